What follows belongs to an exercise in optimizing a design on an open flow for small area; a production flow would make more cautious choices. At most, simulation tests tie the RTL to the original design; equivalence was not proved. Runs are listed by start time; runs that overlapped did not see each other's results, and the first one shown may already differ from the original design. The series may have gaps, and a smaller design here may also do less where the tests do not look. No functional check of the RTL was part of runs 3 to 8 and 11. No activity file was given, so power comes from the tool's default toggle rates.

`design/flow/run.sh`:
```
#!/bin/bash
# synth_recipe.tcl (not shown) runs the flow's synth.tcl, then flattens the netlist and writes it again
# the make line also repeats each setting of config.mk as NAME=value (left out here)
make -C /OpenROAD-flow-scripts/flow DESIGN_CONFIG=/design/flow/config.mk WORK_HOME=/design/flow/orfs CLKGATE_MAP_FILE= SYNTH_SCRIPT=/design/flow/synth_recipe.tcl finish
```
`design/flow/design.v`:
```
module Rx(
  input        clock,
  input        reset,
  input        io_rxd,  
  input        io_channel_ready,  
  output       io_channel_valid,  
  output [7:0] io_channel_bits  
);
  reg  rxReg_REG;  
  reg  rxReg;  
  reg  falling_REG;  
  wire  falling = ~rxReg & falling_REG;  
  reg [7:0] shiftReg;  
  reg [19:0] cntReg;  
  reg [3:0] bitsReg;  
  reg  valReg;  
  wire [19:0] _cntReg_T_1 = cntReg - 20'h1;  
  wire [7:0] _shiftReg_T_1 = {rxReg,shiftReg[7:1]};  
  wire [3:0] _bitsReg_T_1 = bitsReg - 4'h1;  
  wire  _GEN_0 = bitsReg == 4'h1 | valReg;  
  assign io_channel_valid = valReg;  
  assign io_channel_bits = shiftReg;  
  always @(posedge clock) begin
    if (reset) begin  
      rxReg_REG <= 1'h0;  
    end else begin
      rxReg_REG <= io_rxd;  
    end
    if (reset) begin  
      rxReg <= 1'h0;  
    end else begin
      rxReg <= rxReg_REG;  
    end
    falling_REG <= rxReg;  
    if (reset) begin  
      shiftReg <= 8'h0;  
    end else if (!(cntReg != 20'h0)) begin  
      if (bitsReg != 4'h0) begin  
        shiftReg <= _shiftReg_T_1;  
      end
    end
    if (reset) begin  
      cntReg <= 20'h363;  
    end else if (cntReg != 20'h0) begin  
      cntReg <= _cntReg_T_1;  
    end else if (bitsReg != 4'h0) begin  
      cntReg <= 20'h363;  
    end else if (falling) begin  
      cntReg <= 20'h514;  
    end
    if (reset) begin  
      bitsReg <= 4'h0;  
    end else if (!(cntReg != 20'h0)) begin  
      if (bitsReg != 4'h0) begin  
        bitsReg <= _bitsReg_T_1;  
      end else if (falling) begin  
        bitsReg <= 4'h8;  
      end
    end
    if (reset) begin  
      valReg <= 1'h0;  
    end else if (valReg & io_channel_ready) begin  
      valReg <= 1'h0;  
    end else if (!(cntReg != 20'h0)) begin  
      if (bitsReg != 4'h0) begin  
        valReg <= _GEN_0;
      end
    end
  end
endmodule
module Tx(
  input        clock,
  input        reset,
  output       io_txd,  
  output       io_channel_ready,  
  input        io_channel_valid,  
  input  [7:0] io_channel_bits  
);
  reg [10:0] shiftReg;  
  reg [19:0] cntReg;  
  reg [3:0] bitsReg;  
  wire  _io_channel_ready_T = cntReg == 20'h0;  
  wire [9:0] shift = shiftReg[10:1];  
  wire [10:0] _shiftReg_T_1 = {1'h1,shift};  
  wire [3:0] _bitsReg_T_1 = bitsReg - 4'h1;  
  wire [10:0] _shiftReg_T_3 = {2'h3,io_channel_bits,1'h0};  
  wire [19:0] _cntReg_T_1 = cntReg - 20'h1;  
  assign io_txd = shiftReg[0];  
  assign io_channel_ready = cntReg == 20'h0 & bitsReg == 4'h0;  
  always @(posedge clock) begin
    if (reset) begin  
      shiftReg <= 11'h7ff;  
    end else if (_io_channel_ready_T) begin  
      if (bitsReg != 4'h0) begin  
        shiftReg <= _shiftReg_T_1;  
      end else if (io_channel_valid) begin  
        shiftReg <= _shiftReg_T_3;  
      end else begin
        shiftReg <= 11'h7ff;  
      end
    end
    if (reset) begin  
      cntReg <= 20'h0;  
    end else if (_io_channel_ready_T) begin  
      cntReg <= 20'h363;  
    end else begin
      cntReg <= _cntReg_T_1;  
    end
    if (reset) begin  
      bitsReg <= 4'h0;  
    end else if (_io_channel_ready_T) begin  
      if (bitsReg != 4'h0) begin  
        bitsReg <= _bitsReg_T_1;  
      end else if (io_channel_valid) begin  
        bitsReg <= 4'hb;  
      end
    end
  end
endmodule
module Buffer(
  input        clock,
  input        reset,
  output       io_in_ready,  
  input        io_in_valid,  
  input  [7:0] io_in_bits,  
  input        io_out_ready,  
  output       io_out_valid,  
  output [7:0] io_out_bits  
);
  reg  stateReg;  
  reg [7:0] dataReg;  
  wire  _io_in_ready_T = ~stateReg;  
  wire  _GEN_1 = io_in_valid | stateReg;  
  assign io_in_ready = ~stateReg;  
  assign io_out_valid = stateReg;  
  assign io_out_bits = dataReg;  
  always @(posedge clock) begin
    if (reset) begin  
      stateReg <= 1'h0;  
    end else if (_io_in_ready_T) begin  
      stateReg <= _GEN_1;
    end else if (io_out_ready) begin  
      stateReg <= 1'h0;  
    end
    if (reset) begin  
      dataReg <= 8'h0;  
    end else if (_io_in_ready_T) begin  
      if (io_in_valid) begin  
        dataReg <= io_in_bits;  
      end
    end
  end
endmodule
module BufferedTx(
  input        clock,
  input        reset,
  output       io_txd,  
  output       io_channel_ready,  
  input        io_channel_valid,  
  input  [7:0] io_channel_bits  
);
  wire  tx_clock;  
  wire  tx_reset;  
  wire  tx_io_txd;  
  wire  tx_io_channel_ready;  
  wire  tx_io_channel_valid;  
  wire [7:0] tx_io_channel_bits;  
  wire  buf__clock;  
  wire  buf__reset;  
  wire  buf__io_in_ready;  
  wire  buf__io_in_valid;  
  wire [7:0] buf__io_in_bits;  
  wire  buf__io_out_ready;  
  wire  buf__io_out_valid;  
  wire [7:0] buf__io_out_bits;  
  Tx tx (  
    .clock(tx_clock),
    .reset(tx_reset),
    .io_txd(tx_io_txd),
    .io_channel_ready(tx_io_channel_ready),
    .io_channel_valid(tx_io_channel_valid),
    .io_channel_bits(tx_io_channel_bits)
  );
  Buffer buf_ (  
    .clock(buf__clock),
    .reset(buf__reset),
    .io_in_ready(buf__io_in_ready),
    .io_in_valid(buf__io_in_valid),
    .io_in_bits(buf__io_in_bits),
    .io_out_ready(buf__io_out_ready),
    .io_out_valid(buf__io_out_valid),
    .io_out_bits(buf__io_out_bits)
  );
  assign io_txd = tx_io_txd;  
  assign io_channel_ready = buf__io_in_ready;  
  assign tx_clock = clock;
  assign tx_reset = reset;
  assign tx_io_channel_valid = buf__io_out_valid;  
  assign tx_io_channel_bits = buf__io_out_bits;  
  assign buf__clock = clock;
  assign buf__reset = reset;
  assign buf__io_in_valid = io_channel_valid;  
  assign buf__io_in_bits = io_channel_bits;  
  assign buf__io_out_ready = tx_io_channel_ready;  
endmodule
module Queue(
  input   clock,
  input   reset,
  output  io_enq_ready,  
  input   io_enq_valid  
);
  reg [4:0] enq_ptr_value;  
  reg  maybe_full;  
  wire  ptr_match = enq_ptr_value == 5'h0;  
  wire  full = ptr_match & maybe_full;  
  wire  do_enq = io_enq_ready & io_enq_valid;  
  wire [4:0] _value_T_1 = enq_ptr_value + 5'h1;  
  assign io_enq_ready = ~full;  
  always @(posedge clock) begin
    if (reset) begin  
      enq_ptr_value <= 5'h0;  
    end else if (do_enq) begin  
      enq_ptr_value <= _value_T_1;  
    end
    if (reset) begin  
      maybe_full <= 1'h0;  
    end else if (do_enq) begin  
      maybe_full <= do_enq;  
    end
  end
endmodule
module Uart(
  input        clock,
  input        reset,
  input        io_rx,  
  input        io_sendResponse,  
  input  [3:0] io_responseType,  
  input        io_captureEnable,  
  input        io_clearBuffer,  
  output       io_tx  
);
  wire  rxm_clock;  
  wire  rxm_reset;  
  wire  rxm_io_rxd;  
  wire  rxm_io_channel_ready;  
  wire  rxm_io_channel_valid;  
  wire [7:0] rxm_io_channel_bits;  
  wire  txm_clock;  
  wire  txm_reset;  
  wire  txm_io_txd;  
  wire  txm_io_channel_ready;  
  wire  txm_io_channel_valid;  
  wire [7:0] txm_io_channel_bits;  
  wire  inQ_clock;  
  wire  inQ_reset;  
  wire  inQ_io_enq_ready;  
  wire  inQ_io_enq_valid;  
  reg [7:0] rxStored_0;  
  reg [7:0] rxStored_1;  
  reg [7:0] rxStored_2;  
  reg [7:0] rxStored_3;  
  reg [7:0] rxStored_4;  
  reg [7:0] rxStored_5;  
  reg [7:0] rxStored_6;  
  reg [7:0] rxStored_7;  
  reg [7:0] rxStored_8;  
  reg [7:0] rxStored_9;  
  reg [7:0] rxStored_10;  
  reg [7:0] rxStored_11;  
  reg [7:0] rxStored_12;  
  reg [7:0] rxStored_13;  
  reg [7:0] rxStored_14;  
  reg [7:0] rxStored_15;  
  reg [7:0] rxStored_16;  
  reg [7:0] rxStored_17;  
  reg [7:0] rxStored_18;  
  reg [7:0] rxStored_19;  
  reg [7:0] rxStored_20;  
  reg [7:0] rxStored_21;  
  reg [7:0] rxStored_22;  
  reg [7:0] rxStored_23;  
  reg [7:0] rxStored_24;  
  reg [7:0] rxStored_25;  
  reg [7:0] rxStored_26;  
  reg [7:0] rxStored_27;  
  reg [7:0] rxStored_28;  
  reg [7:0] rxStored_29;  
  reg [7:0] rxStored_30;  
  reg [7:0] rxStored_31;  
  reg [5:0] rxCount;  
  wire  rxFire = rxm_io_channel_valid & rxm_io_channel_ready;  
  wire [7:0] _rxStored_T_3 = rxm_io_channel_bits;  
  wire [5:0] _rxCount_T_1 = rxCount + 6'h1;  
  wire [3:0] _msgSel_T_1 = io_responseType <= 4'h2 ? io_responseType : 4'h3;  
  reg [5:0] idx;  
  reg  sending;  
  reg  sendPrev;  
  wire  sendRise = io_sendResponse & ~sendPrev;  
  wire  _GEN_66 = sendRise & ~sending | sending;  
  wire [5:0] _GEN_67 = sendRise & ~sending ? 6'h0 : idx;  
  wire [1:0] msgSel = _msgSel_T_1[1:0];  
  wire [7:0] _GEN_69 = 2'h0 == msgSel & 6'h1 == idx ? 8'h72 : 8'h50;  
  wire [7:0] _GEN_70 = 2'h0 == msgSel & 6'h2 == idx ? 8'h6f : _GEN_69;  
  wire [7:0] _GEN_71 = 2'h0 == msgSel & 6'h3 == idx ? 8'h67 : _GEN_70;  
  wire [7:0] _GEN_72 = 2'h0 == msgSel & 6'h4 == idx ? 8'h72 : _GEN_71;  
  wire [7:0] _GEN_73 = 2'h0 == msgSel & 6'h5 == idx ? 8'h61 : _GEN_72;  
  wire [7:0] _GEN_74 = 2'h0 == msgSel & 6'h6 == idx ? 8'h6d : _GEN_73;  
  wire [7:0] _GEN_75 = 2'h0 == msgSel & 6'h7 == idx ? 8'h20 : _GEN_74;  
  wire [7:0] _GEN_76 = 2'h0 == msgSel & 6'h8 == idx ? 8'h52 : _GEN_75;  
  wire [7:0] _GEN_77 = 2'h0 == msgSel & 6'h9 == idx ? 8'h65 : _GEN_76;  
  wire [7:0] _GEN_78 = 2'h0 == msgSel & 6'ha == idx ? 8'h63 : _GEN_77;  
  wire [7:0] _GEN_79 = 2'h0 == msgSel & 6'hb == idx ? 8'h65 : _GEN_78;  
  wire [7:0] _GEN_80 = 2'h0 == msgSel & 6'hc == idx ? 8'h69 : _GEN_79;  
  wire [7:0] _GEN_81 = 2'h0 == msgSel & 6'hd == idx ? 8'h76 : _GEN_80;  
  wire [7:0] _GEN_82 = 2'h0 == msgSel & 6'he == idx ? 8'h65 : _GEN_81;  
  wire [7:0] _GEN_83 = 2'h0 == msgSel & 6'hf == idx ? 8'h64 : _GEN_82;  
  wire [7:0] _GEN_84 = 2'h0 == msgSel & 6'h10 == idx ? 8'h21 : _GEN_83;  
  wire [7:0] _GEN_85 = 2'h0 == msgSel & 6'h11 == idx ? 8'hd : _GEN_84;  
  wire [7:0] _GEN_86 = 2'h0 == msgSel & 6'h12 == idx ? 8'ha : _GEN_85;  
  wire [7:0] _GEN_87 = 2'h0 == msgSel & 6'h13 == idx ? 8'h20 : _GEN_86;  
  wire [7:0] _GEN_88 = 2'h0 == msgSel & 6'h14 == idx ? 8'h20 : _GEN_87;  
  wire [7:0] _GEN_89 = 2'h0 == msgSel & 6'h15 == idx ? 8'h20 : _GEN_88;  
  wire [7:0] _GEN_90 = 2'h0 == msgSel & 6'h16 == idx ? 8'h20 : _GEN_89;  
  wire [7:0] _GEN_91 = 2'h0 == msgSel & 6'h17 == idx ? 8'h20 : _GEN_90;  
  wire [7:0] _GEN_92 = 2'h0 == msgSel & 6'h18 == idx ? 8'h20 : _GEN_91;  
  wire [7:0] _GEN_93 = 2'h0 == msgSel & 6'h19 == idx ? 8'h20 : _GEN_92;  
  wire [7:0] _GEN_94 = 2'h0 == msgSel & 6'h1a == idx ? 8'h20 : _GEN_93;  
  wire [7:0] _GEN_95 = 2'h0 == msgSel & 6'h1b == idx ? 8'h20 : _GEN_94;  
  wire [7:0] _GEN_96 = 2'h0 == msgSel & 6'h1c == idx ? 8'h20 : _GEN_95;  
  wire [7:0] _GEN_97 = 2'h0 == msgSel & 6'h1d == idx ? 8'h20 : _GEN_96;  
  wire [7:0] _GEN_98 = 2'h0 == msgSel & 6'h1e == idx ? 8'h20 : _GEN_97;  
  wire [7:0] _GEN_99 = 2'h0 == msgSel & 6'h1f == idx ? 8'h20 : _GEN_98;  
  wire [7:0] _GEN_100 = 2'h0 == msgSel & 6'h20 == idx ? 8'h20 : _GEN_99;  
  wire [7:0] _GEN_101 = 2'h0 == msgSel & 6'h21 == idx ? 8'h20 : _GEN_100;  
  wire [7:0] _GEN_102 = 2'h0 == msgSel & 6'h22 == idx ? 8'h20 : _GEN_101;  
  wire [7:0] _GEN_103 = 2'h0 == msgSel & 6'h23 == idx ? 8'h20 : _GEN_102;  
  wire [7:0] _GEN_104 = 2'h0 == msgSel & 6'h24 == idx ? 8'h20 : _GEN_103;  
  wire [7:0] _GEN_105 = 2'h0 == msgSel & 6'h25 == idx ? 8'h20 : _GEN_104;  
  wire [7:0] _GEN_106 = 2'h0 == msgSel & 6'h26 == idx ? 8'h20 : _GEN_105;  
  wire [7:0] _GEN_107 = 2'h0 == msgSel & 6'h27 == idx ? 8'h20 : _GEN_106;  
  wire [7:0] _GEN_108 = 2'h0 == msgSel & 6'h28 == idx ? 8'h20 : _GEN_107;  
  wire [7:0] _GEN_109 = 2'h0 == msgSel & 6'h29 == idx ? 8'h20 : _GEN_108;  
  wire [7:0] _GEN_110 = 2'h0 == msgSel & 6'h2a == idx ? 8'h20 : _GEN_109;  
  wire [7:0] _GEN_111 = 2'h0 == msgSel & 6'h2b == idx ? 8'h20 : _GEN_110;  
  wire [7:0] _GEN_112 = 2'h0 == msgSel & 6'h2c == idx ? 8'h20 : _GEN_111;  
  wire [7:0] _GEN_113 = 2'h0 == msgSel & 6'h2d == idx ? 8'h20 : _GEN_112;  
  wire [7:0] _GEN_114 = 2'h0 == msgSel & 6'h2e == idx ? 8'h20 : _GEN_113;  
  wire [7:0] _GEN_115 = 2'h0 == msgSel & 6'h2f == idx ? 8'h20 : _GEN_114;  
  wire [7:0] _GEN_116 = 2'h0 == msgSel & 6'h30 == idx ? 8'h20 : _GEN_115;  
  wire [7:0] _GEN_117 = 2'h0 == msgSel & 6'h31 == idx ? 8'h20 : _GEN_116;  
  wire [7:0] _GEN_118 = 2'h0 == msgSel & 6'h32 == idx ? 8'h20 : _GEN_117;  
  wire [7:0] _GEN_119 = 2'h0 == msgSel & 6'h33 == idx ? 8'h20 : _GEN_118;  
  wire [7:0] _GEN_120 = 2'h0 == msgSel & 6'h34 == idx ? 8'h20 : _GEN_119;  
  wire [7:0] _GEN_121 = 2'h0 == msgSel & 6'h35 == idx ? 8'h20 : _GEN_120;  
  wire [7:0] _GEN_122 = 2'h0 == msgSel & 6'h36 == idx ? 8'h20 : _GEN_121;  
  wire [7:0] _GEN_123 = 2'h0 == msgSel & 6'h37 == idx ? 8'h20 : _GEN_122;  
  wire [7:0] _GEN_124 = 2'h0 == msgSel & 6'h38 == idx ? 8'h20 : _GEN_123;  
  wire [7:0] _GEN_125 = 2'h0 == msgSel & 6'h39 == idx ? 8'h20 : _GEN_124;  
  wire [7:0] _GEN_126 = 2'h0 == msgSel & 6'h3a == idx ? 8'h20 : _GEN_125;  
  wire [7:0] _GEN_127 = 2'h0 == msgSel & 6'h3b == idx ? 8'h20 : _GEN_126;  
  wire [7:0] _GEN_128 = 2'h0 == msgSel & 6'h3c == idx ? 8'h20 : _GEN_127;  
  wire [7:0] _GEN_129 = 2'h0 == msgSel & 6'h3d == idx ? 8'h20 : _GEN_128;  
  wire [7:0] _GEN_130 = 2'h0 == msgSel & 6'h3e == idx ? 8'h20 : _GEN_129;  
  wire [7:0] _GEN_131 = 2'h0 == msgSel & 6'h3f == idx ? 8'h20 : _GEN_130;  
  wire [7:0] _GEN_132 = 2'h1 == msgSel & 6'h0 == idx ? 8'h44 : _GEN_131;  
  wire [7:0] _GEN_133 = 2'h1 == msgSel & 6'h1 == idx ? 8'h75 : _GEN_132;  
  wire [7:0] _GEN_134 = 2'h1 == msgSel & 6'h2 == idx ? 8'h6d : _GEN_133;  
  wire [7:0] _GEN_135 = 2'h1 == msgSel & 6'h3 == idx ? 8'h6d : _GEN_134;  
  wire [7:0] _GEN_136 = 2'h1 == msgSel & 6'h4 == idx ? 8'h79 : _GEN_135;  
  wire [7:0] _GEN_137 = 2'h1 == msgSel & 6'h5 == idx ? 8'h20 : _GEN_136;  
  wire [7:0] _GEN_138 = 2'h1 == msgSel & 6'h6 == idx ? 8'h50 : _GEN_137;  
  wire [7:0] _GEN_139 = 2'h1 == msgSel & 6'h7 == idx ? 8'h72 : _GEN_138;  
  wire [7:0] _GEN_140 = 2'h1 == msgSel & 6'h8 == idx ? 8'h6f : _GEN_139;  
  wire [7:0] _GEN_141 = 2'h1 == msgSel & 6'h9 == idx ? 8'h66 : _GEN_140;  
  wire [7:0] _GEN_142 = 2'h1 == msgSel & 6'ha == idx ? 8'h69 : _GEN_141;  
  wire [7:0] _GEN_143 = 2'h1 == msgSel & 6'hb == idx ? 8'h6c : _GEN_142;  
  wire [7:0] _GEN_144 = 2'h1 == msgSel & 6'hc == idx ? 8'h69 : _GEN_143;  
  wire [7:0] _GEN_145 = 2'h1 == msgSel & 6'hd == idx ? 8'h6e : _GEN_144;  
  wire [7:0] _GEN_146 = 2'h1 == msgSel & 6'he == idx ? 8'h67 : _GEN_145;  
  wire [7:0] _GEN_147 = 2'h1 == msgSel & 6'hf == idx ? 8'h20 : _GEN_146;  
  wire [7:0] _GEN_148 = 2'h1 == msgSel & 6'h10 == idx ? 8'h44 : _GEN_147;  
  wire [7:0] _GEN_149 = 2'h1 == msgSel & 6'h11 == idx ? 8'h61 : _GEN_148;  
  wire [7:0] _GEN_150 = 2'h1 == msgSel & 6'h12 == idx ? 8'h74 : _GEN_149;  
  wire [7:0] _GEN_151 = 2'h1 == msgSel & 6'h13 == idx ? 8'h61 : _GEN_150;  
  wire [7:0] _GEN_152 = 2'h1 == msgSel & 6'h14 == idx ? 8'h21 : _GEN_151;  
  wire [7:0] _GEN_153 = 2'h1 == msgSel & 6'h15 == idx ? 8'h20 : _GEN_152;  
  wire [7:0] _GEN_154 = 2'h1 == msgSel & 6'h16 == idx ? 8'h28 : _GEN_153;  
  wire [7:0] _GEN_155 = 2'h1 == msgSel & 6'h17 == idx ? 8'h4e : _GEN_154;  
  wire [7:0] _GEN_156 = 2'h1 == msgSel & 6'h18 == idx ? 8'h6f : _GEN_155;  
  wire [7:0] _GEN_157 = 2'h1 == msgSel & 6'h19 == idx ? 8'h74 : _GEN_156;  
  wire [7:0] _GEN_158 = 2'h1 == msgSel & 6'h1a == idx ? 8'h20 : _GEN_157;  
  wire [7:0] _GEN_159 = 2'h1 == msgSel & 6'h1b == idx ? 8'h49 : _GEN_158;  
  wire [7:0] _GEN_160 = 2'h1 == msgSel & 6'h1c == idx ? 8'h6d : _GEN_159;  
  wire [7:0] _GEN_161 = 2'h1 == msgSel & 6'h1d == idx ? 8'h70 : _GEN_160;  
  wire [7:0] _GEN_162 = 2'h1 == msgSel & 6'h1e == idx ? 8'h6c : _GEN_161;  
  wire [7:0] _GEN_163 = 2'h1 == msgSel & 6'h1f == idx ? 8'h65 : _GEN_162;  
  wire [7:0] _GEN_164 = 2'h1 == msgSel & 6'h20 == idx ? 8'h6d : _GEN_163;  
  wire [7:0] _GEN_165 = 2'h1 == msgSel & 6'h21 == idx ? 8'h65 : _GEN_164;  
  wire [7:0] _GEN_166 = 2'h1 == msgSel & 6'h22 == idx ? 8'h6e : _GEN_165;  
  wire [7:0] _GEN_167 = 2'h1 == msgSel & 6'h23 == idx ? 8'h74 : _GEN_166;  
  wire [7:0] _GEN_168 = 2'h1 == msgSel & 6'h24 == idx ? 8'h65 : _GEN_167;  
  wire [7:0] _GEN_169 = 2'h1 == msgSel & 6'h25 == idx ? 8'h64 : _GEN_168;  
  wire [7:0] _GEN_170 = 2'h1 == msgSel & 6'h26 == idx ? 8'h20 : _GEN_169;  
  wire [7:0] _GEN_171 = 2'h1 == msgSel & 6'h27 == idx ? 8'h59 : _GEN_170;  
  wire [7:0] _GEN_172 = 2'h1 == msgSel & 6'h28 == idx ? 8'h65 : _GEN_171;  
  wire [7:0] _GEN_173 = 2'h1 == msgSel & 6'h29 == idx ? 8'h74 : _GEN_172;  
  wire [7:0] _GEN_174 = 2'h1 == msgSel & 6'h2a == idx ? 8'h21 : _GEN_173;  
  wire [7:0] _GEN_175 = 2'h1 == msgSel & 6'h2b == idx ? 8'h29 : _GEN_174;  
  wire [7:0] _GEN_176 = 2'h1 == msgSel & 6'h2c == idx ? 8'hd : _GEN_175;  
  wire [7:0] _GEN_177 = 2'h1 == msgSel & 6'h2d == idx ? 8'ha : _GEN_176;  
  wire [7:0] _GEN_178 = 2'h1 == msgSel & 6'h2e == idx ? 8'h20 : _GEN_177;  
  wire [7:0] _GEN_179 = 2'h1 == msgSel & 6'h2f == idx ? 8'h20 : _GEN_178;  
  wire [7:0] _GEN_180 = 2'h1 == msgSel & 6'h30 == idx ? 8'h20 : _GEN_179;  
  wire [7:0] _GEN_181 = 2'h1 == msgSel & 6'h31 == idx ? 8'h20 : _GEN_180;  
  wire [7:0] _GEN_182 = 2'h1 == msgSel & 6'h32 == idx ? 8'h20 : _GEN_181;  
  wire [7:0] _GEN_183 = 2'h1 == msgSel & 6'h33 == idx ? 8'h20 : _GEN_182;  
  wire [7:0] _GEN_184 = 2'h1 == msgSel & 6'h34 == idx ? 8'h20 : _GEN_183;  
  wire [7:0] _GEN_185 = 2'h1 == msgSel & 6'h35 == idx ? 8'h20 : _GEN_184;  
  wire [7:0] _GEN_186 = 2'h1 == msgSel & 6'h36 == idx ? 8'h20 : _GEN_185;  
  wire [7:0] _GEN_187 = 2'h1 == msgSel & 6'h37 == idx ? 8'h20 : _GEN_186;  
  wire [7:0] _GEN_188 = 2'h1 == msgSel & 6'h38 == idx ? 8'h20 : _GEN_187;  
  wire [7:0] _GEN_189 = 2'h1 == msgSel & 6'h39 == idx ? 8'h20 : _GEN_188;  
  wire [7:0] _GEN_190 = 2'h1 == msgSel & 6'h3a == idx ? 8'h20 : _GEN_189;  
  wire [7:0] _GEN_191 = 2'h1 == msgSel & 6'h3b == idx ? 8'h20 : _GEN_190;  
  wire [7:0] _GEN_192 = 2'h1 == msgSel & 6'h3c == idx ? 8'h20 : _GEN_191;  
  wire [7:0] _GEN_193 = 2'h1 == msgSel & 6'h3d == idx ? 8'h20 : _GEN_192;  
  wire [7:0] _GEN_194 = 2'h1 == msgSel & 6'h3e == idx ? 8'h20 : _GEN_193;  
  wire [7:0] _GEN_195 = 2'h1 == msgSel & 6'h3f == idx ? 8'h20 : _GEN_194;  
  wire [7:0] _GEN_196 = 2'h2 == msgSel & 6'h0 == idx ? rxStored_0 : _GEN_195;  
  wire [7:0] _GEN_197 = 2'h2 == msgSel & 6'h1 == idx ? rxStored_1 : _GEN_196;  
  wire [7:0] _GEN_198 = 2'h2 == msgSel & 6'h2 == idx ? rxStored_2 : _GEN_197;  
  wire [7:0] _GEN_199 = 2'h2 == msgSel & 6'h3 == idx ? rxStored_3 : _GEN_198;  
  wire [7:0] _GEN_200 = 2'h2 == msgSel & 6'h4 == idx ? rxStored_4 : _GEN_199;  
  wire [7:0] _GEN_201 = 2'h2 == msgSel & 6'h5 == idx ? rxStored_5 : _GEN_200;  
  wire [7:0] _GEN_202 = 2'h2 == msgSel & 6'h6 == idx ? rxStored_6 : _GEN_201;  
  wire [7:0] _GEN_203 = 2'h2 == msgSel & 6'h7 == idx ? rxStored_7 : _GEN_202;  
  wire [7:0] _GEN_204 = 2'h2 == msgSel & 6'h8 == idx ? rxStored_8 : _GEN_203;  
  wire [7:0] _GEN_205 = 2'h2 == msgSel & 6'h9 == idx ? rxStored_9 : _GEN_204;  
  wire [7:0] _GEN_206 = 2'h2 == msgSel & 6'ha == idx ? rxStored_10 : _GEN_205;  
  wire [7:0] _GEN_207 = 2'h2 == msgSel & 6'hb == idx ? rxStored_11 : _GEN_206;  
  wire [7:0] _GEN_208 = 2'h2 == msgSel & 6'hc == idx ? rxStored_12 : _GEN_207;  
  wire [7:0] _GEN_209 = 2'h2 == msgSel & 6'hd == idx ? rxStored_13 : _GEN_208;  
  wire [7:0] _GEN_210 = 2'h2 == msgSel & 6'he == idx ? rxStored_14 : _GEN_209;  
  wire [7:0] _GEN_211 = 2'h2 == msgSel & 6'hf == idx ? rxStored_15 : _GEN_210;  
  wire [7:0] _GEN_212 = 2'h2 == msgSel & 6'h10 == idx ? rxStored_16 : _GEN_211;  
  wire [7:0] _GEN_213 = 2'h2 == msgSel & 6'h11 == idx ? rxStored_17 : _GEN_212;  
  wire [7:0] _GEN_214 = 2'h2 == msgSel & 6'h12 == idx ? rxStored_18 : _GEN_213;  
  wire [7:0] _GEN_215 = 2'h2 == msgSel & 6'h13 == idx ? rxStored_19 : _GEN_214;  
  wire [7:0] _GEN_216 = 2'h2 == msgSel & 6'h14 == idx ? rxStored_20 : _GEN_215;  
  wire [7:0] _GEN_217 = 2'h2 == msgSel & 6'h15 == idx ? rxStored_21 : _GEN_216;  
  wire [7:0] _GEN_218 = 2'h2 == msgSel & 6'h16 == idx ? rxStored_22 : _GEN_217;  
  wire [7:0] _GEN_219 = 2'h2 == msgSel & 6'h17 == idx ? rxStored_23 : _GEN_218;  
  wire [7:0] _GEN_220 = 2'h2 == msgSel & 6'h18 == idx ? rxStored_24 : _GEN_219;  
  wire [7:0] _GEN_221 = 2'h2 == msgSel & 6'h19 == idx ? rxStored_25 : _GEN_220;  
  wire [7:0] _GEN_222 = 2'h2 == msgSel & 6'h1a == idx ? rxStored_26 : _GEN_221;  
  wire [7:0] _GEN_223 = 2'h2 == msgSel & 6'h1b == idx ? rxStored_27 : _GEN_222;  
  wire [7:0] _GEN_224 = 2'h2 == msgSel & 6'h1c == idx ? rxStored_28 : _GEN_223;  
  wire [7:0] _GEN_225 = 2'h2 == msgSel & 6'h1d == idx ? rxStored_29 : _GEN_224;  
  wire [7:0] _GEN_226 = 2'h2 == msgSel & 6'h1e == idx ? rxStored_30 : _GEN_225;  
  wire [7:0] _GEN_227 = 2'h2 == msgSel & 6'h1f == idx ? rxStored_31 : _GEN_226;  
  wire [7:0] _GEN_228 = 2'h2 == msgSel & 6'h20 == idx ? 8'h0 : _GEN_227;  
  wire [7:0] _GEN_229 = 2'h2 == msgSel & 6'h21 == idx ? 8'h0 : _GEN_228;  
  wire [7:0] _GEN_230 = 2'h2 == msgSel & 6'h22 == idx ? 8'h0 : _GEN_229;  
  wire [7:0] _GEN_231 = 2'h2 == msgSel & 6'h23 == idx ? 8'h0 : _GEN_230;  
  wire [7:0] _GEN_232 = 2'h2 == msgSel & 6'h24 == idx ? 8'h0 : _GEN_231;  
  wire [7:0] _GEN_233 = 2'h2 == msgSel & 6'h25 == idx ? 8'h0 : _GEN_232;  
  wire [7:0] _GEN_234 = 2'h2 == msgSel & 6'h26 == idx ? 8'h0 : _GEN_233;  
  wire [7:0] _GEN_235 = 2'h2 == msgSel & 6'h27 == idx ? 8'h0 : _GEN_234;  
  wire [7:0] _GEN_236 = 2'h2 == msgSel & 6'h28 == idx ? 8'h0 : _GEN_235;  
  wire [7:0] _GEN_237 = 2'h2 == msgSel & 6'h29 == idx ? 8'h0 : _GEN_236;  
  wire [7:0] _GEN_238 = 2'h2 == msgSel & 6'h2a == idx ? 8'h0 : _GEN_237;  
  wire [7:0] _GEN_239 = 2'h2 == msgSel & 6'h2b == idx ? 8'h0 : _GEN_238;  
  wire [7:0] _GEN_240 = 2'h2 == msgSel & 6'h2c == idx ? 8'h0 : _GEN_239;  
  wire [7:0] _GEN_241 = 2'h2 == msgSel & 6'h2d == idx ? 8'h0 : _GEN_240;  
  wire [7:0] _GEN_242 = 2'h2 == msgSel & 6'h2e == idx ? 8'h0 : _GEN_241;  
  wire [7:0] _GEN_243 = 2'h2 == msgSel & 6'h2f == idx ? 8'h0 : _GEN_242;  
  wire [7:0] _GEN_244 = 2'h2 == msgSel & 6'h30 == idx ? 8'h0 : _GEN_243;  
  wire [7:0] _GEN_245 = 2'h2 == msgSel & 6'h31 == idx ? 8'h0 : _GEN_244;  
  wire [7:0] _GEN_246 = 2'h2 == msgSel & 6'h32 == idx ? 8'h0 : _GEN_245;  
  wire [7:0] _GEN_247 = 2'h2 == msgSel & 6'h33 == idx ? 8'h0 : _GEN_246;  
  wire [7:0] _GEN_248 = 2'h2 == msgSel & 6'h34 == idx ? 8'h0 : _GEN_247;  
  wire [7:0] _GEN_249 = 2'h2 == msgSel & 6'h35 == idx ? 8'h0 : _GEN_248;  
  wire [7:0] _GEN_250 = 2'h2 == msgSel & 6'h36 == idx ? 8'h0 : _GEN_249;  
  wire [7:0] _GEN_251 = 2'h2 == msgSel & 6'h37 == idx ? 8'h0 : _GEN_250;  
  wire [7:0] _GEN_252 = 2'h2 == msgSel & 6'h38 == idx ? 8'h0 : _GEN_251;  
  wire [7:0] _GEN_253 = 2'h2 == msgSel & 6'h39 == idx ? 8'h0 : _GEN_252;  
  wire [7:0] _GEN_254 = 2'h2 == msgSel & 6'h3a == idx ? 8'h0 : _GEN_253;  
  wire [7:0] _GEN_255 = 2'h2 == msgSel & 6'h3b == idx ? 8'h0 : _GEN_254;  
  wire [7:0] _GEN_256 = 2'h2 == msgSel & 6'h3c == idx ? 8'h0 : _GEN_255;  
  wire [7:0] _GEN_257 = 2'h2 == msgSel & 6'h3d == idx ? 8'h0 : _GEN_256;  
  wire [7:0] _GEN_258 = 2'h2 == msgSel & 6'h3e == idx ? 8'h0 : _GEN_257;  
  wire [7:0] _GEN_259 = 2'h2 == msgSel & 6'h3f == idx ? 8'h0 : _GEN_258;  
  wire [7:0] _GEN_260 = 2'h3 == msgSel & 6'h0 == idx ? 8'h49 : _GEN_259;  
  wire [7:0] _GEN_261 = 2'h3 == msgSel & 6'h1 == idx ? 8'h6e : _GEN_260;  
  wire [7:0] _GEN_262 = 2'h3 == msgSel & 6'h2 == idx ? 8'h76 : _GEN_261;  
  wire [7:0] _GEN_263 = 2'h3 == msgSel & 6'h3 == idx ? 8'h61 : _GEN_262;  
  wire [7:0] _GEN_264 = 2'h3 == msgSel & 6'h4 == idx ? 8'h6c : _GEN_263;  
  wire [7:0] _GEN_265 = 2'h3 == msgSel & 6'h5 == idx ? 8'h69 : _GEN_264;  
  wire [7:0] _GEN_266 = 2'h3 == msgSel & 6'h6 == idx ? 8'h64 : _GEN_265;  
  wire [7:0] _GEN_267 = 2'h3 == msgSel & 6'h7 == idx ? 8'h20 : _GEN_266;  
  wire [7:0] _GEN_268 = 2'h3 == msgSel & 6'h8 == idx ? 8'h52 : _GEN_267;  
  wire [7:0] _GEN_269 = 2'h3 == msgSel & 6'h9 == idx ? 8'h65 : _GEN_268;  
  wire [7:0] _GEN_270 = 2'h3 == msgSel & 6'ha == idx ? 8'h73 : _GEN_269;  
  wire [7:0] _GEN_271 = 2'h3 == msgSel & 6'hb == idx ? 8'h70 : _GEN_270;  
  wire [7:0] _GEN_272 = 2'h3 == msgSel & 6'hc == idx ? 8'h6f : _GEN_271;  
  wire [7:0] _GEN_273 = 2'h3 == msgSel & 6'hd == idx ? 8'h6e : _GEN_272;  
  wire [7:0] _GEN_274 = 2'h3 == msgSel & 6'he == idx ? 8'h73 : _GEN_273;  
  wire [7:0] _GEN_275 = 2'h3 == msgSel & 6'hf == idx ? 8'h65 : _GEN_274;  
  wire [7:0] _GEN_276 = 2'h3 == msgSel & 6'h10 == idx ? 8'h20 : _GEN_275;  
  wire [7:0] _GEN_277 = 2'h3 == msgSel & 6'h11 == idx ? 8'h54 : _GEN_276;  
  wire [7:0] _GEN_278 = 2'h3 == msgSel & 6'h12 == idx ? 8'h79 : _GEN_277;  
  wire [7:0] _GEN_279 = 2'h3 == msgSel & 6'h13 == idx ? 8'h70 : _GEN_278;  
  wire [7:0] _GEN_280 = 2'h3 == msgSel & 6'h14 == idx ? 8'h65 : _GEN_279;  
  wire [7:0] _GEN_281 = 2'h3 == msgSel & 6'h15 == idx ? 8'h21 : _GEN_280;  
  wire [7:0] _GEN_282 = 2'h3 == msgSel & 6'h16 == idx ? 8'hd : _GEN_281;  
  wire [7:0] _GEN_283 = 2'h3 == msgSel & 6'h17 == idx ? 8'ha : _GEN_282;  
  wire [7:0] _GEN_284 = 2'h3 == msgSel & 6'h18 == idx ? 8'h20 : _GEN_283;  
  wire [7:0] _GEN_285 = 2'h3 == msgSel & 6'h19 == idx ? 8'h20 : _GEN_284;  
  wire [7:0] _GEN_286 = 2'h3 == msgSel & 6'h1a == idx ? 8'h20 : _GEN_285;  
  wire [7:0] _GEN_287 = 2'h3 == msgSel & 6'h1b == idx ? 8'h20 : _GEN_286;  
  wire [7:0] _GEN_288 = 2'h3 == msgSel & 6'h1c == idx ? 8'h20 : _GEN_287;  
  wire [7:0] _GEN_289 = 2'h3 == msgSel & 6'h1d == idx ? 8'h20 : _GEN_288;  
  wire [7:0] _GEN_290 = 2'h3 == msgSel & 6'h1e == idx ? 8'h20 : _GEN_289;  
  wire [7:0] _GEN_291 = 2'h3 == msgSel & 6'h1f == idx ? 8'h20 : _GEN_290;  
  wire [7:0] _GEN_292 = 2'h3 == msgSel & 6'h20 == idx ? 8'h20 : _GEN_291;  
  wire [7:0] _GEN_293 = 2'h3 == msgSel & 6'h21 == idx ? 8'h20 : _GEN_292;  
  wire [7:0] _GEN_294 = 2'h3 == msgSel & 6'h22 == idx ? 8'h20 : _GEN_293;  
  wire [7:0] _GEN_295 = 2'h3 == msgSel & 6'h23 == idx ? 8'h20 : _GEN_294;  
  wire [7:0] _GEN_296 = 2'h3 == msgSel & 6'h24 == idx ? 8'h20 : _GEN_295;  
  wire [7:0] _GEN_297 = 2'h3 == msgSel & 6'h25 == idx ? 8'h20 : _GEN_296;  
  wire [7:0] _GEN_298 = 2'h3 == msgSel & 6'h26 == idx ? 8'h20 : _GEN_297;  
  wire [7:0] _GEN_299 = 2'h3 == msgSel & 6'h27 == idx ? 8'h20 : _GEN_298;  
  wire [7:0] _GEN_300 = 2'h3 == msgSel & 6'h28 == idx ? 8'h20 : _GEN_299;  
  wire [7:0] _GEN_301 = 2'h3 == msgSel & 6'h29 == idx ? 8'h20 : _GEN_300;  
  wire [7:0] _GEN_302 = 2'h3 == msgSel & 6'h2a == idx ? 8'h20 : _GEN_301;  
  wire [7:0] _GEN_303 = 2'h3 == msgSel & 6'h2b == idx ? 8'h20 : _GEN_302;  
  wire [7:0] _GEN_304 = 2'h3 == msgSel & 6'h2c == idx ? 8'h20 : _GEN_303;  
  wire [7:0] _GEN_305 = 2'h3 == msgSel & 6'h2d == idx ? 8'h20 : _GEN_304;  
  wire [7:0] _GEN_306 = 2'h3 == msgSel & 6'h2e == idx ? 8'h20 : _GEN_305;  
  wire [7:0] _GEN_307 = 2'h3 == msgSel & 6'h2f == idx ? 8'h20 : _GEN_306;  
  wire [7:0] _GEN_308 = 2'h3 == msgSel & 6'h30 == idx ? 8'h20 : _GEN_307;  
  wire [7:0] _GEN_309 = 2'h3 == msgSel & 6'h31 == idx ? 8'h20 : _GEN_308;  
  wire [7:0] _GEN_310 = 2'h3 == msgSel & 6'h32 == idx ? 8'h20 : _GEN_309;  
  wire [7:0] _GEN_311 = 2'h3 == msgSel & 6'h33 == idx ? 8'h20 : _GEN_310;  
  wire [7:0] _GEN_312 = 2'h3 == msgSel & 6'h34 == idx ? 8'h20 : _GEN_311;  
  wire [7:0] _GEN_313 = 2'h3 == msgSel & 6'h35 == idx ? 8'h20 : _GEN_312;  
  wire [7:0] _GEN_314 = 2'h3 == msgSel & 6'h36 == idx ? 8'h20 : _GEN_313;  
  wire [7:0] _GEN_315 = 2'h3 == msgSel & 6'h37 == idx ? 8'h20 : _GEN_314;  
  wire [7:0] _GEN_316 = 2'h3 == msgSel & 6'h38 == idx ? 8'h20 : _GEN_315;  
  wire [7:0] _GEN_317 = 2'h3 == msgSel & 6'h39 == idx ? 8'h20 : _GEN_316;  
  wire [7:0] _GEN_318 = 2'h3 == msgSel & 6'h3a == idx ? 8'h20 : _GEN_317;  
  wire [7:0] _GEN_319 = 2'h3 == msgSel & 6'h3b == idx ? 8'h20 : _GEN_318;  
  wire [7:0] _GEN_320 = 2'h3 == msgSel & 6'h3c == idx ? 8'h20 : _GEN_319;  
  wire [7:0] _GEN_321 = 2'h3 == msgSel & 6'h3d == idx ? 8'h20 : _GEN_320;  
  wire [7:0] _GEN_322 = 2'h3 == msgSel & 6'h3e == idx ? 8'h20 : _GEN_321;  
  wire [7:0] _GEN_323 = 2'h3 == msgSel & 6'h3f == idx ? 8'h20 : _GEN_322;  
  wire [5:0] _T_7 = rxCount - 6'h1;  
  wire [5:0] _idx_T_1 = idx + 6'h1;  
  Rx rxm (  
    .clock(rxm_clock),
    .reset(rxm_reset),
    .io_rxd(rxm_io_rxd),
    .io_channel_ready(rxm_io_channel_ready),
    .io_channel_valid(rxm_io_channel_valid),
    .io_channel_bits(rxm_io_channel_bits)
  );
  BufferedTx txm (  
    .clock(txm_clock),
    .reset(txm_reset),
    .io_txd(txm_io_txd),
    .io_channel_ready(txm_io_channel_ready),
    .io_channel_valid(txm_io_channel_valid),
    .io_channel_bits(txm_io_channel_bits)
  );
  Queue inQ (  
    .clock(inQ_clock),
    .reset(inQ_reset),
    .io_enq_ready(inQ_io_enq_ready),
    .io_enq_valid(inQ_io_enq_valid)
  );
  assign io_tx = txm_io_txd;  
  assign rxm_clock = clock;
  assign rxm_reset = reset;
  assign rxm_io_rxd = io_rx;  
  assign rxm_io_channel_ready = io_captureEnable ? inQ_io_enq_ready : 1'h1;  
  assign txm_clock = clock;
  assign txm_reset = reset;
  assign txm_io_channel_valid = sending;  
  assign txm_io_channel_bits = sending ? _GEN_323 : 8'h0;  
  assign inQ_clock = clock;
  assign inQ_reset = reset;
  assign inQ_io_enq_valid = rxm_io_channel_valid & io_captureEnable;  
  always @(posedge clock) begin
    if (reset) begin  
      rxStored_0 <= 8'h0;  
    end else if (io_captureEnable & rxFire & rxCount < 6'h20) begin  
      if (5'h0 == rxCount[4:0]) begin  
        rxStored_0 <= _rxStored_T_3;  
      end
    end
    if (reset) begin  
      rxStored_1 <= 8'h0;  
    end else if (io_captureEnable & rxFire & rxCount < 6'h20) begin  
      if (5'h1 == rxCount[4:0]) begin  
        rxStored_1 <= _rxStored_T_3;  
      end
    end
    if (reset) begin  
      rxStored_2 <= 8'h0;  
    end else if (io_captureEnable & rxFire & rxCount < 6'h20) begin  
      if (5'h2 == rxCount[4:0]) begin  
        rxStored_2 <= _rxStored_T_3;  
      end
    end
    if (reset) begin  
      rxStored_3 <= 8'h0;  
    end else if (io_captureEnable & rxFire & rxCount < 6'h20) begin  
      if (5'h3 == rxCount[4:0]) begin  
        rxStored_3 <= _rxStored_T_3;  
      end
    end
    if (reset) begin  
      rxStored_4 <= 8'h0;  
    end else if (io_captureEnable & rxFire & rxCount < 6'h20) begin  
      if (5'h4 == rxCount[4:0]) begin  
        rxStored_4 <= _rxStored_T_3;  
      end
    end
    if (reset) begin  
      rxStored_5 <= 8'h0;  
    end else if (io_captureEnable & rxFire & rxCount < 6'h20) begin  
      if (5'h5 == rxCount[4:0]) begin  
        rxStored_5 <= _rxStored_T_3;  
      end
    end
    if (reset) begin  
      rxStored_6 <= 8'h0;  
    end else if (io_captureEnable & rxFire & rxCount < 6'h20) begin  
      if (5'h6 == rxCount[4:0]) begin  
        rxStored_6 <= _rxStored_T_3;  
      end
    end
    if (reset) begin  
      rxStored_7 <= 8'h0;  
    end else if (io_captureEnable & rxFire & rxCount < 6'h20) begin  
      if (5'h7 == rxCount[4:0]) begin  
        rxStored_7 <= _rxStored_T_3;  
      end
    end
    if (reset) begin  
      rxStored_8 <= 8'h0;  
    end else if (io_captureEnable & rxFire & rxCount < 6'h20) begin  
      if (5'h8 == rxCount[4:0]) begin  
        rxStored_8 <= _rxStored_T_3;  
      end
    end
    if (reset) begin  
      rxStored_9 <= 8'h0;  
    end else if (io_captureEnable & rxFire & rxCount < 6'h20) begin  
      if (5'h9 == rxCount[4:0]) begin  
        rxStored_9 <= _rxStored_T_3;  
      end
    end
    if (reset) begin  
      rxStored_10 <= 8'h0;  
    end else if (io_captureEnable & rxFire & rxCount < 6'h20) begin  
      if (5'ha == rxCount[4:0]) begin  
        rxStored_10 <= _rxStored_T_3;  
      end
    end
    if (reset) begin  
      rxStored_11 <= 8'h0;  
    end else if (io_captureEnable & rxFire & rxCount < 6'h20) begin  
      if (5'hb == rxCount[4:0]) begin  
        rxStored_11 <= _rxStored_T_3;  
      end
    end
    if (reset) begin  
      rxStored_12 <= 8'h0;  
    end else if (io_captureEnable & rxFire & rxCount < 6'h20) begin  
      if (5'hc == rxCount[4:0]) begin  
        rxStored_12 <= _rxStored_T_3;  
      end
    end
    if (reset) begin  
      rxStored_13 <= 8'h0;  
    end else if (io_captureEnable & rxFire & rxCount < 6'h20) begin  
      if (5'hd == rxCount[4:0]) begin  
        rxStored_13 <= _rxStored_T_3;  
      end
    end
    if (reset) begin  
      rxStored_14 <= 8'h0;  
    end else if (io_captureEnable & rxFire & rxCount < 6'h20) begin  
      if (5'he == rxCount[4:0]) begin  
        rxStored_14 <= _rxStored_T_3;  
      end
    end
    if (reset) begin  
      rxStored_15 <= 8'h0;  
    end else if (io_captureEnable & rxFire & rxCount < 6'h20) begin  
      if (5'hf == rxCount[4:0]) begin  
        rxStored_15 <= _rxStored_T_3;  
      end
    end
    if (reset) begin  
      rxStored_16 <= 8'h0;  
    end else if (io_captureEnable & rxFire & rxCount < 6'h20) begin  
      if (5'h10 == rxCount[4:0]) begin  
        rxStored_16 <= _rxStored_T_3;  
      end
    end
    if (reset) begin  
      rxStored_17 <= 8'h0;  
    end else if (io_captureEnable & rxFire & rxCount < 6'h20) begin  
      if (5'h11 == rxCount[4:0]) begin  
        rxStored_17 <= _rxStored_T_3;  
      end
    end
    if (reset) begin  
      rxStored_18 <= 8'h0;  
    end else if (io_captureEnable & rxFire & rxCount < 6'h20) begin  
      if (5'h12 == rxCount[4:0]) begin  
        rxStored_18 <= _rxStored_T_3;  
      end
    end
    if (reset) begin  
      rxStored_19 <= 8'h0;  
    end else if (io_captureEnable & rxFire & rxCount < 6'h20) begin  
      if (5'h13 == rxCount[4:0]) begin  
        rxStored_19 <= _rxStored_T_3;  
      end
    end
    if (reset) begin  
      rxStored_20 <= 8'h0;  
    end else if (io_captureEnable & rxFire & rxCount < 6'h20) begin  
      if (5'h14 == rxCount[4:0]) begin  
        rxStored_20 <= _rxStored_T_3;  
      end
    end
    if (reset) begin  
      rxStored_21 <= 8'h0;  
    end else if (io_captureEnable & rxFire & rxCount < 6'h20) begin  
      if (5'h15 == rxCount[4:0]) begin  
        rxStored_21 <= _rxStored_T_3;  
      end
    end
    if (reset) begin  
      rxStored_22 <= 8'h0;  
    end else if (io_captureEnable & rxFire & rxCount < 6'h20) begin  
      if (5'h16 == rxCount[4:0]) begin  
        rxStored_22 <= _rxStored_T_3;  
      end
    end
    if (reset) begin  
      rxStored_23 <= 8'h0;  
    end else if (io_captureEnable & rxFire & rxCount < 6'h20) begin  
      if (5'h17 == rxCount[4:0]) begin  
        rxStored_23 <= _rxStored_T_3;  
      end
    end
    if (reset) begin  
      rxStored_24 <= 8'h0;  
    end else if (io_captureEnable & rxFire & rxCount < 6'h20) begin  
      if (5'h18 == rxCount[4:0]) begin  
        rxStored_24 <= _rxStored_T_3;  
      end
    end
    if (reset) begin  
      rxStored_25 <= 8'h0;  
    end else if (io_captureEnable & rxFire & rxCount < 6'h20) begin  
      if (5'h19 == rxCount[4:0]) begin  
        rxStored_25 <= _rxStored_T_3;  
      end
    end
    if (reset) begin  
      rxStored_26 <= 8'h0;  
    end else if (io_captureEnable & rxFire & rxCount < 6'h20) begin  
      if (5'h1a == rxCount[4:0]) begin  
        rxStored_26 <= _rxStored_T_3;  
      end
    end
    if (reset) begin  
      rxStored_27 <= 8'h0;  
    end else if (io_captureEnable & rxFire & rxCount < 6'h20) begin  
      if (5'h1b == rxCount[4:0]) begin  
        rxStored_27 <= _rxStored_T_3;  
      end
    end
    if (reset) begin  
      rxStored_28 <= 8'h0;  
    end else if (io_captureEnable & rxFire & rxCount < 6'h20) begin  
      if (5'h1c == rxCount[4:0]) begin  
        rxStored_28 <= _rxStored_T_3;  
      end
    end
    if (reset) begin  
      rxStored_29 <= 8'h0;  
    end else if (io_captureEnable & rxFire & rxCount < 6'h20) begin  
      if (5'h1d == rxCount[4:0]) begin  
        rxStored_29 <= _rxStored_T_3;  
      end
    end
    if (reset) begin  
      rxStored_30 <= 8'h0;  
    end else if (io_captureEnable & rxFire & rxCount < 6'h20) begin  
      if (5'h1e == rxCount[4:0]) begin  
        rxStored_30 <= _rxStored_T_3;  
      end
    end
    if (reset) begin  
      rxStored_31 <= 8'h0;  
    end else if (io_captureEnable & rxFire & rxCount < 6'h20) begin  
      if (5'h1f == rxCount[4:0]) begin  
        rxStored_31 <= _rxStored_T_3;  
      end
    end
    if (reset) begin  
      rxCount <= 6'h0;  
    end else if (io_captureEnable & rxFire & rxCount < 6'h20) begin  
      rxCount <= _rxCount_T_1;  
    end else if (io_clearBuffer) begin  
      rxCount <= 6'h0;  
    end
    if (reset) begin  
      idx <= 6'h0;  
    end else if (sending) begin  
      if (txm_io_channel_ready) begin  
        if (idx == _T_7) begin  
          idx <= _GEN_67;
        end else begin
          idx <= _idx_T_1;  
        end
      end else begin
        idx <= _GEN_67;
      end
    end else begin
      idx <= _GEN_67;
    end
    if (reset) begin  
      sending <= 1'h0;  
    end else if (sending) begin  
      if (txm_io_channel_ready) begin  
        if (idx == _T_7) begin  
          sending <= 1'h0;  
        end else begin
          sending <= _GEN_66;
        end
      end else begin
        sending <= _GEN_66;
      end
    end else begin
      sending <= _GEN_66;
    end
    if (reset) begin  
      sendPrev <= 1'h0;  
    end else begin
      sendPrev <= io_sendResponse;  
    end
  end
endmodule
module RISCV(
  input   clock,
  input   reset,
  input   io_rx,  
  input   io_readyToReadProgram,  
  input   io_runProgram,  
  output  io_tx,  
  output  io_idleLED,  
  output  io_listeningLED,  
  output  io_runningLED  
);
  wire  uart_clock;  
  wire  uart_reset;  
  wire  uart_io_rx;  
  wire  uart_io_sendResponse;  
  wire [3:0] uart_io_responseType;  
  wire  uart_io_captureEnable;  
  wire  uart_io_clearBuffer;  
  wire  uart_io_tx;  
  reg [1:0] state;  
  reg [3:0] uartResponseType;  
  reg  readyPrev;  
  reg  runPrev;  
  wire  readyRise = io_readyToReadProgram & ~readyPrev;  
  wire  runRise = io_runProgram & ~runPrev;  
  reg  captureActive;  
  wire  _GEN_0 = readyRise | captureActive;  
  wire  _GEN_2057 = 2'h2 == state ? 1'h0 : 2'h1 == state;  
  Uart uart (  
    .clock(uart_clock),
    .reset(uart_reset),
    .io_rx(uart_io_rx),
    .io_sendResponse(uart_io_sendResponse),
    .io_responseType(uart_io_responseType),
    .io_captureEnable(uart_io_captureEnable),
    .io_clearBuffer(uart_io_clearBuffer),
    .io_tx(uart_io_tx)
  );
  assign io_tx = uart_io_tx;  
  assign io_idleLED = 2'h0 == state;  
  assign io_listeningLED = 2'h0 == state ? 1'h0 : 2'h2 == state;  
  assign io_runningLED = 2'h0 == state ? 1'h0 : _GEN_2057;  
  assign uart_clock = clock;
  assign uart_reset = reset;
  assign uart_io_rx = io_rx;  
  assign uart_io_sendResponse = io_runProgram;  
  assign uart_io_responseType = uartResponseType;  
  assign uart_io_captureEnable = captureActive;  
  assign uart_io_clearBuffer = io_readyToReadProgram & ~readyPrev;  
  always @(posedge clock) begin
    if (reset) begin  
      state <= 2'h0;  
    end else if (io_runProgram) begin  
      state <= 2'h1;  
    end else if (readyRise) begin  
      state <= 2'h2;  
    end
    if (reset) begin  
      uartResponseType <= 4'h0;  
    end else if (io_runProgram) begin  
      uartResponseType <= 4'h2;  
    end
    if (reset) begin  
      readyPrev <= 1'h0;  
    end else begin
      readyPrev <= io_readyToReadProgram;  
    end
    if (reset) begin  
      runPrev <= 1'h0;  
    end else begin
      runPrev <= io_runProgram;  
    end
    if (reset) begin  
      captureActive <= 1'h0;  
    end else if (runRise) begin  
      captureActive <= 1'h0;  
    end else begin
      captureActive <= _GEN_0;
    end
  end
endmodule
```
`design/flow/config.mk`:
```
export PLATFORM = sky130hd
export DESIGN_NAME = RISCV
export DESIGN_NICKNAME = RISCV
export VERILOG_FILES = /design/flow/design.v
export SDC_FILE = /design/flow/constraint.sdc
export NUM_CORES = 4
export LEC_CHECK = 0
export CAP_MARGIN = 20
export CORE_MARGIN = 2
export CORE_UTILIZATION = 40
export SLEW_MARGIN = 20
```
`design/flow/constraint.sdc`:
```
create_clock -name core_clock -period 10.0 [get_ports {clock}]
set_input_delay 2.0000 -clock core_clock [delete_from_list [all_inputs] [get_ports {clock}]]
set_output_delay 2.0000 -clock core_clock [all_outputs]
set_load 0.01 [all_outputs]
```
==> results.cfg, run 1 <==
[global_route]
grt.total_usage = 0.257
grt_pass1_wl_mm = 90.7
use_met1 = 0.343
grt_use_met3 = 0.0420
busiest_layer = met2
grt_pass1_vias = 15446
use_met2 = 0.408
antenna_found_initial = 0
grt_overflow = 0
grt_max_degree = 164

[floorplan]
die_y_um = 214
fp.dieW_um = 214
rows = 76
core_area_um2 = 43300
initial_core_util = 0.406
die_area_um2 = 45700
ios = 9

[clock_tree]
ctsHoldBuffers = 0
cts_setup_buffers = 0
cts_resized = 0
cts_buffers = 39
clk_path_buf_depth = 3
clock_sinks = 359
path_clk_slew_ns = 0.07
clk_latency_ns = 0.57
cts_tree = built
cts_max_level = 2
cts_root_buf = clkbuf_16

[power]
p_int_w = 0.00259
pwr-share-clk = 0.460
p_sw_frac = 0.255
ir_drop_mv = 0.147
p_seq_frac = 0.442
leakage_nw = 7.14
power-per-cell-area_nw_per_um2 = 178
p_sw_w = 0.000886
p_comb_frac = 0.098

[timing]
min_period_over_period = 0.402
finalSetupViolCount = 0
max_freq_mhz = 249
slew_violations = 0
rsz0062_at_grt = false
max_slew_margin = 0.193
finalClockSkew_ns = 0.0203
fin_crit_ns = 4.02
hold_viol = 0
tightest_slew_ns = 1.20
tns_ns = 0

[placement]
dp_hpwl_mm = 38.6
gp_congestion = 0.999
place_area_um2 = 18000
portBuffers = 8

[finish]
areaGrowthSynthToFinish_pct = 10.7
fin_area_um2 = 19500
n_fill_cell = 4290
final_nets = 2126
largest_registers = uart.rxm.cntReg (20), uart.txm.tx.cntReg (20), uart.txm.tx.shiftReg (9)
antenna_cells = 0
register_area_um2 = 7190
multiInputGateArea_um2 = 9640
drive_gt1_frac = 0.0675

[logic_synthesis]
syn-num-nets = 2214
ys_seq_area_frac = 0.409
ys_async_sr_fraction = 0
synth_area_leaders = dfxtp_1 41%, mux2i_1 8.7%, nor2_1 6.5%
synth_most_common_cell = dfxtp_1
synthTopCellsByCount = 359 x dfxtp_1, 306 x nor2_1, 270 x nand2_1
synth_top_area_frac = 0.409
yosysWarnings = 6
synth.distinct_cells = 84
synth_area_um2 = 17600
syn_avg_cell_area_um2 = 8.03
synth_flop_cell = dfxtp_1
ys_ff_latch = 359
synth_top_area_cell = dfxtp_1
syn_inst = 2189
synth_edf_count = 0

[worst_hold_path]
hold_path.class = reg -> reg
min_delay_worst_endpoint = uart.rxm.falling_REG
hold_path_depth = 0
hold_start = uart.rxm.rxReg

[drt]
num_vias = 16393
drt_pass1_iterations = 6
vias_per_cell = 6.03
drc = 0
wl_per_cell_um = 21.7
totalWireLength_mm = 58.9
ant_nets = 0
initialDrtViolationCount = 1946

[worst_setup_path]
required_ns = 10.51
crit_arrival_ns = 4.53
r2r_end = uart.txm.buf_.dataReg[7]
reg2regPathDepth = 8
endpoint_kind = flop
reg2reg_slack_ns = 5.98
crit_fanout = 28
critPathLaunchType = flop
reg2reg_from = uart.idx[1]
crit_type = reg -> reg

[job]
max-cap-violations = 0

[status]
status = complete, no violations
==> how the worst max path moves through the flow <==
stage	start	endpoint	slack, ns	depth (start not counted)
floorplan	reset	uart.txm.buf_.dataReg[1]	6.77	4
global placement	reset	uart.idx[4]	5.90	4
detailed placement	reset	uart.idx[4]	5.88	4
CTS	uart.inQ.enq_ptr_value[0]	uart.rxStored_10[2]	6.09	9
global route	uart.idx[1]	uart.txm.buf_.dataReg[1]	5.78	9
finish	uart.idx[1]	uart.txm.buf_.dataReg[7]	5.98	8
==> cells by family after synthesis <==
group           share of synthesized area
simple gates                        0.254
xor+xnor                           0.0214
mux                                0.0872
compound gates                      0.169
fa+ha+maj                          0.0142
buf+inv                            0.0458
flops                               0.409
==> layer usage <==
metal / vias up / routed length (µm)
li1: 7607 / -
met1: 7913 / 25600
met2: 687 / 26000
met3: 186 / 4360
met4: 0 / 2930
met5: - / 0
==> power groups by stage <==
stage | Clock, W | Sequential [W] | Combinational [W]
after global placement | 0 | 0.00156 | 0.000328
after CTS | 0.00161 | 0.00154 | 0.000337
after floorplan | 0 | 0.00156 | 0.000264
final | 0.00160 | 0.00154 | 0.000340
after detailed placement | 0 | 0.00157 | 0.000334
after global routing | 0.00167 | 0.00154 | 0.000382
==> critical path: stages (launching register included) <==
cell       delay (ns)
dfxtp_1          0.45
ha_1             0.20
buf_4            0.34
and2_1           0.83
nand2_1          0.46
a2111oi_0        0.92
o21ai_0          0.18
o21ai_0          0.41
a21o_1           0.18
==> layout by cell type, fill, tap and decap left out, types with 34 or more instances in the layout <==
master and count:
nand3_1 147, dfxtp_1 359, o21ai_0 53, nor3_1 34
mux2i_1 152, nor2_1 306, nand2_1 270, buf_4 41
a21oi_1 183, clkbuf_16 40
==> cell type report <==
type	instances	share of cell area
clock buffer	56	0.0597
clock inverter	16	0.0132
inverter	26	0.00501
multi-input combinational	1626	0.495
sequential	359	0.369
tap	585	0.0376
timing repair buffer	49	0.0202
==> metrics by stage <==
stage / std cells / worst slack (ns) / hold slack (ns) / utilization / total power, W
floorplan: 2189 / 6.77 / 0.343 / - / 0.00182
global placement: 2644 / 5.90 / 0.358 / 0.417 / 0.00189
detailed placement: 2644 / 5.88 / 0.364 / 0.417 / 0.00190
CTS: 2716 / 6.09 / 0.372 / 0.450 / 0.00349
global route: 2717 / 5.78 / 0.383 / 0.450 / 0.00360
finish: 2717 / 5.98 / 0.374 / 0.450 / 0.00347
==> inputs of run 2 (changes only) <==
==> design/flow/design.v (replaced) <==
module RISCV(
  input  clock,
  input  reset,
  input  io_rx,
  input  io_readyToReadProgram,
  input  io_runProgram,
  output io_tx,
  output io_idleLED,
  output io_listeningLED,
  output io_runningLED
);
  reg readyPrev, runPrev, stRun, stListen, capture;
  wire readyRise = io_readyToReadProgram & ~readyPrev;
  wire runRise = io_runProgram & ~runPrev;
  always @(posedge clock) begin
    if (reset) begin
      readyPrev <= 1'b0;
      runPrev <= 1'b0;
      stRun <= 1'b0;
      stListen <= 1'b0;
      capture <= 1'b0;
    end else begin
      readyPrev <= io_readyToReadProgram;
      runPrev <= io_runProgram;
      stRun <= io_runProgram | (stRun & ~readyRise);
      stListen <= ~io_runProgram & (readyRise | stListen);
      capture <= ~runRise & (readyRise | capture);
    end
  end
  assign io_idleLED = ~stRun & ~stListen;
  assign io_listeningLED = stListen;
  assign io_runningLED = stRun;
  reg s1, s2, fprev;
  reg [7:0] rsh;
  reg [9:0] rcnt;
  reg [3:0] rbits;
  reg rval;
  wire rzero = rcnt == 10'd0;
  wire falling = ~s2 & fprev;
  reg [5:0] qc;           
  wire full = qc[5];
  wire doEnq = capture & rval & ~full;
  always @(posedge clock) begin
    s1 <= io_rx;
    s2 <= s1;
    fprev <= s2;
    if (rzero & rbits != 4'd0 & rbits != 4'd9)
      rsh <= {s2, rsh[7:1]};
    if (reset) begin
      rcnt <= 10'd867;
      rbits <= 4'd0;
      rval <= 1'b0;
    end else begin
      if (!rzero)
        rcnt <= rcnt - 10'd1;
      else if (rbits != 4'd0) begin
        rcnt <= 10'd867;
        rbits <= rbits - 4'd1;
      end else if (falling) begin
        rcnt <= 10'd432;
        rbits <= 4'd9;
      end
      if (rval & ~(capture & full))
        rval <= 1'b0;
      else if (rzero & rbits == 4'd1)
        rval <= 1'b1;
    end
  end
  reg [5:0] rc;
  always @(posedge clock) begin
    if (reset)
      qc <= 6'd0;
    else if (doEnq)
      qc <= qc + 6'd1;
    if (reset)
      rc <= 6'd0;
    else if (doEnq)
      rc <= rc + 6'd1;
    else if (readyRise)
      rc <= 6'd0;
  end
  reg [4:0] ph;
  reg clr;
  reg wpend;
  reg [4:0] wpos;
  reg [255:0] ring;
  wire commit = wpend & (ph == wpos);
  wire [7:0] headOld = clr ? 8'd0 : ring[7:0];
  always @(posedge clock) begin
    ring <= {commit ? rsh : headOld, ring[255:8]};
    if (reset) begin
      ph <= 5'd0;
      clr <= 1'b1;
      wpend <= 1'b0;
    end else begin
      ph <= ph + 5'd1;
      if (ph == 5'd31)
        clr <= 1'b0;
      if (doEnq)
        wpend <= 1'b1;
      else if (commit)
        wpend <= 1'b0;
    end
    if (doEnq)
      wpos <= rc[4:0];
  end
  reg sending;
  reg [5:0] idx;
  reg bstate, bpend, braw;
  reg [7:0] bdata;
  wire issue = sending & ~bstate;
  wire [5:0] idxInc = idx + 6'd1;
  wire last = idxInc == rc;
  always @(posedge clock) begin
    if (reset)
      sending <= 1'b0;
    else if (sending) begin
      if (~bstate & last)
        sending <= 1'b0;
    end else if (runRise)
      sending <= 1'b1;
    if (~sending & runRise)
      idx <= 6'd0;
    else if (issue & ~last)
      idx <= idxInc;
  end
  reg [9:0] tcnt;
  reg [3:0] tbits;
  reg [8:0] tsh;
  reg tpend, traw;
  wire tzero = tcnt == 10'd0;
  wire take = bstate & tzero & (tbits == 4'd0);
  wire fetchB = bpend & (bdata[4:0] == ph);
  wire fetchT = tpend & (tsh[5:1] == ph);
  wire [7:0] fvB = (braw & commit) ? rsh : headOld;
  wire [7:0] fvT = (traw & commit) ? rsh : headOld;
  always @(posedge clock) begin
    if (reset)
      bstate <= 1'b0;
    else if (~bstate)
      bstate <= sending;
    else if (tzero & (tbits == 4'd0))
      bstate <= 1'b0;
    if (issue) begin
      bdata <= {3'd0, idx[5] ? 5'd0 : idx[4:0]};
      bpend <= ~idx[5];
      braw <= wpend;
    end else if (fetchB) begin
      bdata <= fvB;
      bpend <= 1'b0;
    end
  end
  always @(posedge clock) begin
    if (reset) begin
      tcnt <= 10'd0;
      tbits <= 4'd0;
      tsh <= 9'h1ff;
      tpend <= 1'b0;
    end else begin
      tcnt <= tzero ? 10'd867 : tcnt - 10'd1;
      if (tzero & tbits != 4'd0) begin
        tsh <= {1'b1, tsh[8:1]};
        tbits <= tbits - 4'd1;
      end else if (take) begin
        tsh <= {fetchB ? fvB : bdata, 1'b0};
        tbits <= 4'd11;
        tpend <= bpend & ~fetchB;
        traw <= braw;
      end else if (fetchT) begin
        tsh[8:1] <= fvT;
        tpend <= 1'b0;
      end
    end
  end
  assign io_tx = tsh[0];
endmodule
==> run 2 against run 1 <==
Total power is 11% lower. Setup slack improved by 0.55 ns. Global-route usage fell by 14 points. Area after synthesis down 43%. Via count shrank 67%. Combinational power is about 30% lower. Critical path depth decreased by 6. Die area shrank 43%. Synthesized cell count fell by 64%. Count of clock-buffer cells in the layout is 7 lower. First-iteration DRC count shrank 86%. Final cell count shrank 57%. Critical path type is now reg -> out.
==> results.cfg, run 2 <==
[drt]
ant_nets = 0
drc = 0
initialDrtViolationCount = 269
wl_per_cell_um = 13.1
vias_per_cell = 4.69
totalWireLength_mm = 15.2
drt_pass1_iterations = 4
num_vias = 5432

[worst_setup_path]
crit_slowest_cell = clkdlybuf4s50_1
startpoint = stListen
crit_fanout = 3
critPathLaunchType = flop
required_ns = 8.00
cp_cell_sequence = nor2_1 -> clkdlybuf4s50_1
crit_type = reg -> out
crit_arrival_ns = 1.48
cp_top_family = buffers and inverters
reg2regPathDepth = 3
endpoint_kind = output port
crit_cells = 2
crit_buf_inv = 1
max_stage_delay_ns = 0.54
reg2reg_from = rcnt[2]

[clock_tree]
clock_sinks = 354
cts_tree = built
ctsHoldBuffers = 0
cts_root_buf = clkbuf_16
path_clk_slew_ns = 0.06
clk_path_buf_depth = 3
clk_latency_ns = 0.51
cts_buffers = 36
cts_max_level = 2
cts_resized = 0
cts_setup_buffers = 0

[worst_hold_path]
hold_path_depth = 0
hold_path.class = reg -> reg
hold_start = ring[93]

[timing]
finalClockSkew_ns = 0.0176
tightest_slew_ns = 1.05
finalSetupViolCount = 0
min_period_over_period = 0.348
slew_violations = 0
setup_ws_ns = 6.52
rsz0062_at_grt = false
max_freq_mhz = 288
tns_ns = 0
hold_viol = 0
max_slew_margin = 0.300
fin_crit_ns = 3.48

[logic_synthesis]
yosysWarnings = 1
ys_seq_area_frac = 0.726
ys_ff_latch = 354
synthTopCellsByCount = 338 x dfxtp_1, 50 x nor2_1, 36 x a21oi_1
synth_top_area_cell = dfxtp_1
synth_flop_cell = dfxtp_1
synth.distinct_cells = 57
syn_avg_cell_area_um2 = 12.6
syn-num-nets = 809
ys_async_sr_fraction = 0
syn_inst = 794
synth_most_common_cell = dfxtp_1
synth_edf_count = 16
synth_top_area_frac = 0.678
synth_area_leaders = dfxtp_1 68%, edfxtp_1 4.8%, xor2_1 2.3%
synth_area_um2 = 9980

[finish]
layout_common_cells = 338 x dfxtp_1, 50 x nor2_1, 36 x a21oi_1, 36 x clkbuf_16, 29 x o21ai_0
layout_commonest_cell = dfxtp_1
top_register = ring
largest_reg_flops = 256
largest_registers = ring (256), rcnt (10), tcnt (10)
antenna_cells = 0
fin_area_um2 = 11600
utilization = 0.475
final_nets = 823
areaGrowthSynthToFinish_pct = 16.1
drive_gt1_frac = 0.0994
n_fill_cell = 2224

[power]
p_comb_frac = 0.076
power-per-cell-area_nw_per_um2 = 268
p_sw_frac = 0.229
p_seq_frac = 0.488
p_int_w = 0.00240
p_sw_w = 0.000710
leakage_nw = 4.64
ir_drop_mv = 0.119
pwr-share-clk = 0.435

[placement]
gp_congestion = 0.785
dp_hpwl_mm = 8.55
place_ws_ns = 6.70
place_area_um2 = 10300
portBuffers = 8

[floorplan]
ios = 9
die_area_um2 = 26200
die_y_um = 162
rows = 57
fp.dieW_um = 162
core_area_um2 = 24400
initial_core_util = 0.409

[global_route]
busiest_layer = met1
antenna_found_initial = 0
use_met1 = 0.176
grt_pass1_vias = 5113
grt_pass1_wl_mm = 25.6
grt_overflow = 0
use_met2 = 0.167
grt_use_met3 = 0.0278
grt_max_degree = 66
grt.total_usage = 0.118

[status]
status = complete, no violations

[job]
max-cap-violations = 0
## run 2: cell types whose count changed after synthesis, moves of 23 or more
| cell | delta |
|---|---|
| a21oi_1 | -147 |
| clkbuf_1 | -104 |
| nor2_1 | -256 |
| buf_1 | -23 |
| o21ai_0 | -24 |
| nand3_1 | -133 |
| mux2i_1 | -137 |
| nand2_1 | -250 |
## run 2: area by class of cell
type                            instances  area, µm²  share of cell area
Clock buffer                           49       1050              0.0906
Clock inverter                         16        191              0.0165
Inverter                               21       78.8             0.00680
Multi-Input combinational cell        385       2530               0.218
Sequential cell                       354       7250               0.625
Tap cell                              324        405              0.0350
Timing Repair Buffer                   10       90.1             0.00777
## run 2: path summary, 6_finish.rpt
check / end / slack [ns]
setup reg to reg: rsh[6] / 6.78
setup / recovery: io_idleLED / 6.52
hold / removal: ring[85] / 0.31
hold reg to reg: ring[85] / 0.31
## run 2: cells by family (layout without fill, tap and decap cells)
logic type	after synthesis	after routing	share of synthesized area
xor+xnor	42	42	0.0369
flops	354	354	0.726
buf+inv	55	96	0.0212
fa+ha+maj	10	10	0.0125
mux	18	18	0.0184
simple gates	191	191	0.104
compound gates	124	124	0.0805
## run 2: through the flow
step,total power [W],hold slack (ns),std cells
2_1_floorplan,0.00173,0.310,794
3_3_place_gp,0.00178,0.310,1094
3_5_place_dp,0.00178,0.312,1094
4_1_cts,0.00314,0.314,1159
5_1_grt,0.00324,0.325,1159
6_report,0.00311,0.312,1159
## run 2: power by group through the flow
stage / Sequential [W] / Clock, W / Combinational, W
2_1_floorplan: 0.00153 / 0 / 0.000197
3_3_place_gp: 0.00155 / 0 / 0.000233
3_5_place_dp: 0.00155 / 0 / 0.000236
4_1_cts: 0.00152 / 0.00139 / 0.000238
5_1_grt: 0.00152 / 0.00145 / 0.000270
6_report: 0.00152 / 0.00135 / 0.000237
## run 2: routing by layer
metal  routed length (µm)  vias up
met5                    0        -
met4                  400        0
met3                  554       31
met2                 6120       80
met1                 8110     2565
li1                     -     2756
==> inputs of run 3 (changes only) <==
--- a/design/flow/design.v
+++ b/design/flow/design.v
@@ -34,2 +34,3 @@
   reg [7:0] rsh;
+  localparam [9:0] LZ = 10'h3ff, L867 = 10'h00c, L432 = 10'h042;
   reg [9:0] rcnt;
@@ -37,3 +38,3 @@
   reg rval;
-  wire rzero = rcnt == 10'd0;
+  wire rzero = rcnt == LZ;
   wire falling = ~s2 & fprev;
@@ -49,3 +50,3 @@
     if (reset) begin
-      rcnt <= 10'd867;
+      rcnt <= L867;
       rbits <= 4'd0;
@@ -54,8 +55,8 @@
       if (!rzero)
-        rcnt <= rcnt - 10'd1;
+        rcnt <= {rcnt[8:0], rcnt[9] ^ rcnt[6]};
       else if (rbits != 4'd0) begin
-        rcnt <= 10'd867;
+        rcnt <= L867;
         rbits <= rbits - 4'd1;
       end else if (falling) begin
-        rcnt <= 10'd432;
+        rcnt <= L432;
         rbits <= 4'd9;
@@ -69,2 +70,5 @@
   reg [5:0] rc;
+  reg cpend;
+  wire wstay;
+  wire clrReq = readyRise | cpend;
   always @(posedge clock) begin
@@ -74,8 +78,12 @@
       qc <= qc + 6'd1;
-    if (reset)
+    if (reset) begin
       rc <= 6'd0;
-    else if (doEnq)
-      rc <= rc + 6'd1;
-    else if (readyRise)
-      rc <= 6'd0;
+      cpend <= 1'b0;
+    end else begin
+      if (doEnq)
+        rc <= rc + 6'd1;
+      else if (clrReq & ~wstay)
+        rc <= 6'd0;
+      cpend <= ~doEnq & clrReq & wstay;
+    end
   end
@@ -84,5 +92,6 @@
   reg wpend;
-  reg [4:0] wpos;
   reg [255:0] ring;
-  wire commit = wpend & (ph == wpos);
+  wire [4:0] phInc = ph + 5'd1;
+  wire commit = wpend & (phInc == rc[4:0]);
+  assign wstay = wpend & ~commit;
   wire [7:0] headOld = clr ? 8'd0 : ring[7:0];
@@ -95,3 +104,3 @@
     end else begin
-      ph <= ph + 5'd1;
+      ph <= phInc;
       if (ph == 5'd31)
@@ -103,4 +112,2 @@
     end
-    if (doEnq)
-      wpos <= rc[4:0];
   end
@@ -112,3 +119,3 @@
   wire [5:0] idxInc = idx + 6'd1;
-  wire last = idxInc == rc;
+  wire last = idxInc == (cpend ? 6'd0 : rc);
   always @(posedge clock) begin
@@ -130,3 +137,3 @@
   reg tpend, traw;
-  wire tzero = tcnt == 10'd0;
+  wire tzero = tcnt == LZ;
   wire take = bstate & tzero & (tbits == 4'd0);
@@ -154,3 +161,3 @@
     if (reset) begin
-      tcnt <= 10'd0;
+      tcnt <= LZ;
       tbits <= 4'd0;
@@ -159,3 +166,3 @@
     end else begin
-      tcnt <= tzero ? 10'd867 : tcnt - 10'd1;
+      tcnt <= tzero ? L867 : {tcnt[8:0], tcnt[9] ^ tcnt[6]};
       if (tzero & tbits != 4'd0) begin
--- a/design/flow/config.mk
+++ b/design/flow/config.mk
@@ -10,2 +10,3 @@
 export CORE_UTILIZATION = 40
+export CTS_BUF_LIST = sky130_fd_sc_hd__clkbuf_2 sky130_fd_sc_hd__clkbuf_4 sky130_fd_sc_hd__clkbuf_8
 export SLEW_MARGIN = 20
==> run 3 against run 2 <==
Still clean on timing, DRC and antenna. Combinational power hardly changed. Highest routed layer unchanged. Largest power group unchanged. Setup slack worse by 0.016 ns. Critical endpoint unchanged. Sequential cell count is 4 lower. Count of clock-buffer cells in the layout is 26 higher. First-iteration DRC count is 41% lower. Final area is 5.4% lower. Critical path type unchanged. Clock skew is 0.0025 ns lower.
==> results.cfg, run 3 <==
[worst_setup_path]
reg2regPathDepth = 9
required_ns = 8.00
crit_type = reg -> out
r2r_end = tsh[7]
endpoint_kind = output port
crit_arrival_ns = 1.49
critPathCapture = io_idleLED
crit_fanout = 3
critPathLaunchType = flop
startpoint = stListen
reg2reg_slack_ns = 7.05
reg2reg_from = ph[0]

[power]
ir_drop_mv = 0.157
leakage_nw = 4.31
power-per-cell-area_nw_per_um2 = 264

[placement]
dpl.cell_count = 1032
dp_hpwl_mm = 8.13
place_ws_ns = 6.58
gp_congestion = 0.752
place_area_um2 = 9900
portBuffers = 8

[global_route]
grt_max_degree = 67
grt_pass1_vias = 4895
grt_pass1_wl_mm = 23.9
grt_overflow = 0
antenna_found_initial = 0
grt.total_usage = 0.119

[finish]
top_register = ring
areaGrowthSynthToFinish_pct = 15.2
fin_area_um2 = 11000
layout_commonest_cell = dfxtp_1
multiInputGateArea_um2 = 2230
final_nets = 776
antenna_cells = 0
layout_common_cells = 339 x dfxtp_1, 62 x nor2_1, 60 x clkbuf_8
drive_gt1_frac = 0.138
register_area_um2 = 7120
largest_reg_flops = 256
n_fill_cell = 2161
layoutNonFillerInstCount = 1122
largest_registers = ring (256), rcnt (10), tcnt (10)

[timing]
finalClockSkew_ns = 0.0151
slew_violations = 0
tns_ns = 0
hold_viol = 0
min_period_over_period = 0.349
finalSetupViolCount = 0
setup_ws_ns = 6.51
max_freq_mhz = 286
fin_crit_ns = 3.49
tightest_slew_ns = 0.994
rsz0062_at_grt = false
max_slew_margin = 0.337

[logic_synthesis]
yosysWarnings = 1
ys_ff_latch = 350
synth_area_um2 = 9510
synthTopCellsByCount = 339 x dfxtp_1, 62 x nor2_1, 36 x nand2_1
synth_area_leaders = dfxtp_1 71%, edfxtp_1 3.5%, nor2_1 2.4%
synth_top_area_cell = dfxtp_1
ys_seq_area_frac = 0.748
syn_avg_cell_area_um2 = 13.1
synth.distinct_cells = 60
syn_inst = 725
synth_flop_cell = dfxtp_1
ys_async_sr_fraction = 0
syn-num-nets = 736
synth_most_common_cell = dfxtp_1
synth_top_area_frac = 0.713
synth_edf_count = 11

[clock_tree]
ctsHoldBuffers = 0
path_clk_slew_ns = 0.07
cts_buffers = 50
clock_sinks = 350
cts_root_buf = clkbuf_8
cts_setup_buffers = 0
clk_path_buf_depth = 3
clk_latency_ns = 0.55
cts_resized = 0
cts_tree = built
cts_max_level = 2

[drt]
totalWireLength_mm = 14.1
drc = 0
ant_nets = 0
drt_pass1_iterations = 4
initialDrtViolationCount = 159
wl_per_cell_um = 12.6
vias_per_cell = 4.39
num_vias = 4922

[floorplan]
die_y_um = 158
ios = 9
core_area_um2 = 23400
fp.dieW_um = 158
initial_core_util = 0.407
rows = 56
die_area_um2 = 25000

[status]
status = complete, no violations

[worst_hold_path]
hold_path_depth = 0
hold_path.class = reg -> reg

[job]
max-cap-violations = 0
[run 3: changes by cell type after synthesis, sizes merged, moves of 12 or more]
cell	before	now
a21o	3	15
clkbuf	30	16
nand2	20	36
nor2	50	62
o21ai	29	9
xor2	26	10
[run 3: how the worst min path moves through the flow]
stage / start / slack [ns] / end
floorplan: ring[8] / 0.31 / ring[0]
global placement: s1 / 0.31 / s2
detailed placement: ring[20] / 0.31 / ring[12]
CTS: ring[55] / 0.32 / ring[47]
global route: ring[210] / 0.32 / ring[202]
finish: ring[176] / 0.32 / ring[168]
[run 3: cells by family (layout without fill, tap and decap cells)]
logic type | count (synthesis) | in the layout | share of synthesized area
AND/OR/NAND/NOR | 183 | 183 | 0.0959
adder cells (fa/ha/maj) | 6 | 6 | 0.00789
buffers and inverters | 38 | 116 | 0.0172
multiplexers | 27 | 27 | 0.0296
flip-flops | 350 | 350 | 0.748
AO/OA/AOI/OAI | 90 | 90 | 0.0685
XOR/XNOR | 31 | 31 | 0.0329
[run 3: stage by stage]
stage	hold slack (ns)	util	power (W)
after floorplan	0.310	-	0.00171
after global placement	0.310	0.423	0.00176
after detailed placement	0.312	0.423	0.00177
after CTS	0.325	0.468	0.00293
after global routing	0.322	0.468	0.00303
final	0.320	0.468	0.00289
[run 3: critical path: stages (launching register included)]
cell and delay [ns]:
dfxtp_1 0.32, nor2_1 0.09, clkdlybuf4s50_1 0.54
[run 3: layout make-up]
cell class | instances | share of cell area
clock buffer | 75 | 0.0856
clock inverter | 15 | 0.0118
inverter | 17 | 0.00582
multi-input combinational | 337 | 0.204
sequential | 350 | 0.649
tap | 319 | 0.0364
timing repair buffer | 9 | 0.00753
[run 3: where the power goes]
part           internal, W  leakage, nW  total, W  switching (W)
Clock             0.000654        0.572   0.00116       0.000504
Combinational     0.000103        0.898  0.000235       0.000131
Sequential         0.00146         2.84   0.00150      0.0000415
[run 3: layer usage]
layer  part of all wire  wire [µm]  global-route usage
met2               0.40       5680               0.168
met5                  0          0                   0
met1               0.53       7430               0.169
met4              0.028        388              0.0523
met3              0.042        592              0.0342
==> inputs of run 4 (changes only) <==
--- a/design/flow/design.v
+++ b/design/flow/design.v
@@ -94,7 +94,8 @@
   wire [4:0] phInc = ph + 5'd1;
-  wire commit = wpend & (phInc == rc[4:0]);
+  wire fetchB, fetchT, braw, traw;
+  wire commit = wpend & (phInc == rc[4:0]) & ~(fetchB & ~braw) & ~(fetchT & ~traw);
   assign wstay = wpend & ~commit;
-  wire [7:0] headOld = clr ? 8'd0 : ring[7:0];
+  wire [7:0] tail = commit ? rsh : clr ? 8'd0 : ring[7:0];
   always @(posedge clock) begin
-    ring <= {commit ? rsh : headOld, ring[255:8]};
+    ring <= {tail, ring[255:8]};
     if (reset) begin
@@ -115,3 +116,4 @@
   reg [5:0] idx;
-  reg bstate, bpend, braw;
+  reg bstate, bpend, brawR;
+  assign braw = brawR;
   reg [7:0] bdata;
@@ -136,9 +138,8 @@
   reg [8:0] tsh;
-  reg tpend, traw;
+  reg tpend, trawR;
+  assign traw = trawR;
   wire tzero = tcnt == LZ;
   wire take = bstate & tzero & (tbits == 4'd0);
-  wire fetchB = bpend & (bdata[4:0] == ph);
-  wire fetchT = tpend & (tsh[5:1] == ph);
-  wire [7:0] fvB = (braw & commit) ? rsh : headOld;
-  wire [7:0] fvT = (traw & commit) ? rsh : headOld;
+  assign fetchB = bpend & (bdata[4:0] == ph);
+  assign fetchT = tpend & (tsh[5:1] == ph);
   always @(posedge clock) begin
@@ -153,5 +154,5 @@
       bpend <= ~idx[5];
-      braw <= wpend;
+      brawR <= wpend;
     end else if (fetchB) begin
-      bdata <= fvB;
+      bdata <= tail;
       bpend <= 1'b0;
@@ -171,8 +172,8 @@
       end else if (take) begin
-        tsh <= {fetchB ? fvB : bdata, 1'b0};
+        tsh <= {fetchB ? tail : bdata, 1'b0};
         tbits <= 4'd11;
         tpend <= bpend & ~fetchB;
-        traw <= braw;
+        trawR <= brawR;
       end else if (fetchT) begin
-        tsh[8:1] <= fvT;
+        tsh[8:1] <= tail;
         tpend <= 1'b0;
==> design/flow/flow/run.sh (new file) <==
#!/bin/bash
# Standard layout; clock tree synthesis without dummy loads, with larger
# sink clusters, built from small clock buffers.
export CTS_ARGS="-sink_clustering_enable -repair_clock_nets -dont_use_dummy_load -sink_clustering_size 20 -sink_clustering_max_diameter 60 -buf_list {sky130_fd_sc_hd__clkbuf_4 sky130_fd_sc_hd__clkbuf_8}"
bash standard.sh finish > standard.log 2>&1
==> design/flow/standard.sh (new file) <==
#!/bin/bash
# synth_recipe.tcl (not shown) runs the flow's synth.tcl, then flattens the netlist and writes it again
# the make line also repeats each setting of config.mk as NAME=value (left out here)
make -C /OpenROAD-flow-scripts/flow DESIGN_CONFIG=/design/flow/config.mk WORK_HOME=/design/flow/orfs CLKGATE_MAP_FILE= SYNTH_SCRIPT=/design/flow/synth_recipe.tcl "${@:-finish}"
--- a/design/flow/config.mk
+++ b/design/flow/config.mk
@@ -10,3 +10,2 @@
 export CORE_UTILIZATION = 40
-export CTS_BUF_LIST = sky130_fd_sc_hd__clkbuf_2 sky130_fd_sc_hd__clkbuf_4 sky130_fd_sc_hd__clkbuf_8
 export SLEW_MARGIN = 20
removed: design/flow/run.sh
==> run 4 against run 3 <==
Area after synthesis down 0.34%. Hold slack got worse by 0.013 ns. Largest power group unchanged. Still clean. Largest cell class unchanged. Highest routed layer unchanged. Clock skew up 0.030 ns. Sequential power about the same. Critical endpoint unchanged. Count of clock-buffer cells in the layout fell by 53.
==> results.cfg, run 4 <==
[logic_synthesis]
synth_edf_count = 11
ys_ff_latch = 350
synth_top_area_cell = dfxtp_1
syn-num-nets = 754
ys_seq_area_frac = 0.751
synth.distinct_cells = 57
yosysWarnings = 1
ys_async_sr_fraction = 0
synth_top_area_frac = 0.716
synth_area_um2 = 9480
synthTopCellsByCount = 339 x dfxtp_1, 53 x nor2_1, 43 x nand2_1
synth_area_leaders = dfxtp_1 72%, edfxtp_1 3.5%, nor2_1 2.1%
synth_most_common_cell = dfxtp_1
syn_inst = 743
synth_flop_cell = dfxtp_1
syn_avg_cell_area_um2 = 12.8

[drt]
vias_per_cell = 4.57
drt_pass1_iterations = 4
wl_per_cell_um = 12.5
initialDrtViolationCount = 208
ant_nets = 0
totalWireLength_mm = 13.3
drc = 0
num_vias = 4876

[global_route]
grt.total_usage = 0.113
grt_pass1_vias = 4769
grt_overflow = 0
grt_max_degree = 68
antenna_found_initial = 0
grt_pass1_wl_mm = 23.1

[worst_setup_path]
crit_arrival_ns = 1.52
cp_cell_sequence = nor2_1 -> clkdlybuf4s50_1
required_ns = 8.00
max_stage_delay_ns = 0.54
crit_type = reg -> out
crit_fanout = 3
crit_slowest_cell = clkdlybuf4s50_1
endpoint_kind = output port
critPathLaunchType = flop

[timing]
hold_viol = 0
slew_violations = 0
max_freq_mhz = 284
min_period_over_period = 0.352
tightest_slew_ns = 0.770
max_slew_margin = 0.485
tns_ns = 0
finalSetupViolCount = 0
fin_crit_ns = 3.52
finalClockSkew_ns = 0.0452
rsz0062_at_grt = false

[power]
total_power_w = 0.00233
p_comb_frac = 0.106
p_sw_w = 0.000558
p_int_w = 0.00177
power-per-cell-area_nw_per_um2 = 229
p_seq_frac = 0.646
p_sw_frac = 0.239
pwr-share-clk = 0.248
ir_drop_mv = 0.114
leakage_nw = 3.87

[finish]
largest_registers = ring (256), rcnt (10), tcnt (10)
n_fill_cell = 2184
utilization = 0.435
drive_gt1_frac = 0.0549
largest_reg_flops = 256
top_register = ring
layout_common_cells = 339 x dfxtp_1, 53 x nor2_1, 43 x nand2_1
final_nets = 760
layout_commonest_cell = dfxtp_1
areaGrowthSynthToFinish_pct = 7.26
antenna_cells = 0
fin_area_um2 = 10200

[clock_tree]
cts_max_level = 1
clk_latency_ns = 0.55
cts_setup_buffers = 0
clock_sinks = 350
cts_root_buf = clkbuf_8
path_clk_slew_ns = 0.11
clk_path_buf_depth = 3
cts_buffers = 22
cts_resized = 0
cts_tree = built
ctsHoldBuffers = 0

[floorplan]
die_area_um2 = 25000
fp.dieW_um = 158
core_area_um2 = 23400
initial_core_util = 0.405
ios = 9
die_y_um = 158
rows = 56

[status]
status = complete, no violations

[job]
max-cap-violations = 0

[placement]
dp_hpwl_mm = 8.03
gp_congestion = 0.759
place_area_um2 = 9870
portBuffers = 8

[worst_hold_path]
hold_path.class = reg -> reg
run 4: cell types whose count changed in the layout (fill, tap and decap cells not counted), moves of 9 or more:
cell	before	now
o31ai_1	2	14
a21oi_1	33	22
mux2i_1	18	6
o311a_1	0	12
clkinv_2	9	0
nor2_1	62	53
clkbuf_8	60	22
a211oi_1	1	13
clkbuf_4	15	0
run 4: area by class of cell:
cell class	count	area, µm²	share of cell area
timing repair buffer	12	105	0.0103
multi-input combinational	348	2190	0.215
inverter	15	56.3	0.00554
sequential	350	7120	0.700
tap	319	399	0.0392
clock buffer	22	303	0.0298
run 4: per-layer routing:
| metal | share of wire | vias to the layer above | global-route usage |
|---|---|---|---|
| met5 | 0 | - | 0 |
| met3 | 0.038 | 26 | 0.0235 |
| met2 | 0.41 | 60 | 0.167 |
| li1 | - | 2506 | - |
| met4 | 0.024 | 0 | 0.0322 |
| met1 | 0.53 | 2284 | 0.166 |
run 4: cell families (layout without fill, tap and decap cells):
logic type / count (synthesis) / in the layout / share of synthesized area
muxes: 6 / 6 / 0.00633
DFF: 350 / 350 / 0.751
xor gates and xnor gates: 30 / 30 / 0.0277
buffers and inverters: 45 / 49 / 0.0185
and+or+nand+nor: 189 / 189 / 0.0996
adders and majority gates: 6 / 6 / 0.00792
AOI/OAI and AO/OA: 117 / 117 / 0.0893
run 4: worst paths after layout:
check        slack, ns       from    endpoint  cells after the start
max               6.48   stListen  io_idleLED                      2
max reg2reg       6.83      ph[0]      tsh[8]                      9
min reg2reg       0.31  ring[214]   ring[206]                      0
min               0.31  ring[214]   ring[206]                      0
run 4: power by group through the flow:
| stage | logic [W] | clock network [W] | registers (W) |
|---|---|---|---|
| 5_1_grt | 0.000282 | 0.000656 | 0.00151 |
| 3_3_place_gp | 0.000244 | 0 | 0.00154 |
| 6_report | 0.000247 | 0.000577 | 0.00151 |
| 3_5_place_dp | 0.000248 | 0 | 0.00154 |
| 4_1_cts | 0.000250 | 0.000607 | 0.00151 |
| 2_1_floorplan | 0.000199 | 0 | 0.00152 |
run 4: critical path: cells and delay by family (launching register included):
kind          cells  cell delay [ns]
flops             1             0.34
buf+inv           1             0.54
simple gates      1             0.11
run 4: metrics by stage:
step                      worst slack [ns]  hold slack [ns]  std cells
final                                 6.48            0.307       1066
after global routing                  6.41            0.306       1066
after global placement                6.37            0.311       1044
after CTS                             6.44            0.312       1066
after floorplan                       7.09            0.310        743
after detailed placement              6.33            0.312       1044
==> inputs of run 5 (changes only) <==
--- a/design/flow/design.v
+++ b/design/flow/design.v
@@ -11,2 +11,17 @@
 );
+  function [4:0] dbNext(input [4:0] s);
+    dbNext = {s[3:0], s[4] ^ s[2] ^ (s[3:0] == 4'd0)};
+  endfunction
+  function [5:0] cnt6Next(input [5:0] s);
+    cnt6Next = {s[5] ^ (s[4:0] == 5'b10000), dbNext(s[4:0])};
+  endfunction
+  function [3:0] bitNext(input [3:0] s);
+    bitNext = {s[2:0], s[3] ^ s[2]};
+  endfunction
+  localparam [9:0] LZ = 10'h3ff, L867 = 10'h00c, L432 = 10'h042;
+  function [9:0] timNext(input [9:0] s);
+    timNext = {s[8:0], s[9] ^ s[6]};
+  endfunction
+  localparam [3:0] RB9 = 4'd13, RB1 = 4'd8, RB0 = 4'd1;
+  localparam [3:0] TB11 = 4'd3, TB0 = 4'd1;
   reg readyPrev, runPrev, stRun, stListen, capture;
@@ -34,3 +49,2 @@
   reg [7:0] rsh;
-  localparam [9:0] LZ = 10'h3ff, L867 = 10'h00c, L432 = 10'h042;
   reg [9:0] rcnt;
@@ -47,3 +61,3 @@
     fprev <= s2;
-    if (rzero & rbits != 4'd0 & rbits != 4'd9)
+    if (rzero & rbits != RB0 & rbits != RB9)
       rsh <= {s2, rsh[7:1]};
@@ -51,3 +65,3 @@
       rcnt <= L867;
-      rbits <= 4'd0;
+      rbits <= RB0;
       rval <= 1'b0;
@@ -55,9 +69,9 @@
       if (!rzero)
-        rcnt <= {rcnt[8:0], rcnt[9] ^ rcnt[6]};
-      else if (rbits != 4'd0) begin
+        rcnt <= timNext(rcnt);
+      else if (rbits != RB0) begin
         rcnt <= L867;
-        rbits <= rbits - 4'd1;
+        rbits <= bitNext(rbits);
       end else if (falling) begin
         rcnt <= L432;
-        rbits <= 4'd9;
+        rbits <= RB9;
       end
@@ -65,3 +79,3 @@
         rval <= 1'b0;
-      else if (rzero & rbits == 4'd1)
+      else if (rzero & rbits == RB1)
         rval <= 1'b1;
@@ -77,3 +91,3 @@
     else if (doEnq)
-      qc <= qc + 6'd1;
+      qc <= cnt6Next(qc);
     if (reset) begin
@@ -83,3 +97,3 @@
       if (doEnq)
-        rc <= rc + 6'd1;
+        rc <= cnt6Next(rc);
       else if (clrReq & ~wstay)
@@ -93,9 +107,8 @@
   reg [255:0] ring;
-  wire [4:0] phInc = ph + 5'd1;
-  wire fetchB, fetchT, braw, traw;
-  wire commit = wpend & (phInc == rc[4:0]) & ~(fetchB & ~braw) & ~(fetchT & ~traw);
+  wire [4:0] phNext = dbNext(ph);
+  wire commit = wpend & (phNext == rc[4:0]);
   assign wstay = wpend & ~commit;
-  wire [7:0] tail = commit ? rsh : clr ? 8'd0 : ring[7:0];
+  wire [7:0] headOld = clr ? 8'd0 : ring[7:0];
   always @(posedge clock) begin
-    ring <= {tail, ring[255:8]};
+    ring <= {commit ? rsh : headOld, ring[255:8]};
     if (reset) begin
@@ -105,4 +118,4 @@
     end else begin
-      ph <= phInc;
-      if (ph == 5'd31)
+      ph <= phNext;
+      if (ph == 5'b10000)
         clr <= 1'b0;
@@ -116,8 +129,9 @@
   reg [5:0] idx;
-  reg bstate, bpend, brawR;
-  assign braw = brawR;
+  reg bstate, bpend;
   reg [7:0] bdata;
   wire issue = sending & ~bstate;
-  wire [5:0] idxInc = idx + 6'd1;
-  wire last = idxInc == (cpend ? 6'd0 : rc);
+  wire [5:0] idxNext = cnt6Next(idx);
+  wire eqLow = idxNext[4:0] == rc[4:0];
+  wire last = cpend ? (idxNext == 6'd0) : (eqLow & (idxNext[5] == rc[5]));
+  wire wmatch = wpend & eqLow;
   always @(posedge clock) begin
@@ -133,3 +147,3 @@
     else if (issue & ~last)
-      idx <= idxInc;
+      idx <= idxNext;
   end
@@ -138,8 +152,8 @@
   reg [8:0] tsh;
-  reg tpend, trawR;
-  assign traw = trawR;
+  reg tpend;
   wire tzero = tcnt == LZ;
-  wire take = bstate & tzero & (tbits == 4'd0);
-  assign fetchB = bpend & (bdata[4:0] == ph);
-  assign fetchT = tpend & (tsh[5:1] == ph);
+  wire tready = tzero & (tbits == TB0);
+  wire take = bstate & tready;
+  wire fetchB = bpend & (bdata[4:0] == ph);
+  wire fetchT = tpend & (tsh[5:1] == ph);
   always @(posedge clock) begin
@@ -149,10 +163,9 @@
       bstate <= sending;
-    else if (tzero & (tbits == 4'd0))
+    else if (tready)
       bstate <= 1'b0;
     if (issue) begin
-      bdata <= {3'd0, idx[5] ? 5'd0 : idx[4:0]};
-      bpend <= ~idx[5];
-      brawR <= wpend;
+      bdata <= idx[5] ? 8'd0 : wmatch ? rsh : {3'd0, idx[4:0]};
+      bpend <= ~idx[5] & ~wmatch;
     end else if (fetchB) begin
-      bdata <= tail;
+      bdata <= headOld;
       bpend <= 1'b0;
@@ -163,3 +176,3 @@
       tcnt <= LZ;
-      tbits <= 4'd0;
+      tbits <= TB0;
       tsh <= 9'h1ff;
@@ -167,13 +180,12 @@
     end else begin
-      tcnt <= tzero ? L867 : {tcnt[8:0], tcnt[9] ^ tcnt[6]};
-      if (tzero & tbits != 4'd0) begin
+      tcnt <= tzero ? L867 : timNext(tcnt);
+      if (tzero & tbits != TB0) begin
         tsh <= {1'b1, tsh[8:1]};
-        tbits <= tbits - 4'd1;
+        tbits <= bitNext(tbits);
       end else if (take) begin
-        tsh <= {fetchB ? tail : bdata, 1'b0};
-        tbits <= 4'd11;
+        tsh <= {fetchB ? headOld : bdata, 1'b0};
+        tbits <= TB11;
         tpend <= bpend & ~fetchB;
-        trawR <= brawR;
       end else if (fetchT) begin
-        tsh[8:1] <= tail;
+        tsh[8:1] <= headOld;
         tpend <= 1'b0;
==> design/flow/flow/run.sh (replaced) <==
#!/bin/bash
# The standard layout (standard.sh, standard synthesis unchanged) with
# two changes to how the layout is built:
#  - clock tree synthesis adds no dummy loads and clusters up to 20 flip-flops
#    per leaf buffer, using small clock buffers;
#  - the port buffers the standard flow inserts use the smallest buffer.
export CTS_ARGS="-sink_clustering_enable -repair_clock_nets -dont_use_dummy_load -sink_clustering_size 20 -sink_clustering_max_diameter 60 -buf_list {sky130_fd_sc_hd__clkbuf_4 sky130_fd_sc_hd__clkbuf_8}"
export BUFFER_PORTS_ARGS="-buffer_cell sky130_fd_sc_hd__buf_1"
bash standard.sh finish > standard.log 2>&1
==> run 5 against run 4 <==
Core utilization down 0.086 points. Critical path type unchanged. Setup slack better by 0.39 ns. Register-to-register slack better by 0.49 ns. Critical endpoint unchanged. Largest cell class unchanged.
==> results.cfg, run 5 <==
[timing]
finalSetupViolCount = 0
fin_crit_ns = 3.13
min_period_over_period = 0.313
finalClockSkew_ns = 0.0526
tns_ns = 0
hold_viol = 0
max_freq_mhz = 320
slew_violations = 0
rsz0062_at_grt = false
max_slew_margin = 0.310
tightest_slew_ns = 1.03

[drt]
totalWireLength_mm = 13.0
wl_per_cell_um = 13.5
ant_nets = 0
drc = 0
num_vias = 4478
drt_pass1_iterations = 6
initialDrtViolationCount = 306
vias_per_cell = 4.65

[worst_setup_path]
cp_cell_sequence = nor2_1 -> buf_1
required_ns = 8.00
crit_buf_inv = 1
max_stage_delay_ns = 0.34
endpoint_kind = output port
crit_type = reg -> out
crit_slowest_cell = dfxtp_1
critPathLaunchType = flop
cp_top_family = flip-flops
crit_arrival_ns = 1.13
crit_fanout = 3

[logic_synthesis]
synth_area_leaders = dfxtp_1 74%, edfxtp_1 3.0%, a221o_1 1.6%
synth_flop_cell = dfxtp_1
synth_top_area_frac = 0.743
yosysWarnings = 1
synth_most_common_cell = dfxtp_1
synthTopCellsByCount = 339 x dfxtp_1, 33 x nand2_1, 31 x nor2_1
synth_edf_count = 9
ys_async_sr_fraction = 0
ys_ff_latch = 348
synth.distinct_cells = 54
ys_seq_area_frac = 0.773
syn-num-nets = 674
synth_top_area_cell = dfxtp_1
synth_area_um2 = 9130
syn_inst = 665
syn_avg_cell_area_um2 = 13.7

[finish]
drive_gt1_frac = 0.0692
largest_registers = ring (256), rcnt (10), tcnt (10)
largest_reg_flops = 256
layout_commonest_cell = dfxtp_1
antenna_cells = 0
areaGrowthSynthToFinish_pct = 6.88
layout_common_cells = 339 x dfxtp_1, 33 x nand2_1, 31 x nor2_1
final_nets = 690
top_register = ring
fin_area_um2 = 9760
n_fill_cell = 2016

[clock_tree]
cts_setup_buffers = 0
cts_max_level = 1
cts_tree = built
clock_sinks = 348
clk_latency_ns = 0.54
cts_resized = 0
clk_path_buf_depth = 3
cts_root_buf = clkbuf_8
cts_buffers = 23
path_clk_slew_ns = 0.10
ctsHoldBuffers = 0

[global_route]
grt_pass1_wl_mm = 22.5
grt_pass1_vias = 4597
grt_max_degree = 67
grt.total_usage = 0.113
grt_overflow = 0
antenna_found_initial = 0

[power]
ir_drop_mv = 0.0951
leakage_nw = 3.72
power-per-cell-area_nw_per_um2 = 230

[placement]
gp_congestion = 0.783
portBuffers = 8
place_area_um2 = 9440
dp_hpwl_mm = 7.93

[floorplan]
core_area_um2 = 22500
die_y_um = 155
initial_core_util = 0.406
die_area_um2 = 24100
rows = 55
fp.dieW_um = 155
ios = 9

[worst_hold_path]
hold_path.class = reg -> reg

[status]
status = complete, no violations

[job]
max-cap-violations = 0
[run 5: changes by cell type after synthesis, sizes merged, moves of 10 or more]
| cell | change |
|---|---|
| a211oi | -11 |
| a221o | +13 |
| clkbuf | -12 |
| nor2 | -21 |
| nor2b | +13 |
| o21ai | -10 |
| o22ai | +11 |
| o311a | -12 |
| o31ai | -15 |
[run 5: cells by family (layout without fill, tap and decap cells)]
family          after synthesis  in the layout  share of synthesized area
mux                          23             23                     0.0263
buf+inv                      29             43                     0.0145
xor+xnor                     25             25                     0.0256
fa+ha+maj                     4              4                    0.00548
simple gates                151            151                     0.0888
flops                       348            348                      0.773
compound gates               85             85                     0.0665
[run 5: per-stage QoR]
| step | std cells | utilization | hold WS, ns | worst slack [ns] | total power (W) |
|---|---|---|---|---|---|
| after detailed placement | 941 | 0.420 | 0.312 | 6.74 | 0.00170 |
| final | 964 | 0.434 | 0.306 | 6.87 | 0.00225 |
| after CTS | 964 | 0.434 | 0.300 | 6.82 | 0.00228 |
| after global placement | 941 | 0.420 | 0.312 | 6.82 | 0.00169 |
| after global routing | 964 | 0.434 | 0.300 | 6.77 | 0.00235 |
| after floorplan | 665 | - | 0.310 | 7.03 | 0.00166 |
[run 5: path summary, 6_finish.rpt]
check / slack [ns] / endpoint / startpoint / cells past startpoint
hold / removal: 0.31 / ring[206] / ring[214] / 0
setup reg to reg: 7.32 / idx[2] / idx[1] / 5
hold reg to reg: 0.31 / ring[206] / ring[214] / 0
setup / recovery: 6.87 / io_idleLED / stListen / 2
[run 5: layer usage]
| metal | track usage | vias up | routed length [µm] |
|---|---|---|---|
| met3 | 0.0231 | 32 | 441 |
| met2 | 0.173 | 58 | 5580 |
| met5 | 0 | - | 0 |
| met1 | 0.159 | 2147 | 6640 |
| li1 | - | 2241 | - |
| met4 | 0.0388 | 0 | 367 |
[run 5: layout make-up]
cell class | count | area (µm²) | area share
inverters | 9 | 33.8 | 0.00346
clock buffers | 23 | 317 | 0.0324
multi-input cells | 288 | 1940 | 0.199
well taps | 285 | 357 | 0.0365
flip-flops and latches | 348 | 7060 | 0.723
repair buffers | 11 | 53.8 | 0.00551
[run 5: worst reg2reg max path, delay by kind of cell (launching register included)]
| family | cells | cell delay, ns |
|---|---|---|
| flops | 1 | 0.39 |
| simple gates | 2 | 0.79 |
| compound gates | 3 | 1.33 |
[run 5: power by group]
part / internal (W) / switching [W] / leakage [nW] / total, W
sequential: 0.00143 / 0.0000376 / 2.82 / 0.00147
clock: 0.000208 / 0.000375 / 0.165 / 0.000583
combinational: 0.0000864 / 0.000108 / 0.737 / 0.000194
total: 0.00173 / 0.000521 / 3.72 / 0.00225
==> inputs of run 6 (changes only) <==
==> design/flow/flow/run.sh (replaced) <==
#!/bin/bash
# The standard layout (standard.sh, standard synthesis unchanged) with
# two changes to how the layout is built:
#  - clock tree synthesis adds no dummy loads and clusters up to 24 flip-flops
#    per leaf buffer, using small clock buffers;
#  - the port buffers the standard flow inserts use the smallest buffer.
export CTS_ARGS="-sink_clustering_enable -repair_clock_nets -dont_use_dummy_load -sink_clustering_size 24 -sink_clustering_max_diameter 50 -buf_list {sky130_fd_sc_hd__clkbuf_4 sky130_fd_sc_hd__clkbuf_8}"
export BUFFER_PORTS_ARGS="-buffer_cell sky130_fd_sc_hd__buf_1"
bash standard.sh finish > standard.log 2>&1
==> run 6 against run 5 <==
Sequential share of layout area down 0.20 points. Final area up 0.28%. Global-route usage about the same. Clock power up 3%. Sequential cell count unchanged. First-iteration DRC count up 7.5%. Critical endpoint unchanged. Maximum frequency up 0.80%. Non-clock buffer count unchanged.
==> results.cfg, run 6 <==
[clock_tree]
cts_tree = built
path_clk_slew_ns = 0.11
cts_buffers = 25
ctsHoldBuffers = 0
cts_resized = 0
cts_max_level = 1
cts_setup_buffers = 0
clk_latency_ns = 0.55
clock_sinks = 348
cts_root_buf = clkbuf_8
clk_path_buf_depth = 3

[placement]
portBuffers = 8
dp_hpwl_mm = 7.93
gp_congestion = 0.783

[finish]
top_register = ring
utilization = 0.435
antenna_cells = 0
layout_commonest_cell = dfxtp_1
largest_registers = ring (256), rcnt (10), tcnt (10)
layout_common_cells = 339 x dfxtp_1, 33 x nand2_1, 31 x nor2_1
areaGrowthSynthToFinish_pct = 7.18
final_nets = 692
drive_gt1_frac = 0.0720
largest_reg_flops = 256

[worst_setup_path]
crit_fanout = 3
r2r_end = idx[2]
crit_buf_inv = 1
crit_slowest_cell = dfxtp_1
reg2regPathDepth = 5
endpoint_kind = output port
required_ns = 8.00
startpoint = stListen
critPathLaunchType = flop
reg2reg_from = idx[0]
cp_cell_sequence = nor2_1 -> buf_1
reg2reg_slack_ns = 7.35
crit_arrival_ns = 1.10
cp_top_family = flip-flops
max_stage_delay_ns = 0.32
crit_type = reg -> out

[logic_synthesis]
ys_ff_latch = 348
ys_async_sr_fraction = 0
syn_avg_cell_area_um2 = 13.7
ys_seq_area_frac = 0.773
synth_area_um2 = 9130
synth_flop_cell = dfxtp_1
synth_most_common_cell = dfxtp_1
syn-num-nets = 674
yosysWarnings = 1
synth_top_area_frac = 0.743
synthTopCellsByCount = 339 x dfxtp_1, 33 x nand2_1, 31 x nor2_1
synth_edf_count = 9
synth_top_area_cell = dfxtp_1
synth.distinct_cells = 54
syn_inst = 665
synth_area_leaders = dfxtp_1 74%, edfxtp_1 3.0%, a221o_1 1.6%

[timing]
finalSetupViolCount = 0
tightest_slew_ns = 1.03
max_slew_margin = 0.308
fin_crit_ns = 3.10
rsz0062_at_grt = false
max_freq_mhz = 322
hold_viol = 0
finalClockSkew_ns = 0.0468
min_period_over_period = 0.310
slew_violations = 0
tns_ns = 0

[power]
leakage_nw = 3.74
ir_drop_mv = 0.125
power-per-cell-area_nw_per_um2 = 232

[global_route]
grt_overflow = 0
grt_max_degree = 67
grt.total_usage = 0.113
grt_pass1_wl_mm = 22.4
antenna_found_initial = 0
grt_pass1_vias = 4585

[status]
status = complete, no violations

[floorplan]
die_area_um2 = 24100
die_y_um = 155
core_area_um2 = 22500
fp.dieW_um = 155
ios = 9
initial_core_util = 0.406
rows = 55

[drt]
wl_per_cell_um = 13.5
drt_pass1_iterations = 5
met2_length_mm = 5.70
drc = 0
vias_per_cell = 4.65
totalWireLength_mm = 13.0
highest_layer = met4
num_vias = 4496
wl_met3_um = 496
ant_nets = 0
wl_met1_mm = 6.50
initialDrtViolationCount = 329

[worst_hold_path]
hold_start = ring[119]
min_delay_worst_endpoint = ring[111]
hold_path_depth = 0
hold_path.class = reg -> reg

[job]
max-cap-violations = 0
==> run 6: cell counts after synthesis <==
Identical to the previous run, type by type.
==> run 6: cell families (layout without fill, tap and decap cells) <==
kind of cell               Yosys count  in the layout  share of synthesized area
muxes                               23             23                     0.0263
DFF                                348            348                      0.773
xor gates and xnor gates            25             25                     0.0256
AOI/OAI and AO/OA                   85             85                     0.0665
adders and majority gates            4              4                    0.00548
and+or+nand+nor                    151            151                     0.0888
buffers and inverters               29             45                     0.0145
==> run 6: final cells by class <==
class	instances	area, µm²
sequential	348	7060
clock buffer	25	344
multi-input combinational	288	1940
inverter	9	33.8
tap	285	357
fill	2015	12700
timing repair buffer	11	53.8
==> run 6: per-stage QoR <==
stage               hold slack (ns)  instances  instance area (µm²)  setup slack, ns  total power [W]
floorplan                     0.310        665                 9130             7.03          0.00166
global placement              0.312        941                 9440             6.82          0.00169
detailed placement            0.312        941                 9440             6.74          0.00170
CTS                           0.285        966                 9790             6.86          0.00230
global route                  0.280        966                 9790             6.79          0.00237
finish                        0.284        966                 9790             6.90          0.00227
==> run 6: where the power goes <==
group          switching (W)  internal, W
logic               0.000108    0.0000863
clock network       0.000378     0.000224
registers          0.0000387      0.00143
==> run 6: worst max path at each step <==
stage,endpoint,cells after the start
floorplan,rc[5],4
global placement,rc[5],5
detailed placement,rc[3],5
CTS,io_idleLED,2
global route,io_idleLED,2
finish,io_idleLED,2
==> run 6: metal layers <==
layer | up-vias | GRT usage
li1 | 2247 | -
met1 | 2156 | 0.158
met2 | 68 | 0.172
met3 | 25 | 0.0262
met4 | 0 | 0.0384
met5 | - | 0
==> run 6: worst reg2reg max path, cell delays in order, from the launching register on <==
cell and delay, ns:
dfxtp_1 0.38, nor3_1 0.53, and2_1 0.25, o2111ai_1 0.16, a211oi_1 0.89, o21ai_0 0.28
==> inputs of run 7 (changes only) <==
--- a/design/flow/design.v
+++ b/design/flow/design.v
@@ -151,3 +151,3 @@
   reg [3:0] tbits;
-  reg [8:0] tsh;
+  reg [7:0] tsh;           
   reg tpend;
@@ -157,3 +157,4 @@
   wire fetchB = bpend & (bdata[4:0] == ph);
-  wire fetchT = tpend & (tsh[5:1] == ph);
+  wire fetchT = tpend & (tsh[4:0] == ph);
+  wire tstart = tbits == TB11;
   always @(posedge clock) begin
@@ -177,3 +178,3 @@
       tbits <= TB0;
-      tsh <= 9'h1ff;
+      tsh <= 8'hff;
       tpend <= 1'b0;
@@ -182,6 +183,7 @@
       if (tzero & tbits != TB0) begin
-        tsh <= {1'b1, tsh[8:1]};
+        if (~tstart)
+          tsh <= {1'b1, tsh[7:1]};
         tbits <= bitNext(tbits);
       end else if (take) begin
-        tsh <= {fetchB ? headOld : bdata, 1'b0};
+        tsh <= fetchB ? headOld : bdata;
         tbits <= TB11;
@@ -189,3 +191,3 @@
       end else if (fetchT) begin
-        tsh[8:1] <= headOld;
+        tsh <= headOld;
         tpend <= 1'b0;
@@ -194,3 +196,3 @@
   end
-  assign io_tx = tsh[0];
+  assign io_tx = tsh[0] & ~tstart;
 endmodule
==> design/flow/flow/run.sh (replaced) <==
#!/bin/bash
# The standard layout (standard.sh, standard synthesis unchanged) with
# two changes to how the layout is built:
#  - clock tree synthesis adds no dummy loads and clusters up to 12 flip-flops
#    per leaf buffer, using small clock buffers;
#  - the port buffers the standard flow inserts use the smallest buffer.
export CTS_ARGS="-sink_clustering_enable -repair_clock_nets -dont_use_dummy_load -sink_clustering_size 12 -sink_clustering_max_diameter 40 -buf_list {sky130_fd_sc_hd__clkbuf_4}"
export BUFFER_PORTS_ARGS="-buffer_cell sky130_fd_sc_hd__buf_1"
bash standard.sh finish > standard.log 2>&1
==> run 7 against run 6 <==
Routed wire length is 0.68% higher. Sequential cell count is 1 lower. Hold slack worse by 0.0065 ns. Final cell count is 3.5% higher. Setup slack worse by 0.56 ns. Die area is 0.40% lower. Total power is 3.2% lower. Still clean on timing, DRC and antenna. Critical path type unchanged. Global-route usage hardly changed.
==> results.cfg, run 7 <==
[timing]
tightest_slew_ns = 1.01
min_period_over_period = 0.366
setup_ws_ns = 6.34
rsz0062_at_grt = false
max_freq_mhz = 273
fin_crit_ns = 3.66
finalSetupViolCount = 0
hold_viol = 0
slew_violations = 0
finalClockSkew_ns = 0.0755
max_slew_margin = 0.324
tns_ns = 0

[logic_synthesis]
synth.distinct_cells = 54
synthMuxAreaShare = 0.0253
syn_inst = 687
ys_seq_area_frac = 0.774
synth_edf_count = 9
ys_ff_latch = 347
syn_avg_cell_area_um2 = 13.2
synth_area_um2 = 9090
synth_most_common_cell = dfxtp_1
synth-xor-area-share = 0.0257
syn-num-nets = 696
yosysWarnings = 1
synth_area_leaders = dfxtp_1 74%, edfxtp_1 3.0%, nand2_1 2.5%
synthAdderAreaFrac = 0.00550
synth_compound_area_frac = 0.0669
yosys.area_share.simple = 0.0865
synthTopCellsByCount = 338 x dfxtp_1, 60 x nand2_1, 38 x nor2_1
ys_async_sr_fraction = 0
synth_flop_cell = dfxtp_1
synth_top_area_frac = 0.744
synth_top_area_cell = dfxtp_1
synth_top_family_by_area = simple AND/OR/NAND/NOR gates

[finish]
drive_gt1_frac = 0.0784
layout_commonest_cell = dfxtp_1
layoutNonFillerInstCount = 1000
areaGrowthSynthToFinish_pct = 6.55
utilization = 0.431
layout_common_cells = 338 x dfxtp_1, 60 x nand2_1, 40 x clkbuf_4
largest_registers = ring (256), rcnt (10), tcnt (10)
top_register = ring
final_nets = 725
n_fill_cell = 2053
largest_reg_flops = 256

[floorplan]
rows = 55
fp.dieW_um = 155
initial_core_util = 0.404
die_y_um = 155
die_area_um2 = 24000
ios = 9
core_area_um2 = 22500

[worst_setup_path]
cp_cell_sequence = inv_1 -> ha_1 -> a31oi_1 -> buf_1
max_stage_delay_ns = 0.33
crit_type = reg -> out
crit_arrival_ns = 1.66
reg2regPathDepth = 6
required_ns = 8.00
critPathLaunchType = flop
crit_fanout = 4
crit_slowest_cell = dfxtp_1
endpoint_kind = output port

[clock_tree]
cts_tree = built
clk_path_buf_depth = 3
cts_resized = 0
clk_latency_ns = 0.62
cts_root_buf = clkbuf_4
clock_sinks = 347
cts_setup_buffers = 0
ctsHoldBuffers = 0
path_clk_slew_ns = 0.11
cts_buffers = 40
cts_max_level = 2

[placement]
portBuffers = 8
gp_congestion = 0.783
dpl.cell_count = 959
place_ws_ns = 6.01
dp_hpwl_mm = 8.11

[drt]
drc = 0
vias_per_cell = 4.70
totalWireLength_mm = 13.1
initialDrtViolationCount = 294
num_vias = 4700
wl_per_cell_um = 13.1
ant_nets = 0
drt_pass1_iterations = 5

[global_route]
grt_overflow = 0
antenna_found_initial = 1
grt_pass1_wl_mm = 22.1
grt.total_usage = 0.113
grt_pass1_vias = 4629
grt_max_degree = 48

[power]
total_power_w = 0.00220
power-per-cell-area_nw_per_um2 = 227
leakage_nw = 3.77
ir_drop_mv = 0.0758

[job]
max-cap-violations = 0

[worst_hold_path]
hold_path.class = reg -> reg
hold_path_depth = 0

[status]
status = complete, no violations
run 7: power breakdown:
group	switching, W	total [W]	internal [W]
sequential	0.0000351	0.00146	0.00143
combinational	0.000102	0.000170	0.0000677
clock	0.000379	0.000564	0.000185
total	0.000516	0.00220	0.00168
run 7: layout make-up:
| cell class | instances | area [µm²] | area share |
|---|---|---|---|
| Antenna cell | 1 | 2.50 | 0.000258 |
| Inverter | 14 | 52.6 | 0.00542 |
| Timing Repair Buffer | 8 | 31.3 | 0.00323 |
| Tap cell | 285 | 357 | 0.0368 |
| Clock buffer | 40 | 300 | 0.0310 |
| Multi-Input combinational cell | 305 | 1910 | 0.197 |
| Sequential cell | 347 | 7040 | 0.726 |
run 7: cells by family after synthesis:
| kind of cell | after synthesis |
|---|---|
| flops | 347 |
| simple gates | 166 |
| compound gates | 88 |
| buf+inv | 35 |
| xor+xnor | 25 |
| mux | 22 |
| fa+ha+maj | 4 |
run 7: metrics by stage:
stage | hold WS [ns] | cell area, µm²
after floorplan | 0.310 | 9090
after global placement | 0.310 | 9390
after detailed placement | 0.312 | 9390
after CTS | 0.277 | 9690
after global routing | 0.270 | 9690
final | 0.278 | 9690
run 7: per-layer routing:
| metal | GRT usage | vias to the layer above | routed length (µm) |
|---|---|---|---|
| met4 | 0.0542 | 0 | 376 |
| li1 | - | 2354 | - |
| met1 | 0.153 | 2219 | 6450 |
| met5 | 0 | - | 0 |
| met2 | 0.168 | 88 | 5710 |
| met3 | 0.0308 | 39 | 566 |
run 7: final timing paths:
check        startpoint       end  slack (ns)
max reg2reg      idx[1]    idx[5]        7.29
min           ring[102]  ring[94]        0.28
max            tbits[2]     io_tx        6.34
min reg2reg   ring[102]  ring[94]        0.28
run 7: worst max-delay path, delay by kind of cell (launching register included):
kind / cells / cell delay [ns]
adders and majority gates: 1 / 0.23
DFF: 1 / 0.33
buffers and inverters: 2 / 0.26
AOI/OAI and AO/OA: 1 / 0.25
==> inputs of run 8 (changes only) <==
==> design/flow/flow/run.sh (replaced) <==
#!/bin/bash
# The standard layout (standard.sh) with three changes to how the layout
# is made; the design, clock period and constraints are the standard flow's.
#  1. Synthesis is the standard script (synth_recipe.tcl) with one change:
#     the combinational logic is mapped by ABC with flow/abc_area.script, an
#     area-oriented script (delay-relaxed &nf mapping, then downsizing),
#     instead of ORFS's speed script.  Flip-flops are mapped before ABC runs,
#     so the registers, their names and cells are those of standard synthesis.
#  2. Clock tree synthesis adds no dummy loads and clusters up to 12
#     flip-flops on each clkbuf_4.
#  3. Port buffers use the smallest buffer, sky130_fd_sc_hd__buf_1.
# Each tool's output is in orfs/logs (one log per step) and flow.log.
set -euo pipefail
HERE=$(pwd)
{ head -n 1 synth_recipe.tcl; cat flow/abc_override.tcl; tail -n +2 synth_recipe.tcl; } > my_synth.tcl
sed "s#SYNTH_SCRIPT=[^ ]*synth_recipe.tcl#SYNTH_SCRIPT=$HERE/my_synth.tcl#" standard.sh > my_standard.sh
grep -q "SYNTH_SCRIPT=$HERE/my_synth.tcl" my_standard.sh
export MY_ABC_SCRIPT=$HERE/flow/abc_area.script
export CTS_ARGS="-sink_clustering_enable -repair_clock_nets -dont_use_dummy_load -sink_clustering_size 12 -sink_clustering_max_diameter 40 -buf_list {sky130_fd_sc_hd__clkbuf_4}"
export BUFFER_PORTS_ARGS="-buffer_cell sky130_fd_sc_hd__buf_1"
bash my_standard.sh finish > flow.log 2>&1
==> design/flow/flow/abc_area.script (new file) <==
&get -n
&st
&dch
&nf -R 1000
&put
topo
dnsize -c
==> design/flow/flow/abc_override.tcl (new file) <==
# Give Yosys's abc call (the mapping of the combinational logic) the
# area-oriented script flow/abc_area.script instead of ORFS's speed script.
# Flip-flops are mapped before this step, so they are the standard ones.
proc abc {args} {
  set i [lsearch $args -script]
  if { $i >= 0 } {
    set args [lreplace $args [expr {$i + 1}] [expr {$i + 1}] $::env(MY_ABC_SCRIPT)]
  }
  yosys abc {*}$args
}
==> run 8 against run 7 <==
Area after synthesis down 2.7%. Sequential share of layout area grew 1.2 points. Combinational power up 12%. Still clean. Highest routed layer unchanged. Maximum frequency decreased by 2.8%. Die area fell by 2.6%. Global-route usage grew 0.16 points. Core utilization grew 0.78 points. Largest cell class unchanged. Non-clock buffer count is 2 higher. Synthesized cell count down 4.7%. Final area is 1.6% lower. Total power rose by 1.4%.
==> results.cfg, run 8 <==
[status]
status = complete, no violations

[finish]
layout_common_cells = 338 x dfxtp_1, 51 x nor2_1, 45 x nand2_1
fin_area_um2 = 9540
layout_commonest_cell = dfxtp_1
largest_reg_flops = 256
largest_registers = ring (256), rcnt (10), tcnt (10)
n_fill_cell = 2005
areaGrowthSynthToFinish_pct = 7.79
layoutNonFillerInstCount = 984
final_nets = 715
top_register = ring
drive_gt1_frac = 0.0597
antenna_cells = 0

[logic_synthesis]
synth.distinct_cells = 35
yosys.area_share.simple = 0.0858
synth_area_leaders = dfxtp_1 76%, edfxtp_1 3.1%, nor2_1 2.2%
synth_top_family_by_area = simple AND/OR/NAND/NOR gates
synth_edf_count = 9
syn_inst = 655
syn-num-nets = 664
synth_top_area_cell = dfxtp_1
ys_async_sr_fraction = 0
synthAdderAreaFrac = 0.00566
yosysWarnings = 1
synth_top_area_frac = 0.765
syn_avg_cell_area_um2 = 13.5
synth-xor-area-share = 0.0247
synth_compound_area_frac = 0.0605
ys_seq_area_frac = 0.795
synth_area_um2 = 8850
synth_flop_cell = dfxtp_1
synthTopCellsByCount = 338 x dfxtp_1, 51 x nor2_1, 45 x nand2_1
ys_ff_latch = 347
synth_most_common_cell = dfxtp_1
synthMuxAreaShare = 0.0238

[timing]
tightest_slew_ns = 1.15
finalClockSkew_ns = 0.0559
slew_violations = 0
fin_crit_ns = 3.77
rsz0062_at_grt = false
finalSetupViolCount = 0
max_freq_mhz = 265
max_slew_margin = 0.227
tns_ns = 0
min_period_over_period = 0.377
hold_viol = 0

[clock_tree]
cts_tree = built
clk_latency_ns = 0.62
cts_buffers = 39
clock_sinks = 347
cts_setup_buffers = 0
clk_path_buf_depth = 3
cts_max_level = 2
ctsHoldBuffers = 0
cts_resized = 0
cts_root_buf = clkbuf_4
path_clk_slew_ns = 0.11

[drt]
initialDrtViolationCount = 279
drc = 0
num_vias = 4550
totalWireLength_mm = 12.9
vias_per_cell = 4.62
wl_per_cell_um = 13.1
ant_nets = 0
drt_pass1_iterations = 4

[worst_setup_path]
critPathCapture = io_tx
r2r_end = tsh[2]
crit_buf_inv = 2
endpoint_kind = output port
crit_arrival_ns = 1.77
reg2reg_from = tcnt[4]
startpoint = tbits[2]
reg2reg_slack_ns = 7.15
cp_cell_sequence = clkinv_1 -> ha_1 -> a31oi_1 -> buf_1
cp_top_family = flip-flops
crit_type = reg -> out
max_stage_delay_ns = 0.37
crit_cells = 4
required_ns = 8.00
critPathLaunchType = flop
crit_fanout = 3
crit_slowest_cell = dfxtp_1
reg2regPathDepth = 9

[placement]
gp_congestion = 0.843
dpl.cell_count = 945
portBuffers = 8
dp_hpwl_mm = 7.92
place_area_um2 = 9250

[floorplan]
ios = 9
die_area_um2 = 23300
rows = 54
die_y_um = 153
core_area_um2 = 21800
initial_core_util = 0.407
fp.dieW_um = 153

[worst_hold_path]
hold_path.class = reg -> reg

[power]
p_comb_frac = 0.086
total_power_w = 0.00223
ir_drop_mv = 0.113
pwr-share-clk = 0.254
p_int_w = 0.00169
p_sw_w = 0.000538
p_seq_frac = 0.661
power-per-cell-area_nw_per_um2 = 233
leakage_nw = 3.75
p_sw_frac = 0.242

[global_route]
use_met2 = 0.172
grt_use_met3 = 0.0290
grt_pass1_wl_mm = 22.3
grt_max_degree = 45
grt.total_usage = 0.115
antenna_found_initial = 0
busiest_layer = met2
use_met1 = 0.157
grt_overflow = 0
grt_pass1_vias = 4635

[job]
max-cap-violations = 0
-- run 8: worst reg2reg max path: stages (launching register included) --
cell	delay (ns)
dfxtp_1	0.36
nand2_1	0.08
nor4_1	0.77
and3_1	0.62
a21oi_1	0.14
a21boi_0	0.16
buf_4	0.24
a211oi_1	0.27
a21oi_1	0.07
nand2_1	0.07
-- run 8: kinds of logic after synthesis --
| family | count (synthesis) |
|---|---|
| AO/OA/AOI/OAI | 86 |
| adder cells (fa/ha/maj) | 4 |
| XOR/XNOR | 25 |
| multiplexers | 20 |
| AND/OR/NAND/NOR | 163 |
| buffers and inverters | 10 |
| flip-flops | 347 |
-- run 8: cell type report --
cell class                      instances  area [µm²]  share of cell area
Inverter                               10        37.5             0.00394
Sequential cell                       347        7040               0.738
Multi-Input combinational cell        298        1770               0.186
Clock buffer                           39         293              0.0307
Timing Repair Buffer                   10        46.3             0.00485
Tap cell                              280         350              0.0367
-- run 8: worst min path at each step --
| stage | start | endpoint | slack [ns] | cells after the start |
|---|---|---|---|---|
| 2_1_floorplan | ring[8] | ring[0] | 0.31 | 0 |
| 3_3_place_gp | ring[253] | ring[245] | 0.31 | 0 |
| 3_5_place_dp | ring[8] | ring[0] | 0.31 | 0 |
| 4_1_cts | ring[104] | ring[96] | 0.31 | 0 |
| 5_1_grt | ring[240] | ring[232] | 0.30 | 0 |
| 6_report | ring[240] | ring[232] | 0.30 | 0 |
-- run 8: metrics by stage --
step	util	worst slack (ns)	hold WS (ns)
after CTS	0.438	6.20	0.306
after detailed placement	0.425	6.09	0.312
after global placement	0.425	6.18	0.312
final	0.438	6.23	0.304
after global routing	0.438	6.10	0.304
after floorplan	-	6.95	0.310
-- run 8: metal layers --
layer  share of wire  up-vias
met3           0.047       40
met4           0.036        0
met2            0.42       83
met1            0.50     2127
met5               0        -
li1                -     2300
-- run 8: power groups by stage --
| stage | Clock, W | Sequential [W] | Combinational, W |
|---|---|---|---|
| 5_1_grt | 0.000650 | 0.00148 | 0.000216 |
| 4_1_cts | 0.000595 | 0.00147 | 0.000191 |
| 3_3_place_gp | 0 | 0.00150 | 0.000179 |
| 6_report | 0.000564 | 0.00147 | 0.000191 |
| 3_5_place_dp | 0 | 0.00150 | 0.000190 |
| 2_1_floorplan | 0 | 0.00149 | 0.000147 |
==> inputs of run 9 (changes only) <==
--- a/design/flow/design.v
+++ b/design/flow/design.v
@@ -157,3 +157,3 @@
   wire fetchB = bpend & (bdata[4:0] == ph);
-  wire fetchT = tpend & (tsh[4:0] == ph);
+  wire fetchT = tpend & (ph == 5'd0);
   wire tstart = tbits == TB11;
==> run 9 against run 8 <==
Synthesized cell count down 1.7%. First-iteration DRC count is 18% lower. Die area is 0.56% lower. Critical endpoint unchanged. Register-to-register slack improved by 0.02 ns. Final area decreased by 0.62%. Hold slack worse by 0.048 ns. Total power decreased by 0.19%. Global-route usage decreased by 0.26 points. Critical path type unchanged. Critical path depth unchanged.
==> results.cfg, run 9 <==
[logic_synthesis]
synthAdderAreaFrac = 0.00569
synth_area_leaders = dfxtp_1 77%, edfxtp_1 3.1%, nor2_1 2.1%
syn-num-nets = 653
synth_top_area_cell = dfxtp_1
yosys.area_share.simple = 0.0816
syn_inst = 644
synth_most_common_cell = dfxtp_1
yosysWarnings = 1
synthMuxAreaShare = 0.0239
synth_top_area_frac = 0.769
synth.distinct_cells = 37
synth_area_um2 = 8800
synth_compound_area_frac = 0.0651
syn_avg_cell_area_um2 = 13.7
ys_seq_area_frac = 0.800
ys_async_sr_fraction = 0
synthTopCellsByCount = 338 x dfxtp_1, 49 x nor2_1, 40 x nand2_1
ys_ff_latch = 347
synth_flop_cell = dfxtp_1
synth_edf_count = 9
synth-xor-area-share = 0.0199
synth_top_family_by_area = simple AND/OR/NAND/NOR gates

[finish]
antenna_cells = 0
areaGrowthSynthToFinish_pct = 7.75
largest_registers = ring (256), rcnt (10), tcnt (10)
final_nets = 703
top_register = ring
layout_commonest_cell = dfxtp_1
largest_reg_flops = 256
n_fill_cell = 1970
drive_gt1_frac = 0.0592
utilization = 0.437
layoutNonFillerInstCount = 972
layout_common_cells = 338 x dfxtp_1, 49 x nor2_1, 40 x nand2_1

[worst_setup_path]
crit_fanout = 3
startpoint = tbits[2]
critPathLaunchType = flop
reg2regPathDepth = 8
crit_arrival_ns = 1.76
critPathCapture = io_tx
required_ns = 8.00
crit_type = reg -> out
reg2reg_slack_ns = 7.17
endpoint_kind = output port
r2r_end = tsh[0]
reg2reg_from = tcnt[3]

[clock_tree]
cts_max_level = 2
path_clk_slew_ns = 0.11
cts_tree = built
clock_sinks = 347
cts_setup_buffers = 0
cts_root_buf = clkbuf_4
clk_path_buf_depth = 3
ctsHoldBuffers = 0
clk_latency_ns = 0.63
cts_buffers = 39
cts_resized = 0

[global_route]
grt_pass1_vias = 4458
grt_pass1_wl_mm = 21.7
grt_overflow = 0
grt.total_usage = 0.112
grt_max_degree = 45
antenna_found_initial = 0

[drt]
drt_pass1_iterations = 4
ant_nets = 0
drc = 0
initialDrtViolationCount = 230
totalWireLength_mm = 12.7
num_vias = 4484
vias_per_cell = 4.61
wl_per_cell_um = 13.1

[status]
status = complete, no violations

[power]
ir_drop_mv = 0.119
total_power_w = 0.00222
leakage_nw = 3.75
power-per-cell-area_nw_per_um2 = 234

[floorplan]
initial_core_util = 0.406
rows = 54
core_area_um2 = 21700
ios = 9
die_y_um = 152
die_area_um2 = 23200
fp.dieW_um = 152

[placement]
portBuffers = 8
dp_hpwl_mm = 7.74
gp_congestion = 0.796
dpl.cell_count = 933

[timing]
finalClockSkew_ns = 0.0682
max_freq_mhz = 266
hold_viol = 0
max_slew_margin = 0.310
tns_ns = 0
holdWs_ns = 0.256
min_period_over_period = 0.376
slew_violations = 0
finalSetupViolCount = 0
fin_crit_ns = 3.76
tightest_slew_ns = 1.03
rsz0062_at_grt = false

[worst_hold_path]
hold_path.class = reg -> reg

[job]
max-cap-violations = 0
run 9: critical path: stages, from the launching register on:
cell	delay [ns]
dfxtp_1	0.39
clkinv_1	0.08
ha_1	0.21
a31oi_1	0.27
buf_1	0.20
run 9: worst min path at each step:
stage	startpoint	slack [ns]	cells past startpoint	to
finish	ring[114]	0.26	0	ring[106]
global route	ring[114]	0.25	0	ring[106]
CTS	ring[114]	0.26	0	ring[106]
detailed placement	ring[173]	0.31	0	ring[165]
global placement	ring[252]	0.31	0	ring[244]
floorplan	ring[8]	0.31	0	ring[0]
run 9: per-stage QoR:
stage               worst slack [ns]  instance area, µm²
floorplan                       7.02                8800
global placement                6.16                9190
detailed placement              6.04                9190
CTS                             6.15                9480
global route                    6.10                9480
finish                          6.24                9480
run 9: per-layer routing:
metal | global-route usage | vias to the layer above | share of wire
met3 | 0.0293 | 28 | 0.041
met2 | 0.169 | 74 | 0.44
li1 | - | 2270 | -
met5 | 0 | - | 0
met4 | 0.0436 | 0 | 0.022
met1 | 0.155 | 2112 | 0.49
run 9: area by class of cell:
type	instances	area, µm²	area share
sequential	347	7040	0.742
multi-input combinational	288	1730	0.182
tap	280	350	0.0370
clock buffer	39	293	0.0309
timing repair buffer	9	38.8	0.00409
inverter	9	33.8	0.00356
run 9: cell families (layout without fill, tap and decap cells):
| group | after synthesis | count (layout) |
|---|---|---|
| flops | 347 | 347 |
| simple gates | 153 | 153 |
| compound gates | 91 | 91 |
| xor+xnor | 20 | 20 |
| mux | 20 | 20 |
| buf+inv | 9 | 57 |
| fa+ha+maj | 4 | 4 |
run 9: where the power goes:
part           internal, W  switching, W  leakage, nW
registers          0.00143     0.0000355         2.81
logic            0.0000754      0.000115        0.760
clock network     0.000181      0.000381        0.179
total              0.00169      0.000531         3.75
==> inputs of run 10 (changes only) <==
--- a/design/flow/design.v
+++ b/design/flow/design.v
@@ -24,3 +24,3 @@
   endfunction
-  localparam [3:0] RB9 = 4'd13, RB1 = 4'd8, RB0 = 4'd1;
+  localparam [3:0] RB9 = 4'd13, RB1 = 4'd8, RB0 = 4'd1, RBX = 4'd2;
   localparam [3:0] TB11 = 4'd3, TB0 = 4'd1;
@@ -61,3 +61,3 @@
     fprev <= s2;
-    if (rzero & rbits != RB0 & rbits != RB9)
+    if (rzero & rbits != RB0 & rbits != RB9 & rbits != RBX)
       rsh <= {s2, rsh[7:1]};
@@ -68,11 +68,15 @@
     end else begin
-      if (!rzero)
-        rcnt <= timNext(rcnt);
-      else if (rbits != RB0) begin
+      if (rbits == RBX | (rbits == RB0 & rzero)) begin
+        if (falling) begin
+          rcnt <= L432;
+          rbits <= RB9;
+        end else begin
+          rcnt <= timNext(rcnt);
+          rbits <= RBX;
+        end
+      end else if (rzero) begin
         rcnt <= L867;
         rbits <= bitNext(rbits);
-      end else if (falling) begin
-        rcnt <= L432;
-        rbits <= RB9;
-      end
+      end else
+        rcnt <= timNext(rcnt);
       if (rval & ~(capture & full))
@@ -108,7 +112,8 @@
   wire [4:0] phNext = dbNext(ph);
-  wire commit = wpend & (phNext == rc[4:0]);
+  wire fetchB, fetchT;
+  wire commit = wpend & (phNext == rc[4:0]) & ~fetchB & ~fetchT;
   assign wstay = wpend & ~commit;
-  wire [7:0] headOld = clr ? 8'd0 : ring[7:0];
-  always @(posedge clock) begin
-    ring <= {commit ? rsh : headOld, ring[255:8]};
+  wire [7:0] tail = commit ? rsh : clr ? 8'd0 : ring[7:0];
+  always @(posedge clock) begin
+    ring <= {tail, ring[255:8]};
     if (reset) begin
@@ -144,3 +149,3 @@
       sending <= 1'b1;
-    if (~sending & runRise)
+    if (~sending)
       idx <= 6'd0;
@@ -156,5 +161,7 @@
   wire take = bstate & tready;
-  wire fetchB = bpend & (bdata[4:0] == ph);
-  wire fetchT = tpend & (ph == 5'd0);
+  assign fetchB = bpend & (bdata[4:0] == ph);
+  assign fetchT = tpend & (ph == 5'd0);
   wire tstart = tbits == TB11;
+  wire [7:0] bdataD = issue ? (idx[5] ? 8'd0 : wmatch ? rsh : {3'd0, idx[4:0]})
+                    : fetchB ? tail : bdata;
   always @(posedge clock) begin
@@ -166,9 +173,7 @@
       bstate <= 1'b0;
-    if (issue) begin
-      bdata <= idx[5] ? 8'd0 : wmatch ? rsh : {3'd0, idx[4:0]};
+    bdata <= bdataD;
+    if (issue)
       bpend <= ~idx[5] & ~wmatch;
-    end else if (fetchB) begin
-      bdata <= headOld;
+    else if (fetchB)
       bpend <= 1'b0;
-    end
   end
@@ -178,3 +183,2 @@
       tbits <= TB0;
-      tsh <= 8'hff;
       tpend <= 1'b0;
@@ -182,17 +186,19 @@
       tcnt <= tzero ? L867 : timNext(tcnt);
-      if (tzero & tbits != TB0) begin
-        if (~tstart)
-          tsh <= {1'b1, tsh[7:1]};
+      if (tzero & tbits != TB0)
         tbits <= bitNext(tbits);
-      end else if (take) begin
-        tsh <= fetchB ? headOld : bdata;
+      else if (take) begin
         tbits <= TB11;
         tpend <= bpend & ~fetchB;
-      end else if (fetchT) begin
-        tsh <= headOld;
+      end else if (fetchT)
         tpend <= 1'b0;
-      end
-    end
-  end
-  assign io_tx = tsh[0] & ~tstart;
+    end
+    if (tzero & tbits != TB0) begin
+      if (~tstart)
+        tsh <= {1'b1, tsh[7:1]};
+    end else if (take)
+      tsh <= bdataD;       
+    else if (fetchT)
+      tsh <= tail;
+  end
+  assign io_tx = (tbits == TB0) | (tsh[0] & ~tstart);
 endmodule
==> run 10 against run 9 <==
Global-route usage increased by 0.14 points. Hold slack improved by 0.013 ns. Critical endpoint unchanged. Final cell count increased by 2.2%.
==> results.cfg, run 10 <==
[worst_hold_path]
hold_start = ring[127]
hold_path.class = reg -> reg
hold_path_depth = 0
min_delay_worst_endpoint = ring[119]

[placement]
gp_congestion = 0.814
portBuffers = 8
dpl.cell_count = 951
dp_hpwl_mm = 7.83

[timing]
holdWs_ns = 0.269
min_period_over_period = 0.398
rsz0062_at_grt = false
fin_crit_ns = 3.98
max_slew_margin = 0.283
slew_violations = 0
hold_viol = 0
tightest_slew_ns = 1.07
max_freq_mhz = 251
tns_ns = 0
finalClockSkew_ns = 0.0505
finalSetupViolCount = 0

[clock_tree]
clk_path_buf_depth = 3
cts_buffers = 40
ctsHoldBuffers = 0
cts_setup_buffers = 0
clock_sinks = 347
clk_latency_ns = 0.61
path_clk_slew_ns = 0.11
cts_tree = built
cts_max_level = 2
cts_root_buf = clkbuf_4
cts_resized = 0

[global_route]
antenna_found_initial = 1
use_met2 = 0.171
grt_overflow = 0
grt_use_met3 = 0.0301
grt_max_degree = 49
grt_pass1_vias = 4593
grt_pass1_wl_mm = 22.0
grt.total_usage = 0.113
use_met1 = 0.155
busiest_layer = met2

[power]
total_power_w = 0.00219
power-per-cell-area_nw_per_um2 = 230
ir_drop_mv = 0.0924
leakage_nw = 3.68

[worst_setup_path]
reg2reg_from = ph[0]
endpoint_kind = output port
r2r_end = tsh[3]
reg2reg_slack_ns = 6.58
crit_fanout = 9
reg2regPathDepth = 11
crit_type = reg -> out
critPathLaunchType = flop
required_ns = 8.00
crit_arrival_ns = 1.98

[finish]
layout_commonest_cell = dfxtp_1
top_register = ring
layoutNonFillerInstCount = 993
n_fill_cell = 1996
areaGrowthSynthToFinish_pct = 7.79
drive_gt1_frac = 0.0591
multiInputGateArea_um2 = 1650
largest_registers = ring (256), rcnt (10), tcnt (10)
largest_reg_flops = 256
final_nets = 722
register_area_um2 = 7120
layout_common_cells = 330 x dfxtp_1, 52 x nor2_1, 43 x nand2_1
utilization = 0.438

[logic_synthesis]
synth.distinct_cells = 36
ys_seq_area_frac = 0.804
synthAdderAreaFrac = 0.00566
synth_compound_area_frac = 0.0727
syn_avg_cell_area_um2 = 13.3
synth_edf_count = 17
synth-xor-area-share = 0.0198
ys_async_sr_fraction = 0
synth_top_family_by_area = simple AND/OR/NAND/NOR gates
synth_most_common_cell = dfxtp_1
yosysWarnings = 1
syn-num-nets = 672
synth_top_area_frac = 0.747
synth_area_um2 = 8850
syn_inst = 663
synth_top_area_cell = dfxtp_1
yosys.area_share.simple = 0.0885
synth_flop_cell = dfxtp_1
synthTopCellsByCount = 330 x dfxtp_1, 52 x nor2_1, 43 x nand2_1
synthMuxAreaShare = 0
synth_area_leaders = dfxtp_1 75%, edfxtp_1 5.8%, o21ai_0 2.2%
ys_ff_latch = 347

[drt]
vias_per_cell = 4.65
totalWireLength_mm = 12.8
num_vias = 4618
drc = 0
drt_pass1_iterations = 5
ant_nets = 0
initialDrtViolationCount = 218
wl_per_cell_um = 12.9

[floorplan]
die_area_um2 = 23300
core_area_um2 = 21800
fp.dieW_um = 153
initial_core_util = 0.407
die_y_um = 153
ios = 9
rows = 54

[job]
max-cap-violations = 0

[status]
status = complete, no violations
run 10: cell count changes in the layout (fill, tap and decap cells not counted), sizes merged, moves of 11 or more:
| cell | before | now |
|---|---|---|
| clkinv | 9 | 21 |
| a21o | 1 | 12 |
| o22ai | 11 | 0 |
| o21ai | 21 | 39 |
| mux2i | 12 | 0 |
run 10: routing by layer:
| metal | wire length (µm) | up-vias |
|---|---|---|
| li1 | - | 2325 |
| met1 | 6290 | 2169 |
| met2 | 5600 | 98 |
| met3 | 632 | 26 |
| met4 | 298 | 0 |
| met5 | 0 | - |
run 10: worst max path at each step:
| stage | slack [ns] | end | start |
|---|---|---|---|
| 6_report | 6.02 | io_tx | tbits[2] |
| 5_1_grt | 5.86 | io_tx | tbits[2] |
| 4_1_cts | 6.00 | io_tx | tbits[2] |
| 3_5_place_dp | 6.30 | rcnt[5] | reset |
| 3_3_place_gp | 6.45 | rcnt[7] | reset |
| 2_1_floorplan | 6.97 | io_tx | tbits[2] |
run 10: layout make-up:
type | instances | area share
multi-input combinational | 295 | 0.173
clock buffer | 40 | 0.0315
tap | 280 | 0.0367
sequential | 347 | 0.746
timing repair buffer | 8 | 0.00328
inverter | 21 | 0.00827
antenna | 2 | 0.000525
run 10: logic make-up after synthesis:
group,after synthesis
flip-flops,347
XOR/XNOR,20
AO/OA/AOI/OAI,105
adder cells (fa/ha/maj),4
buffers and inverters,21
AND/OR/NAND/NOR,166
run 10: through the flow:
step | worst slack [ns] | instance area [µm²]
global placement | 6.45 | 9230
CTS | 6.00 | 9530
detailed placement | 6.30 | 9230
global route | 5.86 | 9540
finish | 6.02 | 9540
floorplan | 6.97 | 8850
run 10: report_power, final:
part | internal, W | switching (W)
clock | 0.000186 | 0.000384
combinational | 0.0000612 | 0.0000929
sequential | 0.00144 | 0.0000291
run 10: critical path, stage by stage, from the launching register on:
cell and delay, ns:
dfxtp_1 0.33, clkinv_1 0.05, ha_1 0.14, nand2_1 0.09, nor2_1 0.43, a21o_1 0.16
buf_1 0.18
==> inputs of run 11 (changes only) <==
--- a/design/flow/design.v
+++ b/design/flow/design.v
@@ -24,3 +24,3 @@
   endfunction
-  localparam [3:0] RB9 = 4'd13, RB1 = 4'd8, RB0 = 4'd1, RBX = 4'd2;
+  localparam [3:0] RB9 = 4'd13, RB1 = 4'd8, RB0 = 4'd1;
   localparam [3:0] TB11 = 4'd3, TB0 = 4'd1;
@@ -61,3 +61,3 @@
     fprev <= s2;
-    if (rzero & rbits != RB0 & rbits != RB9 & rbits != RBX)
+    if (rzero & rbits != RB0 & rbits != RB9)
       rsh <= {s2, rsh[7:1]};
@@ -68,15 +68,11 @@
     end else begin
-      if (rbits == RBX | (rbits == RB0 & rzero)) begin
-        if (falling) begin
-          rcnt <= L432;
-          rbits <= RB9;
-        end else begin
-          rcnt <= timNext(rcnt);
-          rbits <= RBX;
-        end
-      end else if (rzero) begin
+      if (!rzero)
+        rcnt <= timNext(rcnt);
+      else if (rbits != RB0) begin
         rcnt <= L867;
         rbits <= bitNext(rbits);
-      end else
-        rcnt <= timNext(rcnt);
+      end else if (falling) begin
+        rcnt <= L432;
+        rbits <= RB9;
+      end
       if (rval & ~(capture & full))
--- a/design/flow/flow/run.sh
+++ b/design/flow/flow/run.sh
@@ -5,3 +5,3 @@
 #     the combinational logic is mapped by ABC with flow/abc_area.script, an
-#     area-oriented script (delay-relaxed &nf mapping, then downsizing),
+#     area-oriented script (dch, amap area mapping, then downsizing),
 #     instead of ORFS's speed script.  Flip-flops are mapped before ABC runs,
==> design/flow/flow/abc_area.script (replaced) <==
strash
dch
amap
topo
dnsize -c
==> run 11 against run 10 <==
Non-clock buffer count rose by 4. Critical path depth grew 6. Critical endpoint is now tsh[4]. Final area barely moved. Hold slack better by 0.029 ns. Via count increased by 4.9%. Core utilization hardly changed. Setup slack worse by 0.45 ns. Sequential share of layout area about the same. Sequential power hardly changed. Still clean. Largest power group unchanged.
==> results.cfg, run 11 <==
[timing]
fin_crit_ns = 4.44
hold_viol = 0
finalSetupViolCount = 0
slew_violations = 0
rsz0062_at_grt = false
max_slew_margin = 0.351
finalClockSkew_ns = 0.0561
setup_ws_ns = 5.56
min_period_over_period = 0.444
max_freq_mhz = 225
tns_ns = 0
tightest_slew_ns = 0.971

[global_route]
grt_pass1_wl_mm = 24.6
antenna_found_initial = 0
grt_pass1_vias = 5037
grt.total_usage = 0.129
grt_overflow = 0
grt_max_degree = 42

[worst_hold_path]
hold_path.class = reg -> reg
hold_start = ring[112]

[logic_synthesis]
syn_avg_cell_area_um2 = 13.0
syn-num-nets = 685
synth_flop_cell = dfxtp_1
synth_area_um2 = 8820
syn_inst = 676
synth_top_area_cell = dfxtp_1
ys_async_sr_fraction = 0
yosysWarnings = 1
synth_most_common_cell = dfxtp_1
synthTopCellsByCount = 330 x dfxtp_1, 65 x nor2_1, 49 x clkinv_1
synth_top_area_frac = 0.749
synth_area_leaders = dfxtp_1 75%, edfxtp_1 5.8%, nor2_1 2.8%
ys_ff_latch = 347
ys_seq_area_frac = 0.807
synth.distinct_cells = 37
synth_edf_count = 17

[floorplan]
rows = 54
die_area_um2 = 23200
die_y_um = 152
fp.dieW_um = 152
ios = 9
core_area_um2 = 21800
initial_core_util = 0.405

[worst_setup_path]
crit_arrival_ns = 4.77
endpoint_kind = flop
crit_cells = 12
crit_slowest_cell = nor2b_1
reg2regPathDepth = 12
r2r_end = tsh[4]
reg2reg_from = ph[2]
startpoint = ph[2]
crit_buf_inv = 3
cp_top_family = compound AO/OA/AOI/OAI gates
critPathLaunchType = flop
critPathCapture = tsh[4]
required_ns = 10.34
crit_top_cell = clkinv_1
max_stage_delay_ns = 0.69
crit_fanout = 13
reg2reg_slack_ns = 5.56
cp_cell_sequence = clkinv_1 -> a221oi_1 -> nand4b_1 -> nor2b_1 -> clkinv_1 -> o211ai_1 -> clkinv_1 -> a32o_1 -> o221a_1 -> a221o_1 -> o22ai_1 -> o21ai_0
crit_type = reg -> reg

[placement]
dp_hpwl_mm = 8.97
portBuffers = 8
gp_congestion = 0.777
place_ws_ns = 5.59

[clock_tree]
cts_resized = 0
ctsHoldBuffers = 0
cts_max_level = 2
clk_path_buf_depth = 3
cts_tree = built
clk_latency_ns = 0.64
clock_sinks = 347
cts_setup_buffers = 0
path_clk_slew_ns = 0.11
cts_buffers = 40
cts_root_buf = clkbuf_4

[drt]
drt_pass1_iterations = 6
drc = 0
vias_per_cell = 4.80
wl_per_cell_um = 14.1
num_vias = 4842
initialDrtViolationCount = 293
totalWireLength_mm = 14.2
ant_nets = 0

[finish]
drive_gt1_frac = 0.0618
layout_common_cells = 330 x dfxtp_1, 65 x nor2_1, 49 x clkinv_1
largest_registers = ring (256), rcnt (10), tcnt (10)
areaGrowthSynthToFinish_pct = 8.13
final_nets = 739
layout_commonest_cell = dfxtp_1
antenna_cells = 0
top_register = ring
largest_reg_flops = 256
n_fill_cell = 2023

[power]
leakage_nw = 3.62
ir_drop_mv = 0.107
power-per-cell-area_nw_per_um2 = 234

[status]
status = complete, no violations

[job]
max-cap-violations = 0
-- run 11: cell types whose count changed after synthesis, moves of 6 or more --
cell,previous run,this run
nor2_1,52,65
and2_0,6,0
nor2b_1,11,3
clkinv_1,21,49
a21o_1,12,0
xor2_1,10,0
o22ai_1,0,15
xnor2_1,10,0
-- run 11: worst reg2reg max path, delay by kind of cell (launching register included) --
family                 cells  cell delay, ns
AO/OA/AOI/OAI              7            1.82
buffers and inverters      3            1.06
AND/OR/NAND/NOR            2            0.86
flip-flops                 1            0.40
-- run 11: routing by layer --
| metal | vias up | global-route usage | wire length [µm] |
|---|---|---|---|
| met5 | - | 0 | 0 |
| met3 | 39 | 0.0287 | 785 |
| met1 | 2277 | 0.176 | 6820 |
| met4 | 0 | 0.0608 | 481 |
| li1 | 2410 | - | - |
| met2 | 116 | 0.195 | 6090 |
-- run 11: report_power, final --
group	leakage [nW]	total, W	internal (W)	switching [W]
clock network	0.184	0.000572	0.000185	0.000387
logic	0.613	0.000183	0.0000681	0.000115
registers	2.82	0.00147	0.00144	0.0000316
-- run 11: kinds of logic after synthesis --
| family | synth area share |
|---|---|
| fa+ha+maj | 0.00568 |
| flops | 0.807 |
| compound gates | 0.0890 |
| buf+inv | 0.0209 |
| simple gates | 0.0772 |
-- run 11: metrics by stage --
stage | cells | utilization | total power (W) | hold slack, ns | area (µm²)
finish | 1008 | 0.438 | 0.00223 | 0.297 | 9530
global route | 1008 | 0.438 | 0.00235 | 0.306 | 9530
CTS | 1008 | 0.438 | 0.00226 | 0.298 | 9530
detailed placement | 968 | 0.424 | 0.00169 | 0.312 | 9230
global placement | 968 | 0.424 | 0.00168 | 0.311 | 9230
floorplan | 676 | - | 0.00163 | 0.310 | 8820
-- run 11: worst min path at each step --
stage	to	slack (ns)	depth (start not counted)
2_1_floorplan	ring[0]	0.31	0
3_3_place_gp	ring[170]	0.31	0
3_5_place_dp	ring[175]	0.31	0
4_1_cts	ring[104]	0.30	0
5_1_grt	ring[3]	0.31	0
6_report	ring[104]	0.30	0
-- run 11: cell type report --
cell class / instances / area, µm² / area share
Clock buffer: 40 / 300 / 0.0315
Inverter: 49 / 184 / 0.0193
Multi-Input combinational cell: 280 / 1520 / 0.160
Sequential cell: 347 / 7120 / 0.747
Tap cell: 280 / 350 / 0.0368
Timing Repair Buffer: 12 / 60.1 / 0.00630
==> inputs of run 12 (changes only) <==
--- a/design/flow/design.v
+++ b/design/flow/design.v
@@ -108,8 +108,7 @@
   wire [4:0] phNext = dbNext(ph);
-  wire fetchB, fetchT;
-  wire commit = wpend & (phNext == rc[4:0]) & ~fetchB & ~fetchT;
+  wire commit = wpend & (phNext == rc[4:0]);
   assign wstay = wpend & ~commit;
-  wire [7:0] tail = commit ? rsh : clr ? 8'd0 : ring[7:0];
+  wire [7:0] headOld = clr ? 8'd0 : ring[7:0];
   always @(posedge clock) begin
-    ring <= {tail, ring[255:8]};
+    ring <= {commit ? rsh : headOld, ring[255:8]};
     if (reset) begin
@@ -145,3 +144,3 @@
       sending <= 1'b1;
-    if (~sending)
+    if (~sending & runRise)
       idx <= 6'd0;
@@ -157,7 +156,5 @@
   wire take = bstate & tready;
-  assign fetchB = bpend & (bdata[4:0] == ph);
-  assign fetchT = tpend & (ph == 5'd0);
+  wire fetchB = bpend & (bdata[4:0] == ph);
+  wire fetchT = tpend & (ph == 5'd0);
   wire tstart = tbits == TB11;
-  wire [7:0] bdataD = issue ? (idx[5] ? 8'd0 : wmatch ? rsh : {3'd0, idx[4:0]})
-                    : fetchB ? tail : bdata;
   always @(posedge clock) begin
@@ -169,7 +166,9 @@
       bstate <= 1'b0;
-    bdata <= bdataD;
-    if (issue)
+    if (issue) begin
+      bdata <= idx[5] ? 8'd0 : wmatch ? rsh : {3'd0, idx[4:0]};
       bpend <= ~idx[5] & ~wmatch;
-    else if (fetchB)
+    end else if (fetchB) begin
+      bdata <= headOld;
       bpend <= 1'b0;
+    end
   end
@@ -179,2 +178,3 @@
       tbits <= TB0;
+      tsh <= 8'hff;
       tpend <= 1'b0;
@@ -182,19 +182,17 @@
       tcnt <= tzero ? L867 : timNext(tcnt);
-      if (tzero & tbits != TB0)
+      if (tzero & tbits != TB0) begin
+        if (~tstart)
+          tsh <= {1'b1, tsh[7:1]};
         tbits <= bitNext(tbits);
-      else if (take) begin
+      end else if (take) begin
+        tsh <= fetchB ? headOld : bdata;
         tbits <= TB11;
         tpend <= bpend & ~fetchB;
-      end else if (fetchT)
+      end else if (fetchT) begin
+        tsh <= headOld;
         tpend <= 1'b0;
+      end
     end
-    if (tzero & tbits != TB0) begin
-      if (~tstart)
-        tsh <= {1'b1, tsh[7:1]};
-    end else if (take)
-      tsh <= bdataD;       
-    else if (fetchT)
-      tsh <= tail;
   end
-  assign io_tx = (tbits == TB0) | (tsh[0] & ~tstart);
+  assign io_tx = tsh[0] & ~tstart;
 endmodule
--- a/design/flow/flow/run.sh
+++ b/design/flow/flow/run.sh
@@ -5,3 +5,3 @@
 #     the combinational logic is mapped by ABC with flow/abc_area.script, an
-#     area-oriented script (dch, amap area mapping, then downsizing),
+#     area-oriented script (delay-relaxed &nf mapping, then downsizing),
 #     instead of ORFS's speed script.  Flip-flops are mapped before ABC runs,
@@ -18,3 +18,3 @@
 export MY_ABC_SCRIPT=$HERE/flow/abc_area.script
-export CTS_ARGS="-sink_clustering_enable -repair_clock_nets -dont_use_dummy_load -sink_clustering_size 12 -sink_clustering_max_diameter 40 -buf_list {sky130_fd_sc_hd__clkbuf_4}"
+export CTS_ARGS="-sink_clustering_enable -repair_clock_nets -dont_use_dummy_load -sink_clustering_size 8 -sink_clustering_max_diameter 30 -buf_list {sky130_fd_sc_hd__clkbuf_2 sky130_fd_sc_hd__clkbuf_4}"
 export BUFFER_PORTS_ARGS="-buffer_cell sky130_fd_sc_hd__buf_1"
==> design/flow/flow/abc_area.script (replaced) <==
&get -n
&st
&dch
&nf -R 1000
&put
topo
dnsize -c
==> run 12 against run 11 <==
Routed wire length fell by 9.8%. Final cell count down 2.3%. Hold slack better by 0.0033 ns. Combinational power is 4% higher. Clock skew is 0.011 ns lower. Global-route usage fell by 1.6 points. Maximum frequency increased by 17%. Via count is 5.8% lower. Critical path type is now reg -> out. Critical endpoint is now io_tx.
==> results.cfg, run 12 <==
[global_route]
grt_pass1_wl_mm = 21.7
grt.total_usage = 0.112
antenna_found_initial = 0
grt_max_degree = 45
grt_pass1_vias = 4523
grt_overflow = 0

[finish]
largest_registers = ring (256), rcnt (10), tcnt (10)
layout_commonest_cell = dfxtp_1
largest_reg_flops = 256
final_nets = 716
areaGrowthSynthToFinish_pct = 8.86
drive_gt1_frac = 0.0766
layoutNonFillerInstCount = 985
layout_common_cells = 338 x dfxtp_1, 52 x clkbuf_4, 49 x nor2_1
antenna_cells = 0
top_register = ring

[drt]
num_vias = 4559
ant_nets = 0
wl_per_cell_um = 13.0
totalWireLength_mm = 12.8
initialDrtViolationCount = 231
drt_pass1_iterations = 4
drc = 0
vias_per_cell = 4.63

[worst_setup_path]
reg2reg_slack_ns = 7.20
cp_cell_sequence = clkinv_1 -> ha_1 -> a31oi_1 -> buf_1
crit_cells = 4
required_ns = 8.00
r2r_end = tsh[5]
crit_arrival_ns = 1.78
crit_fanout = 3
reg2regPathDepth = 8
crit_buf_inv = 2
endpoint_kind = output port
cp_top_family = flip-flops
crit_slowest_cell = dfxtp_1
critPathLaunchType = flop
max_stage_delay_ns = 0.37
critPathCapture = io_tx
reg2reg_from = tcnt[0]
crit_type = reg -> out
startpoint = tbits[2]

[timing]
fin_crit_ns = 3.78
rsz0062_at_grt = false
finalClockSkew_ns = 0.0453
min_period_over_period = 0.378
max_freq_mhz = 264
hold_viol = 0
tightest_slew_ns = 1.03
max_slew_margin = 0.313
finalSetupViolCount = 0
slew_violations = 0
tns_ns = 0

[power]
pwr-share-clk = 0.277
p_comb_frac = 0.083
p_int_w = 0.00175
leakage_nw = 3.81
p_seq_frac = 0.640
ir_drop_mv = 0.141
p_sw_frac = 0.238
p_sw_w = 0.000545
power-per-cell-area_nw_per_um2 = 239

[placement]
dpl.cell_count = 933
portBuffers = 8
gp_congestion = 0.796
dp_hpwl_mm = 7.74

[logic_synthesis]
synth_top_area_frac = 0.769
synthTopCellsByCount = 338 x dfxtp_1, 49 x nor2_1, 40 x nand2_1
ys_async_sr_fraction = 0
ys_ff_latch = 347
synth_area_um2 = 8800
synth_most_common_cell = dfxtp_1
synth_top_area_cell = dfxtp_1
synth_edf_count = 9
syn-num-nets = 653
syn_inst = 644
ys_seq_area_frac = 0.800
syn_avg_cell_area_um2 = 13.7
synth.distinct_cells = 37
yosysWarnings = 1
synth_flop_cell = dfxtp_1
synth_area_leaders = dfxtp_1 77%, edfxtp_1 3.1%, nor2_1 2.1%

[floorplan]
fp.dieW_um = 152
rows = 54
die_area_um2 = 23200
core_area_um2 = 21700
initial_core_util = 0.406
die_y_um = 152
ios = 9

[worst_hold_path]
hold_path.class = reg -> reg

[clock_tree]
cts_root_buf = clkbuf_4
cts_setup_buffers = 0
cts_buffers = 52
clk_path_buf_depth = 3
path_clk_slew_ns = 0.08
ctsHoldBuffers = 0
clk_latency_ns = 0.64
cts_resized = 0
clock_sinks = 347
cts_tree = built
cts_max_level = 2

[status]
status = complete, no violations

[job]
max-cap-violations = 0
## run 12: cell count changes after synthesis, sizes merged, moves of 8 or more
cell / delta
clkinv: -40
xor2: +17
nor2: -16
nor2b: +16
o21ai: -15
mux2i: +12
a211oi: +8
dfxtp: +8
edfxtp: -8
mux2: +8
## run 12: layout make-up
cell class	instances	area (µm²)
Timing Repair Buffer	9	38.8
Multi-Input combinational cell	288	1730
Clock buffer	52	390
Sequential cell	347	7040
Inverter	9	33.8
Tap cell	280	350
Fill cell	1963	12100
## run 12: routing by layer
| metal | track usage | routed length [µm] |
|---|---|---|
| met3 | 0.0350 | 599 |
| met5 | 0 | 0 |
| met2 | 0.165 | 5550 |
| met4 | 0.0449 | 204 |
| met1 | 0.155 | 6430 |
## run 12: stage by stage
stage | util | instance area, µm² | hold slack (ns) | total power (W) | setup WS (ns)
3_5_place_dp | 0.424 | 9190 | 0.312 | 0.00169 | 6.04
2_1_floorplan | - | 8800 | 0.310 | 0.00164 | 7.02
3_3_place_gp | 0.424 | 9190 | 0.310 | 0.00168 | 6.16
5_1_grt | 0.442 | 9580 | 0.299 | 0.00243 | 6.05
6_report | 0.442 | 9580 | 0.301 | 0.00229 | 6.22
4_1_cts | 0.442 | 9580 | 0.295 | 0.00234 | 6.13
## run 12: worst min-delay path by stage
stage                     depth (start not counted)  startpoint  slack, ns        end
after floorplan                                   0     ring[8]       0.31    ring[0]
after global placement                            0   ring[252]       0.31  ring[244]
after CTS                                         0   ring[239]       0.29  ring[231]
final                                             0    ring[56]       0.30   ring[48]
after detailed placement                          0   ring[173]       0.31  ring[165]
after global routing                              0    ring[56]       0.30   ring[48]
## run 12: kinds of logic (layout without fill, tap and decap cells)
logic type      Yosys count  count (layout)  share of synthesized area
compound gates           91              91                     0.0651
xor+xnor                 20              20                     0.0199
fa+ha+maj                 4               4                    0.00569
buf+inv                   9              70                    0.00384
flops                   347             347                      0.800
mux                      20              20                     0.0239
simple gates            153             153                     0.0816
## run 12: power groups by stage
stage / sequential, W / clock, W / combinational [W]
3_3_place_gp: 0.00150 / 0 / 0.000180
2_1_floorplan: 0.00149 / 0 / 0.000147
3_5_place_dp: 0.00150 / 0 / 0.000189
4_1_cts: 0.00147 / 0.000678 / 0.000190
6_report: 0.00147 / 0.000634 / 0.000190
5_1_grt: 0.00147 / 0.000735 / 0.000216
## run 12: worst reg2reg max path, stage by stage (launching register included)
cell and delay [ns]:
dfxtp_1 0.34, nand4_1 0.11, nor4_1 0.64, o21ai_1 0.48, a31oi_1 0.32, a21boi_0 0.20
buf_4 0.22, a211oi_1 0.08, a211o_1 0.29
==> inputs of run 13 (changes only) <==
--- a/design/flow/flow/run.sh
+++ b/design/flow/flow/run.sh
@@ -18,3 +18,3 @@
 export MY_ABC_SCRIPT=$HERE/flow/abc_area.script
-export CTS_ARGS="-sink_clustering_enable -repair_clock_nets -dont_use_dummy_load -sink_clustering_size 8 -sink_clustering_max_diameter 30 -buf_list {sky130_fd_sc_hd__clkbuf_2 sky130_fd_sc_hd__clkbuf_4}"
+export CTS_ARGS="-sink_clustering_enable -repair_clock_nets -dont_use_dummy_load -sink_clustering_size 13 -sink_clustering_max_diameter 40 -buf_list {sky130_fd_sc_hd__clkbuf_4}"
 export BUFFER_PORTS_ARGS="-buffer_cell sky130_fd_sc_hd__buf_1"
==> run 13 against run 12 <==
Largest power group unchanged. Synthesized cell count unchanged. Sequential cell count unchanged. Critical endpoint unchanged. Maximum frequency grew 0.31%.
==> results.cfg, run 13 <==
[finish]
largest_registers = ring (256), rcnt (10), tcnt (10)
top_register = ring
multiInputGateArea_um2 = 1730
register_area_um2 = 7040
final_nets = 701
drive_gt1_frac = 0.0565
n_fill_cell = 1960
areaGrowthSynthToFinish_pct = 7.58
antenna_cells = 0
largest_reg_flops = 256
layout_commonest_cell = dfxtp_1
layout_common_cells = 338 x dfxtp_1, 49 x nor2_1, 40 x nand2_1

[worst_setup_path]
crit_type = reg -> out
crit_arrival_ns = 1.77
cp_cell_sequence = clkinv_1 -> ha_1 -> a31oi_1 -> buf_1
critPathLaunchType = flop
crit_slowest_cell = dfxtp_1
reg2regPathDepth = 8
max_stage_delay_ns = 0.39
r2r_end = tsh[0]
crit_fanout = 3
reg2reg_from = tcnt[0]
endpoint_kind = output port
reg2reg_slack_ns = 7.20
required_ns = 8.00

[worst_hold_path]
hold_path_depth = 0
hold_start = ring[184]
min_delay_worst_endpoint = ring[176]
hold_path.class = reg -> reg

[global_route]
grt_overflow = 0
antenna_found_initial = 0
grt_pass1_vias = 4400
grt_pass1_wl_mm = 21.6
grt_max_degree = 45
grt.total_usage = 0.111

[power]
pwr-share-clk = 0.250
p_seq_frac = 0.664
leakage_nw = 3.74
p_sw_w = 0.000531
p_int_w = 0.00168
ir_drop_mv = 0.122
p_sw_frac = 0.240
power-per-cell-area_nw_per_um2 = 234
p_comb_frac = 0.086

[clock_tree]
cts_setup_buffers = 0
ctsHoldBuffers = 0
cts_resized = 0
cts_tree = built
path_clk_slew_ns = 0.12
cts_root_buf = clkbuf_4
cts_buffers = 37
cts_max_level = 2
clk_path_buf_depth = 3
clk_latency_ns = 0.63
clock_sinks = 347

[timing]
fin_crit_ns = 3.77
setup_ws_ns = 6.23
max_slew_margin = 0.308
hold_viol = 0
finalSetupViolCount = 0
finalClockSkew_ns = 0.0844
min_period_over_period = 0.377
tightest_slew_ns = 1.03
rsz0062_at_grt = false
max_freq_mhz = 265
slew_violations = 0
tns_ns = 0

[drt]
wl_per_cell_um = 13.1
num_vias = 4465
totalWireLength_mm = 12.7
ant_nets = 0
initialDrtViolationCount = 223
drc = 0
drt_pass1_iterations = 4
vias_per_cell = 4.60

[logic_synthesis]
synth.distinct_cells = 37
ys_ff_latch = 347
syn-num-nets = 653
synth_top_area_frac = 0.769
syn_avg_cell_area_um2 = 13.7
ys_async_sr_fraction = 0
synth_area_leaders = dfxtp_1 77%, edfxtp_1 3.1%, nor2_1 2.1%
syn_inst = 644
synth_edf_count = 9
synth_flop_cell = dfxtp_1
yosysWarnings = 1
synth_top_area_cell = dfxtp_1
synthTopCellsByCount = 338 x dfxtp_1, 49 x nor2_1, 40 x nand2_1
ys_seq_area_frac = 0.800
synth_most_common_cell = dfxtp_1
synth_area_um2 = 8800

[floorplan]
initial_core_util = 0.406
ios = 9
core_area_um2 = 21700
rows = 54
die_y_um = 152
fp.dieW_um = 152
die_area_um2 = 23200

[placement]
place_ws_ns = 6.04
portBuffers = 8
gp_congestion = 0.796
dp_hpwl_mm = 7.74

[status]
status = complete, no violations

[job]
max-cap-violations = 0
==> run 13: cell counts after synthesis <==
No cell type changed its count.
==> run 13: routing by layer <==
metal	wire [µm]	part of all wire	track usage	vias to the layer above
met5	0	0	0	-
met4	291	0.023	0.0401	0
met3	513	0.040	0.0293	27
met2	5470	0.43	0.167	75
met1	6420	0.51	0.156	2092
li1	-	-	-	2271
==> run 13: how the worst max path moves through the flow <==
stage / slack, ns / endpoint / cells past startpoint / startpoint
floorplan: 7.02 / tsh[0] / 7 / tcnt[3]
global placement: 6.16 / sending / 4 / reset
detailed placement: 6.04 / sending / 4 / reset
CTS: 6.16 / io_tx / 4 / tbits[2]
global route: 6.11 / io_tx / 4 / tbits[2]
finish: 6.23 / io_tx / 4 / tbits[2]
==> run 13: final cells by class <==
cell class | count | area share
well taps | 280 | 0.0370
clock buffers | 37 | 0.0293
repair buffers | 9 | 0.00410
inverters | 9 | 0.00357
flip-flops and latches | 347 | 0.744
multi-input cells | 288 | 0.182
==> run 13: logic make-up (layout without fill, tap and decap cells) <==
logic type / count (synthesis) / after routing / share of synthesized area
AND/OR/NAND/NOR: 153 / 153 / 0.0816
buffers and inverters: 9 / 55 / 0.00384
AO/OA/AOI/OAI: 91 / 91 / 0.0651
adder cells (fa/ha/maj): 4 / 4 / 0.00569
multiplexers: 20 / 20 / 0.0239
XOR/XNOR: 20 / 20 / 0.0199
flip-flops: 347 / 347 / 0.800
==> run 13: power by group through the flow <==
stage | clock, W | combinational [W] | sequential [W]
finish | 0.000553 | 0.000190 | 0.00147
global route | 0.000640 | 0.000216 | 0.00148
CTS | 0.000581 | 0.000190 | 0.00147
detailed placement | 0 | 0.000189 | 0.00150
global placement | 0 | 0.000180 | 0.00150
floorplan | 0 | 0.000147 | 0.00149
==> run 13: per-stage QoR <==
step | utilization | hold WS [ns] | power [W] | cells | instance area (µm²)
finish | 0.436 | 0.283 | 0.00221 | 970 | 9460
global route | 0.436 | 0.284 | 0.00233 | 970 | 9460
CTS | 0.436 | 0.290 | 0.00224 | 970 | 9460
detailed placement | 0.424 | 0.312 | 0.00169 | 933 | 9190
global placement | 0.424 | 0.310 | 0.00168 | 933 | 9190
floorplan | - | 0.310 | 0.00164 | 644 | 8800
==> run 13: critical path: cells and delay by family, from the launching register on <==
kind	cells	cell delay [ns]
fa+ha+maj	1	0.21
flops	1	0.39
compound gates	1	0.29
buf+inv	2	0.29
==> inputs of run 14 (changes only) <==
--- a/design/flow/flow/run.sh
+++ b/design/flow/flow/run.sh
@@ -18,3 +18,3 @@
 export MY_ABC_SCRIPT=$HERE/flow/abc_area.script
-export CTS_ARGS="-sink_clustering_enable -repair_clock_nets -dont_use_dummy_load -sink_clustering_size 13 -sink_clustering_max_diameter 40 -buf_list {sky130_fd_sc_hd__clkbuf_4}"
+export CTS_ARGS="-sink_clustering_enable -repair_clock_nets -dont_use_dummy_load -sink_clustering_size 14 -sink_clustering_max_diameter 25 -buf_list {sky130_fd_sc_hd__clkbuf_4}"
 export BUFFER_PORTS_ARGS="-buffer_cell sky130_fd_sc_hd__buf_1"
==> run 14 against run 13 <==
Area after synthesis unchanged. Final cell count rose by 3.0%. Register-to-register slack worse by 0.03 ns. Global-route usage increased by 0.43 points. Critical path depth did not move. Non-clock buffer count is the same. Critical path type unchanged. Sequential cell count is the same. Still clean on timing, DRC and antenna.
==> results.cfg, run 14 <==
[global_route]
grt_max_degree = 45
grt_pass1_wl_mm = 22.1
grt.total_usage = 0.116
antenna_found_initial = 0
grt_pass1_vias = 4659
grt_overflow = 0

[clock_tree]
ctsHoldBuffers = 0
cts_tree = built
clk_latency_ns = 0.63
clock_sinks = 347
cts_setup_buffers = 0
path_clk_slew_ns = 0.08
cts_resized = 0
cts_buffers = 66
cts_max_level = 3
cts_root_buf = clkbuf_4
clk_path_buf_depth = 3

[logic_synthesis]
synth_most_common_cell = dfxtp_1
syn-num-nets = 653
syn_avg_cell_area_um2 = 13.7
ys_seq_area_frac = 0.800
synth.distinct_cells = 37
synth_area_leaders = dfxtp_1 77%, edfxtp_1 3.1%, nor2_1 2.1%
synth_flop_cell = dfxtp_1
ys_async_sr_fraction = 0
ys_ff_latch = 347
synth_edf_count = 9
syn_inst = 644
yosysWarnings = 1
synthTopCellsByCount = 338 x dfxtp_1, 49 x nor2_1, 40 x nand2_1
synth_area_um2 = 8800
synth_top_area_cell = dfxtp_1
synth_top_area_frac = 0.769

[worst_setup_path]
endpoint_kind = output port
r2r_end = tsh[0]
max_stage_delay_ns = 0.36
crit_arrival_ns = 1.73
reg2reg_slack_ns = 7.17
cp_cell_sequence = clkinv_1 -> ha_1 -> a31oi_1 -> buf_1
cp_top_family = flip-flops
reg2reg_from = tcnt[4]
required_ns = 8.00
crit_type = reg -> out
crit_fanout = 3
reg2regPathDepth = 8
critPathLaunchType = flop
crit_buf_inv = 2
crit_slowest_cell = dfxtp_1

[timing]
fin_crit_ns = 3.73
finalSetupViolCount = 0
tightest_slew_ns = 1.02
min_period_over_period = 0.373
slew_violations = 0
rsz0062_at_grt = false
hold_viol = 0
max_slew_margin = 0.315
tns_ns = 0
finalClockSkew_ns = 0.0653
max_freq_mhz = 268

[placement]
portBuffers = 8
gp_congestion = 0.796
dp_hpwl_mm = 7.74
place_area_um2 = 9190

[finish]
largest_reg_flops = 256
fin_area_um2 = 9680
layout_commonest_cell = dfxtp_1
top_register = ring
layout_common_cells = 338 x dfxtp_1, 66 x clkbuf_4, 49 x nor2_1
areaGrowthSynthToFinish_pct = 10.1
drive_gt1_frac = 0.0946
antenna_cells = 0
final_nets = 730
largest_registers = ring (256), rcnt (10), tcnt (10)
utilization = 0.446

[job]
max-cap-violations = 0

[drt]
wl_per_cell_um = 13.0
ant_nets = 0
totalWireLength_mm = 13.0
initialDrtViolationCount = 225
drc = 0
num_vias = 4589
drt_pass1_iterations = 4
vias_per_cell = 4.59

[power]
p_sw_w = 0.000564
ir_drop_mv = 0.105
p_sw_frac = 0.237
power-per-cell-area_nw_per_um2 = 245
p_seq_frac = 0.618
p_int_w = 0.00181
pwr-share-clk = 0.302
leakage_nw = 3.88
p_comb_frac = 0.080

[floorplan]
die_y_um = 152
fp.dieW_um = 152
rows = 54
initial_core_util = 0.406
core_area_um2 = 21700
die_area_um2 = 23200
ios = 9

[status]
status = complete, no violations

[worst_hold_path]
hold_path.class = reg -> reg
hold_start = ring[240]
hold_path_depth = 0
min_delay_worst_endpoint = ring[232]
[run 14: power by group through the flow]
stage | clock network [W] | registers [W] | logic [W]
CTS | 0.000757 | 0.00147 | 0.000190
global route | 0.000823 | 0.00148 | 0.000216
floorplan | 0 | 0.00149 | 0.000147
finish | 0.000717 | 0.00147 | 0.000190
global placement | 0 | 0.00150 | 0.000180
detailed placement | 0 | 0.00150 | 0.000189
[run 14: worst max-delay path by stage]
stage	to	cells past startpoint	slack, ns	start
5_1_grt	io_tx	4	6.12	tbits[2]
4_1_cts	io_tx	4	6.19	tbits[2]
3_5_place_dp	sending	4	6.04	reset
2_1_floorplan	tsh[0]	7	7.02	tcnt[3]
6_report	io_tx	4	6.27	tbits[2]
3_3_place_gp	sending	4	6.16	reset
[run 14: through the flow]
stage               worst slack, ns  cells  total power (W)  hold slack, ns
floorplan                      7.02    644          0.00164           0.310
global placement               6.16    933          0.00168           0.310
detailed placement             6.04    933          0.00169           0.312
CTS                            6.19    999          0.00242           0.249
global route                   6.12    999          0.00252           0.253
finish                         6.27    999          0.00238           0.261
[run 14: layout make-up]
class	instances	area [µm²]
repair buffers	9	38.8
inverters	9	33.8
multi-input cells	288	1730
clock buffers	66	495
well taps	280	350
flip-flops and latches	347	7040
fillers	1961	12000
[run 14: metal layers]
metal	vias up	GRT usage	part of all wire
li1	2334	-	-
met3	29	0.0441	0.036
met1	2143	0.153	0.50
met4	0	0.0530	0.021
met5	-	0	0
met2	83	0.168	0.44
[run 14: logic make-up (layout without fill, tap and decap cells)]
group                      after synthesis  count (layout)  share of synthesized area
and+or+nand+nor                        153             153                     0.0816
buffers and inverters                    9              84                    0.00384
xor gates and xnor gates                20              20                     0.0199
adders and majority gates                4               4                    0.00569
AOI/OAI and AO/OA                       91              91                     0.0651
DFF                                    347             347                      0.800
muxes                                   20              20                     0.0239
[run 14: worst reg2reg max path, cell delays in order (launching register included)]
cell	delay (ns)
dfxtp_1	0.34
nand2_1	0.07
nor4_1	0.66
o21ai_1	0.48
a31oi_1	0.32
a21boi_0	0.20
buf_4	0.23
a211oi_1	0.07
a211o_1	0.29

## afterwards: timing with drivers on the ports
In the flow no input, the clock included, has a driving cell. The finished layouts below were timed again as built, in two steps.
Step 1 sets driving cells, clkbuf_16 on the clock port and buf_2 on the other inputs (assumed; they add their load-dependent delay and slew).
Step 2 adds t to the input delays and takes it off the output delays; t is the mean of the earliest and latest rising clock arrival at the registers after step 1. Input paths then give back, and output paths get back, about the clock's delay inside the block.
a / b / c = ideal / step 1 / step 2; a / b = the first two.
run | t (ns) | slack for setup (ns) | worst setup path after step 2 | clock arrival spread, ns | worst register clock-pin slew, ns
run 1 | 0.613 | 5.980 / 5.980 / 5.782 | input to register | 0.020 / 0.021 | 0.07 / 0.07
run 2 | 0.544 | 6.525 / 6.481 / 6.716 | input to register | 0.019 / 0.020 | 0.06 / 0.06
run 3 | 0.585 | 6.508 / 6.467 / 6.540 | input to register | 0.015 / 0.016 | 0.07 / 0.07
run 4 | 0.571 | 6.482 / 6.440 / 6.368 | input to register | 0.045 / 0.045 | 0.12 / 0.12
run 5 | 0.556 | 6.872 / 6.832 / 6.713 | input to register | 0.052 / 0.052 | 0.12 / 0.12
run 6 | 0.570 | 6.897 / 6.857 / 6.730 | input to register | 0.064 / 0.064 | 0.12 / 0.12
run 7 | 0.627 | 6.336 / 6.298 / 5.987 | input to register | 0.081 / 0.081 | 0.12 / 0.12
run 8 | 0.635 | 6.229 / 6.193 / 6.028 | input to register | 0.060 / 0.060 | 0.12 / 0.12
run 9 | 0.629 | 6.243 / 6.207 / 6.033 | input to register | 0.081 / 0.081 | 0.12 / 0.12
run 10 | 0.633 | 6.018 / 5.981 / 6.355 | input to register | 0.066 / 0.066 | 0.12 / 0.12
run 11 | 0.648 | 5.564 / 5.564 / 5.564 | register to register | 0.059 / 0.058 | 0.11 / 0.11
run 12 | 0.641 | 6.219 / 6.186 / 6.021 | input to register | 0.054 / 0.055 | 0.09 / 0.09
run 13 | 0.622 | 6.230 / 6.194 / 6.014 | input to register | 0.085 / 0.084 | 0.12 / 0.12
run 14 | 0.641 | 6.265 / 6.230 / 5.964 | input to register | 0.076 / 0.076 | 0.11 / 0.11
After both steps setup and hold are still met in every run listed. For run 7, which loses most, drivers alone change the setup slack by -0.038 ns; drivers and shift together by -0.349 ns.
